Background: an optimization exercise with open tools, aiming at small area. Do not read the settings as production practice. RTL that was checked went through simulation tests only; none was proved equivalent to the original. Runs are listed by start time; runs that overlapped did not see each other's results, and the first one shown may already differ from the original design. The series may have gaps, and a smaller design here may also do less where the tests do not look. Only the layout flow was run in run 1; the RTL was not checked for function there. No driver is modelled on the clock port, so clock power and skew are understated where the tree is cut down; a real chip needs a root buffer or a tree. Power figures rest on the tool's default switching activity, not on a simulated workload.

--- run.sh ---
#!/bin/bash
# synth_recipe.tcl (not shown) runs the flow's synth.tcl, then flattens the netlist and writes it again
# the make line also repeats each setting of config.mk as NAME=value (left out here)
make -C /OpenROAD-flow-scripts/flow DESIGN_CONFIG=/design/flow/config.mk WORK_HOME=/design/flow/orfs CLKGATE_MAP_FILE= SYNTH_SCRIPT=/design/flow/synth_recipe.tcl finish
--- config.mk ---
export PLATFORM = sky130hd
export DESIGN_NAME = buck_v1_0
export DESIGN_NICKNAME = buck_v1_0
export VERILOG_FILES = /design/flow/design.v
export SDC_FILE = /design/flow/constraint.sdc
export NUM_CORES = 4
export LEC_CHECK = 0
export CAP_MARGIN = 20
export CORE_MARGIN = 2
export CORE_UTILIZATION = 40
export SLEW_MARGIN = 20
--- design.v ---
module buck_v1_0 #(
  parameter model_data_width = 25,
  parameter model_decimal_width = 16
)(
  input aclk, 
  input resetn, 
  input clock_enable,
  input pwm, 
  input signed [model_data_width-1:0] input_voltage,
  input signed [model_data_width-1:0] period_inductor,
  input signed [model_data_width-1:0] period_capacitor,
  input signed [model_data_width-1:0] inverse_resistor,
  output reg signed [model_data_width-1:0] inductor_current,
  output signed [model_data_width-1:0] capacitor_current,
  output signed [model_data_width-1:0] output_current,
  output reg signed [model_data_width-1:0] output_voltage  
);
  wire signed [model_data_width-1:0] voltage_diff;  
  wire signed [(model_data_width*2)-1:0] voltage_diff_intl_2width;  
  wire signed [model_data_width-1:0] voltage_diff_intl;  
  wire signed [(model_data_width*2)-1:0] capacitor_current_intc_2width;  
  wire signed [model_data_width-1:0] capacitor_current_intc;  
  wire signed [(model_data_width*2)-1:0] output_current_2width;  
  assign voltage_diff = pwm? input_voltage - output_voltage: -output_voltage;
  assign voltage_diff_intl_2width = voltage_diff * period_inductor;
  assign voltage_diff_intl = voltage_diff_intl_2width >>> model_decimal_width;
  always @(posedge aclk)
    if (!resetn)
      inductor_current <= 0;
    else 
      if (clock_enable)
        inductor_current <= inductor_current + voltage_diff_intl;
  assign capacitor_current = inductor_current - output_current;
  assign capacitor_current_intc_2width = capacitor_current * period_capacitor;
  assign capacitor_current_intc = capacitor_current_intc_2width >>> model_decimal_width;
  always @(posedge aclk)
    if (!resetn)
      output_voltage <= 0;
    else 
      if (clock_enable)
        output_voltage <= output_voltage + capacitor_current_intc;
  assign output_current_2width = output_voltage * inverse_resistor;
  assign output_current = output_current_2width >>> model_decimal_width;
endmodule
--- constraint.sdc ---
create_clock -name core_clock -period 28.0 [get_ports {aclk}]
set_input_delay 5.6000 -clock core_clock [delete_from_list [all_inputs] [get_ports {aclk}]]
set_output_delay 5.6000 -clock core_clock [all_outputs]
set_load 0.01 [all_outputs]
==> results of run 1 <==
-- metal layers --
metal | vias up | global-route usage (%) | part of all wire, %
met1 | 24700 | 33.5 | 43
met2 | 1603 | 37.9 | 45
li1 | 20700 | - | -
met3 | 192 | 5.19 | 9.0
met5 | - | 0 | 0.0069
met4 | 2 | 5.15 | 2.3
-- area by class of cell --
cell class / count / area [um2] / area share (%)
Clock buffer: 5 / 125 / 0.182
Timing Repair Buffer: 330 / 2960 / 4.30
Sequential cell: 50 / 1000 / 1.46
Multi-Input combinational cell: 4945 / 55000 / 79.9
Inverter: 1882 / 7060 / 10.3
Antenna cell: 2 / 5.00 / 0.00728
Clock inverter: 3 / 47.5 / 0.0691
Tap cell: 2072 / 2590 / 3.77
-- logic make-up after synthesis --
kind of cell    after synthesis  synth area share [%]
compound gates              383                  4.02
mux                          33                 0.520
buf+inv                    2215                  13.0
fa+ha+maj                  2142                  61.3
flops                        50                  1.56
xor+xnor                    228                  3.23
simple gates               2159                  16.4
-- tightest hold or removal path, cell delays in order, from the launching register on --
cell and delay [ns]:
dfxtp_1 0.33, mux2i_1 0.07, nor2_1 0.08
-- cell usage after synthesis, types with 3 or more instances --
| cell type | instances | area, um2 |
|---|---|---|
| a31o_1 | 3 | 26.3 |
| and4_1 | 3 | 26.3 |
| nor2b_1 | 61 | 382 |
| nand2_1 | 999 | 3750 |
| nand2b_1 | 45 | 282 |
| and2_1 | 741 | 4640 |
| o21ba_2 | 5 | 50.1 |
| o21bai_1 | 20 | 150 |
| buf_1 | 9 | 33.8 |
| fa_1 | 1660 | 33200 |
| xor2_1 | 39 | 342 |
| a311o_1 | 3 | 30.0 |
| nor3_1 | 37 | 185 |
| or4_1 | 3 | 22.5 |
| dfxtp_1 | 50 | 1000 |
| o22ai_1 | 7 | 43.8 |
| nor2_1 | 186 | 698 |
| o31ai_1 | 9 | 67.6 |
| or2_2 | 11 | 68.8 |
| a31oi_1 | 11 | 68.8 |
| xnor2_1 | 184 | 1610 |
| mux2i_1 | 31 | 310 |
| o21a_1 | 42 | 315 |
| o21ai_0 | 43 | 215 |
| ha_1 | 482 | 6030 |
| nor4_1 | 10 | 62.6 |
| o31a_1 | 8 | 70.1 |
| o21ai_1 | 12 | 60.1 |
| xnor3_1 | 4 | 90.1 |
| a21o_1 | 38 | 285 |
| nand3_1 | 29 | 145 |
| a211oi_1 | 18 | 135 |
| inv_1 | 1879 | 7050 |
| nand4_1 | 12 | 75.1 |
| a311oi_1 | 3 | 26.3 |
| a21oi_1 | 117 | 586 |
| o41ai_1 | 5 | 43.8 |
| or3_1 | 12 | 75.1 |
| clkbuf_1 | 322 | 1210 |
| a211o_1 | 5 | 43.8 |
| and3_1 | 8 | 50.1 |
-- placed cells by master (no fill, tap or decap), drive strengths merged, types with 29 or more instances in the layout --
cell type and instances:
a21o 38, buf 133, clkdlybuf4s50 197, o21ai 55
nor3 37, nor2 186, nand2 999, o21a 42
nand2b 45, ha 482, dfxtp 50, inv 1882
xnor2 184, xor2 39, a21oi 118, nand3 29
fa 1660, nor2b 61, and2 741, mux2i 31
-- per-stage QoR --
step | util [%] | hold WS, ns | cells | instance area [um2]
3_3_place_gp | 43.2 | 0.476 | 9279 | 68600
5_1_grt | 43.3 | 0.517 | 9287 | 68800
4_1_cts | 43.3 | 0.506 | 9287 | 68800
2_1_floorplan | - | 0.536 | 7210 | 64000
6_report | 43.3 | 0.510 | 9289 | 68800
3_5_place_dp | 43.2 | 0.485 | 9279 | 68600
-- worst max-delay path by stage --
stage                               from                  to  slack (ns)  depth (start not counted)
floorplan            inverse_resistor[4]  output_voltage[24]        5.89                         72
global placement     inverse_resistor[1]  output_voltage[24]        2.98                         75
detailed placement  inverse_resistor[12]  output_voltage[24]        2.73                         75
CTS                  inverse_resistor[1]  output_voltage[24]        3.00                         72
global route         inverse_resistor[1]  output_voltage[24]        1.71                         75
finish               inverse_resistor[1]  output_voltage[24]        2.99                         71
-- state kept, by name, indices dropped and copies added (netlist names) --
register	count
output_voltage	25
inductor_current	25
==> reports/metrics.json, run 1 <==
{
  "status": {"value": "timing/DRC/antenna clean"},
  "rsz_0062_raised_after_global_routing": {"value": "no"},
  "final_nets": {"value": 9460},
  "route.detailed.vias_per_inst": {"value": 5.08},
  "detail_route.wirelength": {"value": 188000, "unit": "um"},
  "grt_start_max_net_pins": {"value": 51},
  "drc_errors": {"value": 0},
  "max_slew_margin": {"value": 19.3, "unit": "%"},
  "tritoncts": {"value": "yes"},
  "initial_standard_cell_utilization_of_the_core": {"value": 40.3, "unit": "%"},
  "die_width": {"value": 404, "unit": "um"},
  "synthCells": {"value": 7210},
  "synthArstFlopShare": {"value": 0, "unit": "%"},
  "final_hold_viol_count": {"value": 0},
  "routabilityCongestion": {"value": 0.911},
  "timing_limited_maximum_frequency": {"value": 40.0, "unit": "MHz"},
  "number_of_buffers_created_by_cts": {"value": 5},
  "path_class": {"value": "in -> reg"},
  "worst-endpoint-arrival": {"value": 25.25, "unit": "ns"},
  "rows": {"value": 146},
  "clkLatencyLatePin": {"value": 0.32, "unit": "ns"},
  "design.die.area": {"value": 163000, "unit": "um2"},
  "grt_remaining_overflow": {"value": 0},
  "grt_first_pass_wirelength": {"value": 301000, "unit": "um"},
  "worst_ep_required_time": {"value": 28.24, "unit": "ns"},
  "post_route_clock_period_utilization": {"value": 89.3, "unit": "%"},
  "dr_total_vias": {"value": 47200},
  "firstDrtPassIters": {"value": 6},
  "r2r-start": {"value": "output_voltage[6]"},
  "hold_path_depth": {"value": 2},
  "critical_path.reg2reg.endpoint": {"value": "output_voltage[24]"},
  "postSynthAreaPerCell": {"value": 8.88, "unit": "um2"},
  "critical_path.slowest_cell": {"value": "xnor3_1"},
  "critical_path_peak_fanout": {"value": 24},
  "hold_path.class": {"value": "reg -> reg"},
  "fin_setup_tns": {"value": 0, "unit": "ns"},
  "syn-num-nets": {"value": 9456},
  "slew_viol_final": {"value": 0},
  "die-height": {"value": 404, "unit": "um"},
  "synth-seq-area-share": {"value": 1.56, "unit": "%"},
  "post_synth_num_cell_types": {"value": 74},
  "top_level_ports": {"value": 204},
  "timing.critical_path.from_type": {"value": "input pin"},
  "synth_area": {"value": 64000, "unit": "um2"},
  "clock_sinks": {"value": 50},
  "synthToLayoutAreaGrowth": {"value": 7.39, "unit": "%"},
  "cpPeakStageDelay": {"value": 0.85, "unit": "ns"},
  "layout_cell_share_with_drive_strength_beyond_1": {"value": 2.95, "unit": "%"},
  "postCtsHoldBufs": {"value": 0},
  "clk_transition_reported_paths": {"value": 0.08, "unit": "ns"},
  "drt-initial-drc-count": {"value": 2729},
  "timing.clock.skew": {"value": 0.0126, "unit": "ns"},
  "setup_ws": {"value": 2.99, "unit": "ns"},
  "synth-main-ff-cell": {"value": "dfxtp_1"},
  "cpLargestDelayFamily": {"value": "adder cells"},
  "number_of_synthesized_register_bits": {"value": 50},
  "reg2reg_depth": {"value": 70},
  "fillCellCount": {"value": 15600},
  "ant_nets": {"value": 0},
  "first_global_vias": {"value": 51800},
  "end_kind": {"value": "register"},
  "yosysWarningCount": {"value": 1},
  "min_delay_worst_endpoint": {"value": "output_voltage[22]"},
  "clock_path_buffers": {"value": 2},
  "max_slew.worst_pin.slew": {"value": 1.21, "unit": "ns"},
  "avgRoutedWirePerCell": {"value": 20.2, "unit": "um"},
  "cp_common_cell": {"value": "fa_1"},
  "setup.reg_to_reg.worst_slack": {"value": 8.57, "unit": "ns"},
  "period_needed": {"value": 25.01, "unit": "ns"},
  "post_placement_worst_setup_slack": {"value": 2.73, "unit": "ns"},
  "report.final.setup_viol": {"value": 0},
  "cts_setup_buffers": {"value": 0},
  "dpl.hpwl": {"value": 151000, "unit": "um"},
  "placeableCoreArea": {"value": 159000, "unit": "um2"},
  "synth_enable_flop_cells": {"value": 0},
  "port_buffers": {"value": 203},
  "grt_antenna_before_repair": {"value": 6},
  "grt_usage": {"value": 23.8, "unit": "%"},
  "htree_num_levels": {"value": 2},
  "worstPathBufferInverterCount": {"value": 9},
  "cell_chosen_for_the_clock_root": {"value": "clkbuf_16"},
  "postCtsResizedCells": {"value": 0},
  "timing.max_cap.violations": {"value": 0},
  "hold_path_startpoint": {"value": "output_voltage[22]"}
}
Power of run 1 is left out: the tool's default activity adds up to more than one toggle a clock period on the data nets, which glitch-free logic cannot reach.
==> inputs of run 2 (changes only) <==
==> design.v (replaced) <==
module buck_v1_0 #(
  parameter model_data_width = 25,
  parameter model_decimal_width = 16
)(
  input aclk,
  input resetn,
  input clock_enable,
  input pwm,
  input signed [model_data_width-1:0] input_voltage,
  input signed [model_data_width-1:0] period_inductor,
  input signed [model_data_width-1:0] period_capacitor,
  input signed [model_data_width-1:0] inverse_resistor,
  output reg signed [model_data_width-1:0] inductor_current,
  output signed [model_data_width-1:0] capacitor_current,
  output reg signed [model_data_width-1:0] output_current,
  output reg signed [model_data_width-1:0] output_voltage
);
  reg        busy;
  reg  [1:0] ph;
  reg  [5:0] it;
  reg        p;
  reg [24:0] acc;
  reg        c1;    
  reg        c2;    
  wire it_last = it[5] & it[3];           
  wire it_hi   = it[5] | it[4];           
  wire it_lo   = ~it[5] & ~(it[4] & it[3]);  
  wire [4:0] vidx = it_lo ? it[4:0] : 5'd24;
  wire a2  = p & input_voltage[vidx];
  wire b2  = ~output_voltage[0];
  wire dv  = a2 ^ b2 ^ c2;
  wire x = (ph == 2'd1) ? dv : (ph == 2'd2) ? output_current[0] : output_voltage[0];
  wire [24:0] y  = (ph == 2'd1) ? period_inductor :
                   (ph == 2'd2) ? period_capacitor : inverse_resistor;
  wire [24:0] pp = x ? y : 25'd0;
  wire [25:0] s  = {acc[24], acc} + {pp[24], pp};
  wire ob = s[0];
  wire a1 = (ph == 2'd2) ? output_voltage[0] : inductor_current[0];
  wire b1 = ob ^ (ph == 2'd0);
  wire sum1 = a1 ^ b1 ^ c1;
  always @(posedge aclk) begin
    if (!resetn) begin
      busy <= 1'b0;
    end else if (clock_enable) begin
      busy <= 1'b1;
      ph <= 2'd0;
      it <= 6'd0;
      p <= pwm;
    end else if (busy) begin
      it <= it_last ? 6'd0 : it + 6'd1;
      if (it_last) begin
        ph <= ph + 2'd1;
        if (ph == 2'd3) busy <= 1'b0;
      end
    end
  end
  always @(posedge aclk)
    acc <= (busy & ~it_last) ? s[25:1] : 25'd0;
  always @(posedge aclk)
    c1 <= it_hi ? ((a1 & b1) | (a1 & c1) | (b1 & c1)) : (ph == 2'd0);
  always @(posedge aclk)
    if (ph != 2'd1)
      c2 <= 1'b1;
    else if (it_lo)
      c2 <= (a2 & b2) | (a2 & c2) | (b2 & c2);
  always @(posedge aclk)
    if (!resetn)
      inductor_current <= 0;
    else if (busy & it_hi & ~ph[1])
      inductor_current <= {(ph[0] ? sum1 : inductor_current[0]), inductor_current[24:1]};
  always @(posedge aclk)
    if (!resetn)
      output_voltage <= 0;
    else if (busy & ((ph == 2'd2) ? it_hi : (it_lo | it_last)))
      output_voltage <= {((ph == 2'd2) ? sum1 : output_voltage[0]), output_voltage[24:1]};
  always @(posedge aclk)
    if (!resetn)
      output_current <= 0;
    else if (busy & ((ph == 2'd2) | (it_hi & (ph != 2'd1))))
      output_current <= {((ph == 2'd0) ? sum1 : (ph == 2'd2) ? output_current[24] : ob),
                         output_current[24:1]};
  assign capacitor_current = inductor_current - output_current;
endmodule
==> run 2 against run 1 <==
Still clean. Worst setup slack better by 15 ns. Critical path depth decreased by 52. Global-route usage shrank 2.9 points. Critical endpoint is now acc[14]. Largest cell class unchanged.
==> reports/metrics.json, run 2 <==
{
  "dr_wl_met2": {"value": 10300, "unit": "um", "change": "-88%"},
  "clock_path_buffers": {"value": 2, "change": "unchanged"},
  "post_placement_worst_setup_slack": {"value": 17.85, "unit": "ns", "change": "+15.12 ns"},
  "number_of_synthesized_register_bits": {"value": 112, "change": "+120%"},
  "final_hold_viol_count": {"value": 0, "change": "unchanged"},
  "design.die.area": {"value": 20800, "unit": "um2", "change": "-87%"},
  "clk_transition_reported_paths": {"value": 0.08, "unit": "ns", "change": "about the same"},
  "most_common_cell_after_layout_fill_and_taps_aside": {"value": "clkdlybuf4s50_1"},
  "postCtsResizedCells": {"value": 0, "change": "unchanged"},
  "drt-initial-drc-count": {"value": 412, "change": "-85%"},
  "timing.critical_path.from_type": {"value": "input pin"},
  "die-height": {"value": 144, "unit": "um", "change": "-64%"},
  "post_route_clock_period_utilization": {"value": 34.4, "unit": "%", "change": "-55 points"},
  "synthCells": {"value": 985, "change": "-86%"},
  "synth_area_leaders": {"value": "dfxtp_1 (26%), ha_1 (8.6%), mux2i_1 (7.3%)"},
  "rsz_0062_raised_after_global_routing": {"value": "no"},
  "post_synth_num_cell_types": {"value": 71, "change": "-4.1%"},
  "firstDrtPassIters": {"value": 4, "change": "-2"},
  "clockPowerShare": {"value": 37.8, "unit": "%"},
  "placeableCoreArea": {"value": 19400, "unit": "um2", "change": "-88%"},
  "timing.clock.skew": {"value": 0.00860, "unit": "ns", "change": "-0.00396 ns"},
  "status": {"value": "timing/DRC/antenna clean"},
  "worst_setup_path_startpoint": {"value": "input_voltage[8]"},
  "grt_first_pass_wirelength": {"value": 34800, "unit": "um", "change": "-88%"},
  "antenna_cells_inserted": {"value": 0, "change": "-2"},
  "path_class": {"value": "in -> reg"},
  "grt_antenna_before_repair": {"value": 0, "change": "-6"},
  "timing.max_cap.violations": {"value": 0, "change": "unchanged"},
  "avgRoutedWirePerCell": {"value": 15.2, "unit": "um", "change": "-25%"},
  "r2r-start": {"value": "it[5]"},
  "cts_setup_buffers": {"value": 0, "change": "unchanged"},
  "synthDominantCellAreaShare": {"value": 26.2, "unit": "%", "change": "-26 points"},
  "clock_sinks": {"value": 112, "change": "+120%"},
  "met1Wirelength": {"value": 10000, "unit": "um", "change": "-88%"},
  "period_needed": {"value": 9.63, "unit": "ns", "change": "-15.38 ns"},
  "postSynthAreaPerCell": {"value": 7.98, "unit": "um2", "change": "-10%"},
  "power.switching": {"value": 0.100, "unit": "mW"},
  "clkLatencyLatePin": {"value": 0.36, "unit": "ns", "change": "+0.04 ns"},
  "htree_num_levels": {"value": 3, "change": "+1"},
  "grt_start_max_net_pins": {"value": 79, "change": "+55%"},
  "hold_path_startpoint": {"value": "output_current[20]"},
  "critical_path_peak_fanout": {"value": 25, "change": "+4.2%"},
  "sw_share": {"value": 27.3, "unit": "%"},
  "post-synth-top-area-cell": {"value": "dfxtp_1"},
  "combPwrFrac": {"value": 16.6, "unit": "%"},
  "port_buffers": {"value": 203, "change": "unchanged"},
  "end_kind": {"value": "register"},
  "routabilityCongestion": {"value": 0.884, "change": "-2.9%"},
  "cpPeakStageDelay": {"value": 0.57, "unit": "ns", "change": "-0.28 ns"},
  "critical_path.slowest_cell": {"value": "a31oi_1"},
  "post_dp_cell_area": {"value": 10100, "unit": "um2", "change": "-85%"},
  "initial_standard_cell_utilization_of_the_core": {"value": 40.5, "unit": "%", "change": "+0.19 points"},
  "dr_total_vias": {"value": 7393, "change": "-84%"},
  "final_nets": {"value": 1318, "change": "-86%"},
  "ant_nets": {"value": 0, "change": "unchanged"},
  "worst_ep_required_time": {"value": 28.25, "unit": "ns", "change": "about the same"},
  "synth-main-ff-cell": {"value": "dfxtp_1"},
  "hold_path.class": {"value": "reg -> reg"},
  "max_slew.worst_pin.slew": {"value": 0.930, "unit": "ns", "change": "-0.277 ns"},
  "grt_usage": {"value": 20.9, "unit": "%", "change": "-2.9 points"},
  "max_slew_margin": {"value": 38.0, "unit": "%", "change": "+19 points"},
  "drc_errors": {"value": 0, "change": "unchanged"},
  "detail_route.wirelength": {"value": 21700, "unit": "um", "change": "-88%"},
  "critical_path.cell_chain": {"value": "clkdlybuf4s50_1, inv_1, mux2_1, a221oi_1, a31oi_1, o21ai_1, a41oi_1, fa_1, nand2_1, o21ai_4, nand2b_1, inv_1, ha_1, a21oi_1, nor2_1, o2111ai_1, a31oi_1, xnor2_1, nor2_1"},
  "report.final.setup_viol": {"value": 0, "change": "unchanged"},
  "die_width": {"value": 144, "unit": "um", "change": "-64%"},
  "top_level_ports": {"value": 204, "change": "unchanged"},
  "seqPwrFrac": {"value": 45.6, "unit": "%"},
  "most-common-layout-cells": {"value": "clkdlybuf4s50_1 (202), nand2_1 (149), dfxtp_1 (103), nor2_1 (98), a21oi_1 (77)"},
  "synthMostInstantiatedCell": {"value": "nand2_1"},
  "syn-num-nets": {"value": 1147, "change": "-88%"},
  "slew_viol_final": {"value": 0, "change": "unchanged"},
  "route.detailed.vias_per_inst": {"value": 5.18, "change": "+2.1%"},
  "fin_setup_tns": {"value": 0, "unit": "ns", "change": "unchanged"},
  "layout_cell_share_with_drive_strength_beyond_1": {"value": 4.13, "unit": "%", "change": "+1.2 points"},
  "worst-endpoint-arrival": {"value": 9.88, "unit": "ns", "change": "-15.37 ns"},
  "setup_ws": {"value": 18.37, "unit": "ns", "change": "+15.38 ns"},
  "dpl.hpwl": {"value": 16600, "unit": "um", "change": "-89%"},
  "cell_internal_pwr": {"value": 0.268, "unit": "mW"},
  "timing_limited_maximum_frequency": {"value": 104, "unit": "MHz", "change": "+160%"},
  "highest_metal_layer_with_signal_wires": {"value": "met4"},
  "synthArstFlopShare": {"value": 0, "unit": "%", "change": "unchanged"},
  "number_of_buffers_created_by_cts": {"value": 9, "change": "+4"},
  "grt_remaining_overflow": {"value": 0, "change": "unchanged"},
  "finalInstanceArea": {"value": 10400, "unit": "um2", "change": "-85%"},
  "postCtsHoldBufs": {"value": 0, "change": "unchanged"},
  "tritoncts": {"value": "yes"},
  "synth_enable_flop_cells": {"value": 9, "change": "+9"},
  "cell_chosen_for_the_clock_root": {"value": "clkbuf_16"},
  "yosysWarningCount": {"value": 1, "change": "unchanged"},
  "rows": {"value": 51, "change": "-65%"},
  "powerDensity": {"value": 35.4, "unit": "nW/um2"},
  "vdd_ir_drop_max": {"value": 0.0000269, "unit": "V"},
  "first_global_vias": {"value": 6903, "change": "-87%"},
  "synth_area": {"value": 7860, "unit": "um2", "change": "-88%"},
  "synth-seq-area-share": {"value": 29.7, "unit": "%", "change": "+28 points"},
  "p_leak": {"value": 4.01, "unit": "nW"},
  "met3RoutedLength": {"value": 881, "unit": "um", "change": "-95%"},
  "synthToLayoutAreaGrowth": {"value": 32.6, "unit": "%"},
  "ys_top_cells_by_count": {"value": "nand2_1 (149), dfxtp_1 (103), nor2_1 (98)"}
}
## run 2: changes by cell type after synthesis, moves of 162 or more
cell,before,now
fa_1,1660,4
and2_1,741,4
clkbuf_1,322,29
nand2_1,999,149
ha_1,482,54
xnor2_1,184,22
inv_1,1879,48
## run 2: logic make-up (layout without fill, tap and decap cells)
| group | after synthesis | in the layout | share of synthesized area (%) |
|---|---|---|---|
| AO/OA/AOI/OAI | 252 | 252 | 21.7 |
| adder cells (fa/ha/maj) | 58 | 58 | 9.61 |
| XOR/XNOR | 29 | 29 | 3.23 |
| flip-flops | 112 | 112 | 29.7 |
| AND/OR/NAND/NOR | 369 | 369 | 21.5 |
| multiplexers | 66 | 66 | 8.98 |
| buffers and inverters | 99 | 275 | 5.30 |
## run 2: metal layers
metal  track usage [%]  vias up
met1              26.8     3383
met4              6.34        0
met5                 0        -
li1                  -     3806
met3              3.18       30
met2              36.4      174
## run 2: worst max-delay path: cells and delay by family
family,cells,cell delay (ns)
mux,1,0.27
simple gates,4,0.64
fa+ha+maj,2,0.78
xor+xnor,1,0.19
compound gates,8,1.80
buf+inv,3,0.59
## run 2: path summary, 6_finish.rpt
check,to,slack [ns],depth (start not counted)
setup / recovery,acc[14],18.37,19
hold / removal,output_current[19],0.49,2
setup reg to reg,acc[17],23.12,19
hold reg to reg,output_current[19],0.49,2
## run 2: per-stage QoR
step                util [%]  instances  power [mW]  hold slack [ns]
global placement        51.9       1409       0.232            0.467
finish                  53.7       1426       0.369            0.487
floorplan                  -        985       0.208            0.455
CTS                     53.5       1425       0.373            0.488
detailed placement      51.9       1409       0.233            0.476
global route            53.7       1426       0.386            0.519
## run 2: final cells by class
cell class / count / area [um2]
clock buffer: 9 / 225
tap: 265 / 332
clock inverter: 7 / 95.1
sequential: 112 / 2330
timing repair buffer: 210 / 2100
multi-input combinational: 774 / 5150
inverter: 49 / 184
fill: 1940 / 8980
## run 2: power groups by stage
stage | Sequential [mW] | Combinational [mW] | Clock [mW]
6_report | 0.168 | 0.0613 | 0.139
3_5_place_dp | 0.172 | 0.0609 | 0
3_3_place_gp | 0.172 | 0.0604 | 0
5_1_grt | 0.169 | 0.0676 | 0.150
2_1_floorplan | 0.170 | 0.0380 | 0
4_1_cts | 0.168 | 0.0610 | 0.144
==> inputs of run 3 (changes only) <==
==> design.v (replaced) <==
module buck_v1_0 #(
  parameter model_data_width = 25,
  parameter model_decimal_width = 16
)(
  input aclk,
  input resetn,
  input clock_enable,
  input pwm,
  input signed [model_data_width-1:0] input_voltage,
  input signed [model_data_width-1:0] period_inductor,
  input signed [model_data_width-1:0] period_capacitor,
  input signed [model_data_width-1:0] inverse_resistor,
  output reg signed [model_data_width-1:0] inductor_current,
  output reg signed [model_data_width-1:0] capacitor_current,
  output reg signed [model_data_width-1:0] output_current,
  output reg signed [model_data_width-1:0] output_voltage
);
  reg  [2:0] ph;    
  reg  [5:0] it;    
  reg        p;     
  reg        c1;    
  reg        c2;    
  wire idle = ph[2] & (ph[1] | ph[0]);
  wire run  = ~idle;
  wire ph0 = (ph == 3'd0);
  wire ph1 = (ph == 3'd1);
  wire ph2 = (ph == 3'd2);
  wire ph3 = (ph == 3'd3);
  wire ph4 = (ph == 3'd4);
  wire it_last = it[5] & it[3];               
  wire it_hi   = it[5] | it[4];               
  wire it_lo   = ~it[5] & ~(it[4] & it[3]);   
  always @(posedge aclk)
    if (!resetn)
      ph <= 3'd7;
    else if (clock_enable) begin
      ph <= 3'd0;
      it <= 6'd0;
      p <= pwm;
    end else if (run) begin
      if (it_last) begin
        ph <= ph + 3'd1;
        it <= ph3 ? 6'd16 : 6'd0;
      end else
        it <= it + 6'd1;
    end
  wire [4:0] vidx = it_lo ? it[4:0] : 5'd24;
  wire a2 = p & input_voltage[vidx];
  wire b2 = ~output_voltage[0];
  wire dv = a2 ^ b2 ^ c2;
  always @(posedge aclk)
    if (!ph1)
      c2 <= 1'b1;
    else if (it_lo)
      c2 <= (a2 & b2) | (a2 & c2) | (b2 & c2);
  wire x  = ph1 ? dv : ph2 ? output_current[0] : output_voltage[0];
  wire gx = x & (ph0 | ph3);
  wire lx = x & ph1;
  wire cx = x & ph2;
  wire [24:0] ppn = ~((inverse_resistor & {25{gx}}) |
                      (period_inductor  & {25{lx}}) |
                      (period_capacitor & {25{cx}}));
  wire [24:0] q = capacitor_current;
  wire [24:0] fo;
  wire [25:0] cn;
  assign cn[0] = 1'b1;
  genvar k;
  generate
    for (k = 0; k < 25; k = k + 1) begin : g_add
      assign fo[k] = q[k] ^ ppn[k] ^ cn[k];
      assign cn[k+1] = (q[k] & ppn[k]) | (q[k] & cn[k]) | (ppn[k] & cn[k]);
    end
  endgenerate
  wire fo25 = q[24] ^ ppn[24] ^ cn[25];
  wire ob = ~fo[0];    
  wire sub = ph0 | ph4;
  wire a1 = ph2 ? output_voltage[0] : inductor_current[0];
  wire b1 = (ph4 ? output_current[0] : ob) ^ sub;
  wire sum1 = a1 ^ b1 ^ c1;
  always @(posedge aclk)
    c1 <= (it_hi & ~it_last) ? ((a1 & b1) | (a1 & c1) | (b1 & c1)) : (ph0 | ph3);
  wire acc_clr = clock_enable | (run & it_last & ~ph[2] & ~(ph[1] & ph[0]));
  wire ic_set  = resetn & acc_clr;
  wire ic_hold = resetn & ~clock_enable & idle;
  wire ic_load = resetn & ~acc_clr & run;
  wire [24:0] ic_next = {(ph4 ? sum1 : fo25), fo[24:1]};
  always @(posedge aclk)
    capacitor_current <= {25{ic_set}} | ({25{ic_hold}} & capacitor_current) |
                         ({25{ic_load}} & ic_next);
  wire il_en = run & it_hi & (ph0 | ph1 | ph4);
  wire il_in = ph1 ? sum1 : inductor_current[0];
  always @(posedge aclk)
    inductor_current <= ({25{resetn & ~il_en}} & inductor_current) |
                        ({25{resetn & il_en}} & {il_in, inductor_current[24:1]});
  wire vo_en = run & (ph2 ? it_hi : (~ph[2] & (it_lo | it_last)));
  wire vo_in = ph2 ? sum1 : output_voltage[0];
  always @(posedge aclk)
    output_voltage <= ({25{resetn & ~vo_en}} & output_voltage) |
                      ({25{resetn & vo_en}} & {vo_in, output_voltage[24:1]});
  wire io_en = run & (ph2 | (it_hi & ~ph1));
  wire io_in = ph0 ? sum1 : ph2 ? output_current[24] : ph3 ? ob : output_current[0];
  always @(posedge aclk)
    output_current <= ({25{resetn & ~io_en}} & output_current) |
                      ({25{resetn & io_en}} & {io_in, output_current[24:1]});
endmodule
==> flow/run.sh (new file) <==
#!/bin/bash
# Standard ORFS layout; the only change is that ports are buffered with the
# smallest buffer cell instead of the one buffer_ports picks by default.
set -euo pipefail
export BUFFER_PORTS_ARGS="-buffer_cell sky130_fd_sc_hd__buf_1"
bash standard.sh finish > standard_finish.log 2>&1
==> standard.sh (new file) <==
#!/bin/bash
# synth_recipe.tcl (not shown) runs the flow's synth.tcl, then flattens the netlist and writes it again
# the make line also repeats each setting of config.mk as NAME=value (left out here)
make -C /OpenROAD-flow-scripts/flow DESIGN_CONFIG=/design/flow/config.mk WORK_HOME=/design/flow/orfs CLKGATE_MAP_FILE= SYNTH_SCRIPT=/design/flow/synth_recipe.tcl "${@:-finish}"
--- a/config.mk
+++ b/config.mk
@@ -5,6 +5,7 @@
 export SDC_FILE = /design/flow/constraint.sdc
 export NUM_CORES = 4
 export LEC_CHECK = 0
+export ABC_AREA = 1
 export CAP_MARGIN = 20
 export CORE_MARGIN = 2
 export CORE_UTILIZATION = 40
removed: run.sh
==> run 3 against run 2 <==
Worst hold slack got worse by 0.012 ns. Still clean. Sequential share of layout area is 12 points higher. Critical endpoint is now capacitor_current[23]. Largest power group unchanged. Core utilization is 4.7 points lower. Clock power down 6%.
==> reports/metrics.json, run 3 <==
{
  "status": {"value": "timing/DRC/antenna clean"},
  "ys_top_cells_by_count": {"value": "inv_1 (178), dfxtp_1 (105), o22ai_1 (75)"},
  "clock_sinks": {"value": 112, "change": "unchanged"},
  "final_hold_viol_count": {"value": 0, "change": "unchanged"},
  "most_common_cell_after_layout_fill_and_taps_aside": {"value": "buf_1"},
  "top_level_ports": {"value": 204, "change": "unchanged"},
  "synth_simple_gate_area_share": {"value": 12.8, "unit": "%", "change": "-8.7 points"},
  "fin_setup_tns": {"value": 0, "unit": "ns", "change": "unchanged"},
  "worst_ep_required_time": {"value": 28.19, "unit": "ns", "change": "-0.06 ns"},
  "max_slew.worst_pin.slew": {"value": 0.973, "unit": "ns", "change": "+0.0430 ns"},
  "synthCells": {"value": 655, "change": "-34%"},
  "avgRoutedWirePerCell": {"value": 13.5, "unit": "um", "change": "-11%"},
  "synthDominantCellAreaShare": {"value": 37.5, "unit": "%", "change": "+11 points"},
  "rows": {"value": 43, "change": "-16%"},
  "clock_path_buffers": {"value": 2, "change": "unchanged"},
  "post_route_clock_period_utilization": {"value": 63.1, "unit": "%", "change": "+29 points"},
  "muxShareOfSynthArea": {"value": 0, "unit": "%", "change": "-9.0 points"},
  "worst-endpoint-arrival": {"value": 17.87, "unit": "ns", "change": "+7.99 ns"},
  "htree_num_levels": {"value": 3, "change": "unchanged"},
  "timing.critical_path.from_type": {"value": "input pin"},
  "number_of_buffers_created_by_cts": {"value": 9, "change": "unchanged"},
  "layout_cell_share_with_drive_strength_beyond_1": {"value": 6.05, "unit": "%", "change": "+1.9 points"},
  "first_global_vias": {"value": 4841, "change": "-30%"},
  "timing.max_cap.violations": {"value": 0, "change": "unchanged"},
  "final_core_utilization": {"value": 49.0, "unit": "%", "change": "-4.7 points"},
  "synth_xor_xnor_area_share": {"value": 0.156, "unit": "%", "change": "-3.1 points"},
  "grt_usage": {"value": 18.8, "unit": "%", "change": "-2.1 points"},
  "fillCellCount": {"value": 1416, "change": "-27%"},
  "antenna_cells_inserted": {"value": 0, "change": "unchanged"},
  "postCtsResizedCells": {"value": 0, "change": "unchanged"},
  "tritoncts": {"value": "yes"},
  "port_buffers": {"value": 203, "change": "unchanged"},
  "drc_errors": {"value": 0, "change": "unchanged"},
  "syn-num-nets": {"value": 792, "change": "-31%"},
  "clk_transition_reported_paths": {"value": 0.07, "unit": "ns", "change": "about the same"},
  "dpl.hpwl": {"value": 10400, "unit": "um", "change": "-38%"},
  "grt_antenna_before_repair": {"value": 0, "change": "unchanged"},
  "synthMostInstantiatedCell": {"value": "inv_1"},
  "end_kind": {"value": "register"},
  "dominant_combinational_cell_family_by_area_after_synthesis": {"value": "compound AO/OA/AOI/OAI gates"},
  "synth_area": {"value": 5610, "unit": "um2", "change": "-29%"},
  "rsz_0062_raised_after_global_routing": {"value": "no"},
  "grt_start_max_net_pins": {"value": 26, "change": "-67%"},
  "vdd_ir_drop_max": {"value": 0.0000405, "unit": "V", "change": "+50%"},
  "die_width": {"value": 122, "unit": "um", "change": "-15%"},
  "cts_setup_buffers": {"value": 0, "change": "unchanged"},
  "detail_route.wirelength": {"value": 13800, "unit": "um", "change": "-36%"},
  "timing.clock.skew": {"value": 0.00933, "unit": "ns", "change": "+0.000726 ns"},
  "firstDrtPassIters": {"value": 5, "change": "+1"},
  "p_leak": {"value": 2.71, "unit": "nW", "change": "-32%"},
  "finalInstanceArea": {"value": 6750, "unit": "um2", "change": "-35%"},
  "yosysWarningCount": {"value": 1, "change": "unchanged"},
  "routabilityCongestion": {"value": 0.860, "change": "-2.8%"},
  "most-common-layout-cells": {"value": "buf_1 (203), inv_1 (178), dfxtp_1 (105), o22ai_1 (75), nand2_1 (69)"},
  "cpPeakStageDelay": {"value": 0.53, "unit": "ns", "change": "-0.04 ns"},
  "placeableCoreArea": {"value": 13800, "unit": "um2", "change": "-29%"},
  "powerDensity": {"value": 53.8, "unit": "nW/um2", "change": "+52%"},
  "synthToLayoutAreaGrowth": {"value": 20.2, "unit": "%"},
  "period_needed": {"value": 17.67, "unit": "ns", "change": "+8.05 ns"},
  "postCtsHoldBufs": {"value": 0, "change": "unchanged"},
  "post-synth-top-area-cell": {"value": "dfxtp_1"},
  "dr_total_vias": {"value": 4962, "change": "-33%"},
  "synth_area_leaders": {"value": "dfxtp_1 (37%), inv_1 (12%), fa_1 (9.3%)"},
  "hold_path.class": {"value": "reg -> reg"},
  "number_of_synthesized_register_bits": {"value": 112, "change": "unchanged"},
  "post_synth_num_cell_types": {"value": 38, "change": "-46%"},
  "synth-main-ff-cell": {"value": "dfxtp_1"},
  "slew_viol_final": {"value": 0, "change": "unchanged"},
  "route.detailed.vias_per_inst": {"value": 4.85, "change": "-6.4%"},
  "grt_remaining_overflow": {"value": 0, "change": "unchanged"},
  "timing_limited_maximum_frequency": {"value": 56.6, "unit": "MHz", "change": "-46%"},
  "post_dp_cell_area": {"value": 6430, "unit": "um2", "change": "-36%"},
  "max_slew_margin": {"value": 35.1, "unit": "%", "change": "-2.9 points"},
  "cell_chosen_for_the_clock_root": {"value": "clkbuf_16"},
  "synth_fa_ha_area_share": {"value": 10.8, "unit": "%", "change": "+1.2 points"},
  "design.die.area": {"value": 15000, "unit": "um2", "change": "-28%"},
  "report.final.setup_viol": {"value": 0, "change": "unchanged"},
  "clkLatencyLatePin": {"value": 0.35, "unit": "ns", "change": "about the same"},
  "synthArstFlopShare": {"value": 0, "unit": "%", "change": "unchanged"},
  "cp_common_cell": {"value": "fa_1"},
  "final_nets": {"value": 975, "change": "-26%"},
  "initial_standard_cell_utilization_of_the_core": {"value": 40.7, "unit": "%", "change": "+0.22 points"},
  "post-place-cells": {"value": 1007, "change": "-29%"},
  "grt_first_pass_wirelength": {"value": 22600, "unit": "um", "change": "-35%"},
  "drt-initial-drc-count": {"value": 204, "change": "-50%"},
  "path_class": {"value": "in -> reg"},
  "critical_path_peak_fanout": {"value": 25, "change": "unchanged"},
  "critical_path.slowest_cell": {"value": "or2_2"},
  "synth_compound_gate_area_share": {"value": 20.0, "unit": "%", "change": "-1.7 points"},
  "final_cell_count_no_fill": {"value": 1023, "change": "-28%"},
  "synth_enable_flop_cells": {"value": 7, "change": "-2"},
  "postSynthAreaPerCell": {"value": 8.57, "unit": "um2", "change": "+7.3%"},
  "ant_nets": {"value": 0, "change": "unchanged"},
  "synth-seq-area-share": {"value": 41.2, "unit": "%", "change": "+12 points"},
  "die-height": {"value": 122, "unit": "um", "change": "-15%"}
}
[run 3: per-layer routing]
metal  wire length, um  vias up  track usage (%)
li1                  -     2531                -
met4               161        0             5.60
met2              6210      183             31.0
met5                 0        -                0
met3              1320       16             5.48
met1              6100     2232             23.9
[run 3: worst paths after layout]
kind / from / endpoint / slack [ns] / depth (start not counted)
worst max-delay path: input_voltage[19] / capacitor_current[23] / 10.33 / 43
worst min register to register: c2 / c2 / 0.47 / 2
worst max register to register: it[3] / capacitor_current[23] / 14.47 / 41
worst min-delay path: c2 / c2 / 0.47 / 2
[run 3: report_power, final]
| part | internal, mW | switching, mW |
|---|---|---|
| Sequential | 0.167 | 0.00463 |
| Clock | 0.0697 | 0.0609 |
| Combinational | 0.0214 | 0.0389 |
| Total | 0.258 | 0.104 |
[run 3: through the flow]
| step | power [mW] | hold WS [ns] | setup WS, ns |
|---|---|---|---|
| finish | 0.363 | 0.475 | 10.33 |
| global route | 0.384 | 0.506 | 9.66 |
| CTS | 0.368 | 0.487 | 10.21 |
| detailed placement | 0.236 | 0.469 | 9.84 |
| global placement | 0.237 | 0.452 | 10.01 |
| floorplan | 0.218 | 0.442 | 10.70 |
[run 3: logic make-up (layout without fill, tap and decap cells)]
| group | Yosys count | in the layout |
|---|---|---|
| AOI/OAI and AO/OA | 152 | 152 |
| xor gates and xnor gates | 1 | 1 |
| adders and majority gates | 33 | 33 |
| buffers and inverters | 211 | 399 |
| DFF | 112 | 112 |
| and+or+nand+nor | 146 | 146 |
[run 3: final cells by class]
| type | instances | area [um2] | area share (%) |
|---|---|---|---|
| Tap cell | 180 | 225 | 3.34 |
| Clock buffer | 11 | 264 | 3.91 |
| Sequential cell | 112 | 2310 | 34.3 |
| Multi-Input combinational cell | 332 | 2460 | 36.4 |
| Inverter | 180 | 678 | 10.1 |
| Clock inverter | 5 | 47.5 | 0.705 |
| Timing Repair Buffer | 203 | 762 | 11.3 |
[run 3: worst max-delay path, delay by kind of cell]
family	cells	cell delay (ns)
adders and majority gates	26	10.55
and+or+nand+nor	10	1.14
buffers and inverters	5	0.34
AOI/OAI and AO/OA	2	0.24
==> inputs of run 4 (changes only) <==
--- a/design.v
+++ b/design.v
@@ -61,31 +61,37 @@
                       (period_inductor  & {25{lx}}) |
                       (period_capacitor & {25{cx}}));
   wire [24:0] q = capacitor_current;
-  wire [24:0] fo;
-  wire [25:0] cn;
-  assign cn[0] = 1'b1;
+  wire [24:0] s;
+  wire [25:0] cy;
+  assign cy[0] = 1'b1;
   genvar k;
   generate
     for (k = 0; k < 25; k = k + 1) begin : g_add
-      assign fo[k] = q[k] ^ ppn[k] ^ cn[k];
-      assign cn[k+1] = (q[k] & ppn[k]) | (q[k] & cn[k]) | (ppn[k] & cn[k]);
+      assign s[k] = q[k] ^ ppn[k] ^ cy[k];
+      assign cy[k+1] = (q[k] & ppn[k]) | (q[k] & cy[k]) | (ppn[k] & cy[k]);
     end
   endgenerate
-  wire fo25 = q[24] ^ ppn[24] ^ cn[25];
-  wire ob = ~fo[0];    
-  wire sub = ph0 | ph4;
-  wire a1 = ph2 ? output_voltage[0] : inductor_current[0];
+  wire s25 = q[24] ^ ppn[24] ^ cy[25];
+  wire ob = s[0];    
+  wire sub = ~ph0;
+  wire a1 = ph2 ? output_voltage[0] : ph3 ? 1'b0 : inductor_current[0];
   wire b1 = (ph4 ? output_current[0] : ob) ^ sub;
   wire sum1 = a1 ^ b1 ^ c1;
   always @(posedge aclk)
-    c1 <= (it_hi & ~it_last) ? ((a1 & b1) | (a1 & c1) | (b1 & c1)) : (ph0 | ph3);
+    if (clock_enable)
+      c1 <= 1'b0;
+    else if (it_last)
+      c1 <= 1'b1;
+    else if (it_hi)
+      c1 <= (a1 & b1) | (a1 & c1) | (b1 & c1);
+    else
+      c1 <= ((c1 ^ sub) | ob) ^ sub;
   wire acc_clr = clock_enable | (run & it_last & ~ph[2] & ~(ph[1] & ph[0]));
-  wire ic_set  = resetn & acc_clr;
   wire ic_hold = resetn & ~clock_enable & idle;
   wire ic_load = resetn & ~acc_clr & run;
-  wire [24:0] ic_next = {(ph4 ? sum1 : fo25), fo[24:1]};
+  wire [24:0] ic_next = {(ph4 ? sum1 : s25), s[24:1]};
   always @(posedge aclk)
-    capacitor_current <= {25{ic_set}} | ({25{ic_hold}} & capacitor_current) |
+    capacitor_current <= ({25{ic_hold}} & capacitor_current) |
                          ({25{ic_load}} & ic_next);
   wire il_en = run & it_hi & (ph0 | ph1 | ph4);
   wire il_in = ph1 ? sum1 : inductor_current[0];
@@ -98,7 +104,7 @@
     output_voltage <= ({25{resetn & ~vo_en}} & output_voltage) |
                       ({25{resetn & vo_en}} & {vo_in, output_voltage[24:1]});
   wire io_en = run & (ph2 | (it_hi & ~ph1));
-  wire io_in = ph0 ? sum1 : ph2 ? output_current[24] : ph3 ? ob : output_current[0];
+  wire io_in = (ph0 | ph3) ? sum1 : ph2 ? output_current[24] : output_current[0];
   always @(posedge aclk)
     output_current <= ({25{resetn & ~io_en}} & output_current) |
                       ({25{resetn & io_en}} & {io_in, output_current[24:1]});
==> flow/run.sh (replaced) <==
#!/bin/bash
# Layout flow: the standard ORFS flow with three changes that only affect
# how cells are chosen, not the design or its constraints:
#  1. synthesis maps the combinational logic with an area-oriented ABC script
#     (flow/abc_area.script); flip-flops are mapped by the standard steps;
#  2. ports are buffered with the smallest buffer (buf_1);
#  3. CTS uses small clock buffers and no dummy loads.
set -euo pipefail
W=$PWD
rm -rf "$W/scripts_area"
cp -r "$FLOW_HOME/scripts" "$W/scripts_area"
cp "$W/flow/abc_area.script" "$W/scripts_area/abc_area.script"
bash standard.sh SCRIPTS_DIR="$W/scripts_area" synth > "$W/log_synth.txt" 2>&1
export BUFFER_PORTS_ARGS="-buffer_cell sky130_fd_sc_hd__buf_1"
export CTS_ARGS="-sink_clustering_enable -repair_clock_nets -dont_use_dummy_load -buf_list {sky130_fd_sc_hd__clkbuf_4 sky130_fd_sc_hd__clkbuf_8}"
bash standard.sh finish > "$W/log_finish.txt" 2>&1
==> flow/abc_area.script (new file) <==
strash
&get -n
&dch -f
&nf -a -R 1000
&put
topo
==> run 4 against run 3 <==
Synthesized cell count shrank 30%. Still clean on timing, DRC and antenna. Clock power fell by 42%. Global-route usage grew 0.12 points. Worst hold slack lost 0.0029 ns. Largest power group unchanged. Sequential power decreased by 2%.
==> reports/metrics.json, run 4 <==
{
  "fillCellCount": {"value": 1216, "change": "-14%"},
  "synthMostInstantiatedCell": {"value": "dfxtp_1"},
  "post_synth_num_cell_types": {"value": 34, "change": "-11%"},
  "design.die.area": {"value": 13100, "unit": "um2", "change": "-13%"},
  "postCtsResizedCells": {"value": 0, "change": "unchanged"},
  "period_needed": {"value": 17.95, "unit": "ns", "change": "+0.273 ns"},
  "cts_setup_buffers": {"value": 0, "change": "unchanged"},
  "p_leak": {"value": 2.14, "unit": "nW", "change": "-21%"},
  "postSynthAreaPerCell": {"value": 10.6, "unit": "um2", "change": "+24%"},
  "clk_transition_reported_paths": {"value": 0.07, "unit": "ns", "change": "about the same"},
  "rows": {"value": 40, "change": "-7.0%"},
  "worst-endpoint-arrival": {"value": 18.18, "unit": "ns", "change": "+0.31 ns"},
  "synthArstFlopShare": {"value": 0, "unit": "%", "change": "unchanged"},
  "cell_chosen_for_the_clock_root": {"value": "clkbuf_8"},
  "setup.reg_to_reg.worst_slack": {"value": 13.97, "unit": "ns", "change": "-0.50 ns"},
  "powerDensity": {"value": 48.9, "unit": "nW/um2", "change": "-9.0%"},
  "synthDominantCellAreaShare": {"value": 43.0, "unit": "%", "change": "+5.6 points"},
  "clock_sinks": {"value": 112, "change": "unchanged"},
  "number_of_buffers_created_by_cts": {"value": 9, "change": "unchanged"},
  "timing.max_cap.violations": {"value": 0, "change": "unchanged"},
  "worstPathBufferInverterCount": {"value": 6, "change": "+1"},
  "number_of_synthesized_register_bits": {"value": 112, "change": "unchanged"},
  "synth_area_leaders": {"value": "dfxtp_1 (43%), a22o_1 (14%), fa_1 (11%)"},
  "cpPeakStageDelay": {"value": 0.53, "unit": "ns", "change": "about the same"},
  "final_hold_viol_count": {"value": 0, "change": "unchanged"},
  "grt_antenna_before_repair": {"value": 0, "change": "unchanged"},
  "drt-initial-drc-count": {"value": 266, "change": "+30%"},
  "most_common_cell_after_layout_fill_and_taps_aside": {"value": "buf_1"},
  "path_class": {"value": "in -> reg"},
  "synth_enable_flop_cells": {"value": 7, "change": "unchanged"},
  "synthToLayoutAreaGrowth": {"value": 23.7, "unit": "%"},
  "critical_path.slowest_cell": {"value": "fa_1"},
  "layout_cell_share_with_drive_strength_beyond_1": {"value": 3.68, "unit": "%", "change": "-2.4 points"},
  "synth-main-ff-cell": {"value": "dfxtp_1"},
  "hold_path.class": {"value": "reg -> reg"},
  "dpl.hpwl": {"value": 9360, "unit": "um", "change": "-9.7%"},
  "vdd_ir_drop_max": {"value": 0.0000192, "unit": "V", "change": "-53%"},
  "grt_usage": {"value": 18.9, "unit": "%", "change": "+0.12 points"},
  "grt_start_max_net_pins": {"value": 27, "change": "+3.8%"},
  "die_width": {"value": 115, "unit": "um", "change": "-6.5%"},
  "avgRoutedWirePerCell": {"value": 15.3, "unit": "um", "change": "+13%"},
  "cpLargestDelayFamily": {"value": "adder cells"},
  "max_slew.worst_pin.slew": {"value": 1.11, "unit": "ns", "change": "+0.138 ns"},
  "rsz_0062_raised_after_global_routing": {"value": "no"},
  "critical_path_peak_fanout": {"value": 26, "change": "+4.0%"},
  "antenna_cells_inserted": {"value": 0, "change": "unchanged"},
  "end_kind": {"value": "register"},
  "port_buffers": {"value": 203, "change": "unchanged"},
  "slew_viol_final": {"value": 0, "change": "unchanged"},
  "timing.critical_path.from_type": {"value": "input pin"},
  "synth-seq-area-share": {"value": 47.3, "unit": "%", "change": "+6.1 points"},
  "clock_path_buffers": {"value": 2, "change": "unchanged"},
  "report.final.setup_viol": {"value": 0, "change": "unchanged"},
  "initial_standard_cell_utilization_of_the_core": {"value": 40.8, "unit": "%", "change": "+0.10 points"},
  "synthCells": {"value": 460, "change": "-30%"},
  "top_level_ports": {"value": 204, "change": "unchanged"},
  "syn-num-nets": {"value": 597, "change": "-25%"},
  "ant_nets": {"value": 0, "change": "unchanged"},
  "firstDrtPassIters": {"value": 8, "change": "+3"},
  "cp_common_cell": {"value": "fa_1"},
  "tritoncts": {"value": "yes"},
  "first_global_vias": {"value": 4140, "change": "-14%"},
  "placeableCoreArea": {"value": 12000, "unit": "um2", "change": "-13%"},
  "grt_remaining_overflow": {"value": 0, "change": "unchanged"},
  "timing_limited_maximum_frequency": {"value": 55.7, "unit": "MHz", "change": "-1.5%"},
  "postCtsHoldBufs": {"value": 0, "change": "unchanged"},
  "detail_route.wirelength": {"value": 12600, "unit": "um", "change": "-8.3%"},
  "grt_first_pass_wirelength": {"value": 19700, "unit": "um", "change": "-13%"},
  "route.detailed.vias_per_inst": {"value": 5.28, "change": "+8.8%"},
  "status": {"value": "timing/DRC/antenna clean"},
  "post-synth-top-area-cell": {"value": "dfxtp_1"},
  "yosysWarningCount": {"value": 1, "change": "unchanged"},
  "htree_num_levels": {"value": 3, "change": "unchanged"},
  "synth_area": {"value": 4890, "unit": "um2", "change": "-13%"},
  "dr_total_vias": {"value": 4365, "change": "-12%"},
  "most-common-layout-cells": {"value": "buf_1 (203), dfxtp_1 (105), a22o_1 (76), clkinv_1 (57), nand2_1 (46)"},
  "drc_errors": {"value": 0, "change": "unchanged"},
  "max_slew_margin": {"value": 25.9, "unit": "%", "change": "-9.3 points"},
  "final_nets": {"value": 819, "change": "-16%"},
  "ys_top_cells_by_count": {"value": "dfxtp_1 (105), a22o_1 (76), clkinv_1 (57)"},
  "timing.clock.skew": {"value": 0.0544, "unit": "ns", "change": "+0.0451 ns"},
  "post_route_clock_period_utilization": {"value": 64.1, "unit": "%", "change": "+0.98 points"},
  "fin_setup_tns": {"value": 0, "unit": "ns", "change": "unchanged"},
  "die-height": {"value": 115, "unit": "um", "change": "-6.5%"},
  "total_power": {"value": 0.296, "unit": "mW", "change": "-18%"},
  "worst_ep_required_time": {"value": 28.24, "unit": "ns", "change": "+0.05 ns"},
  "clkLatencyLatePin": {"value": 0.39, "unit": "ns", "change": "+0.04 ns"},
  "routabilityCongestion": {"value": 0.805, "change": "-6.4%"}
}
[run 4: changes by cell type after synthesis, sizes merged, moves of 35 or more]
cell	delta
inv	-180
a22o	+76
o22ai	-75
clkinv	+57
o221ai	-44
nand2	-35
[run 4: per-stage QoR]
stage | utilization (%) | instance area, um2 | setup WS (ns) | hold WS, ns | cells
CTS | 50.4 | 6030 | 9.98 | 0.475 | 826
global placement | 49.4 | 5900 | 9.85 | 0.446 | 817
finish | 50.5 | 6040 | 10.05 | 0.472 | 827
global route | 50.5 | 6040 | 9.29 | 0.506 | 827
floorplan | - | 4890 | 10.15 | 0.467 | 460
detailed placement | 49.4 | 5900 | 9.63 | 0.465 | 817
[run 4: layer usage]
layer	wire length (um)	vias to the layer above	GRT usage (%)	part of all wire [%]
met2	5870	150	31.2	46
met1	5620	2044	24.1	44
li1	-	2151	-	-
met3	966	20	4.92	7.6
met5	0	-	0	0
met4	184	0	6.42	1.5
[run 4: final timing paths]
check	cells after the start	to	from
worst max register to register	45	capacitor_current[23]	it[3]
worst min-delay path	2	output_voltage[24]	output_voltage[24]
worst max-delay path	45	capacitor_current[23]	input_voltage[7]
worst min register to register	2	output_voltage[24]	output_voltage[24]
[run 4: area by class of cell]
type,count,area (um2),share of cell area [%]
well taps,147,184,3.04
multi-input cells,291,2380,39.4
clock buffers,9,124,2.05
flip-flops and latches,112,2310,38.3
repair buffers,211,830,13.7
inverters,57,214,3.54
[run 4: cells by family (layout without fill, tap and decap cells)]
| logic type | count (synthesis) | after routing | share of synthesized area [%] |
|---|---|---|---|
| adders and majority gates | 33 | 33 | 12.4 |
| and+or+nand+nor | 88 | 88 | 7.71 |
| buffers and inverters | 57 | 277 | 4.38 |
| xor gates and xnor gates | 2 | 2 | 0.359 |
| muxes | 4 | 4 | 1.59 |
| AOI/OAI and AO/OA | 164 | 164 | 26.2 |
| DFF | 112 | 112 | 47.3 |
[run 4: power by group]
part | internal (mW) | total (mW) | switching [mW]
Sequential | 0.164 | 0.168 | 0.00372
Clock | 0.0290 | 0.0763 | 0.0473
Combinational | 0.0212 | 0.0513 | 0.0302
[run 4: worst register-to-register path: cells and delay by family, from the launching register on]
family / cells / cell delay [ns]
AOI/OAI and AO/OA: 7 / 1.24
adders and majority gates: 26 / 10.40
buffers and inverters: 5 / 0.45
DFF: 1 / 0.47
muxes: 1 / 0.44
and+or+nand+nor: 6 / 0.92
==> inputs of run 5 (changes only) <==
--- a/config.mk
+++ b/config.mk
@@ -8,5 +8,5 @@
 export ABC_AREA = 1
 export CAP_MARGIN = 20
 export CORE_MARGIN = 2
-export CORE_UTILIZATION = 40
+export CORE_UTILIZATION = 65
 export SLEW_MARGIN = 20
==> run 5 against run 4 <==
Still clean on timing, DRC and antenna. Routed wire length rose by 0.35%. Clock skew fell by 0.0038 ns. Sequential power barely moved. Cell count fell by 5.8%.
==> reports/metrics.json, run 5 <==
{
  "synthDominantCellAreaShare": {"value": 43.0, "unit": "%", "change": "unchanged"},
  "cpLargestDelayFamily": {"value": "adder cells"},
  "critical_path.slowest_cell": {"value": "fa_1"},
  "report.final.setup_viol": {"value": 0, "change": "unchanged"},
  "final_hold_viol_count": {"value": 0, "change": "unchanged"},
  "reg2reg_depth": {"value": 46, "change": "+2.2%"},
  "clock_sinks": {"value": 112, "change": "unchanged"},
  "grt_usage": {"value": 30.6, "unit": "%", "change": "+12 points"},
  "final_cell_count_no_fill": {"value": 779, "change": "-5.8%"},
  "synth_simple_gate_area_share": {"value": 7.71, "unit": "%", "change": "unchanged"},
  "design.die.area": {"value": 8230, "unit": "um2", "change": "-37%"},
  "rsz_0062_raised_after_global_routing": {"value": "no"},
  "fillCellCount": {"value": 487, "change": "-60%"},
  "muxShareOfSynthArea": {"value": 1.59, "unit": "%", "change": "unchanged"},
  "status": {"value": "timing/DRC/antenna clean"},
  "post-synth-top-area-cell": {"value": "dfxtp_1"},
  "hold_path_startpoint": {"value": "capacitor_current[20]"},
  "avgRoutedWirePerCell": {"value": 16.3, "unit": "um", "change": "+6.5%"},
  "firstDrtPassIters": {"value": 8, "change": "unchanged"},
  "max_slew.worst_pin.slew": {"value": 0.878, "unit": "ns", "change": "-0.232 ns"},
  "grt_antenna_before_repair": {"value": 0, "change": "unchanged"},
  "path_class": {"value": "in -> reg"},
  "hold_path.class": {"value": "reg -> reg"},
  "clock_path_buffers": {"value": 2, "change": "unchanged"},
  "min_delay_worst_endpoint": {"value": "capacitor_current[20]"},
  "dpl.hpwl": {"value": 9220, "unit": "um", "change": "-1.5%"},
  "number_of_buffers_created_by_cts": {"value": 9, "change": "unchanged"},
  "synth_area": {"value": 4890, "unit": "um2", "change": "unchanged"},
  "synth_compound_gate_area_share": {"value": 26.2, "unit": "%", "change": "unchanged"},
  "timing_limited_maximum_frequency": {"value": 55.8, "unit": "MHz", "change": "about the same"},
  "top_level_ports": {"value": 204, "change": "unchanged"},
  "synthArstFlopShare": {"value": 0, "unit": "%", "change": "unchanged"},
  "grt_first_pass_wirelength": {"value": 20500, "unit": "um", "change": "+3.8%"},
  "post-place-cells": {"value": 770, "change": "-5.8%"},
  "worst-endpoint-arrival": {"value": 18.16, "unit": "ns", "change": "-0.02 ns"},
  "ant_nets": {"value": 0, "change": "unchanged"},
  "critical_path.reg2reg.endpoint": {"value": "capacitor_current[23]"},
  "finalInstanceArea": {"value": 5970, "unit": "um2", "change": "-1.2%"},
  "route.detailed.vias_per_inst": {"value": 5.85, "change": "+11%"},
  "cell_chosen_for_the_clock_root": {"value": "clkbuf_8"},
  "synth-seq-area-share": {"value": 47.3, "unit": "%", "change": "unchanged"},
  "layout_cell_share_with_drive_strength_beyond_1": {"value": 3.24, "unit": "%", "change": "-0.44 points"},
  "critical_path_peak_fanout": {"value": 26, "change": "unchanged"},
  "routabilityCongestion": {"value": 0.855, "change": "+6.2%"},
  "most-common-layout-cells": {"value": "buf_1 (203), dfxtp_1 (105), a22o_1 (76), clkinv_1 (57), nand2_1 (46)"},
  "detail_route.wirelength": {"value": 12700, "unit": "um", "change": "+0.35%"},
  "postSynthAreaPerCell": {"value": 10.6, "unit": "um2", "change": "unchanged"},
  "ys_top_cells_by_count": {"value": "dfxtp_1 (105), a22o_1 (76), clkinv_1 (57)"},
  "hold-worst-slack": {"value": 0.485, "unit": "ns", "change": "+0.0128 ns"},
  "postCtsHoldBufs": {"value": 0, "change": "unchanged"},
  "syn-num-nets": {"value": 597, "change": "unchanged"},
  "max_slew_margin": {"value": 41.4, "unit": "%", "change": "+16 points"},
  "slew_viol_final": {"value": 0, "change": "unchanged"},
  "first_global_vias": {"value": 4276, "change": "+3.3%"},
  "dominant_combinational_cell_family_by_area_after_synthesis": {"value": "compound AO/OA/AOI/OAI gates"},
  "die-height": {"value": 90.7, "unit": "um", "change": "-21%"},
  "grt_start_max_net_pins": {"value": 27, "change": "unchanged"},
  "post_placement_worst_setup_slack": {"value": 9.66, "unit": "ns", "change": "+0.0324 ns"},
  "p_leak": {"value": 2.14, "unit": "nW", "change": "about the same"},
  "cts_setup_buffers": {"value": 0, "change": "unchanged"},
  "final_nets": {"value": 819, "change": "unchanged"},
  "timing.max_cap.violations": {"value": 0, "change": "unchanged"},
  "grt_remaining_overflow": {"value": 0, "change": "unchanged"},
  "tritoncts": {"value": "yes"},
  "worst_ep_required_time": {"value": 28.23, "unit": "ns", "change": "about the same"},
  "drt-initial-drc-count": {"value": 299, "change": "+12%"},
  "setup.reg_to_reg.worst_slack": {"value": 13.95, "unit": "ns", "change": "-0.02 ns"},
  "placeableCoreArea": {"value": 7250, "unit": "um2", "change": "-39%"},
  "synthMostInstantiatedCell": {"value": "dfxtp_1"},
  "postCtsResizedCells": {"value": 0, "change": "unchanged"},
  "cpPeakStageDelay": {"value": 0.51, "unit": "ns", "change": "-0.02 ns"},
  "synth_fa_ha_area_share": {"value": 12.4, "unit": "%", "change": "unchanged"},
  "vdd_ir_drop_max": {"value": 0.0000371, "unit": "V", "change": "+93%"},
  "worstPathBufferInverterCount": {"value": 7, "change": "+1"},
  "clkLatencyLatePin": {"value": 0.38, "unit": "ns", "change": "about the same"},
  "setup_ws": {"value": 10.07, "unit": "ns", "change": "+0.0150 ns"},
  "drc_errors": {"value": 0, "change": "unchanged"},
  "end_kind": {"value": "register"},
  "post_route_clock_period_utilization": {"value": 64.0, "unit": "%", "change": "about the same"},
  "yosysWarningCount": {"value": 1, "change": "unchanged"},
  "antenna_cells_inserted": {"value": 0, "change": "unchanged"},
  "hold_path_depth": {"value": 2, "change": "unchanged"},
  "most_common_cell_after_layout_fill_and_taps_aside": {"value": "buf_1"},
  "synth_enable_flop_cells": {"value": 7, "change": "unchanged"},
  "port_buffers": {"value": 203, "change": "unchanged"},
  "synth_area_leaders": {"value": "dfxtp_1 (43%), a22o_1 (14%), fa_1 (11%)"},
  "timing.critical_path.from_type": {"value": "input pin"},
  "timing.clock.skew": {"value": 0.0507, "unit": "ns", "change": "-0.00377 ns"},
  "number_of_synthesized_register_bits": {"value": 112, "change": "unchanged"},
  "initial_standard_cell_utilization_of_the_core": {"value": 67.4, "unit": "%", "change": "+27 points"},
  "synth-main-ff-cell": {"value": "dfxtp_1"},
  "r2r-start": {"value": "it[3]"},
  "synth_xor_xnor_area_share": {"value": 0.359, "unit": "%", "change": "unchanged"},
  "fin_setup_tns": {"value": 0, "unit": "ns", "change": "unchanged"},
  "die_width": {"value": 90.7, "unit": "um", "change": "-21%"},
  "total_power": {"value": 0.296, "unit": "mW", "change": "+0.15%"},
  "post_synth_num_cell_types": {"value": 34, "change": "unchanged"},
  "powerDensity": {"value": 49.6, "unit": "nW/um2", "change": "+1.4%"},
  "clk_transition_reported_paths": {"value": 0.08, "unit": "ns", "change": "about the same"},
  "cp_common_cell": {"value": "fa_1"},
  "synthToLayoutAreaGrowth": {"value": 22.2, "unit": "%"},
  "period_needed": {"value": 17.93, "unit": "ns", "change": "-0.0150 ns"},
  "htree_num_levels": {"value": 3, "change": "unchanged"},
  "dr_total_vias": {"value": 4558, "change": "+4.4%"},
  "post_dp_cell_area": {"value": 5840, "unit": "um2", "change": "-1.0%"},
  "final_core_utilization": {"value": 82.3, "unit": "%", "change": "+32 points"},
  "rows": {"value": 31, "change": "-23%"},
  "synthCells": {"value": 460, "change": "unchanged"}
}
run 5: changes by cell type in the layout (fill, tap and decap cells not counted), moves of 2 or more:
cell,before,now
and2_0,4,2
and2_1,0,2
nor2_1,20,22
nor2_2,2,0
run 5: tightest hold or removal path, delay by kind of cell (launching register included):
kind	cells	cell delay (ns)
simple gates	1	0.05
compound gates	1	0.06
flops	1	0.32
run 5: kinds of logic (layout without fill, tap and decap cells):
group           Yosys count  in the layout
simple gates             88             88
buf+inv                  57            277
mux                       4              4
xor+xnor                  2              2
compound gates          164            164
flops                   112            112
fa+ha+maj                33             33
run 5: area by class of cell:
class | count | area [um2] | area share [%]
repair buffers | 211 | 822 | 13.8
clock buffers | 9 | 124 | 2.08
flip-flops and latches | 112 | 2310 | 38.7
well taps | 99 | 124 | 2.08
inverters | 57 | 214 | 3.58
multi-input cells | 291 | 2370 | 39.7
run 5: layer usage:
metal	track usage [%]	vias to the layer above	wire, um
met5	0	-	0
met4	8.46	0	210
met3	6.51	25	971
met2	53.9	215	6490
met1	38.1	2171	5020
li1	-	2147	-
run 5: worst max path at each step:
stage | endpoint | depth (start not counted) | startpoint | slack (ns)
after floorplan | capacitor_current[23] | 43 | input_voltage[7] | 10.15
after global placement | capacitor_current[23] | 46 | input_voltage[7] | 9.89
after detailed placement | capacitor_current[23] | 46 | input_voltage[23] | 9.66
after CTS | capacitor_current[23] | 46 | input_voltage[23] | 10.03
after global routing | capacitor_current[23] | 46 | input_voltage[15] | 9.48
final | capacitor_current[23] | 46 | input_voltage[23] | 10.07
run 5: report_power, final:
group          internal [mW]  total, mW  switching [mW]
clock                 0.0291     0.0766          0.0476
sequential             0.164      0.168         0.00369
combinational         0.0211     0.0515          0.0304
total                  0.215      0.296          0.0816
==> inputs of run 6 (changes only) <==
--- a/flow/run.sh
+++ b/flow/run.sh
@@ -12,5 +12,5 @@
 cp "$W/flow/abc_area.script" "$W/scripts_area/abc_area.script"
 bash standard.sh SCRIPTS_DIR="$W/scripts_area" synth > "$W/log_synth.txt" 2>&1
 export BUFFER_PORTS_ARGS="-buffer_cell sky130_fd_sc_hd__buf_1"
-export CTS_ARGS="-sink_clustering_enable -repair_clock_nets -dont_use_dummy_load -buf_list {sky130_fd_sc_hd__clkbuf_4 sky130_fd_sc_hd__clkbuf_8}"
+export CTS_ARGS="-sink_clustering_enable -repair_clock_nets -dont_use_dummy_load -buf_list {sky130_fd_sc_hd__clkbuf_16}"
 bash standard.sh finish > "$W/log_finish.txt" 2>&1
==> run 6 against run 5 <==
Still clean. Core utilization increased by 1.4 points. Clock-buffer cell count unchanged. Critical endpoint unchanged. Worst setup slack got worse by 0.077 ns. Power increased by 11%. Clock power increased by 41%. Area after synthesis unchanged. Cell count unchanged. Sequential power about the same. Worst hold slack got worse by 0.0029 ns. Largest cell class unchanged. Clock skew decreased by 0.019 ns. Critical path depth unchanged.
==> reports/metrics.json, run 6 <==
{
  "routabilityCongestion": {"value": 0.855, "change": "unchanged"},
  "initial_standard_cell_utilization_of_the_core": {"value": 67.4, "unit": "%", "change": "unchanged"},
  "cpLargestDelayFamily": {"value": "adder cells"},
  "post_dp_cell_area": {"value": 5840, "unit": "um2", "change": "unchanged"},
  "antenna_cells_inserted": {"value": 0, "change": "unchanged"},
  "synthArstFlopShare": {"value": 0, "unit": "%", "change": "unchanged"},
  "reg2reg_depth": {"value": 46, "change": "unchanged"},
  "postCtsResizedCells": {"value": 0, "change": "unchanged"},
  "cell_chosen_for_the_clock_root": {"value": "clkbuf_16"},
  "route.detailed.vias_per_inst": {"value": 5.92, "change": "+1.2%"},
  "worstPathBufferInverterCount": {"value": 7, "change": "unchanged"},
  "firstDrtPassIters": {"value": 10, "change": "+2"},
  "min_delay_worst_endpoint": {"value": "output_voltage[24]"},
  "slew_viol_final": {"value": 0, "change": "unchanged"},
  "path_class": {"value": "in -> reg"},
  "period_needed": {"value": 18.01, "unit": "ns", "change": "+0.0768 ns"},
  "synthCells": {"value": 460, "change": "unchanged"},
  "avgRoutedWirePerCell": {"value": 16.6, "unit": "um", "change": "+1.7%"},
  "synth_enable_flop_cells": {"value": 7, "change": "unchanged"},
  "synth_area": {"value": 4890, "unit": "um2", "change": "unchanged"},
  "cts_setup_buffers": {"value": 0, "change": "unchanged"},
  "placeableCoreArea": {"value": 7250, "unit": "um2", "change": "unchanged"},
  "tritoncts": {"value": "yes"},
  "first_global_vias": {"value": 4379, "change": "+2.4%"},
  "synthDominantCellAreaShare": {"value": 43.0, "unit": "%", "change": "unchanged"},
  "worst-endpoint-arrival": {"value": 18.22, "unit": "ns", "change": "+0.06 ns"},
  "fin_setup_tns": {"value": 0, "unit": "ns", "change": "unchanged"},
  "finalInstanceArea": {"value": 6070, "unit": "um2", "change": "+1.7%"},
  "layout_cell_share_with_drive_strength_beyond_1": {"value": 3.24, "unit": "%", "change": "unchanged"},
  "clkLatencyLatePin": {"value": 0.35, "unit": "ns", "change": "-0.03 ns"},
  "dr_total_vias": {"value": 4613, "change": "+1.2%"},
  "post_route_clock_period_utilization": {"value": 64.3, "unit": "%", "change": "+0.27 points"},
  "vdd_ir_drop_max": {"value": 0.0000406, "unit": "V", "change": "+9.4%"},
  "grt_first_pass_wirelength": {"value": 20900, "unit": "um", "change": "+2.2%"},
  "final_core_utilization": {"value": 83.7, "unit": "%", "change": "+1.4 points"},
  "cp_common_cell": {"value": "fa_1"},
  "postCtsHoldBufs": {"value": 0, "change": "unchanged"},
  "design.die.area": {"value": 8230, "unit": "um2", "change": "unchanged"},
  "hold-worst-slack": {"value": 0.482, "unit": "ns", "change": "-0.00285 ns"},
  "timing.critical_path.from_type": {"value": "input pin"},
  "syn-num-nets": {"value": 597, "change": "unchanged"},
  "synth_area_leaders": {"value": "dfxtp_1 (43%), a22o_1 (14%), fa_1 (11%)"},
  "rsz_0062_raised_after_global_routing": {"value": "no"},
  "most-common-layout-cells": {"value": "buf_1 (203), dfxtp_1 (105), a22o_1 (76), clkinv_1 (57), nand2_1 (46)"},
  "number_of_synthesized_register_bits": {"value": 112, "change": "unchanged"},
  "max_slew.worst_pin.slew": {"value": 0.895, "unit": "ns", "change": "+0.0164 ns"},
  "ys_top_cells_by_count": {"value": "dfxtp_1 (105), a22o_1 (76), clkinv_1 (57)"},
  "die-height": {"value": 90.7, "unit": "um", "change": "unchanged"},
  "report.final.setup_viol": {"value": 0, "change": "unchanged"},
  "grt_antenna_before_repair": {"value": 0, "change": "unchanged"},
  "die_width": {"value": 90.7, "unit": "um", "change": "unchanged"},
  "timing.clock.skew": {"value": 0.0312, "unit": "ns", "change": "-0.0195 ns"},
  "status": {"value": "timing/DRC/antenna clean"},
  "clock_path_buffers": {"value": 2, "change": "unchanged"},
  "most_common_cell_after_layout_fill_and_taps_aside": {"value": "buf_1"},
  "clock_sinks": {"value": 112, "change": "unchanged"},
  "synthMostInstantiatedCell": {"value": "dfxtp_1"},
  "rows": {"value": 31, "change": "unchanged"},
  "yosysWarningCount": {"value": 1, "change": "unchanged"},
  "timing_limited_maximum_frequency": {"value": 55.5, "unit": "MHz", "change": "-0.43%"},
  "synth-main-ff-cell": {"value": "dfxtp_1"},
  "post-synth-top-area-cell": {"value": "dfxtp_1"},
  "number_of_buffers_created_by_cts": {"value": 9, "change": "unchanged"},
  "end_kind": {"value": "register"},
  "final_nets": {"value": 819, "change": "unchanged"},
  "drt-initial-drc-count": {"value": 320, "change": "+7.0%"},
  "r2r-start": {"value": "it[3]"},
  "final_hold_viol_count": {"value": 0, "change": "unchanged"},
  "synth-seq-area-share": {"value": 47.3, "unit": "%", "change": "unchanged"},
  "detail_route.wirelength": {"value": 12900, "unit": "um", "change": "+1.7%"},
  "grt_start_max_net_pins": {"value": 27, "change": "unchanged"},
  "drc_errors": {"value": 0, "change": "unchanged"},
  "top_level_ports": {"value": 204, "change": "unchanged"},
  "htree_num_levels": {"value": 3, "change": "unchanged"},
  "post_synth_num_cell_types": {"value": 34, "change": "unchanged"},
  "postSynthAreaPerCell": {"value": 10.6, "unit": "um2", "change": "unchanged"},
  "grt_remaining_overflow": {"value": 0, "change": "unchanged"},
  "cpPeakStageDelay": {"value": 0.51, "unit": "ns", "change": "about the same"},
  "grt_usage": {"value": 31.2, "unit": "%", "change": "+0.58 points"},
  "powerDensity": {"value": 53.9, "unit": "nW/um2", "change": "+8.7%"},
  "max_slew_margin": {"value": 40.3, "unit": "%", "change": "-1.1 points"},
  "port_buffers": {"value": 203, "change": "unchanged"},
  "clk_transition_reported_paths": {"value": 0.06, "unit": "ns", "change": "-0.02 ns"},
  "total_power": {"value": 0.327, "unit": "mW", "change": "+11%"},
  "hold_path.class": {"value": "reg -> reg"},
  "critical_path.slowest_cell": {"value": "fa_1"},
  "p_leak": {"value": 2.19, "unit": "nW", "change": "+2.2%"},
  "hold_path_depth": {"value": 2, "change": "unchanged"},
  "hold_path_startpoint": {"value": "output_voltage[24]"},
  "critical_path_peak_fanout": {"value": 26, "change": "unchanged"},
  "synthToLayoutAreaGrowth": {"value": 24.2, "unit": "%"},
  "timing.max_cap.violations": {"value": 0, "change": "unchanged"},
  "critical_path.reg2reg.endpoint": {"value": "capacitor_current[23]"},
  "setup.reg_to_reg.worst_slack": {"value": 13.85, "unit": "ns", "change": "-0.10 ns"},
  "worst_ep_required_time": {"value": 28.21, "unit": "ns", "change": "-0.02 ns"},
  "dpl.hpwl": {"value": 9220, "unit": "um", "change": "unchanged"},
  "ant_nets": {"value": 0, "change": "unchanged"}
}
-- run 6: cell counts after synthesis --
No cell type changed its count.
-- run 6: cell families after synthesis --
family,Yosys count,synth area share [%]
AOI/OAI and AO/OA,164,26.2
xor gates and xnor gates,2,0.359
adders and majority gates,33,12.4
buffers and inverters,57,4.38
DFF,112,47.3
muxes,4,1.59
and+or+nand+nor,88,7.71
-- run 6: tightest hold or removal path, stage by stage (launching register included) --
cell     delay (ns)
dfxtp_1        0.32
nand2_1        0.07
nand2_1        0.05
-- run 6: where the power goes --
| part | total (mW) | leakage, nW | internal (mW) | switching (mW) |
|---|---|---|---|---|
| clock | 0.108 | 0.111 | 0.0569 | 0.0507 |
| sequential | 0.168 | 0.916 | 0.164 | 0.00370 |
| combinational | 0.0517 | 1.16 | 0.0211 | 0.0306 |
| total | 0.327 | 2.19 | 0.242 | 0.0850 |
-- run 6: worst max path at each step --
stage	cells after the start	slack, ns	start	to
final	46	9.99	input_voltage[23]	capacitor_current[23]
after global routing	46	9.39	input_voltage[15]	capacitor_current[23]
after CTS	46	9.96	input_voltage[23]	capacitor_current[23]
after detailed placement	46	9.66	input_voltage[23]	capacitor_current[23]
after global placement	46	9.89	input_voltage[7]	capacitor_current[23]
after floorplan	43	10.15	input_voltage[7]	capacitor_current[23]
-- run 6: layer usage --
metal  up-vias  track usage (%)  share of wire [%]
li1       2150                -                  -
met1      2213             38.6                 39
met2       224             55.4                 51
met3        26             6.26                7.5
met4         0             8.72                1.6
met5         -                0                  0
-- run 6: layout make-up --
class / instances / area (um2)
Multi-Input combinational cell: 291 / 2370
Sequential cell: 112 / 2310
Fill cell: 464 / 1180
Timing Repair Buffer: 211 / 822
Clock buffer: 9 / 225
Inverter: 57 / 214
Tap cell: 99 / 124
-- run 6: through the flow --
stage | std cells | worst slack, ns
CTS | 779 | 9.96
global route | 779 | 9.39
finish | 779 | 9.99
floorplan | 460 | 10.15
detailed placement | 770 | 9.66
global placement | 770 | 9.89
==> inputs of run 7 (changes only) <==
==> flow/run.sh (replaced) <==
#!/bin/bash
# Layout flow: the standard ORFS flow (standard.sh) with changes that only
# affect which cells implement the logic, not the design or its constraints:
#  1. synthesis maps the combinational logic with an area-oriented ABC script
#     (flow/abc_area.script); flip-flops come from the standard steps;
#  2. after synthesis, chains of full adders fed through inverters are
#     flipped to the other polarity (flow/fixfa.py) and the combinational
#     logic around them is re-mapped with ABC (flow/remap.ys); registers,
#     their names and cell types are untouched;
#  3. ports are buffered with the smallest buffer (buf_1);
#  4. CTS uses clkbuf_8 without dummy loads; clock buffers whose sinks see a
#     slow edge are then upsized (flow/post_cts.tcl).
# Each tool's output goes to a log_*.txt file in the work folder.
set -euo pipefail
W=$PWD
R=$W/orfs/results/sky130hd/buck_v1_0/base
YOSYS=$FLOW_HOME/../tools/install/yosys/bin/yosys
rm -rf "$W/scripts_area"
cp -r "$FLOW_HOME/scripts" "$W/scripts_area"
cp "$W/flow/abc_area.script" "$W/scripts_area/abc_area.script"
bash standard.sh SCRIPTS_DIR="$W/scripts_area" "$R/1_2_yosys.v" > "$W/log_synth.txt" 2>&1
cp "$R/1_2_yosys.v" "$W/synth_standard_abc.v"
python3 "$W/flow/fixfa.py" "$R/1_2_yosys.v" "$W/remap_in.v" > "$W/log_fixfa.txt" 2>&1
cp "$W/flow/abc_area.script" "$W/abc_area.script"
"$YOSYS" -s "$W/flow/remap.ys" > "$W/log_remap.txt" 2>&1
cp "$W/remap_out.v" "$R/1_2_yosys.v"
bash standard.sh synth > "$W/log_synth_odb.txt" 2>&1
export BUFFER_PORTS_ARGS="-buffer_cell sky130_fd_sc_hd__buf_1"
export CTS_ARGS="-sink_clustering_enable -repair_clock_nets -dont_use_dummy_load -buf_list {sky130_fd_sc_hd__clkbuf_8}"
export POST_CTS_TCL="$W/flow/post_cts.tcl"
bash standard.sh finish > "$W/log_finish.txt" 2>&1
==> flow/fixfa.py (new file) <==
#!/usr/bin/env python3
"""Flip the polarity of chains of sky130 full adders in a Yosys netlist.

A full adder is self-dual: fa(~a, ~b, ~c) = (~sum, ~cout). Synthesis often
feeds a chain of full adders through inverters on most inputs. For each
connected chain (full adders linked cout -> input) this tool feeds every
input in the other polarity (taking the inverter's input where an inverter
drives it, else adding one) and inverts the outputs that leave the chain.
It does so only when that removes more inverters than it adds. Logic
function is unchanged; a later ABC run absorbs the added inverters.
"""
import re, sys, collections

src = open(sys.argv[1]).read()
inst_re = re.compile(r'^(\s*)(sky130_fd_sc_hd__\w+)\s+(\S+)\s*\((.*?)\);\s*$', re.S | re.M)
pin_re = re.compile(r'\.(\w+)\(([^()]*?)\s*\)')
OUTS = {'X', 'Y', 'Q', 'Q_N', 'SUM', 'COUT', 'HI', 'LO'}

insts = []
for m in inst_re.finditer(src):
    pins = [(p, n.strip()) for p, n in pin_re.findall(m.group(4))]
    insts.append({'type': m.group(2), 'name': m.group(3), 'pins': pins, 'span': m.span()})

drv = {}
loads = collections.defaultdict(list)
for i, c in enumerate(insts):
    for p, n in c['pins']:
        if p in OUTS:
            drv[n] = (i, p)
        else:
            loads[n].append((i, p))

def is_inv(i):
    t = insts[i]['type']
    return re.search(r'__(clk)?inv_\d+$', t) is not None

def is_fa(i):
    return re.search(r'__fa_\d+$', insts[i]['type']) is not None

# connected components of fa cells through cout -> fa input
fa_ids = [i for i in range(len(insts)) if is_fa(i)]
parent = {i: i for i in fa_ids}
def find(x):
    while parent[x] != x:
        parent[x] = parent[parent[x]]
        x = parent[x]
    return x
for i in fa_ids:
    cout = dict(insts[i]['pins']).get('COUT')
    for (j, p) in loads.get(cout, []):
        if j in parent:
            parent[find(j)] = find(i)
comps = collections.defaultdict(list)
for i in fa_ids:
    comps[find(i)].append(i)

# existing inverter outputs for each net (to reuse)
inv_of = {}
for i in range(len(insts)):
    if is_inv(i):
        d = dict(insts[i]['pins'])
        inv_of.setdefault(d['A'], d['Y'])

new_cells = []
counter = [0]
def newnet():
    counter[0] += 1
    return '\\fafix_n%d ' % counter[0]
def newinv(a):
    y = newnet()
    counter[0] += 1
    new_cells.append('  sky130_fd_sc_hd__clkinv_1 \\fafix_i%d  (\n    .A(%s),\n    .Y(%s)\n  );\n' % (counter[0], a, y))
    return y

edits = {}  # inst index -> dict pin -> new net
total_gain = 0
for root, comp in comps.items():
    cs = set(comp)
    outnets = set()
    for i in comp:
        d = dict(insts[i]['pins'])
        outnets.add(d['SUM']); outnets.add(d['COUT'])
    # estimate gain
    removed = set(); added = 0
    for i in comp:
        for p, n in insts[i]['pins']:
            if p in ('A', 'B', 'CIN'):
                if n in drv and drv[n][0] in cs:
                    continue
                if n in drv and is_inv(drv[n][0]):
                    removed.add(drv[n][0])
                elif n not in inv_of:
                    added += 1
    # inverters we bypass are only removable if all their loads are comp inputs
    real_removed = 0
    for k in removed:
        y = dict(insts[k]['pins'])['Y']
        if all(j in cs and p in ('A', 'B', 'CIN') for j, p in loads[y]):
            real_removed += 1
    for n in outnets:
        if any(not (j in cs and p in ('A', 'B', 'CIN')) for j, p in loads.get(n, [])) or n not in loads:
            added += 1
    gain = real_removed - added
    sys.stderr.write('chain of %d fa: removes %d inverters, adds %d\n' % (len(comp), real_removed, added))
    if gain <= 0:
        continue
    total_gain += gain
    # apply
    flipped = {}  # original out net -> new net carrying its complement
    for i in comp:
        d = dict(insts[i]['pins'])
        for p in ('SUM', 'COUT'):
            flipped[d[p]] = newnet()
    for i in comp:
        e = {}
        for p, n in insts[i]['pins']:
            if p in ('A', 'B', 'CIN'):
                if n in flipped:
                    e[p] = flipped[n]
                elif n in drv and is_inv(drv[n][0]):
                    e[p] = dict(insts[drv[n][0]]['pins'])['A']
                elif n in inv_of:
                    e[p] = inv_of[n]
                else:
                    e[p] = newinv(n)
                    inv_of[n] = e[p]
            elif p in ('SUM', 'COUT'):
                e[p] = flipped[n]
        edits[i] = e
    for n, nn in flipped.items():
        others = [(j, p) for j, p in loads.get(n, []) if not (j in cs and p in ('A', 'B', 'CIN'))]
        if others or n not in loads:
            # restore the original net from the complement
            counter[0] += 1
            new_cells.append('  sky130_fd_sc_hd__clkinv_1 \\fafix_i%d  (\n    .A(%s),\n    .Y(%s)\n  );\n' % (counter[0], nn, n))

out = []
last = 0
for i, c in enumerate(insts):
    if i not in edits:
        continue
    s, e = c['span']
    out.append(src[last:s])
    body = '  %s %s (\n' % (c['type'], c['name']) + ',\n'.join('    .%s(%s)' % (p, edits[i].get(p, n)) for p, n in c['pins']) + '\n  );'
    out.append(body)
    last = e
out.append(src[last:])
res = ''.join(out)
# declare new nets and add new cells before endmodule
decl = ''.join('  wire \\fafix_n%d ;\n' % k for k in range(1, counter[0] + 1))
idx = res.rindex('endmodule')
res = res[:idx] + decl + ''.join(new_cells) + res[idx:]
open(sys.argv[2], 'w').write(res)
sys.stderr.write('total inverter gain %d\n' % total_gain)
==> flow/post_cts.tcl (new file) <==
# After CTS: a clock buffer whose sinks see a slow clock edge is upsized to
# clkbuf_16 (the tree is built with clkbuf_8), then placement is legalized.
set_propagated_clock [all_clocks]
proc my_clk_fix {} {
  estimate_parasitics -placement
  set changed 0
  foreach inst [[ord::get_db_block] getInsts] {
    if {![string match "clkbuf_*" [$inst getName]]} { continue }
    if {[[$inst getMaster] getName] eq "sky130_fd_sc_hd__clkbuf_16"} { continue }
    set onet [[$inst findITerm X] getNet]
    set w 0
    foreach it [$onet getITerms] {
      if {[$it isOutputSignal]} { continue }
      set p [get_pins "[[$it getInst] getName]/[[$it getMTerm] getName]"]
      foreach a {slew_max_rise slew_max_fall} {
        set w [expr {max($w, [sta::time_ui_sta [get_property $p $a]] * 1e12)}]
      }
    }
    puts "clock buffer [$inst getName] [[$inst getMaster] getName]: sink slew $w ps"
    if {$w > 90} {
      replace_cell [get_cells [$inst getName]] sky130_fd_sc_hd__clkbuf_16
      incr changed
    }
  }
  return $changed
}
for {set i 0} {$i < 3} {incr i} {
  if {[my_clk_fix] == 0} { break }
}
detailed_placement
check_placement -verbose
estimate_parasitics -placement
==> flow/remap.ys (new file) <==
# Re-map the combinational logic of the synthesized netlist with ABC.
# Flip-flops, full/half adders and tie cells stay as they are (black boxes);
# every other cell is replaced by its function and mapped again.
read_liberty -ignore_miss_func /OpenROAD-flow-scripts/flow/platforms/sky130hd/lib/sky130_fd_sc_hd__tt_025C_1v80.lib
blackbox sky130_fd_sc_hd__dfxtp_* sky130_fd_sc_hd__edfxtp_* sky130_fd_sc_hd__fa_* sky130_fd_sc_hd__ha_* sky130_fd_sc_hd__conb_1
read_verilog remap_in.v
hierarchy -top buck_v1_0
flatten
rename -hide w:*.*
opt_clean -purge
abc -script abc_area.script -liberty /OpenROAD-flow-scripts/flow/platforms/sky130hd/lib/sky130_fd_sc_hd__tt_025C_1v80.lib -dont_use sky130_fd_sc_hd__lpflow_bleeder_1 -dont_use sky130_fd_sc_hd__lpflow_clkbufkapwr_1 -dont_use sky130_fd_sc_hd__lpflow_clkbufkapwr_16 -dont_use sky130_fd_sc_hd__lpflow_clkbufkapwr_2 -dont_use sky130_fd_sc_hd__lpflow_clkbufkapwr_4 -dont_use sky130_fd_sc_hd__lpflow_clkbufkapwr_8 -dont_use sky130_fd_sc_hd__lpflow_clkinvkapwr_1 -dont_use sky130_fd_sc_hd__lpflow_clkinvkapwr_16 -dont_use sky130_fd_sc_hd__lpflow_clkinvkapwr_2 -dont_use sky130_fd_sc_hd__lpflow_clkinvkapwr_4 -dont_use sky130_fd_sc_hd__lpflow_clkinvkapwr_8 -dont_use sky130_fd_sc_hd__lpflow_decapkapwr_12 -dont_use sky130_fd_sc_hd__lpflow_decapkapwr_3 -dont_use sky130_fd_sc_hd__lpflow_decapkapwr_4 -dont_use sky130_fd_sc_hd__lpflow_decapkapwr_6 -dont_use sky130_fd_sc_hd__lpflow_decapkapwr_8 -dont_use sky130_fd_sc_hd__lpflow_inputiso0n_1 -dont_use sky130_fd_sc_hd__lpflow_inputiso0p_1 -dont_use sky130_fd_sc_hd__lpflow_inputiso1n_1 -dont_use sky130_fd_sc_hd__lpflow_inputiso1p_1 -dont_use sky130_fd_sc_hd__lpflow_inputisolatch_1 -dont_use sky130_fd_sc_hd__lpflow_isobufsrc_1 -dont_use sky130_fd_sc_hd__lpflow_isobufsrc_16 -dont_use sky130_fd_sc_hd__lpflow_isobufsrc_2 -dont_use sky130_fd_sc_hd__lpflow_isobufsrc_4 -dont_use sky130_fd_sc_hd__lpflow_isobufsrc_8 -dont_use sky130_fd_sc_hd__lpflow_isobufsrckapwr_16 -dont_use sky130_fd_sc_hd__lpflow_lsbuf_lh_hl_isowell_tap_1 -dont_use sky130_fd_sc_hd__lpflow_lsbuf_lh_hl_isowell_tap_2 -dont_use sky130_fd_sc_hd__lpflow_lsbuf_lh_hl_isowell_tap_4 -dont_use sky130_fd_sc_hd__lpflow_lsbuf_lh_isowell_4 -dont_use sky130_fd_sc_hd__lpflow_lsbuf_lh_isowell_tap_1 -dont_use sky130_fd_sc_hd__lpflow_lsbuf_lh_isowell_tap_2 -dont_use sky130_fd_sc_hd__lpflow_lsbuf_lh_isowell_tap_4 -dont_use sky130_fd_sc_hd__probe_p_8 -dont_use sky130_fd_sc_hd__probec_p_8 -D 28000
opt_clean -purge
hilomap -singleton -hicell sky130_fd_sc_hd__conb_1 HI -locell sky130_fd_sc_hd__conb_1 LO
insbuf -buf sky130_fd_sc_hd__buf_4 A X
opt_clean -purge
check
stat -liberty /OpenROAD-flow-scripts/flow/platforms/sky130hd/lib/sky130_fd_sc_hd__tt_025C_1v80.lib
write_verilog -noattr -nohex -nodec remap_out.v
==> run 7 against run 6 <==
Critical path depth fell by 2. Area after synthesis fell by 3.3%. Combinational power is essentially flat. Clock power shrank 21%. Maximum frequency shrank 2.9%. Largest power group unchanged.
==> reports/metrics.json, run 7 <==
{
  "rows": {"value": 31, "change": "unchanged"},
  "synthCells": {"value": 402, "change": "-13%"},
  "met1_track_usage_gr": {"value": 37.1, "unit": "%", "change": "-1.5 points"},
  "drt-initial-drc-count": {"value": 290, "change": "-9.4%"},
  "first_global_vias": {"value": 3928, "change": "-10%"},
  "timing.critical_path.from_type": {"value": "input pin"},
  "worst_setup_path_startpoint": {"value": "input_voltage[11]"},
  "report.final.setup_viol": {"value": 0, "change": "unchanged"},
  "grt_antenna_before_repair": {"value": 0, "change": "unchanged"},
  "timing_limited_maximum_frequency": {"value": 53.9, "unit": "MHz", "change": "-2.9%"},
  "timing.max_cap.violations": {"value": 0, "change": "unchanged"},
  "hold_path_depth": {"value": 2, "change": "unchanged"},
  "status": {"value": "timing/DRC/antenna clean"},
  "timing.clock.skew": {"value": 0.0270, "unit": "ns", "change": "-0.00421 ns"},
  "tritoncts": {"value": "yes"},
  "yosysWarningCount": {"value": 1, "change": "unchanged"},
  "vdd_ir_drop_max": {"value": 0.0000371, "unit": "V", "change": "-8.5%"},
  "register_area": {"value": 2310, "unit": "um2", "change": "unchanged"},
  "initial_standard_cell_utilization_of_the_core": {"value": 66.2, "unit": "%", "change": "-1.2 points"},
  "clk_transition_reported_paths": {"value": 0.09, "unit": "ns", "change": "+0.03 ns"},
  "max_slew.worst_pin.slew": {"value": 0.998, "unit": "ns", "change": "+0.103 ns"},
  "max_slew_margin": {"value": 33.1, "unit": "%", "change": "-7.3 points"},
  "grt_remaining_overflow": {"value": 0, "change": "unchanged"},
  "syn-num-nets": {"value": 539, "change": "-9.7%"},
  "post_placement_worst_setup_slack": {"value": 9.08, "unit": "ns", "change": "-0.580 ns"},
  "critPathCapture": {"value": "capacitor_current[23]"},
  "path_class": {"value": "in -> reg"},
  "top_usage_layer": {"value": "met2"},
  "avgRoutedWirePerCell": {"value": 16.5, "unit": "um", "change": "-0.17%"},
  "ant_nets": {"value": 0, "change": "unchanged"},
  "grt_start_max_net_pins": {"value": 27, "change": "unchanged"},
  "cpPeakStageDelay": {"value": 0.45, "unit": "ns", "change": "-0.06 ns"},
  "fin_setup_tns": {"value": 0, "unit": "ns", "change": "unchanged"},
  "antenna_cells_inserted": {"value": 0, "change": "unchanged"},
  "critical_path_peak_fanout": {"value": 26, "change": "unchanged"},
  "post_route_clock_period_utilization": {"value": 66.2, "unit": "%", "change": "+1.9 points"},
  "critical_path.reg2reg.endpoint": {"value": "capacitor_current[23]"},
  "end_kind": {"value": "register"},
  "global_route_met3_usage": {"value": 5.54, "unit": "%", "change": "-0.72 points"},
  "design.die.area": {"value": 7970, "unit": "um2", "change": "-3.2%"},
  "die_width": {"value": 89.3, "unit": "um", "change": "-1.6%"},
  "powerDensity": {"value": 52.6, "unit": "nW/um2", "change": "-2.5%"},
  "layout_cell_share_with_drive_strength_beyond_1": {"value": 2.42, "unit": "%", "change": "-0.81 points"},
  "synthToLayoutAreaGrowth": {"value": 23.0, "unit": "%"},
  "hold-worst-slack": {"value": 0.491, "unit": "ns", "change": "+0.00890 ns"},
  "final_nets": {"value": 758, "change": "-7.4%"},
  "final_hold_viol_count": {"value": 0, "change": "unchanged"},
  "port_buffers": {"value": 203, "change": "unchanged"},
  "top_level_ports": {"value": 204, "change": "unchanged"},
  "worst-endpoint-arrival": {"value": 18.80, "unit": "ns", "change": "+0.58 ns"},
  "hold_path.class": {"value": "reg -> reg"},
  "setup_ws": {"value": 9.45, "unit": "ns", "change": "-0.537 ns"},
  "detail_route.wirelength": {"value": 11900, "unit": "um", "change": "-8.0%"},
  "use_met2": {"value": 47.1, "unit": "%", "change": "-8.3 points"},
  "slew_viol_final": {"value": 0, "change": "unchanged"},
  "most-common-layout-cells": {"value": "buf_1 (203), dfxtp_1 (105), a22o_1 (95), fa_1 (26), a222oi_1 (25)"},
  "reg2reg_depth": {"value": 43, "change": "-6.5%"},
  "clkLatencyLatePin": {"value": 0.33, "unit": "ns", "change": "-0.02 ns"},
  "cp_common_cell": {"value": "fa_1"},
  "fillCellCount": {"value": 496, "change": "+6.9%"},
  "p_leak": {"value": 2.06, "unit": "nW", "change": "-6.0%"},
  "most_common_cell_after_layout_fill_and_taps_aside": {"value": "buf_1"},
  "clock_sinks": {"value": 112, "change": "unchanged"},
  "setup.reg_to_reg.worst_slack": {"value": 13.45, "unit": "ns", "change": "-0.40 ns"},
  "dr_total_vias": {"value": 4336, "change": "-6.0%"},
  "period_needed": {"value": 18.55, "unit": "ns", "change": "+0.537 ns"},
  "routabilityCongestion": {"value": 0.886, "change": "+3.6%"},
  "grt_first_pass_wirelength": {"value": 17900, "unit": "um", "change": "-15%"},
  "critical_path.slowest_cell": {"value": "fa_1"},
  "post_dp_cell_area": {"value": 5650, "unit": "um2", "change": "-3.3%"},
  "synth_area": {"value": 4720, "unit": "um2", "change": "-3.3%"},
  "die-height": {"value": 89.3, "unit": "um", "change": "-1.6%"},
  "r2r-start": {"value": "it[3]"},
  "dpl.hpwl": {"value": 8810, "unit": "um", "change": "-4.5%"},
  "multi_input_comb_area": {"value": 2370, "unit": "um2", "change": "about the same"},
  "firstDrtPassIters": {"value": 6, "change": "-4"},
  "grt_usage": {"value": 29.1, "unit": "%", "change": "-2.1 points"},
  "rsz_0062_raised_after_global_routing": {"value": "no"},
  "postSynthAreaPerCell": {"value": 11.8, "unit": "um2", "change": "+11%"},
  "finalInstanceArea": {"value": 5810, "unit": "um2", "change": "-4.3%"},
  "worst_ep_required_time": {"value": 28.25, "unit": "ns", "change": "+0.04 ns"},
  "drc_errors": {"value": 0, "change": "unchanged"},
  "placeableCoreArea": {"value": 7140, "unit": "um2", "change": "-1.6%"},
  "route.detailed.vias_per_inst": {"value": 6.04, "change": "+2.0%"},
  "total_power": {"value": 0.306, "unit": "mW", "change": "-6.7%"}
}
[run 7: per-layer routing]
layer  part of all wire [%]  vias up
met1                     41     2038
met2                     48      221
met5                      0        -
met4                    3.1        0
met3                    7.6       32
li1                       -     2045
[run 7: worst max-delay path: cells and delay by family]
| family | cells | cell delay (ns) |
|---|---|---|
| fa+ha+maj | 26 | 10.88 |
| compound gates | 7 | 0.98 |
| buf+inv | 6 | 0.83 |
| simple gates | 5 | 0.50 |
[run 7: power breakdown]
| part | internal, mW | total, mW | switching, mW |
|---|---|---|---|
| Combinational | 0.0212 | 0.0517 | 0.0305 |
| Sequential | 0.164 | 0.169 | 0.00452 |
| Clock | 0.0385 | 0.0851 | 0.0466 |
[run 7: worst min-delay path by stage]
| stage | startpoint | to |
|---|---|---|
| after global routing | inductor_current[24] | inductor_current[24] |
| final | output_voltage[24] | output_voltage[24] |
| after global placement | output_current[11] | output_current[10] |
| after detailed placement | output_current[1] | output_current[0] |
| after floorplan | c2 | c2 |
[run 7: cell type report]
| cell class | instances | area share [%] |
|---|---|---|
| clock buffers | 9 | 2.71 |
| flip-flops and latches | 112 | 39.8 |
| multi-input cells | 278 | 40.8 |
| repair buffers | 208 | 13.8 |
| inverters | 12 | 0.775 |
| well taps | 99 | 2.13 |
[run 7: metrics by stage]
step                std cells  util [%]
finish                    718      81.4
detailed placement        709      79.2
global route              718      81.4
floorplan                 402         -
global placement          709      79.2
==> inputs of run 8 (changes only) <==
--- a/design.v
+++ b/design.v
@@ -35,17 +35,18 @@
       ph <= 3'd7;
     else if (clock_enable) begin
       ph <= 3'd0;
+      p <= pwm;
+    end else if (run & it_last)
+      ph <= ph + 3'd1;
+  always @(posedge aclk)
+    if (clock_enable)
       it <= 6'd0;
-      p <= pwm;
-    end else if (run) begin
-      if (it_last) begin
-        ph <= ph + 3'd1;
-        it <= ph3 ? 6'd16 : 6'd0;
-      end else
-        it <= it + 6'd1;
-    end
-  wire [4:0] vidx = it_lo ? it[4:0] : 5'd24;
-  wire a2 = p & input_voltage[vidx];
+    else if (it_last)
+      it <= ph3 ? 6'd16 : 6'd0;
+    else
+      it <= it + 6'd1;
+  wire [31:0] vin_ext = {{7{input_voltage[24]}}, input_voltage};
+  wire a2 = p & (it[5] ? input_voltage[24] : vin_ext[it[4:0]]);
   wire b2 = ~output_voltage[0];
   wire dv = a2 ^ b2 ^ c2;
   always @(posedge aclk)
--- a/flow/run.sh
+++ b/flow/run.sh
@@ -8,8 +8,8 @@
 #     logic around them is re-mapped with ABC (flow/remap.ys); registers,
 #     their names and cell types are untouched;
 #  3. ports are buffered with the smallest buffer (buf_1);
-#  4. CTS uses clkbuf_8 without dummy loads; clock buffers whose sinks see a
-#     slow edge are then upsized (flow/post_cts.tcl).
+#  4. CTS uses clkbuf_8 without dummy loads; each clock buffer is then sized
+#     to the smallest clkbuf that keeps the clock edge fast (flow/post_cts.tcl).
 # Each tool's output goes to a log_*.txt file in the work folder.
 set -euo pipefail
 W=$PWD
==> flow/post_cts.tcl (replaced) <==
# After CTS: size each clock buffer to the smallest clkbuf that keeps the
# clock edge at its sinks fast (placement-based estimate), then legalize.
set_propagated_clock [all_clocks]
set my_clk_sizes {sky130_fd_sc_hd__clkbuf_2 sky130_fd_sc_hd__clkbuf_4 sky130_fd_sc_hd__clkbuf_8 sky130_fd_sc_hd__clkbuf_16}
set my_clk_limit_ps 95
proc my_clk_bufs {} {
  set r {}
  foreach inst [[ord::get_db_block] getInsts] {
    if {[string match "clkbuf_*" [$inst getName]]} { lappend r $inst }
  }
  return $r
}
proc my_sink_slew {inst} {
  set w 0
  foreach it [[[$inst findITerm X] getNet] getITerms] {
    if {[$it isOutputSignal]} { continue }
    set p [get_pins "[[$it getInst] getName]/[[$it getMTerm] getName]"]
    foreach a {slew_max_rise slew_max_fall slew_min_rise slew_min_fall} {
      set w [expr {max($w, [sta::time_ui_sta [get_property $p $a]] * 1e12)}]
    }
  }
  return $w
}
foreach inst [my_clk_bufs] {
  replace_cell [get_cells [$inst getName]] [lindex $my_clk_sizes 0]
}
for {set i 0} {$i < 12} {incr i} {
  estimate_parasitics -placement
  set changed 0
  foreach inst [my_clk_bufs] {
    set m [[$inst getMaster] getName]
    set k [lsearch $my_clk_sizes $m]
    set w [my_sink_slew $inst]
    puts "clock buffer [$inst getName] $m: sink slew $w ps"
    if {$w > $my_clk_limit_ps && $k >= 0 && $k < [llength $my_clk_sizes] - 1} {
      replace_cell [get_cells [$inst getName]] [lindex $my_clk_sizes [expr {$k + 1}]]
      incr changed
    }
  }
  if {$changed == 0} { break }
}
detailed_placement
check_placement -verbose
estimate_parasitics -placement
--- a/flow/remap.ys
+++ b/flow/remap.ys
@@ -2,7 +2,7 @@
 # Flip-flops, full/half adders and tie cells stay as they are (black boxes);
 # every other cell is replaced by its function and mapped again.
 read_liberty -ignore_miss_func /OpenROAD-flow-scripts/flow/platforms/sky130hd/lib/sky130_fd_sc_hd__tt_025C_1v80.lib
-blackbox sky130_fd_sc_hd__dfxtp_* sky130_fd_sc_hd__edfxtp_* sky130_fd_sc_hd__fa_* sky130_fd_sc_hd__ha_* sky130_fd_sc_hd__conb_1
+blackbox sky130_fd_sc_hd__dfxtp_* sky130_fd_sc_hd__edfxtp_* sky130_fd_sc_hd__fa_* sky130_fd_sc_hd__conb_1
 read_verilog remap_in.v
 hierarchy -top buck_v1_0
 flatten
==> run 8 against run 7 <==
Worst hold slack worse by 0.0097 ns. Highest routed layer unchanged. Power down 5.1%. Die area decreased by 3.0%. Largest cell class unchanged. Combinational power down 25%. Clock skew shrank 0.0043 ns.
==> reports/metrics.json, run 8 <==
{
  "max_slew.worst_pin.slew": {"value": 0.894, "unit": "ns", "change": "-0.105 ns"},
  "top_level_ports": {"value": 204, "change": "unchanged"},
  "tritoncts": {"value": "yes"},
  "powerDensity": {"value": 50.9, "unit": "nW/um2", "change": "-3.3%"},
  "drt-initial-drc-count": {"value": 311, "change": "+7.2%"},
  "post_route_clock_period_utilization": {"value": 67.0, "unit": "%", "change": "+0.78 points"},
  "post_placement_worst_setup_slack": {"value": 8.99, "unit": "ns", "change": "-0.0927 ns"},
  "grt_remaining_overflow": {"value": 0, "change": "unchanged"},
  "antenna_cells_inserted": {"value": 0, "change": "unchanged"},
  "final_hold_viol_count": {"value": 0, "change": "unchanged"},
  "grt_antenna_before_repair": {"value": 0, "change": "unchanged"},
  "worst_ep_required_time": {"value": 28.26, "unit": "ns", "change": "about the same"},
  "fin_setup_tns": {"value": 0, "unit": "ns", "change": "unchanged"},
  "vdd_ir_drop_max": {"value": 0.0000446, "unit": "V", "change": "+20%"},
  "worst-endpoint-arrival": {"value": 19.03, "unit": "ns", "change": "+0.23 ns"},
  "avgRoutedWirePerCell": {"value": 17.5, "unit": "um", "change": "+5.8%"},
  "path_class": {"value": "in -> reg"},
  "clock_sinks": {"value": 112, "change": "unchanged"},
  "hold_path_startpoint": {"value": "it[0]"},
  "dr_total_vias": {"value": 4316, "change": "-0.46%"},
  "p_leak": {"value": 2.02, "unit": "nW", "change": "-2.0%"},
  "cpPeakStageDelay": {"value": 0.48, "unit": "ns", "change": "+0.03 ns"},
  "slew_viol_final": {"value": 0, "change": "unchanged"},
  "timing.clock.skew": {"value": 0.0226, "unit": "ns", "change": "-0.00433 ns"},
  "layout_cell_share_with_drive_strength_beyond_1": {"value": 3.29, "unit": "%", "change": "+0.87 points"},
  "critical_path.slowest_cell": {"value": "fa_1"},
  "setup_ws": {"value": 9.24, "unit": "ns", "change": "-0.218 ns"},
  "finalInstanceArea": {"value": 5700, "unit": "um2", "change": "-1.9%"},
  "detail_route.wirelength": {"value": 12300, "unit": "um", "change": "+3.7%"},
  "timing.max_cap.violations": {"value": 0, "change": "unchanged"},
  "grt_start_max_net_pins": {"value": 28, "change": "+3.7%"},
  "end_kind": {"value": "register"},
  "max_slew_margin": {"value": 40.4, "unit": "%", "change": "+7.4 points"},
  "yosysWarningCount": {"value": 1, "change": "unchanged"},
  "worst_setup_path_startpoint": {"value": "input_voltage[12]"},
  "syn-num-nets": {"value": 518, "change": "-3.9%"},
  "synth_area": {"value": 4580, "unit": "um2", "change": "-3.1%"},
  "status": {"value": "timing/DRC/antenna clean"},
  "ant_nets": {"value": 0, "change": "unchanged"},
  "port_buffers": {"value": 203, "change": "unchanged"},
  "fillCellCount": {"value": 425, "change": "-14%"},
  "rows": {"value": 30, "change": "-3.2%"},
  "hold-worst-slack": {"value": 0.481, "unit": "ns", "change": "-0.00971 ns"},
  "synthCells": {"value": 388, "change": "-3.5%"},
  "die_width": {"value": 87.9, "unit": "um", "change": "-1.5%"},
  "drc_errors": {"value": 0, "change": "unchanged"},
  "initial_standard_cell_utilization_of_the_core": {"value": 67.4, "unit": "%", "change": "+1.2 points"},
  "synthToLayoutAreaGrowth": {"value": 24.4, "unit": "%"},
  "placeableCoreArea": {"value": 6790, "unit": "um2", "change": "-4.8%"},
  "hold_path.class": {"value": "reg -> reg"},
  "most-common-layout-cells": {"value": "buf_1 (203), dfxtp_1 (111), a22o_1 (99), fa_1 (26)"},
  "clkLatencyLatePin": {"value": 0.33, "unit": "ns", "change": "about the same"},
  "first_global_vias": {"value": 3975, "change": "+1.2%"},
  "critical_path_peak_fanout": {"value": 27, "change": "+3.8%"},
  "route.detailed.vias_per_inst": {"value": 6.13, "change": "+1.5%"},
  "grt_first_pass_wirelength": {"value": 18500, "unit": "um", "change": "+3.6%"},
  "cp_common_cell": {"value": "fa_1"},
  "design.die.area": {"value": 7730, "unit": "um2", "change": "-3.0%"},
  "die-height": {"value": 87.9, "unit": "um", "change": "-1.5%"},
  "postSynthAreaPerCell": {"value": 11.8, "unit": "um2", "change": "+0.40%"},
  "most_common_cell_after_layout_fill_and_taps_aside": {"value": "buf_1"},
  "routabilityCongestion": {"value": 0.901, "change": "+1.7%"},
  "clk_transition_reported_paths": {"value": 0.10, "unit": "ns", "change": "about the same"},
  "report.final.setup_viol": {"value": 0, "change": "unchanged"},
  "timing_limited_maximum_frequency": {"value": 53.3, "unit": "MHz", "change": "-1.2%"},
  "dpl.hpwl": {"value": 8840, "unit": "um", "change": "+0.38%"},
  "grt_usage": {"value": 30.8, "unit": "%", "change": "+1.7 points"},
  "period_needed": {"value": 18.76, "unit": "ns", "change": "+0.218 ns"},
  "timing.critical_path.from_type": {"value": "input pin"},
  "final_nets": {"value": 740, "change": "-2.4%"},
  "post_dp_cell_area": {"value": 5530, "unit": "um2", "change": "-2.1%"},
  "rsz_0062_raised_after_global_routing": {"value": "no"},
  "r2r-start": {"value": "it[0]"},
  "firstDrtPassIters": {"value": 6, "change": "unchanged"}
}
[run 8: cell types whose count changed in the layout (fill, tap and decap cells not counted), sizes merged, moves of 5 or more]
cell / previous run / this run
clkinv: 12 / 4
ha: 7 / 0
dfxtp: 105 / 111
nand3: 11 / 5
a22oi: 1 / 6
o21ai: 22 / 7
edfxtp: 7 / 1
[run 8: worst paths after layout]
kind                            to  slack (ns)  cells past startpoint
max          capacitor_current[23]        9.24                     42
min                          it[0]        0.48                      1
max reg2reg  capacitor_current[23]       13.99                     41
min reg2reg                  it[0]        0.48                      1
[run 8: final cells by class]
class	instances	area, um2	area share [%]
Clock buffer	9	163	2.86
Inverter	4	15.0	0.264
Multi-Input combinational cell	272	2320	40.8
Sequential cell	112	2250	39.5
Tap cell	96	120	2.11
Timing Repair Buffer	211	822	14.4
[run 8: stage by stage]
stage | instances | power [mW] | utilization [%]
6_report | 704 | 0.290 | 83.8
5_1_grt | 704 | 0.302 | 83.8
2_1_floorplan | 388 | 0.191 | -
3_3_place_gp | 695 | 0.204 | 81.5
3_5_place_dp | 695 | 0.206 | 81.5
[run 8: layer usage]
| layer | vias to the layer above | wire, um | GRT usage [%] |
|---|---|---|---|
| met5 | - | 0 | 0 |
| li1 | 1996 | - | - |
| met4 | 0 | 309 | 12.4 |
| met2 | 220 | 6320 | 54.3 |
| met3 | 33 | 896 | 5.37 |
| met1 | 2067 | 4780 | 37.6 |
[run 8: critical path, delay by kind of cell]
family,cells,cell delay [ns]
adders and majority gates,25,10.80
AOI/OAI and AO/OA,7,1.18
and+or+nand+nor,6,0.74
buffers and inverters,4,0.71
[run 8: power by group]
group,internal [mW],leakage [nW],switching (mW)
clock network,0.0401,0.0827,0.0464
logic,0.0169,1.03,0.0217
registers,0.162,0.905,0.00327
==> inputs of run 9 (changes only) <==
--- a/config.mk
+++ b/config.mk
@@ -8,5 +8,6 @@
 export ABC_AREA = 1
 export CAP_MARGIN = 20
 export CORE_MARGIN = 2
-export CORE_UTILIZATION = 65
+export CORE_UTILIZATION = 75
+export PLACE_DENSITY = 0.85
 export SLEW_MARGIN = 20
==> run 9 against run 8 <==
The flow now stops in global routing. Synthesized cell count unchanged. Area after synthesis unchanged.
==> reports/metrics.json, run 9 <==
{
  "grt_usage": {"value": 68.8, "unit": "%"},
  "grt_remaining_overflow": {"value": 4},
  "synth_area": {"value": 4580, "unit": "um2", "change": "unchanged"},
  "outcome.stop_stage": {"value": "global routing"},
  "die_width": {"value": 82.1, "unit": "um", "change": "-6.6%"},
  "yosysWarningCount": {"value": 1, "change": "unchanged"},
  "initial_standard_cell_utilization_of_the_core": {"value": 77.3, "unit": "%", "change": "+9.9 points"},
  "dpl.hpwl": {"value": 10300, "unit": "um", "change": "+16%"},
  "grt_first_pass_wirelength": {"value": 33600, "unit": "um"},
  "post_dp_cell_area": {"value": 5510, "unit": "um2", "change": "-0.47%"},
  "top_level_ports": {"value": 204, "change": "unchanged"},
  "status": {"value": "aborted with a tool error"},
  "rows": {"value": 28, "change": "-6.7%"},
  "synthCells": {"value": 388, "change": "unchanged"},
  "port_buffers": {"value": 203, "change": "unchanged"},
  "syn-num-nets": {"value": 518, "change": "unchanged"},
  "grt_start_max_net_pins": {"value": 28},
  "first_global_vias": {"value": 5948},
  "error_message": {"value": "[ERROR GRT-0116] Global routing finished with congestion. Check the congestion regions in the DRC Viewer."},
  "postSynthAreaPerCell": {"value": 11.8, "unit": "um2", "change": "unchanged"},
  "routabilityCongestion": {"value": 0.861, "change": "-4.4%"},
  "die-height": {"value": 82.1, "unit": "um", "change": "-6.6%"}
}
## run 9: metrics by stage
stage          setup WS [ns]  util [%]  hold WS (ns)  instances
2_1_floorplan           8.57         -         0.438        388
3_3_place_gp            9.43      93.0         0.452        674
3_5_place_dp            8.98      93.0         0.478        674
## run 9: layer usage
metal	track usage, %	GRT overflow
met1	69.0	0
met2	87.9	0
met3	52.0	0
met4	66.7	4
met5	11.7	0
## run 9: worst max-delay path by stage
stage,from,endpoint,slack (ns)
3_5_place_dp,input_voltage[12],capacitor_current[23],8.98
3_3_place_gp,input_voltage[12],capacitor_current[23],9.43
2_1_floorplan,input_voltage[12],capacitor_current[23],8.57
==> inputs of run 10 (changes only) <==
==> flow/post_cts.tcl (replaced) <==
# After CTS: size each clock buffer, from the root of the tree down, to the
# smallest clkbuf that keeps the clock edge at its sinks fast (placement-based
# estimate), then legalize the placement.
set_propagated_clock [all_clocks]
set my_clk_sizes {sky130_fd_sc_hd__clkbuf_2 sky130_fd_sc_hd__clkbuf_4 sky130_fd_sc_hd__clkbuf_8 sky130_fd_sc_hd__clkbuf_16}
set my_clk_limit_ps 95
proc my_sink_slew {inst} {
  set w 0
  foreach it [[[$inst findITerm X] getNet] getITerms] {
    if {[$it isOutputSignal]} { continue }
    set p [get_pins "[[$it getInst] getName]/[[$it getMTerm] getName]"]
    foreach a {slew_max_rise slew_max_fall slew_min_rise slew_min_fall} {
      set w [expr {max($w, [sta::time_ui_sta [get_property $p $a]] * 1e12)}]
    }
  }
  return $w
}
# clock buffers level by level, starting from those the clock port drives
set my_levels {}
set frontier {}
foreach bt [[[ord::get_db_block] findNet aclk] getITerms] {
  if {[string match "clkbuf_*" [[$bt getInst] getName]]} { lappend frontier [$bt getInst] }
}
while {[llength $frontier]} {
  lappend my_levels $frontier
  set next {}
  foreach inst $frontier {
    foreach it [[[$inst findITerm X] getNet] getITerms] {
      if {[$it isOutputSignal]} { continue }
      if {[string match "clkbuf_*" [[$it getInst] getName]]} { lappend next [$it getInst] }
    }
  }
  set frontier $next
}
foreach level $my_levels {
  foreach inst $level {
    replace_cell [get_cells [$inst getName]] [lindex $my_clk_sizes 0]
  }
  for {set i 0} {$i < [llength $my_clk_sizes]} {incr i} {
    estimate_parasitics -placement
    set changed 0
    foreach inst $level {
      set m [[$inst getMaster] getName]
      set k [lsearch $my_clk_sizes $m]
      set w [my_sink_slew $inst]
      puts "clock buffer [$inst getName] $m: sink slew $w ps"
      if {$w > $my_clk_limit_ps && $k >= 0 && $k < [llength $my_clk_sizes] - 1} {
        replace_cell [get_cells [$inst getName]] [lindex $my_clk_sizes [expr {$k + 1}]]
        incr changed
      }
    }
    if {$changed == 0} { break }
  }
}
detailed_placement
check_placement -verbose
estimate_parasitics -placement
--- a/config.mk
+++ b/config.mk
@@ -8,6 +8,5 @@
 export ABC_AREA = 1
 export CAP_MARGIN = 20
 export CORE_MARGIN = 2
-export CORE_UTILIZATION = 75
-export PLACE_DENSITY = 0.85
+export CORE_UTILIZATION = 65
 export SLEW_MARGIN = 20
==> run 10 against run 9 <==
Now clean on timing, DRC and antenna. Area after synthesis is the same. Synthesized cell count unchanged.
==> reports/metrics.json, run 10 <==
{
  "status": {"value": "timing/DRC/antenna clean"},
  "grt_antenna_before_repair": {"value": 0},
  "grt_start_max_net_pins": {"value": 28},
  "critical_path.slowest_cell": {"value": "fa_1"},
  "worst_ep_required_time": {"value": 28.26, "unit": "ns"},
  "fin_setup_tns": {"value": 0, "unit": "ns"},
  "dr_total_vias": {"value": 4316},
  "drc_errors": {"value": 0},
  "clockPowerShare": {"value": 29.8, "unit": "%"},
  "rows": {"value": 30, "change": "+7.1%"},
  "syn-num-nets": {"value": 518, "change": "unchanged"},
  "report.final.setup_viol": {"value": 0},
  "cp_common_cell": {"value": "fa_1"},
  "port_buffers": {"value": 203, "change": "unchanged"},
  "end_kind": {"value": "register"},
  "critical_path_peak_fanout": {"value": 27},
  "grt_remaining_overflow": {"value": 0},
  "first_global_vias": {"value": 3975},
  "period_needed": {"value": 18.76, "unit": "ns"},
  "max_slew.worst_pin.slew": {"value": 0.894, "unit": "ns"},
  "timing_limited_maximum_frequency": {"value": 53.3, "unit": "MHz"},
  "top_level_ports": {"value": 204, "change": "unchanged"},
  "p_leak": {"value": 2.02, "unit": "nW"},
  "combPwrFrac": {"value": 13.3, "unit": "%"},
  "dpl.hpwl": {"value": 8840, "unit": "um", "change": "-14%"},
  "die_width": {"value": 87.9, "unit": "um", "change": "+7.1%"},
  "layout_cell_share_with_drive_strength_beyond_1": {"value": 3.29, "unit": "%"},
  "synthCells": {"value": 388, "change": "unchanged"},
  "die-height": {"value": 87.9, "unit": "um", "change": "+7.1%"},
  "avgRoutedWirePerCell": {"value": 17.5, "unit": "um"},
  "tritoncts": {"value": "yes"},
  "synthToLayoutAreaGrowth": {"value": 24.4, "unit": "%"},
  "rsz_0062_raised_after_global_routing": {"value": "no"},
  "total_power": {"value": 0.290, "unit": "mW"},
  "most_common_cell_after_layout_fill_and_taps_aside": {"value": "buf_1"},
  "post_route_clock_period_utilization": {"value": 67.0, "unit": "%"},
  "power.switching": {"value": 0.0714, "unit": "mW"},
  "synth_area": {"value": 4580, "unit": "um2", "change": "unchanged"},
  "clock_sinks": {"value": 112},
  "cpPeakStageDelay": {"value": 0.48, "unit": "ns"},
  "grt_usage": {"value": 30.8, "unit": "%"},
  "design.die.area": {"value": 7730, "unit": "um2"},
  "clkLatencyLatePin": {"value": 0.33, "unit": "ns"},
  "route.detailed.vias_per_inst": {"value": 6.13},
  "sw_share": {"value": 24.6, "unit": "%"},
  "slew_viol_final": {"value": 0},
  "final_hold_viol_count": {"value": 0},
  "finalInstanceArea": {"value": 5700, "unit": "um2"},
  "vdd_ir_drop_max": {"value": 0.0000446, "unit": "V"},
  "firstDrtPassIters": {"value": 6},
  "final_nets": {"value": 740},
  "routabilityCongestion": {"value": 0.901, "change": "+4.6%"},
  "hold_path.class": {"value": "reg -> reg"},
  "timing.clock.skew": {"value": 0.0226, "unit": "ns"},
  "drt-initial-drc-count": {"value": 311},
  "initial_standard_cell_utilization_of_the_core": {"value": 67.4, "unit": "%", "change": "-9.9 points"},
  "timing.critical_path.from_type": {"value": "input pin"},
  "detail_route.wirelength": {"value": 12300, "unit": "um"},
  "grt_first_pass_wirelength": {"value": 18500, "unit": "um"},
  "post_dp_cell_area": {"value": 5530, "unit": "um2", "change": "+0.48%"},
  "postSynthAreaPerCell": {"value": 11.8, "unit": "um2", "change": "unchanged"},
  "ant_nets": {"value": 0},
  "path_class": {"value": "in -> reg"},
  "clk_transition_reported_paths": {"value": 0.10, "unit": "ns"},
  "fillCellCount": {"value": 425},
  "cell_internal_pwr": {"value": 0.219, "unit": "mW"},
  "antenna_cells_inserted": {"value": 0},
  "worst-endpoint-arrival": {"value": 19.03, "unit": "ns"},
  "powerDensity": {"value": 50.9, "unit": "nW/um2"},
  "seqPwrFrac": {"value": 56.9, "unit": "%"},
  "timing.max_cap.violations": {"value": 0},
  "yosysWarningCount": {"value": 1, "change": "unchanged"},
  "placeableCoreArea": {"value": 6790, "unit": "um2"},
  "most-common-layout-cells": {"value": "buf_1 (203), dfxtp_1 (111), a22o_1 (99), fa_1 (26)"},
  "hold-worst-slack": {"value": 0.481, "unit": "ns"},
  "max_slew_margin": {"value": 40.4, "unit": "%"}
}
-- run 10: worst paths after layout --
path,end,slack [ns],start,cells past startpoint
worst min-delay path,it[0],0.48,it[0],1
worst min register to register,it[0],0.48,it[0],1
worst max register to register,capacitor_current[23],13.99,it[0],41
worst max-delay path,capacitor_current[23],9.24,input_voltage[12],42
-- run 10: cell type report --
class / instances / area [um2] / share of cell area (%)
clock buffer: 9 / 163 / 2.86
inverter: 4 / 15.0 / 0.264
multi-input combinational: 272 / 2320 / 40.8
sequential: 112 / 2250 / 39.5
tap: 96 / 120 / 2.11
timing repair buffer: 211 / 822 / 14.4
-- run 10: per-layer routing --
layer	wire length, um	share of wire (%)	GRT usage [%]	up-vias
met3	896	7.3	5.37	33
met1	4780	39	37.6	2067
met5	0	0	0	-
met2	6320	51	54.3	220
li1	-	-	-	1996
met4	309	2.5	12.4	0
-- run 10: critical path: cells and delay by family --
family,cells,cell delay [ns]
adders and majority gates,25,10.80
AOI/OAI and AO/OA,7,1.18
and+or+nand+nor,6,0.74
buffers and inverters,4,0.71
-- run 10: power groups by stage --
stage / combinational, mW / clock [mW] / sequential, mW
after detailed placement: 0.0374 / 0 / 0.168
final: 0.0386 / 0.0865 / 0.165
after global routing: 0.0433 / 0.0933 / 0.165
after floorplan: 0.0226 / 0 / 0.168
after global placement: 0.0352 / 0 / 0.168
-- run 10: metrics by stage --
| step | setup WS (ns) | util [%] | std cells |
|---|---|---|---|
| global placement | 9.35 | 81.5 | 695 |
| global route | 8.74 | 83.8 | 704 |
| finish | 9.24 | 83.8 | 704 |
| floorplan | 8.57 | - | 388 |
| detailed placement | 8.99 | 81.5 | 695 |
==> inputs of run 11 (changes only) <==
--- a/design.v
+++ b/design.v
@@ -104,8 +104,8 @@
   always @(posedge aclk)
     output_voltage <= ({25{resetn & ~vo_en}} & output_voltage) |
                       ({25{resetn & vo_en}} & {vo_in, output_voltage[24:1]});
-  wire io_en = run & (ph2 | (it_hi & ~ph1));
-  wire io_in = (ph0 | ph3) ? sum1 : ph2 ? output_current[24] : output_current[0];
+  wire io_en = run & (ph2 ? it_lo : (it_hi & ~ph1));
+  wire io_in = (ph0 | ph3) ? sum1 : output_current[0];
   always @(posedge aclk)
     output_current <= ({25{resetn & ~io_en}} & output_current) |
                       ({25{resetn & io_en}} & {io_in, output_current[24:1]});
==> flow/abc_area.script (replaced) <==
strash
&get -n
&dch -f
&nf -a -R 1000
&put
strash
&get -n
&dch -f
&nf -a -R 1000
&put
topo
--- a/config.mk
+++ b/config.mk
@@ -6,7 +6,8 @@
 export NUM_CORES = 4
 export LEC_CHECK = 0
 export ABC_AREA = 1
-export CAP_MARGIN = 20
+export CAP_MARGIN = 5
 export CORE_MARGIN = 2
 export CORE_UTILIZATION = 65
-export SLEW_MARGIN = 20
+export GPL_TIMING_DRIVEN = 0
+export SLEW_MARGIN = 5
==> run 11 against run 10 <==
Still clean on timing, DRC and antenna. Highest routed layer unchanged. Clock power increased by 3.1%. Largest cell class unchanged. Die area decreased by 1.5%. Area after synthesis decreased by 1.5%. Critical endpoint unchanged.
==> reports/metrics.json, run 11 <==
{
  "hold-worst-slack": {"value": 0.474, "unit": "ns", "change": "-0.00686 ns"},
  "grt_first_pass_wirelength": {"value": 18500, "unit": "um", "change": "-0.30%"},
  "placeableCoreArea": {"value": 6760, "unit": "um2", "change": "-0.55%"},
  "die-height": {"value": 87.3, "unit": "um", "change": "-0.73%"},
  "die_width": {"value": 87.3, "unit": "um", "change": "-0.73%"},
  "hold_path.class": {"value": "reg -> reg"},
  "grt_remaining_overflow": {"value": 0, "change": "unchanged"},
  "antenna_cells_inserted": {"value": 0, "change": "unchanged"},
  "detail_route.wirelength": {"value": 12500, "unit": "um", "change": "+1.8%"},
  "synth_area": {"value": 4510, "unit": "um2", "change": "-1.5%"},
  "design.die.area": {"value": 7620, "unit": "um2", "change": "-1.5%"},
  "worst-endpoint-arrival": {"value": 19.48, "unit": "ns", "change": "+0.45 ns"},
  "avgRoutedWirePerCell": {"value": 18.7, "unit": "um", "change": "+6.7%"},
  "tritoncts": {"value": "yes"},
  "worstPathBufferInverterCount": {"value": 2, "change": "-2"},
  "hold_path_depth": {"value": 1, "change": "unchanged"},
  "clkLatencyLatePin": {"value": 0.33, "unit": "ns", "change": "about the same"},
  "worst_ep_required_time": {"value": 28.25, "unit": "ns", "change": "about the same"},
  "report.final.setup_viol": {"value": 0, "change": "unchanged"},
  "dr_total_vias": {"value": 4260, "change": "-1.3%"},
  "final_nets": {"value": 724, "change": "-2.2%"},
  "timing.clock.skew": {"value": 0.0130, "unit": "ns", "change": "-0.00965 ns"},
  "critical_path.reg2reg.endpoint": {"value": "capacitor_current[23]"},
  "timing.max_cap.violations": {"value": 0, "change": "unchanged"},
  "drt-initial-drc-count": {"value": 392, "change": "+26%"},
  "grt_start_max_net_pins": {"value": 26, "change": "-7.1%"},
  "postSynthAreaPerCell": {"value": 12.0, "unit": "um2", "change": "+1.9%"},
  "path_class": {"value": "in -> reg"},
  "slew_viol_final": {"value": 0, "change": "unchanged"},
  "rsz_0062_raised_after_global_routing": {"value": "no"},
  "r2r-start": {"value": "it[0]"},
  "cpLargestDelayFamily": {"value": "adder cells"},
  "reg2reg_depth": {"value": 38, "change": "-7.3%"},
  "hold_path_startpoint": {"value": "it[0]"},
  "fillCellCount": {"value": 423, "change": "-0.47%"},
  "clk_transition_reported_paths": {"value": 0.07, "unit": "ns", "change": "-0.03 ns"},
  "grt_usage": {"value": 31.1, "unit": "%", "change": "+0.28 points"},
  "most-common-layout-cells": {"value": "buf_1 (203), dfxtp_1 (111), a22o_1 (98), a222oi_1 (31), fa_1 (26)"},
  "cpPeakStageDelay": {"value": 0.83, "unit": "ns", "change": "+0.35 ns"},
  "clock_sinks": {"value": 112, "change": "unchanged"},
  "drc_errors": {"value": 0, "change": "unchanged"},
  "vdd_ir_drop_max": {"value": 0.0000401, "unit": "V", "change": "-10%"},
  "synthToLayoutAreaGrowth": {"value": 24.8, "unit": "%"},
  "synthCells": {"value": 375, "change": "-3.4%"},
  "post_route_clock_period_utilization": {"value": 68.7, "unit": "%", "change": "+1.7 points"},
  "max_slew_margin": {"value": 17.7, "unit": "%", "change": "-23 points"},
  "total_power": {"value": 0.297, "unit": "mW", "change": "+2.4%"},
  "setup_ws": {"value": 8.77, "unit": "ns", "change": "-0.465 ns"},
  "first_global_vias": {"value": 3808, "change": "-4.2%"},
  "rows": {"value": 30, "change": "unchanged"},
  "critical_path_peak_fanout": {"value": 25, "change": "-7.4%"},
  "syn-num-nets": {"value": 505, "change": "-2.5%"},
  "register_area": {"value": 2250, "unit": "um2", "change": "unchanged"},
  "ant_nets": {"value": 0, "change": "unchanged"},
  "timing.critical_path.from_type": {"value": "input pin"},
  "initial_standard_cell_utilization_of_the_core": {"value": 66.7, "unit": "%", "change": "-0.66 points"},
  "post_placement_worst_setup_slack": {"value": 8.58, "unit": "ns", "change": "-0.411 ns"},
  "route.detailed.vias_per_inst": {"value": 6.34, "change": "+3.4%"},
  "multi_input_comb_area": {"value": 2260, "unit": "um2", "change": "-2.8%"},
  "final_core_utilization": {"value": 83.3, "unit": "%", "change": "-0.59 points"},
  "top_level_ports": {"value": 204, "change": "unchanged"},
  "critical_path.slowest_cell": {"value": "nor2_2"},
  "most_common_cell_after_layout_fill_and_taps_aside": {"value": "buf_1"},
  "fin_setup_tns": {"value": 0, "unit": "ns", "change": "unchanged"},
  "end_kind": {"value": "register"},
  "timing_limited_maximum_frequency": {"value": 52.0, "unit": "MHz", "change": "-2.4%"},
  "grt_antenna_before_repair": {"value": 0, "change": "unchanged"},
  "port_buffers": {"value": 203, "change": "unchanged"},
  "p_leak": {"value": 2.00, "unit": "nW", "change": "-0.98%"},
  "dpl.hpwl": {"value": 8900, "unit": "um", "change": "+0.71%"},
  "min_delay_worst_endpoint": {"value": "it[0]"},
  "powerDensity": {"value": 52.8, "unit": "nW/um2", "change": "+3.7%"},
  "cp_common_cell": {"value": "fa_1"},
  "routabilityCongestion": {"value": 0.904, "change": "+0.40%"},
  "layout_cell_share_with_drive_strength_beyond_1": {"value": 3.89, "unit": "%", "change": "+0.60 points"},
  "worst_setup_path_startpoint": {"value": "input_voltage[13]"},
  "period_needed": {"value": 19.23, "unit": "ns", "change": "+0.465 ns"},
  "max_slew.worst_pin.slew": {"value": 1.23, "unit": "ns", "change": "+0.340 ns"},
  "yosysWarningCount": {"value": 1, "change": "unchanged"},
  "setup.reg_to_reg.worst_slack": {"value": 13.28, "unit": "ns", "change": "-0.71 ns"},
  "crit_path_cell_count": {"value": 38, "change": "-9.5%"},
  "status": {"value": "timing/DRC/antenna clean"},
  "final_hold_viol_count": {"value": 0, "change": "unchanged"},
  "firstDrtPassIters": {"value": 9, "change": "+3"}
}
[run 11: routing by layer]
metal | part of all wire [%] | track usage [%]
met4 | 2.5 | 10.5
met2 | 49 | 52.1
met1 | 40 | 39.8
met3 | 8.4 | 7.11
met5 | 0 | 0
[run 11: how the worst max path moves through the flow]
stage          slack [ns]               endpoint
6_report             8.77  capacitor_current[23]
2_1_floorplan        8.64  capacitor_current[23]
5_1_grt              8.27  capacitor_current[23]
3_3_place_gp         7.29  capacitor_current[23]
3_5_place_dp         8.58  capacitor_current[23]
[run 11: layout make-up]
type | instances | share of cell area [%]
clock buffer | 9 | 3.00
tap | 80 | 1.78
sequential | 112 | 40.0
timing repair buffer | 208 | 14.5
multi-input combinational | 256 | 40.2
inverter | 7 | 0.467
[run 11: stage by stage]
stage	area [um2]	instances
final	5630	672
after global routing	5630	672
after detailed placement	5460	663
after global placement	5370	658
after floorplan	4510	375
[run 11: power breakdown]
part           internal, mW  total [mW]  switching [mW]  leakage [nW]
sequential            0.162       0.165         0.00333         0.905
clock                0.0416      0.0892          0.0476        0.0852
combinational        0.0186      0.0424          0.0237          1.01
==> inputs of run 12 (changes only) <==
--- a/config.mk
+++ b/config.mk
@@ -6,8 +6,7 @@
 export NUM_CORES = 4
 export LEC_CHECK = 0
 export ABC_AREA = 1
-export CAP_MARGIN = 5
+export CAP_MARGIN = 20
 export CORE_MARGIN = 2
 export CORE_UTILIZATION = 65
-export GPL_TIMING_DRIVEN = 0
-export SLEW_MARGIN = 5
+export SLEW_MARGIN = 20
==> run 12 against run 11 <==
Sequential power is essentially flat. First-iteration DRC count grew 18%. Clock-buffer cell count is the same. Cell area shrank 0.27%. Critical path depth grew 2. Register-to-register slack gained 0.51 ns. Global-route usage shrank 0.72 points. Clock power shrank 3.1%. Non-clock buffer count grew 4. Sequential cell count is the same. Clock skew grew 0.0091 ns. Critical endpoint unchanged.
==> reports/metrics.json, run 12 <==
{
  "fillCellCount": {"value": 444, "change": "+5.0%"},
  "clkLatencyLatePin": {"value": 0.33, "unit": "ns", "change": "about the same"},
  "grt_antenna_before_repair": {"value": 0, "change": "unchanged"},
  "synthCells": {"value": 375, "change": "unchanged"},
  "cell_internal_pwr": {"value": 0.219, "unit": "mW", "change": "-1.3%"},
  "finalInstanceArea": {"value": 5610, "unit": "um2", "change": "-0.27%"},
  "final_nets": {"value": 728, "change": "+0.55%"},
  "cpLargestDelayFamily": {"value": "adder cells"},
  "top_level_ports": {"value": 204, "change": "unchanged"},
  "rsz_0062_raised_after_global_routing": {"value": "no"},
  "powerDensity": {"value": 52.4, "unit": "nW/um2", "change": "-0.69%"},
  "cp_common_cell": {"value": "fa_1"},
  "post_route_clock_period_utilization": {"value": 66.8, "unit": "%", "change": "-1.9 points"},
  "hold_path_depth": {"value": 2, "change": "+1"},
  "postSynthAreaPerCell": {"value": 12.0, "unit": "um2", "change": "unchanged"},
  "firstDrtPassIters": {"value": 9, "change": "unchanged"},
  "p_leak": {"value": 2.01, "unit": "nW", "change": "+0.62%"},
  "grt_first_pass_wirelength": {"value": 17900, "unit": "um", "change": "-2.8%"},
  "timing.max_cap.violations": {"value": 0, "change": "unchanged"},
  "clockPowerShare": {"value": 29.4, "unit": "%", "change": "-0.7 points"},
  "ant_nets": {"value": 0, "change": "unchanged"},
  "status": {"value": "timing/DRC/antenna clean"},
  "crit_path_cell_count": {"value": 40, "change": "+5.3%"},
  "grt_remaining_overflow": {"value": 0, "change": "unchanged"},
  "clock_sinks": {"value": 112, "change": "unchanged"},
  "max_slew_margin": {"value": 42.8, "unit": "%", "change": "+25 points"},
  "power.switching": {"value": 0.0747, "unit": "mW", "change": "about the same"},
  "synthToLayoutAreaGrowth": {"value": 24.5, "unit": "%"},
  "most_common_cell_after_layout_fill_and_taps_aside": {"value": "buf_1"},
  "cpPeakStageDelay": {"value": 0.44, "unit": "ns", "change": "-0.39 ns"},
  "route.detailed.vias_per_inst": {"value": 6.28, "change": "-0.87%"},
  "dpl.hpwl": {"value": 8800, "unit": "um", "change": "-1.2%"},
  "die-height": {"value": 87.3, "unit": "um", "change": "unchanged"},
  "routabilityCongestion": {"value": 0.930, "change": "+2.8%"},
  "worstPathBufferInverterCount": {"value": 4, "change": "+2"},
  "sw_share": {"value": 25.4, "unit": "%", "change": "+0.24 points"},
  "most-common-layout-cells": {"value": "buf_1 (203), dfxtp_1 (111), a22o_1 (98), a222oi_1 (31), fa_1 (26)"},
  "path_class": {"value": "in -> reg"},
  "grt_start_max_net_pins": {"value": 27, "change": "+3.8%"},
  "synth_area": {"value": 4510, "unit": "um2", "change": "unchanged"},
  "critical_path.slowest_cell": {"value": "fa_1"},
  "layout_cell_share_with_drive_strength_beyond_1": {"value": 3.52, "unit": "%", "change": "-0.36 points"},
  "avgRoutedWirePerCell": {"value": 17.9, "unit": "um", "change": "-4.1%"},
  "drt-initial-drc-count": {"value": 463, "change": "+18%"},
  "first_global_vias": {"value": 3757, "change": "-1.3%"},
  "worst_ep_required_time": {"value": 28.23, "unit": "ns", "change": "-0.02 ns"},
  "detail_route.wirelength": {"value": 12100, "unit": "um", "change": "-3.5%"},
  "end_kind": {"value": "register"},
  "period_needed": {"value": 18.69, "unit": "ns", "change": "-0.536 ns"},
  "tritoncts": {"value": "yes"},
  "die_width": {"value": 87.3, "unit": "um", "change": "unchanged"},
  "report.final.setup_viol": {"value": 0, "change": "unchanged"},
  "hold_path.class": {"value": "reg -> reg"},
  "initial_standard_cell_utilization_of_the_core": {"value": 66.7, "unit": "%", "change": "unchanged"},
  "dr_total_vias": {"value": 4248, "change": "-0.28%"},
  "reg2reg_depth": {"value": 40, "change": "+5.3%"},
  "placeableCoreArea": {"value": 6760, "unit": "um2", "change": "unchanged"},
  "rows": {"value": 30, "change": "unchanged"},
  "final_hold_viol_count": {"value": 0, "change": "unchanged"},
  "timing.clock.skew": {"value": 0.0221, "unit": "ns", "change": "+0.00915 ns"},
  "combPwrFrac": {"value": 14.4, "unit": "%", "change": "about the same"},
  "slew_viol_final": {"value": 0, "change": "unchanged"},
  "fin_setup_tns": {"value": 0, "unit": "ns", "change": "unchanged"},
  "syn-num-nets": {"value": 505, "change": "unchanged"},
  "antenna_cells_inserted": {"value": 0, "change": "unchanged"},
  "timing_limited_maximum_frequency": {"value": 53.5, "unit": "MHz", "change": "+2.9%"},
  "max_slew.worst_pin.slew": {"value": 0.858, "unit": "ns", "change": "-0.376 ns"},
  "vdd_ir_drop_max": {"value": 0.0000388, "unit": "V", "change": "-3.3%"},
  "drc_errors": {"value": 0, "change": "unchanged"},
  "yosysWarningCount": {"value": 1, "change": "unchanged"},
  "grt_usage": {"value": 30.4, "unit": "%", "change": "-0.72 points"},
  "seqPwrFrac": {"value": 56.3, "unit": "%", "change": "+0.6 points"},
  "design.die.area": {"value": 7620, "unit": "um2", "change": "unchanged"},
  "post_dp_cell_area": {"value": 5450, "unit": "um2", "change": "about the same"},
  "critical_path_peak_fanout": {"value": 26, "change": "+4.0%"},
  "timing.critical_path.from_type": {"value": "input pin"},
  "clk_transition_reported_paths": {"value": 0.08, "unit": "ns", "change": "about the same"},
  "port_buffers": {"value": 203, "change": "unchanged"},
  "worst-endpoint-arrival": {"value": 18.92, "unit": "ns", "change": "-0.56 ns"}
}
run 12: area by class of cell:
cell class                 instances  area (um2)  area share [%]
clock buffer                       9         158            2.81
tap                               80         100            1.78
multi-input combinational        256        2240            40.0
timing repair buffer             212         830            14.8
sequential                       112        2250            40.1
inverter                           7        26.3           0.468
run 12: final timing paths:
kind                                    startpoint  slack (ns)                    end
worst max-delay path             input_voltage[13]        9.31  capacitor_current[23]
worst min register to register  output_voltage[24]        0.47     output_voltage[24]
worst min-delay path            output_voltage[24]        0.47     output_voltage[24]
worst max register to register               it[0]       13.79  capacitor_current[23]
run 12: worst reg2reg max path: cells and delay by family (launching register included):
family,cells,cell delay (ns)
and+or+nand+nor,5,1.08
DFF,1,0.41
adders and majority gates,25,10.75
buffers and inverters,3,0.64
AOI/OAI and AO/OA,7,1.25
run 12: power by group through the flow:
stage	combinational [mW]	sequential [mW]	clock (mW)
detailed placement	0.0411	0.169	0
global placement	0.0383	0.169	0
finish	0.0422	0.165	0.0864
global route	0.0472	0.166	0.0947
floorplan	0.0252	0.169	0
run 12: routing by layer:
layer	vias to the layer above	GRT usage [%]	share of wire, %
met2	235	49.5	49
li1	1956	-	-
met4	0	12.4	2.5
met3	24	6.73	8.6
met1	2033	39.3	40
met5	-	0	0
run 12: through the flow:
| step | setup WS (ns) | std cells | hold slack (ns) | power (mW) | utilization (%) |
|---|---|---|---|---|---|
| detailed placement | 9.11 | 667 | 0.461 | 0.210 | 80.7 |
| floorplan | 8.64 | 375 | 0.430 | 0.194 | - |
| finish | 9.31 | 676 | 0.475 | 0.294 | 83.0 |
| global route | 8.80 | 676 | 0.510 | 0.308 | 83.0 |
| global placement | 9.39 | 667 | 0.444 | 0.207 | 80.7 |
==> inputs of run 13 (changes only) <==
--- a/flow/run.sh
+++ b/flow/run.sh
@@ -8,8 +8,9 @@
 #     logic around them is re-mapped with ABC (flow/remap.ys); registers,
 #     their names and cell types are untouched;
 #  3. ports are buffered with the smallest buffer (buf_1);
-#  4. CTS uses clkbuf_8 without dummy loads; each clock buffer is then sized
-#     to the smallest clkbuf that keeps the clock edge fast (flow/post_cts.tcl).
+#  4. CTS uses clkbuf_8 without dummy loads; the registers are then regrouped
+#     into 4 balanced clusters, each with one leaf buffer driven by the clock
+#     port and sized to keep the clock edge fast (flow/post_cts.tcl).
 # Each tool's output goes to a log_*.txt file in the work folder.
 set -euo pipefail
 W=$PWD
==> flow/post_cts.tcl (replaced) <==
set_propagated_clock [all_clocks]
set my_clk_sizes {sky130_fd_sc_hd__clkbuf_2 sky130_fd_sc_hd__clkbuf_4 sky130_fd_sc_hd__clkbuf_8 sky130_fd_sc_hd__clkbuf_16}
set my_clk_limit_ps 95
set my_max_leaves 4
set block [ord::get_db_block]
set clknet [$block findNet aclk]

proc my_is_clkbuf {inst} { return [string match "clkbuf_*" [$inst getName]] }
proc my_out_net {inst} { return [[$inst findITerm X] getNet] }
proc my_center {inst} {
  set b [$inst getBBox]
  return [list [expr {([$b xMin] + [$b xMax]) / 2.0}] [expr {([$b yMin] + [$b yMax]) / 2.0}]]
}
proc my_sinks {net} {
  set r {}
  foreach it [$net getITerms] { if {![$it isOutputSignal]} { lappend r $it } }
  return $r
}
proc my_sink_slew {inst} {
  set w 0
  foreach it [my_sinks [my_out_net $inst]] {
    set p [get_pins "[[$it getInst] getName]/[[$it getMTerm] getName]"]
    foreach a {slew_max_rise slew_max_fall slew_min_rise slew_min_fall} {
      set w [expr {max($w, [sta::time_ui_sta [get_property $p $a]] * 1e12)}]
    }
  }
  return $w
}

# leaves: clock buffers that drive registers
set leaves {}
set inner {}
foreach inst [$block getInsts] {
  if {![my_is_clkbuf $inst]} { continue }
  set drives_buf 0
  foreach it [my_sinks [my_out_net $inst]] {
    if {[my_is_clkbuf [$it getInst]]} { set drives_buf 1 }
  }
  if {$drives_buf} { lappend inner $inst } else { lappend leaves $inst }
}
# regroup the registers into at most my_max_leaves clusters (k-means on
# their positions); each cluster gets one leaf buffer at its centroid
set sinks {}
foreach inst $leaves { foreach it [my_sinks [my_out_net $inst]] { lappend sinks $it } }
set pos {}
foreach it $sinks { lappend pos [my_center [$it getInst]] }
set nk [expr {min($my_max_leaves, [llength $leaves])}]
# initial centers: the first nk leaves, ordered by sink count
set seeds [lsort -decreasing -command {apply {{a b} {
  expr {[llength [my_sinks [my_out_net $a]]] - [llength [my_sinks [my_out_net $b]]]}}}} $leaves]
set centers {}
foreach inst [lrange $seeds 0 [expr {$nk - 1}]] {
  set sx 0.0; set sy 0.0; set sn 0
  foreach it [my_sinks [my_out_net $inst]] {
    lassign [my_center [$it getInst]] x y
    set sx [expr {$sx + $x}]; set sy [expr {$sy + $y}]; incr sn
  }
  lappend centers [list [expr {$sx / $sn}] [expr {$sy / $sn}]]
}
for {set iter 0} {$iter < 50} {incr iter} {
  # balanced assignment: closest (register, center) pairs first, each
  # center taking at most cap registers
  set cap [expr {([llength $pos] + $nk - 1) / $nk + 1}]
  set pairs {}
  set i 0
  foreach p $pos {
    lassign $p x y
    for {set k 0} {$k < $nk} {incr k} {
      lassign [lindex $centers $k] cx cy
      lappend pairs [list [expr {abs($x - $cx) + abs($y - $cy)}] $i $k]
    }
    incr i
  }
  set assign [lrepeat [llength $pos] -1]
  set fill [lrepeat $nk 0]
  foreach pr [lsort -real -index 0 $pairs] {
    lassign $pr d i k
    if {[lindex $assign $i] >= 0 || [lindex $fill $k] >= $cap} { continue }
    lset assign $i $k
    lset fill $k [expr {[lindex $fill $k] + 1}]
  }
  set newc {}
  for {set k 0} {$k < $nk} {incr k} {
    set sx 0.0; set sy 0.0; set sn 0
    foreach p $pos a $assign {
      if {$a == $k} { lassign $p x y; set sx [expr {$sx + $x}]; set sy [expr {$sy + $y}]; incr sn }
    }
    if {$sn == 0} { lappend newc [lindex $centers $k] } else { lappend newc [list [expr {$sx / $sn}] [expr {$sy / $sn}]] }
  }
  if {$newc eq $centers} { break }
  set centers $newc
}
set keep [lrange $seeds 0 [expr {$nk - 1}]]
foreach it $sinks a $assign {
  $it disconnect
  $it connect [my_out_net [lindex $keep $a]]
}
for {set k 0} {$k < $nk} {incr k} {
  lassign [lindex $centers $k] cx cy
  [lindex $keep $k] setLocation [expr {int($cx)}] [expr {int($cy)}]
}
foreach inst [lrange $seeds $nk end] {
  set onet [my_out_net $inst]
  foreach it [$inst getITerms] { $it disconnect }
  odb::dbInst_destroy $inst
  if {[llength [$onet getITerms]] == 0} { odb::dbNet_destroy $onet }
}
set leaves $keep
# the clock port drives the leaves directly
foreach inst $leaves {
  [$inst findITerm A] disconnect
  [$inst findITerm A] connect $clknet
}
foreach inst $inner {
  set onet [my_out_net $inst]
  foreach it [$inst getITerms] { $it disconnect }
  odb::dbInst_destroy $inst
  if {[llength [$onet getITerms]] == 0} { odb::dbNet_destroy $onet }
}
foreach inst $leaves {
  replace_cell [get_cells [$inst getName]] [lindex $my_clk_sizes 0]
}
for {set i 0} {$i < [llength $my_clk_sizes]} {incr i} {
  estimate_parasitics -placement
  set changed 0
  foreach inst $leaves {
    set m [[$inst getMaster] getName]
    set k [lsearch $my_clk_sizes $m]
    set w [my_sink_slew $inst]
    puts "clock buffer [$inst getName] $m: [llength [my_sinks [my_out_net $inst]]] sinks, sink slew $w ps"
    if {$w > $my_clk_limit_ps && $k >= 0 && $k < [llength $my_clk_sizes] - 1} {
      replace_cell [get_cells [$inst getName]] [lindex $my_clk_sizes [expr {$k + 1}]]
      incr changed
    }
  }
  if {$changed == 0} { break }
}
detailed_placement
check_placement -verbose
estimate_parasitics -placement
==> run 13 against run 12 <==
Worst hold slack better by 0.0063 ns. Combinational power about the same. Register-to-register slack better by 0.08 ns. Critical path type unchanged. Critical endpoint unchanged. Largest power group unchanged.
==> reports/metrics.json, run 13 <==
{
  "clk_transition_reported_paths": {"value": 0.11, "unit": "ns", "change": "+0.03 ns"},
  "worstPathBufferInverterCount": {"value": 4, "change": "unchanged"},
  "setup_ws": {"value": 9.22, "unit": "ns", "change": "-0.0881 ns"},
  "ant_nets": {"value": 0, "change": "unchanged"},
  "worst-endpoint-arrival": {"value": 18.87, "unit": "ns", "change": "-0.05 ns"},
  "hold_path.class": {"value": "reg -> reg"},
  "cpPeakStageDelay": {"value": 0.45, "unit": "ns", "change": "about the same"},
  "grt_first_pass_wirelength": {"value": 17900, "unit": "um", "change": "about the same"},
  "timing.critical_path.from_type": {"value": "input pin"},
  "status": {"value": "timing/DRC/antenna clean"},
  "synthCells": {"value": 375, "change": "unchanged"},
  "grt_usage": {"value": 29.7, "unit": "%", "change": "-0.67 points"},
  "routabilityCongestion": {"value": 0.930, "change": "unchanged"},
  "post_route_clock_period_utilization": {"value": 67.1, "unit": "%", "change": "+0.31 points"},
  "hold_path_depth": {"value": 2, "change": "unchanged"},
  "r2r-start": {"value": "it[0]"},
  "rows": {"value": 30, "change": "unchanged"},
  "avgRoutedWirePerCell": {"value": 17.9, "unit": "um", "change": "-0.15%"},
  "die-height": {"value": 87.3, "unit": "um", "change": "unchanged"},
  "postSynthAreaPerCell": {"value": 12.0, "unit": "um2", "change": "unchanged"},
  "p_leak": {"value": 1.98, "unit": "nW", "change": "-1.5%"},
  "layout_cell_share_with_drive_strength_beyond_1": {"value": 2.71, "unit": "%", "change": "-0.82 points"},
  "die_width": {"value": 87.3, "unit": "um", "change": "unchanged"},
  "vdd_ir_drop_max": {"value": 0.0000502, "unit": "V", "change": "+29%"},
  "antenna_cells_inserted": {"value": 0, "change": "unchanged"},
  "finalInstanceArea": {"value": 5550, "unit": "um2", "change": "-1.0%"},
  "first_global_vias": {"value": 3713, "change": "-1.2%"},
  "most_common_cell_after_layout_fill_and_taps_aside": {"value": "buf_1"},
  "worst_ep_required_time": {"value": 28.09, "unit": "ns", "change": "-0.14 ns"},
  "reg2reg_depth": {"value": 40, "change": "unchanged"},
  "final_hold_viol_count": {"value": 0, "change": "unchanged"},
  "period_needed": {"value": 18.78, "unit": "ns", "change": "+0.0881 ns"},
  "yosysWarningCount": {"value": 1, "change": "unchanged"},
  "min_delay_worst_endpoint": {"value": "output_voltage[24]"},
  "placeableCoreArea": {"value": 6760, "unit": "um2", "change": "unchanged"},
  "syn-num-nets": {"value": 505, "change": "unchanged"},
  "firstDrtPassIters": {"value": 9, "change": "unchanged"},
  "synthToLayoutAreaGrowth": {"value": 23.2, "unit": "%"},
  "clkLatencyLatePin": {"value": 0.17, "unit": "ns", "change": "-0.16 ns"},
  "clock_sinks": {"value": 112, "change": "unchanged"},
  "timing_limited_maximum_frequency": {"value": 53.2, "unit": "MHz", "change": "-0.47%"},
  "timing.clock.skew": {"value": 0.0131, "unit": "ns", "change": "-0.00906 ns"},
  "port_buffers": {"value": 203, "change": "unchanged"},
  "rsz_0062_raised_after_global_routing": {"value": "no"},
  "fin_setup_tns": {"value": 0, "unit": "ns", "change": "unchanged"},
  "critical_path_peak_fanout": {"value": 26, "change": "unchanged"},
  "critical_path.slowest_cell": {"value": "fa_1"},
  "end_kind": {"value": "register"},
  "initial_standard_cell_utilization_of_the_core": {"value": 66.7, "unit": "%", "change": "unchanged"},
  "grt_remaining_overflow": {"value": 0, "change": "unchanged"},
  "powerDensity": {"value": 49.0, "unit": "nW/um2", "change": "-6.5%"},
  "detail_route.wirelength": {"value": 12000, "unit": "um", "change": "-0.88%"},
  "cpLargestDelayFamily": {"value": "adder cells"},
  "top_level_ports": {"value": 204, "change": "unchanged"},
  "post_placement_worst_setup_slack": {"value": 9.11, "unit": "ns", "change": "unchanged"},
  "path_class": {"value": "in -> reg"},
  "final_core_utilization": {"value": 82.2, "unit": "%", "change": "-0.85 points"},
  "max_slew.worst_pin.slew": {"value": 0.853, "unit": "ns", "change": "-0.00514 ns"},
  "design.die.area": {"value": 7620, "unit": "um2", "change": "unchanged"},
  "drt-initial-drc-count": {"value": 414, "change": "-11%"},
  "route.detailed.vias_per_inst": {"value": 6.28, "change": "-0.11%"},
  "hold_path_startpoint": {"value": "output_voltage[24]"},
  "synth_area": {"value": 4510, "unit": "um2", "change": "unchanged"},
  "grt_antenna_before_repair": {"value": 0, "change": "unchanged"},
  "critical_path.reg2reg.endpoint": {"value": "capacitor_current[23]"},
  "timing.max_cap.violations": {"value": 0, "change": "unchanged"},
  "setup.reg_to_reg.worst_slack": {"value": 13.87, "unit": "ns", "change": "+0.08 ns"},
  "hold-worst-slack": {"value": 0.481, "unit": "ns", "change": "+0.00629 ns"},
  "most-common-layout-cells": {"value": "buf_1 (203), dfxtp_1 (111), a22o_1 (98), a222oi_1 (31), fa_1 (26)"},
  "slew_viol_final": {"value": 0, "change": "unchanged"},
  "dr_total_vias": {"value": 4212, "change": "-0.85%"},
  "grt_start_max_net_pins": {"value": 30, "change": "+11%"},
  "max_slew_margin": {"value": 43.2, "unit": "%", "change": "+0.34 points"},
  "cp_common_cell": {"value": "fa_1"},
  "drc_errors": {"value": 0, "change": "unchanged"},
  "post_dp_cell_area": {"value": 5450, "unit": "um2", "change": "unchanged"},
  "report.final.setup_viol": {"value": 0, "change": "unchanged"},
  "final_nets": {"value": 723, "change": "-0.69%"},
  "dpl.hpwl": {"value": 8800, "unit": "um", "change": "unchanged"}
}
==> run 13: final cells by class <==
cell class,instances,area (um2)
clock buffer,4,100
fill,447,1200
inverter,7,26.3
multi-input combinational,256,2240
sequential,112,2250
tap,80,100
timing repair buffer,212,830
==> run 13: worst reg2reg max path, delay by kind of cell (launching register included) <==
kind / cells / cell delay, ns
and+or+nand+nor: 5 / 1.05
buffers and inverters: 3 / 0.62
AOI/OAI and AO/OA: 7 / 1.23
DFF: 1 / 0.41
adders and majority gates: 25 / 10.76
==> run 13: power by group <==
part / switching, mW / total (mW) / internal, mW
Combinational: 0.0233 / 0.0422 / 0.0189
Sequential: 0.00351 / 0.166 / 0.162
Clock: 0.0381 / 0.0645 / 0.0264
Total: 0.0649 / 0.272 / 0.207
==> run 13: how the worst max path moves through the flow <==
stage / startpoint / endpoint / cells after the start
2_1_floorplan: input_voltage[13] / capacitor_current[23] / 37
5_1_grt: input_voltage[13] / capacitor_current[23] / 40
3_3_place_gp: input_voltage[13] / capacitor_current[23] / 40
6_report: input_voltage[13] / capacitor_current[23] / 40
3_5_place_dp: input_voltage[13] / capacitor_current[23] / 40
==> run 13: per-layer routing <==
metal / up-vias / wire length [um] / GRT usage [%]
met5: - / 0 / 0
met4: 0 / 282 / 8.95
met3: 23 / 1020 / 5.31
met2: 232 / 5910 / 50.7
met1: 2006 / 4780 / 38.7
li1: 1951 / - / -
==> run 13: stage by stage <==
stage	power, mW	cells
after floorplan	0.194	375
after global placement	0.207	667
after detailed placement	0.210	667
after global routing	0.285	671
final	0.272	671
==> inputs of run 14 (changes only) <==
--- a/config.mk
+++ b/config.mk
@@ -6,7 +6,7 @@
 export NUM_CORES = 4
 export LEC_CHECK = 0
 export ABC_AREA = 1
-export CAP_MARGIN = 20
+export CAP_MARGIN = 0
 export CORE_MARGIN = 2
 export CORE_UTILIZATION = 65
-export SLEW_MARGIN = 20
+export SLEW_MARGIN = 0
==> run 14 against run 13 <==
Combinational power about the same. Critical path depth unchanged. Clock skew up 0.0011 ns. Via count down 0.64%. Cell area unchanged. Die area unchanged. Sequential power about the same.
==> reports/metrics.json, run 14 <==
{
  "clkLatencyLatePin": {"value": 0.17, "unit": "ns", "change": "about the same"},
  "most_common_cell_after_layout_fill_and_taps_aside": {"value": "buf_1"},
  "max_slew_margin": {"value": 18.5, "unit": "%", "change": "-25 points"},
  "status": {"value": "timing/DRC/antenna clean"},
  "design.die.area": {"value": 7620, "unit": "um2", "change": "unchanged"},
  "first_global_vias": {"value": 3713, "change": "unchanged"},
  "report.final.setup_viol": {"value": 0, "change": "unchanged"},
  "worst-endpoint-arrival": {"value": 18.89, "unit": "ns", "change": "+0.02 ns"},
  "synthToLayoutAreaGrowth": {"value": 23.2, "unit": "%", "change": "unchanged"},
  "crit_path_cell_count": {"value": 40, "change": "unchanged"},
  "rows": {"value": 30, "change": "unchanged"},
  "combPwrFrac": {"value": 15.5, "unit": "%", "change": "about the same"},
  "post_dp_cell_area": {"value": 5450, "unit": "um2", "change": "unchanged"},
  "critical_path.reg2reg.endpoint": {"value": "capacitor_current[23]"},
  "timing.clock.skew": {"value": 0.0142, "unit": "ns", "change": "+0.00112 ns"},
  "port_buffers": {"value": 203, "change": "unchanged"},
  "layout_cell_share_with_drive_strength_beyond_1": {"value": 2.71, "unit": "%", "change": "unchanged"},
  "hold_path_startpoint": {"value": "output_voltage[24]"},
  "clk_transition_reported_paths": {"value": 0.11, "unit": "ns", "change": "about the same"},
  "timing.max_cap.violations": {"value": 0, "change": "unchanged"},
  "seqPwrFrac": {"value": 60.8, "unit": "%", "change": "about the same"},
  "p_leak": {"value": 1.98, "unit": "nW", "change": "about the same"},
  "path_class": {"value": "in -> reg"},
  "antenna_cells_inserted": {"value": 0, "change": "unchanged"},
  "powerDensity": {"value": 49.0, "unit": "nW/um2", "change": "about the same"},
  "vdd_ir_drop_max": {"value": 0.0000502, "unit": "V", "change": "about the same"},
  "cpLargestDelayFamily": {"value": "adder cells"},
  "route.detailed.vias_per_inst": {"value": 6.24, "change": "-0.64%"},
  "final_nets": {"value": 723, "change": "unchanged"},
  "slew_viol_final": {"value": 0, "change": "unchanged"},
  "post-place-cells": {"value": 667, "change": "unchanged"},
  "clock_sinks": {"value": 112, "change": "unchanged"},
  "firstDrtPassIters": {"value": 9, "change": "unchanged"},
  "fin_setup_tns": {"value": 0, "unit": "ns", "change": "unchanged"},
  "synth_area": {"value": 4510, "unit": "um2", "change": "unchanged"},
  "postSynthAreaPerCell": {"value": 12.0, "unit": "um2", "change": "unchanged"},
  "worstPathBufferInverterCount": {"value": 4, "change": "unchanged"},
  "grt_usage": {"value": 29.7, "unit": "%", "change": "unchanged"},
  "post_route_clock_period_utilization": {"value": 67.1, "unit": "%", "change": "about the same"},
  "cp_common_cell": {"value": "fa_1"},
  "dpl.hpwl": {"value": 8800, "unit": "um", "change": "unchanged"},
  "rsz_0062_raised_after_global_routing": {"value": "no"},
  "routabilityCongestion": {"value": 0.930, "change": "unchanged"},
  "cell_internal_pwr": {"value": 0.207, "unit": "mW", "change": "about the same"},
  "placeableCoreArea": {"value": 6760, "unit": "um2", "change": "unchanged"},
  "grt_first_pass_wirelength": {"value": 17900, "unit": "um", "change": "unchanged"},
  "avgRoutedWirePerCell": {"value": 17.9, "unit": "um", "change": "about the same"},
  "die-height": {"value": 87.3, "unit": "um", "change": "unchanged"},
  "end_kind": {"value": "register"},
  "hold_path.class": {"value": "reg -> reg"},
  "setup_ws": {"value": 9.21, "unit": "ns", "change": "-0.0113 ns"},
  "reg2reg_depth": {"value": 40, "change": "unchanged"},
  "syn-num-nets": {"value": 505, "change": "unchanged"},
  "critical_path_peak_fanout": {"value": 26, "change": "unchanged"},
  "clockPowerShare": {"value": 23.7, "unit": "%", "change": "about the same"},
  "dr_total_vias": {"value": 4185, "change": "-0.64%"},
  "timing_limited_maximum_frequency": {"value": 53.2, "unit": "MHz", "change": "about the same"},
  "period_needed": {"value": 18.79, "unit": "ns", "change": "+0.0113 ns"},
  "setup.reg_to_reg.worst_slack": {"value": 13.85, "unit": "ns", "change": "-0.02 ns"},
  "max_slew.worst_pin.slew": {"value": 1.22, "unit": "ns", "change": "+0.369 ns"},
  "sw_share": {"value": 23.9, "unit": "%", "change": "+0.031 points"},
  "worst_ep_required_time": {"value": 28.09, "unit": "ns", "change": "about the same"},
  "power.switching": {"value": 0.0650, "unit": "mW", "change": "+0.17%"},
  "yosysWarningCount": {"value": 1, "change": "unchanged"},
  "most-common-layout-cells": {"value": "buf_1 (203), dfxtp_1 (111), a22o_1 (98), a222oi_1 (31), fa_1 (26)"},
  "final_hold_viol_count": {"value": 0, "change": "unchanged"},
  "final_cell_count_no_fill": {"value": 671, "change": "unchanged"},
  "grt_remaining_overflow": {"value": 0, "change": "unchanged"},
  "critical_path.slowest_cell": {"value": "fa_1"},
  "total_power": {"value": 0.272, "unit": "mW", "change": "about the same"},
  "drt-initial-drc-count": {"value": 406, "change": "-1.9%"},
  "ant_nets": {"value": 0, "change": "unchanged"},
  "cpPeakStageDelay": {"value": 0.44, "unit": "ns", "change": "about the same"},
  "finalInstanceArea": {"value": 5550, "unit": "um2", "change": "unchanged"},
  "post_placement_worst_setup_slack": {"value": 9.11, "unit": "ns", "change": "unchanged"},
  "critPathCapture": {"value": "capacitor_current[23]"},
  "grt_antenna_before_repair": {"value": 0, "change": "unchanged"},
  "grt_start_max_net_pins": {"value": 30, "change": "unchanged"},
  "initial_standard_cell_utilization_of_the_core": {"value": 66.7, "unit": "%", "change": "unchanged"},
  "top_level_ports": {"value": 204, "change": "unchanged"},
  "synthCells": {"value": 375, "change": "unchanged"},
  "detail_route.wirelength": {"value": 12000, "unit": "um", "change": "about the same"},
  "timing.critical_path.from_type": {"value": "input pin"},
  "worst_setup_path_startpoint": {"value": "input_voltage[13]"},
  "r2r-start": {"value": "it[0]"},
  "die_width": {"value": 87.3, "unit": "um", "change": "unchanged"},
  "drc_errors": {"value": 0, "change": "unchanged"}
}
[run 14: worst min path at each step]
stage / slack, ns / cells after the start / endpoint
after floorplan: 0.43 / 1 / it[0]
after global placement: 0.44 / 1 / it[0]
after detailed placement: 0.46 / 2 / output_voltage[24]
after global routing: 0.52 / 2 / output_voltage[24]
final: 0.48 / 2 / output_voltage[24]
[run 14: metal layers]
metal / vias up / global-route usage (%) / share of wire [%]
li1: 1949 / - / -
met1: 2007 / 38.7 / 40
met2: 204 / 50.7 / 49
met3: 25 / 5.31 / 8.0
met4: 0 / 8.95 / 2.5
met5: - / 0 / 0
[run 14: layout make-up]
type | instances | area [um2]
Multi-Input combinational cell | 256 | 2240
Fill cell | 447 | 1200
Timing Repair Buffer | 212 | 830
Clock buffer | 4 | 100
Sequential cell | 112 | 2250
Tap cell | 80 | 100
Inverter | 7 | 26.3
[run 14: power groups by stage]
stage,Combinational [mW],Clock [mW],Sequential [mW]
floorplan,0.0252,0,0.169
global placement,0.0383,0,0.169
detailed placement,0.0411,0,0.169
global route,0.0474,0.0714,0.166
finish,0.0422,0.0647,0.166
[run 14: worst register-to-register path: cells and delay by family, from the launching register on]
family	cells	cell delay [ns]
fa+ha+maj	25	10.76
buf+inv	3	0.64
compound gates	7	1.23
flops	1	0.41
simple gates	5	1.05
[run 14: stage by stage]
step / util, % / hold WS (ns)
final: 82.2 / 0.481
after global routing: 82.2 / 0.516
after detailed placement: 80.7 / 0.461
after global placement: 80.7 / 0.444
after floorplan: - / 0.430
==> inputs of run 15 (changes only) <==
--- a/design.v
+++ b/design.v
@@ -72,7 +72,7 @@
       assign cy[k+1] = (q[k] & ppn[k]) | (q[k] & cy[k]) | (ppn[k] & cy[k]);
     end
   endgenerate
-  wire s25 = q[24] ^ ppn[24] ^ cy[25];
+  wire s25 = (q[24] & ppn[24]) | (q[24] & s[24]) | (ppn[24] & s[24]);
   wire ob = s[0];    
   wire sub = ~ph0;
   wire a1 = ph2 ? output_voltage[0] : ph3 ? 1'b0 : inductor_current[0];
--- a/flow/remap.ys
+++ b/flow/remap.ys
@@ -1,5 +1,5 @@
 # Re-map the combinational logic of the synthesized netlist with ABC.
-# Flip-flops, full/half adders and tie cells stay as they are (black boxes);
+# Flip-flops, full adders and tie cells stay as they are (black boxes);
 # every other cell is replaced by its function and mapped again.
 read_liberty -ignore_miss_func /OpenROAD-flow-scripts/flow/platforms/sky130hd/lib/sky130_fd_sc_hd__tt_025C_1v80.lib
 blackbox sky130_fd_sc_hd__dfxtp_* sky130_fd_sc_hd__edfxtp_* sky130_fd_sc_hd__fa_* sky130_fd_sc_hd__conb_1
--- a/config.mk
+++ b/config.mk
@@ -6,7 +6,7 @@
 export NUM_CORES = 4
 export LEC_CHECK = 0
 export ABC_AREA = 1
-export CAP_MARGIN = 0
+export CAP_MARGIN = 20
 export CORE_MARGIN = 2
 export CORE_UTILIZATION = 65
-export SLEW_MARGIN = 0
+export SLEW_MARGIN = 20
==> run 15 against run 14 <==
Non-clock buffer count is 1 higher. Clock power is 0.6% higher. Worst setup slack worse by 0.17 ns. Combinational power fell by 37%. Critical path type unchanged. Critical endpoint unchanged.
==> reports/metrics.json, run 15 <==
{
  "timing.max_cap.violations": {"value": 0, "change": "unchanged"},
  "ant_nets": {"value": 0, "change": "unchanged"},
  "slew_viol_final": {"value": 0, "change": "unchanged"},
  "timing_limited_maximum_frequency": {"value": 52.7, "unit": "MHz", "change": "-0.91%"},
  "path_class": {"value": "in -> reg"},
  "cell_internal_pwr": {"value": 0.198, "unit": "mW", "change": "-4.4%"},
  "most-common-layout-cells": {"value": "buf_1 (203), dfxtp_1 (111), a22o_1 (100), a222oi_1 (27), fa_1 (26)"},
  "clock_sinks": {"value": 112, "change": "unchanged"},
  "p_leak": {"value": 2.00, "unit": "nW", "change": "+0.93%"},
  "detail_route.wirelength": {"value": 12000, "unit": "um", "change": "-0.20%"},
  "seqPwrFrac": {"value": 64.0, "unit": "%", "change": "+3.2 points"},
  "routabilityCongestion": {"value": 0.902, "change": "-3.0%"},
  "rsz_0062_raised_after_global_routing": {"value": "no"},
  "synthCells": {"value": 385, "change": "+2.7%"},
  "hold_path_depth": {"value": 1, "change": "-1"},
  "clkLatencyLatePin": {"value": 0.16, "unit": "ns", "change": "about the same"},
  "rows": {"value": 30, "change": "unchanged"},
  "avgRoutedWirePerCell": {"value": 17.5, "unit": "um", "change": "-1.8%"},
  "grt_start_max_net_pins": {"value": 30, "change": "unchanged"},
  "timing.critical_path.from_type": {"value": "input pin"},
  "fin_setup_tns": {"value": 0, "unit": "ns", "change": "unchanged"},
  "finalInstanceArea": {"value": 5600, "unit": "um2", "change": "+0.79%"},
  "clockPowerShare": {"value": 25.6, "unit": "%", "change": "+1.9 points"},
  "yosysWarningCount": {"value": 1, "change": "unchanged"},
  "postSynthAreaPerCell": {"value": 11.8, "unit": "um2", "change": "-2.0%"},
  "worst_ep_required_time": {"value": 28.10, "unit": "ns", "change": "about the same"},
  "crit_path_cell_count": {"value": 42, "change": "+5.0%"},
  "dpl.hpwl": {"value": 8610, "unit": "um", "change": "-2.1%"},
  "critical_path.slowest_cell": {"value": "fa_1"},
  "final_nets": {"value": 734, "change": "+1.5%"},
  "combPwrFrac": {"value": 10.4, "unit": "%", "change": "-5.1 points"},
  "cp_common_cell": {"value": "fa_1"},
  "powerDensity": {"value": 45.5, "unit": "nW/um2", "change": "-7.3%"},
  "drc_errors": {"value": 0, "change": "unchanged"},
  "timing.clock.skew": {"value": 0.00795, "unit": "ns", "change": "-0.00624 ns"},
  "antenna_cells_inserted": {"value": 0, "change": "unchanged"},
  "cpLargestDelayFamily": {"value": "adder cells"},
  "post_dp_cell_area": {"value": 5500, "unit": "um2", "change": "+0.80%"},
  "final_cell_count_no_fill": {"value": 682, "change": "+1.6%"},
  "synth_area": {"value": 4540, "unit": "um2", "change": "+0.61%"},
  "drt-initial-drc-count": {"value": 359, "change": "-12%"},
  "syn-num-nets": {"value": 515, "change": "+2.0%"},
  "grt_antenna_before_repair": {"value": 0, "change": "unchanged"},
  "layout_cell_share_with_drive_strength_beyond_1": {"value": 3.16, "unit": "%", "change": "+0.45 points"},
  "grt_first_pass_wirelength": {"value": 18500, "unit": "um", "change": "+3.5%"},
  "post_route_clock_period_utilization": {"value": 67.7, "unit": "%", "change": "+0.62 points"},
  "grt_remaining_overflow": {"value": 0, "change": "unchanged"},
  "design.die.area": {"value": 7660, "unit": "um2", "change": "+0.59%"},
  "cpPeakStageDelay": {"value": 0.48, "unit": "ns", "change": "+0.04 ns"},
  "max_slew.worst_pin.slew": {"value": 0.808, "unit": "ns", "change": "-0.413 ns"},
  "dr_total_vias": {"value": 4263, "change": "+1.9%"},
  "fillCellCount": {"value": 463, "change": "+3.6%"},
  "final_hold_viol_count": {"value": 0, "change": "unchanged"},
  "first_global_vias": {"value": 3970, "change": "+6.9%"},
  "vdd_ir_drop_max": {"value": 0.0000409, "unit": "V", "change": "-18%"},
  "reg2reg_depth": {"value": 42, "change": "+5.0%"},
  "placeableCoreArea": {"value": 6760, "unit": "um2", "change": "unchanged"},
  "critical_path_peak_fanout": {"value": 29, "change": "+12%"},
  "worst-endpoint-arrival": {"value": 19.06, "unit": "ns", "change": "+0.17 ns"},
  "sw_share": {"value": 22.1, "unit": "%", "change": "-1.8 points"},
  "end_kind": {"value": "register"},
  "hold_path.class": {"value": "reg -> reg"},
  "die-height": {"value": 87.5, "unit": "um", "change": "+0.29%"},
  "synthToLayoutAreaGrowth": {"value": 23.4, "unit": "%"},
  "power.switching": {"value": 0.0562, "unit": "mW", "change": "-14%"},
  "firstDrtPassIters": {"value": 10, "change": "+1"},
  "worstPathBufferInverterCount": {"value": 5, "change": "+1"},
  "grt_usage": {"value": 30.4, "unit": "%", "change": "+0.63 points"},
  "route.detailed.vias_per_inst": {"value": 6.25, "change": "+0.22%"},
  "max_slew_margin": {"value": 46.1, "unit": "%", "change": "+28 points"},
  "die_width": {"value": 87.5, "unit": "um", "change": "+0.29%"},
  "status": {"value": "timing/DRC/antenna clean"},
  "report.final.setup_viol": {"value": 0, "change": "unchanged"},
  "port_buffers": {"value": 203, "change": "unchanged"},
  "most_common_cell_after_layout_fill_and_taps_aside": {"value": "buf_1"},
  "clk_transition_reported_paths": {"value": 0.10, "unit": "ns", "change": "about the same"},
  "top_level_ports": {"value": 204, "change": "unchanged"},
  "post-place-cells": {"value": 678, "change": "+1.6%"},
  "period_needed": {"value": 18.96, "unit": "ns", "change": "+0.172 ns"},
  "initial_standard_cell_utilization_of_the_core": {"value": 67.1, "unit": "%", "change": "+0.41 points"}
}
run 15: cell types whose count changed in the layout (fill, tap and decap cells not counted), moves of 3 or more:
cell / change
a21oi_1: +15
a222oi_1: -4
o21ai_0: -4
nand3_1: -3
o31ai_1: +3
run 15: cell type report:
type                            count  area, um2  area share [%]
Multi-Input combinational cell    267       2280            40.8
Sequential cell                   112       2250            40.2
Timing Repair Buffer              213        837            15.0
Clock buffer                        4        100            1.79
Tap cell                           80        100            1.79
Inverter                            6       22.5           0.402
run 15: worst paths after layout:
kind,start,endpoint,slack (ns)
worst max-delay path,input_voltage[17],capacitor_current[23],9.04
worst min-delay path,it[0],it[0],0.49
worst max register to register,it[0],capacitor_current[23],13.76
worst min register to register,it[0],it[0],0.49
run 15: power groups by stage:
| stage | sequential [mW] | combinational, mW | clock, mW |
|---|---|---|---|
| floorplan | 0.166 | 0.0146 | 0 |
| global placement | 0.166 | 0.0245 | 0 |
| detailed placement | 0.166 | 0.0258 | 0 |
| global route | 0.163 | 0.0295 | 0.0705 |
| finish | 0.163 | 0.0265 | 0.0651 |
run 15: per-layer routing:
metal / up-vias / wire length, um / GRT usage [%]
met5: - / 0 / 0
met4: 0 / 248 / 9.79
met3: 23 / 902 / 6.41
met2: 213 / 6000 / 51.8
met1: 2050 / 4820 / 38.8
li1: 1977 / - / -
run 15: metrics by stage:
step	hold slack [ns]	setup slack, ns	util (%)	total power [mW]
3_5_place_dp	0.453	8.94	81.4	0.192
5_1_grt	0.502	8.37	82.8	0.263
6_report	0.485	9.04	82.8	0.254
3_3_place_gp	0.441	9.25	81.4	0.191
2_1_floorplan	0.430	8.40	-	0.181
run 15: worst reg2reg max path, delay by kind of cell, from the launching register on:
kind | cells | cell delay [ns]
buffers and inverters | 4 | 0.77
AND/OR/NAND/NOR | 5 | 0.89
adder cells (fa/ha/maj) | 25 | 10.82
flip-flops | 1 | 0.40
AO/OA/AOI/OAI | 8 | 1.29
==> inputs of run 16 (changes only) <==
--- a/design.v
+++ b/design.v
@@ -72,7 +72,7 @@
       assign cy[k+1] = (q[k] & ppn[k]) | (q[k] & cy[k]) | (ppn[k] & cy[k]);
     end
   endgenerate
-  wire s25 = (q[24] & ppn[24]) | (q[24] & s[24]) | (ppn[24] & s[24]);
+  wire s25 = q[24] ^ ppn[24] ^ cy[25];
   wire ob = s[0];    
   wire sub = ~ph0;
   wire a1 = ph2 ? output_voltage[0] : ph3 ? 1'b0 : inductor_current[0];
--- a/flow/remap.ys
+++ b/flow/remap.ys
@@ -1,5 +1,5 @@
 # Re-map the combinational logic of the synthesized netlist with ABC.
-# Flip-flops, full adders and tie cells stay as they are (black boxes);
+# Flip-flops, full/half adders and tie cells stay as they are (black boxes);
 # every other cell is replaced by its function and mapped again.
 read_liberty -ignore_miss_func /OpenROAD-flow-scripts/flow/platforms/sky130hd/lib/sky130_fd_sc_hd__tt_025C_1v80.lib
 blackbox sky130_fd_sc_hd__dfxtp_* sky130_fd_sc_hd__edfxtp_* sky130_fd_sc_hd__fa_* sky130_fd_sc_hd__conb_1
--- a/config.mk
+++ b/config.mk
@@ -8,5 +8,5 @@
 export ABC_AREA = 1
 export CAP_MARGIN = 20
 export CORE_MARGIN = 2
-export CORE_UTILIZATION = 65
+export CORE_UTILIZATION = 70
 export SLEW_MARGIN = 20
==> run 16 against run 15 <==
Area after synthesis decreased by 0.61%. Combinational power grew about 60%. Sequential power hardly changed. Synthesized cell count is 2.6% lower. Critical endpoint unchanged.
==> reports/metrics.json, run 16 <==
{
  "grt_start_max_net_pins": {"value": 30, "change": "unchanged"},
  "critical_path_peak_fanout": {"value": 26, "change": "-10%"},
  "antenna_cells_inserted": {"value": 0, "change": "unchanged"},
  "path_class": {"value": "in -> reg"},
  "final_nets": {"value": 723, "change": "-1.5%"},
  "grt_usage": {"value": 35.1, "unit": "%", "change": "+4.8 points"},
  "port_buffers": {"value": 203, "change": "unchanged"},
  "slew_viol_final": {"value": 0, "change": "unchanged"},
  "synthToLayoutAreaGrowth": {"value": 23.1, "unit": "%"},
  "layout_cell_share_with_drive_strength_beyond_1": {"value": 2.71, "unit": "%", "change": "-0.45 points"},
  "critical_path.slowest_cell": {"value": "fa_1"},
  "worst_setup_path_startpoint": {"value": "input_voltage[13]"},
  "cpPeakStageDelay": {"value": 0.44, "unit": "ns", "change": "-0.04 ns"},
  "synth_area": {"value": 4510, "unit": "um2", "change": "-0.61%"},
  "most-common-layout-cells": {"value": "buf_1 (203), dfxtp_1 (111), a22o_1 (98), a222oi_1 (31), fa_1 (26)"},
  "rsz_0062_raised_after_global_routing": {"value": "no"},
  "max_slew.worst_pin.slew": {"value": 0.858, "unit": "ns", "change": "+0.0496 ns"},
  "top_level_ports": {"value": 204, "change": "unchanged"},
  "avgRoutedWirePerCell": {"value": 19.1, "unit": "um", "change": "+8.8%"},
  "postSynthAreaPerCell": {"value": 12.0, "unit": "um2", "change": "+2.0%"},
  "r2r-start": {"value": "it[0]"},
  "syn-num-nets": {"value": 505, "change": "-1.9%"},
  "timing.max_cap.violations": {"value": 0, "change": "unchanged"},
  "hold_path_startpoint": {"value": "c2"},
  "worst_ep_required_time": {"value": 28.07, "unit": "ns", "change": "-0.03 ns"},
  "status": {"value": "timing/DRC/antenna clean"},
  "fillCellCount": {"value": 311, "change": "-33%"},
  "timing.critical_path.from_type": {"value": "input pin"},
  "period_needed": {"value": 18.95, "unit": "ns", "change": "-0.0108 ns"},
  "p_leak": {"value": 1.98, "unit": "nW", "change": "-0.83%"},
  "grt_antenna_before_repair": {"value": 0, "change": "unchanged"},
  "timing_limited_maximum_frequency": {"value": 52.8, "unit": "MHz", "change": "about the same"},
  "final_core_utilization": {"value": 88.4, "unit": "%", "change": "+5.6 points"},
  "report.final.setup_viol": {"value": 0, "change": "unchanged"},
  "post_placement_worst_setup_slack": {"value": 8.91, "unit": "ns", "change": "-0.0317 ns"},
  "most_common_cell_after_layout_fill_and_taps_aside": {"value": "buf_1"},
  "vdd_ir_drop_max": {"value": 0.0000499, "unit": "V", "change": "+22%"},
  "max_slew_margin": {"value": 42.8, "unit": "%", "change": "-3.3 points"},
  "clock_sinks": {"value": 112, "change": "unchanged"},
  "placeableCoreArea": {"value": 6280, "unit": "um2", "change": "-7.1%"},
  "cp_common_cell": {"value": "fa_1"},
  "routabilityCongestion": {"value": 0.899, "change": "-0.30%"},
  "die-height": {"value": 84.3, "unit": "um", "change": "-3.8%"},
  "firstDrtPassIters": {"value": 14, "change": "+4"},
  "post_dp_cell_area": {"value": 5450, "unit": "um2", "change": "-0.86%"},
  "dpl.hpwl": {"value": 9180, "unit": "um", "change": "+6.6%"},
  "clk_transition_reported_paths": {"value": 0.11, "unit": "ns", "change": "about the same"},
  "timing.clock.skew": {"value": 0.0180, "unit": "ns", "change": "+0.0100 ns"},
  "ant_nets": {"value": 0, "change": "unchanged"},
  "worst-endpoint-arrival": {"value": 19.02, "unit": "ns", "change": "-0.04 ns"},
  "yosysWarningCount": {"value": 1, "change": "unchanged"},
  "hold_path.class": {"value": "reg -> reg"},
  "finalInstanceArea": {"value": 5550, "unit": "um2", "change": "-0.85%"},
  "route.detailed.vias_per_inst": {"value": 6.49, "change": "+3.7%"},
  "final_hold_viol_count": {"value": 0, "change": "unchanged"},
  "post_route_clock_period_utilization": {"value": 67.7, "unit": "%", "change": "about the same"},
  "grt_remaining_overflow": {"value": 0, "change": "unchanged"},
  "final_cell_count_no_fill": {"value": 668, "change": "-2.1%"},
  "hold-worst-slack": {"value": 0.492, "unit": "ns", "change": "+0.00636 ns"},
  "grt_first_pass_wirelength": {"value": 20000, "unit": "um", "change": "+7.9%"},
  "post-place-cells": {"value": 664, "change": "-2.1%"},
  "clkLatencyLatePin": {"value": 0.17, "unit": "ns", "change": "about the same"},
  "initial_standard_cell_utilization_of_the_core": {"value": 71.8, "unit": "%", "change": "+4.7 points"},
  "detail_route.wirelength": {"value": 12800, "unit": "um", "change": "+6.6%"},
  "drt-initial-drc-count": {"value": 456, "change": "+27%"},
  "end_kind": {"value": "register"},
  "total_power": {"value": 0.275, "unit": "mW", "change": "+8.0%"},
  "register_area": {"value": 2250, "unit": "um2", "change": "unchanged"},
  "drc_errors": {"value": 0, "change": "unchanged"},
  "powerDensity": {"value": 49.5, "unit": "nW/um2", "change": "+8.9%"},
  "dr_total_vias": {"value": 4332, "change": "+1.6%"},
  "design.die.area": {"value": 7100, "unit": "um2", "change": "-7.4%"},
  "rows": {"value": 29, "change": "-3.3%"},
  "fin_setup_tns": {"value": 0, "unit": "ns", "change": "unchanged"},
  "die_width": {"value": 84.3, "unit": "um", "change": "-3.8%"},
  "first_global_vias": {"value": 4078, "change": "+2.7%"},
  "synthCells": {"value": 375, "change": "-2.6%"},
  "setup_ws": {"value": 9.05, "unit": "ns", "change": "+0.0108 ns"},
  "multi_input_comb_area": {"value": 2240, "unit": "um2", "change": "-1.8%"}
}
[run 16: layer usage]
| metal | share of wire [%] | vias to the layer above | GRT usage [%] |
|---|---|---|---|
| li1 | - | 1949 | - |
| met1 | 38 | 2049 | 44.8 |
| met2 | 50 | 286 | 58.9 |
| met3 | 9.1 | 48 | 6.78 |
| met4 | 3.7 | 0 | 15.0 |
| met5 | 0 | - | 0 |
[run 16: power by group]
| group | leakage (nW) | switching, mW | internal [mW] |
|---|---|---|---|
| Sequential | 0.905 | 0.00342 | 0.162 |
| Combinational | 1.02 | 0.0237 | 0.0187 |
| Clock | 0.0493 | 0.0403 | 0.0265 |
[run 16: area by class of cell]
class,instances,share of cell area [%]
Inverter,7,0.474
Timing Repair Buffer,212,14.9
Tap cell,77,1.74
Clock buffer,4,1.80
Multi-Input combinational cell,256,40.5
Sequential cell,112,40.6
[run 16: path summary, 6_finish.rpt]
| path | end | depth (start not counted) | slack [ns] |
|---|---|---|---|
| min reg2reg | c2 | 2 | 0.49 |
| max reg2reg | capacitor_current[23] | 40 | 13.70 |
| max | capacitor_current[23] | 40 | 9.05 |
| min | c2 | 2 | 0.49 |
[run 16: worst max-delay path: cells and delay by family]
kind                       cells  cell delay (ns)
AOI/OAI and AO/OA              7             1.39
buffers and inverters          4             0.71
adders and majority gates     25            10.76
and+or+nand+nor                4             0.60
==> inputs of run 17 (changes only) <==
--- a/flow/remap.ys
+++ b/flow/remap.ys
@@ -1,5 +1,5 @@
 # Re-map the combinational logic of the synthesized netlist with ABC.
-# Flip-flops, full/half adders and tie cells stay as they are (black boxes);
+# Flip-flops, full adders and tie cells stay as they are (black boxes);
 # every other cell is replaced by its function and mapped again.
 read_liberty -ignore_miss_func /OpenROAD-flow-scripts/flow/platforms/sky130hd/lib/sky130_fd_sc_hd__tt_025C_1v80.lib
 blackbox sky130_fd_sc_hd__dfxtp_* sky130_fd_sc_hd__edfxtp_* sky130_fd_sc_hd__fa_* sky130_fd_sc_hd__conb_1
--- a/config.mk
+++ b/config.mk
@@ -8,5 +8,5 @@
 export ABC_AREA = 1
 export CAP_MARGIN = 20
 export CORE_MARGIN = 2
-export CORE_UTILIZATION = 70
+export CORE_UTILIZATION = 65
 export SLEW_MARGIN = 20
==> run 17 against run 16 <==
Still clean. Clock-buffer cell count is the same. Non-clock buffer count is the same. Cell area is essentially flat. Worst setup slack gained 0.17 ns. Global-route usage shrank 5.4 points. Synthesized cell count is the same. Worst hold slack lost 0.011 ns. Combinational power is essentially flat. Via count shrank 2.8%.
==> reports/metrics.json, run 17 <==
{
  "timing.critical_path.from_type": {"value": "input pin"},
  "cpLargestDelayFamily": {"value": "adder cells"},
  "timing.clock.skew": {"value": 0.0131, "unit": "ns", "change": "-0.00491 ns"},
  "power.switching": {"value": 0.0649, "unit": "mW", "change": "-3.7%"},
  "final_cell_count_no_fill": {"value": 671, "change": "+0.45%"},
  "clock_sinks": {"value": 112, "change": "unchanged"},
  "antenna_cells_inserted": {"value": 0, "change": "unchanged"},
  "grt_first_pass_wirelength": {"value": 17900, "unit": "um", "change": "-10%"},
  "layout_cell_share_with_drive_strength_beyond_1": {"value": 2.71, "unit": "%", "change": "unchanged"},
  "seqPwrFrac": {"value": 60.8, "unit": "%", "change": "+0.6 points"},
  "synthCells": {"value": 375, "change": "unchanged"},
  "cpPeakStageDelay": {"value": 0.45, "unit": "ns", "change": "about the same"},
  "clockPowerShare": {"value": 23.7, "unit": "%", "change": "-0.6 points"},
  "dpl.hpwl": {"value": 8800, "unit": "um", "change": "-4.2%"},
  "grt_start_max_net_pins": {"value": 30, "change": "unchanged"},
  "final_nets": {"value": 723, "change": "unchanged"},
  "firstDrtPassIters": {"value": 9, "change": "-5"},
  "worstPathBufferInverterCount": {"value": 4, "change": "unchanged"},
  "vdd_ir_drop_max": {"value": 0.0000502, "unit": "V", "change": "+0.56%"},
  "post_route_clock_period_utilization": {"value": 67.1, "unit": "%", "change": "-0.62 points"},
  "detail_route.wirelength": {"value": 12000, "unit": "um", "change": "-6.0%"},
  "dr_total_vias": {"value": 4212, "change": "-2.8%"},
  "hold_path.class": {"value": "reg -> reg"},
  "fin_setup_tns": {"value": 0, "unit": "ns", "change": "unchanged"},
  "final_hold_viol_count": {"value": 0, "change": "unchanged"},
  "syn-num-nets": {"value": 505, "change": "unchanged"},
  "ant_nets": {"value": 0, "change": "unchanged"},
  "report.final.setup_viol": {"value": 0, "change": "unchanged"},
  "cp_common_cell": {"value": "fa_1"},
  "route.detailed.vias_per_inst": {"value": 6.28, "change": "-3.2%"},
  "synthToLayoutAreaGrowth": {"value": 23.2, "unit": "%", "change": "about the same"},
  "rsz_0062_raised_after_global_routing": {"value": "no"},
  "final_core_utilization": {"value": 82.2, "unit": "%", "change": "-6.2 points"},
  "clk_transition_reported_paths": {"value": 0.11, "unit": "ns", "change": "about the same"},
  "design.die.area": {"value": 7620, "unit": "um2", "change": "+7.3%"},
  "port_buffers": {"value": 203, "change": "unchanged"},
  "max_slew.worst_pin.slew": {"value": 0.853, "unit": "ns", "change": "-0.00535 ns"},
  "most-common-layout-cells": {"value": "buf_1 (203), dfxtp_1 (111), a22o_1 (98), a222oi_1 (31), fa_1 (26)"},
  "top_level_ports": {"value": 204, "change": "unchanged"},
  "postSynthAreaPerCell": {"value": 12.0, "unit": "um2", "change": "unchanged"},
  "end_kind": {"value": "register"},
  "slew_viol_final": {"value": 0, "change": "unchanged"},
  "post_dp_cell_area": {"value": 5450, "unit": "um2", "change": "about the same"},
  "sw_share": {"value": 23.8, "unit": "%", "change": "-0.70 points"},
  "initial_standard_cell_utilization_of_the_core": {"value": 66.7, "unit": "%", "change": "-5.1 points"},
  "worst_ep_required_time": {"value": 28.09, "unit": "ns", "change": "+0.02 ns"},
  "avgRoutedWirePerCell": {"value": 17.9, "unit": "um", "change": "-6.4%"},
  "drt-initial-drc-count": {"value": 414, "change": "-9.2%"},
  "first_global_vias": {"value": 3713, "change": "-9.0%"},
  "most_common_cell_after_layout_fill_and_taps_aside": {"value": "buf_1"},
  "die_width": {"value": 87.3, "unit": "um", "change": "+3.6%"},
  "status": {"value": "timing/DRC/antenna clean"},
  "total_power": {"value": 0.272, "unit": "mW", "change": "-0.90%"},
  "routabilityCongestion": {"value": 0.930, "change": "+3.4%"},
  "drc_errors": {"value": 0, "change": "unchanged"},
  "period_needed": {"value": 18.78, "unit": "ns", "change": "-0.173 ns"},
  "synth_area": {"value": 4510, "unit": "um2", "change": "unchanged"},
  "post-place-cells": {"value": 667, "change": "+0.45%"},
  "path_class": {"value": "in -> reg"},
  "finalInstanceArea": {"value": 5550, "unit": "um2", "change": "about the same"},
  "critical_path.slowest_cell": {"value": "fa_1"},
  "rows": {"value": 30, "change": "+3.4%"},
  "cell_internal_pwr": {"value": 0.207, "unit": "mW", "change": "about the same"},
  "die-height": {"value": 87.3, "unit": "um", "change": "+3.6%"},
  "grt_remaining_overflow": {"value": 0, "change": "unchanged"},
  "critical_path_peak_fanout": {"value": 26, "change": "unchanged"},
  "timing.max_cap.violations": {"value": 0, "change": "unchanged"},
  "grt_antenna_before_repair": {"value": 0, "change": "unchanged"},
  "timing_limited_maximum_frequency": {"value": 53.2, "unit": "MHz", "change": "+0.92%"},
  "p_leak": {"value": 1.98, "unit": "nW", "change": "unchanged"},
  "placeableCoreArea": {"value": 6760, "unit": "um2", "change": "+7.6%"},
  "clkLatencyLatePin": {"value": 0.17, "unit": "ns", "change": "about the same"},
  "max_slew_margin": {"value": 43.2, "unit": "%", "change": "+0.36 points"},
  "fillCellCount": {"value": 447, "change": "+44%"},
  "yosysWarningCount": {"value": 1, "change": "unchanged"},
  "hold-worst-slack": {"value": 0.481, "unit": "ns", "change": "-0.0105 ns"},
  "post_placement_worst_setup_slack": {"value": 9.11, "unit": "ns", "change": "+0.201 ns"},
  "worst-endpoint-arrival": {"value": 18.87, "unit": "ns", "change": "-0.15 ns"},
  "powerDensity": {"value": 49.0, "unit": "nW/um2", "change": "-0.97%"},
  "setup_ws": {"value": 9.22, "unit": "ns", "change": "+0.173 ns"},
  "grt_usage": {"value": 29.7, "unit": "%", "change": "-5.4 points"},
  "combPwrFrac": {"value": 15.5, "unit": "%", "change": "about the same"}
}
## run 17: path summary, 6_finish.rpt
| check | start | endpoint | slack, ns | depth (start not counted) |
|---|---|---|---|---|
| min reg2reg | output_voltage[24] | output_voltage[24] | 0.48 | 2 |
| max reg2reg | it[0] | capacitor_current[23] | 13.87 | 40 |
| max | input_voltage[13] | capacitor_current[23] | 9.22 | 40 |
| min | output_voltage[24] | output_voltage[24] | 0.48 | 2 |
## run 17: layout make-up
cell class	instances	area [um2]	share of cell area (%)
clock buffers	4	100	1.80
inverters	7	26.3	0.473
multi-input cells	256	2240	40.4
flip-flops and latches	112	2250	40.6
well taps	80	100	1.80
repair buffers	212	830	14.9
## run 17: metal layers
| layer | track usage [%] | vias up | share of wire [%] |
|---|---|---|---|
| li1 | - | 1951 | - |
| met1 | 38.7 | 2006 | 40 |
| met2 | 50.7 | 232 | 49 |
| met4 | 8.95 | 0 | 2.4 |
| met3 | 5.31 | 23 | 8.5 |
| met5 | 0 | - | 0 |
## run 17: worst reg2reg max path: cells and delay by family, from the launching register on
kind / cells / cell delay [ns]
AOI/OAI and AO/OA: 7 / 1.23
adders and majority gates: 25 / 10.76
buffers and inverters: 3 / 0.62
DFF: 1 / 0.41
and+or+nand+nor: 5 / 1.05
## run 17: power by group through the flow
stage / Clock [mW] / Sequential [mW] / Combinational, mW
final: 0.0645 / 0.166 / 0.0422
after global placement: 0 / 0.169 / 0.0383
after global routing: 0.0714 / 0.166 / 0.0474
after floorplan: 0 / 0.169 / 0.0252
after detailed placement: 0 / 0.169 / 0.0411

## re-timing with driven ports
The flow's constraints put no driver on any port. The routed layouts listed below were extracted and timed again, unchanged, in two steps.
Step 1 assumes that a clkbuf_16 drives the clock port and a buf_2 every other input.
Step 2 moves the port delays by t, midway between the first and last clock arrival at a register: inputs arrive t later, outputs are due t later. That takes back most of the time a late clock gives input paths.
Slacks: ideal / step 1 / step 2; pairs: ideal / step 1.
run | shift t [ns] | setup WS [ns] | slew at the worst register clock pin (ns)
run 1 | 0.359 | 2.989 / 3.017 / 2.658 | 0.08 / 0.08
run 2 | 0.406 | 18.371 / 18.392 / 17.985 | 0.08 / 0.08
run 3 | 0.378 | 10.326 / 10.338 / 9.961 | 0.08 / 0.08
run 4 | 0.394 | 10.052 / 10.062 / 9.667 | 0.13 / 0.13
run 5 | 0.385 | 10.068 / 10.069 / 9.684 | 0.12 / 0.12
run 6 | 0.371 | 9.991 / 10.000 / 9.629 | 0.08 / 0.08
run 7 | 0.356 | 9.454 / 9.475 / 9.119 | 0.09 / 0.09
run 8 | 0.359 | 9.236 / 9.249 / 8.890 | 0.10 / 0.10
run 10 | 0.359 | 9.236 / 9.249 / 8.890 | 0.10 / 0.10
run 11 | 0.355 | 8.771 / 8.783 / 8.428 | 0.09 / 0.09
run 12 | 0.356 | 9.307 / 9.325 / 8.969 | 0.10 / 0.10
run 13 | 0.234 | 9.219 / 9.271 / 9.037 | 0.11 / 0.11
run 14 | 0.235 | 9.207 / 9.260 / 9.025 | 0.11 / 0.11
run 15 | 0.235 | 9.035 / 9.087 / 8.852 | 0.10 / 0.10
run 16 | 0.240 | 9.046 / 9.101 / 8.861 | 0.11 / 0.11
run 17 | 0.234 | 9.219 / 9.271 / 9.037 | 0.11 / 0.11
After both steps every run listed still meets setup and hold. The setup slack of run 2, which loses most, moves by +0.021 ns with the drivers and by -0.386 ns with both steps.
